From an optimization exercise on the open Yosys and OpenROAD flow, aimed at small area, a short achievable clock period and few clock cycles; shortcuts taken in it are not production practice. At most, simulation tests tie the RTL to the original design; equivalence was not proved. Runs are listed by start time; runs that overlapped did not see each other's results, and the first one shown may already differ from the original design. The series may have gaps, and a smaller design here may also do less where the tests do not look. Only the layout flow was run in run 2; the RTL was not checked for function there.

==> flow/design.v <==
module top(
    input             clk,          
    input             rst,          
    input             read_n,       
    input             start_in,     
    input             valid_input,  
    input      [7:0]  r_addr,        
    input      [7:0]  X_load,        
    output            ry,           
    output     [8:0]  data_out,     
    output            finish      
);
  wire web;
  wire xload_done;
  wire ALU_en;
  wire input_load_en;
  controller controller_inst (
      .clk           (clk          ),
      .rst           (rst          ),
      .start_in      (start_in     ),
      .web           (web          ),
      .xload_done    (xload_done   ),
      .valid_input   (valid_input  ),
      .ALU_en        (ALU_en       ),
      .input_load_en (input_load_en)
  );
  logic_top logic_top_inst (
      .clk           ( clk          ),
      .rst           ( rst          ),
      .read_n        ( read_n       ),
      .ALU_en        ( ALU_en       ),
      .r_addr        ( r_addr       ),
      .X_load        ( X_load       ),
      .valid_input   ( valid_input  ),
      .input_load_en ( input_load_en),
      .web           ( web          ),
      .xload_done    ( xload_done   ),
      .ry            ( ry           ),
      .data_out      ( data_out     ),
      .ALU_done      ( finish       )
  );
endmodule
module logic_top(
    input  clk,
    input  rst,
	input  read_n,
	input  ALU_en,
    input  input_load_en,
	input  [7:0] r_addr,
    input  [7:0] X_load,
    input  valid_input,
    output ry,
	output web,
	output ALU_done,
	output [8:0]data_out,
    output xload_done
);
wire [7:0] 	X_reg1;
wire [7:0] 	X_reg2;
wire [7:0] 	X_reg3;
wire [7:0] 	X_reg4;
X_buffer u_X_buffer(
	.clk           	( clk            ),
	.rst           	( rst            ),
	.valid_input   	( valid_input    ),
	.input_load_en 	( input_load_en  ),
	.X_load        	( X_load         ),
	.X_shift       	( ALU_en         ),
	.X_reg1        	( X_reg1         ),
	.X_reg2        	( X_reg2         ),
	.X_reg3        	( X_reg3         ),
	.X_reg4        	( X_reg4         ),
	.xload_done    	( xload_done     )
);
wire [13:0] 	A_input;
wire [3:0]      rom_addr;
A_rom u_A_rom(
	.clk     	( clk       ),
	.rst     	( rst       ),
	.rom_addr   ( rom_addr  ),
	.A_input 	( A_input   )
);
wire [17:0] 	MU1;
wire [17:0] 	MU2;
wire [17:0] 	MU3;
wire [17:0] 	MU4;
ALU u_ALU(
	.clk       	( clk        ),
	.rst       	( rst        ),
	.A_input   	( A_input    ),
	.ALU_en     ( ALU_en     ),
	.X_reg1    	( X_reg1     ),
	.X_reg2    	( X_reg2     ),
	.X_reg3    	( X_reg3     ),
	.X_reg4    	( X_reg4     ),
	.MU1       	( MU1        ),
	.MU2       	( MU2        ),
	.MU3       	( MU3        ),
	.MU4       	( MU4        ),
	.web        ( web        ),
	.ALU_done   ( ALU_done   ),
    .rom_addr   ( rom_addr   )
);
wire            we_n;
wire [7:0 ]     w_addr;
wire [31:0] 	dataRAM;
wb u_wb(
	.clk     	( clk      ),
	.rst     	( rst      ),
	.web     	( web      ),
	.MU1     	( MU1      ),
	.MU2     	( MU2      ),
	.MU3     	( MU3      ),
	.MU4     	( MU4      ),
	.we_n  	    ( we_n     ),
	.w_addr 	( w_addr   ),
	.dataRAM 	( dataRAM  ) 
);
sram_mem u_sram_mem(
	.clk        	( clk         ),
	.rst        	( rst         ),
	.we_n       	( we_n        ),
	.read_n     	( read_n      ),
	.w_addr     	( w_addr      ),
	.r_addr     	( r_addr      ),
	.write_data 	( dataRAM     ),
	.ry         	( ry          ),
	.data_out   	( data_out    )
);
endmodule
module controller(
    input  clk,
    input  rst,
    input  web,
    input  start_in,
    input  xload_done,
    input  valid_input,
    output input_load_en,
    output ALU_en
);  
    parameter IDLE        = 2'b00;
    parameter shift_input = 2'b01;
    parameter ALU         = 2'b10;
    parameter next_col    = 2'b11;
    reg [1:0] state;
    reg [1:0] state_next;
    reg [1:0] count_col;
    reg [1:0] count_col_next;
    assign ALU_en=(state == ALU) ? 1'b1 : 1'b0;
    assign input_load_en = (state == shift_input) ? 1'b1 : 1'b0;
always @(posedge clk or negedge rst) begin
    if(!rst) begin
        count_col   <= 2'b0;
        state <= IDLE;
    end
    else begin
        state <= state_next;
        count_col <= count_col_next;
    end
end
always @(*) begin
    count_col_next = count_col;
    state_next = state;
    case (state) 
        IDLE        : begin state_next = start_in ? shift_input : IDLE; count_col_next  = 2'b0; end 
        shift_input : state_next = (xload_done && valid_input) ? ALU : shift_input; 
        ALU         : state_next = web   ? next_col : ALU;         
        next_col    : begin state_next = (count_col == 2'b11) ? IDLE : ALU; count_col_next = count_col + 2'b1;end  
        default     : state_next = IDLE;
    endcase
end
endmodule
module X_buffer(
    input  clk,
    input  rst,
    input  valid_input,
    input  input_load_en,
    input  [7:0] X_load, 
    input  X_shift,
    output [7:0] X_reg1,
    output [7:0] X_reg2,
    output [7:0] X_reg3,
    output [7:0] X_reg4,
    output xload_done
);
    reg [4:0] count;
    reg [4:0] count_next;
    reg [63:0] s_reg1;
    reg [63:0] s_reg2;
    reg [63:0] s_reg3;
    reg [63:0] s_reg4;
    reg [63:0] s_reg1_next;
    reg [63:0] s_reg2_next;
    reg [63:0] s_reg3_next;
    reg [63:0] s_reg4_next;
    assign X_reg1 = s_reg1[63:56];
    assign X_reg2 = s_reg2[63:56];
    assign X_reg3 = s_reg3[63:56];
    assign X_reg4 = s_reg4[63:56];
    assign xload_done = (count == 5'b11111);
always @(posedge clk or negedge rst) begin
    if(!rst) begin
        s_reg1      <= 64'b0;
        s_reg2      <= 64'b0;
        s_reg3      <= 64'b0;
        s_reg4      <= 64'b0;
        count       <= 5'b0;
    end
    else begin
        count       <= count_next;
        s_reg1      <= s_reg1_next;
        s_reg2      <= s_reg2_next;
        s_reg3      <= s_reg3_next;
        s_reg4      <= s_reg4_next;
    end
end
always @(*) begin
    count_next     = count;
    s_reg1_next    = s_reg1;
    s_reg2_next    = s_reg2;
    s_reg3_next    = s_reg3;
    s_reg4_next    = s_reg4;
    if(input_load_en && valid_input)begin
        case(count[1:0])
        2'b00 : s_reg1_next = {s_reg1[55:0] , X_load} ;
        2'b01 : s_reg2_next = {s_reg2[55:0] , X_load} ;
        2'b10 : s_reg3_next = {s_reg3[55:0] , X_load} ;
        2'b11 : s_reg4_next = {s_reg4[55:0] , X_load} ;
        endcase
        count_next = count + 5'b1;
    end
    else if(X_shift) begin
        s_reg1_next = {s_reg1[55:0] , s_reg1[63:56]};
        s_reg2_next = {s_reg2[55:0] , s_reg2[63:56]};
        s_reg3_next = {s_reg3[55:0] , s_reg3[63:56]};
        s_reg4_next = {s_reg4[55:0] , s_reg4[63:56]};
    end
end
endmodule
module A_rom(
    input  clk,
    input  rst,
    input  [3:0]  rom_addr,
    output [13:0] A_input
);
    parameter num_1_1 = 7'b1100011;
    parameter num_2_1 = 7'b1000000;
    parameter num_3_1 = 7'b0110110;
    parameter num_4_1 = 7'b1001110;
    parameter num_5_1 = 7'b1101101;
    parameter num_6_1 = 7'b1010101;
    parameter num_7_1 = 7'b1000011;
    parameter num_8_1 = 7'b0100110;
    parameter num_1_2 = 7'b1011010;
    parameter num_2_2 = 7'b0110000;
    parameter num_3_2 = 7'b1001000;
    parameter num_4_2 = 7'b1110001;
    parameter num_5_2 = 7'b1101011;
    parameter num_6_2 = 7'b1110011;
    parameter num_7_2 = 7'b1111000;
    parameter num_8_2 = 7'b1101000;
    parameter num_1_3 = 7'b0000000;
    parameter num_2_3 = 7'b0000000;
    parameter num_3_3 = 7'b0001011;
    parameter num_4_3 = 7'b0100001;
    parameter num_5_3 = 7'b0000010;
    parameter num_6_3 = 7'b0110110;
    parameter num_7_3 = 7'b0101011;
    parameter num_8_3 = 7'b1000101;
    parameter num_1_4 = 7'b1110110;
    parameter num_2_4 = 7'b0100110;
    parameter num_3_4 = 7'b0101011;
    parameter num_4_4 = 7'b1101110;
    parameter num_5_4 = 7'b0101011;
    parameter num_6_4 = 7'b0010001;
    parameter num_7_4 = 7'b1000000;
    parameter num_8_4 = 7'b1101101;
    reg [13:0] rom_out;
    reg [13:0] rom_out_next;
    assign A_input = rom_out;
always @(posedge clk or negedge rst) begin
    if(!rst) begin
        rom_out <= 14'b0;
    end
    else begin
       rom_out <= rom_out_next;
    end
end
always @(*) begin
    case (rom_addr)
        4'b0000 : rom_out_next = {num_1_1 , num_2_1};
        4'b0001 : rom_out_next = {num_3_1 , num_4_1};
        4'b0010 : rom_out_next = {num_5_1 , num_6_1};
        4'b0011 : rom_out_next = {num_7_1 , num_8_1};
        4'b0100 : rom_out_next = {num_1_2 , num_2_2};
        4'b0101 : rom_out_next = {num_3_2 , num_4_2};
        4'b0110 : rom_out_next = {num_5_2 , num_6_2};
        4'b0111 : rom_out_next = {num_7_2 , num_8_2};
        4'b1000 : rom_out_next = {num_1_3 , num_2_3};
        4'b1001 : rom_out_next = {num_3_3 , num_4_3};
        4'b1010 : rom_out_next = {num_5_3 , num_6_3};
        4'b1011 : rom_out_next = {num_7_3 , num_8_3};
        4'b1100 : rom_out_next = {num_1_4 , num_2_4};
        4'b1101 : rom_out_next = {num_3_4 , num_4_4};
        4'b1110 : rom_out_next = {num_5_4 , num_6_4};
        4'b1111 : rom_out_next = {num_7_4 , num_8_4};
        default : rom_out_next = 14'b0;
    endcase
end
endmodule
module ALU(
    input  clk,
    input  rst,
    input [13:0] A_input,
    input [7:0] X_reg1,         
    input [7:0] X_reg2,
    input [7:0] X_reg3,  
    input [7:0] X_reg4,
    input       ALU_en,
    output [17:0] MU1,      
    output [17:0] MU2,
    output [17:0] MU3,
    output [17:0] MU4,
    output [3:0] rom_addr,      
    output web,
    output ALU_done   
);  
    reg [4:0] counter, counter_next;
    assign rom_addr  = counter_next[4:1];
    assign ALU_done= (counter[4:0] == 5'd31);
    assign web     = (counter[2:0] == 3'd7);
    reg [17:0]  MU1_r;
    reg [17:0]  MU2_r;
    reg [17:0]  MU3_r;
    reg [17:0]  MU4_r;
    reg [17:0]  MU1_next,MU2_next,MU3_next,MU4_next;
    assign MU1 = MU1_next;
    assign MU2 = MU2_next;
    assign MU3 = MU3_next;
    assign MU4 = MU4_next;
    wire [6:0]  data_even = A_input [13:7];
    wire [6:0]  data_odd  = A_input [6:0];
    wire [6:0]  A;
    assign A = (counter[0] == 1) ? data_odd : data_even;
    always @(posedge clk or negedge rst) begin
        if(!rst) begin
            MU1_r <= 0; MU2_r <= 0; MU3_r <= 0; MU4_r <= 0;
            counter <= 0; 
        end
        else begin
                counter <= counter_next;
                MU1_r <= MU1_next; 
                MU2_r <= MU2_next; 
                MU3_r <= MU3_next; 
                MU4_r <= MU4_next;
        end
    end
    always @(*) begin
        counter_next = counter;
        if (ALU_en) begin
            counter_next = counter + 1;
            MU1_next = A*X_reg1 + MU1_r;
            MU2_next = A*X_reg2 + MU2_r;
            MU3_next = A*X_reg3 + MU3_r;
            MU4_next = A*X_reg4 + MU4_r;
        end
        else begin
            MU1_next = 18'b0; MU2_next = 18'b0; MU3_next = 18'b0; MU4_next = 18'b0; 
        end
    end 
endmodule
module wb(
    input  clk,
    input  rst,
    input  web,
    input  [17:0] MU1,
    input  [17:0] MU2,
    input  [17:0] MU3,
    input  [17:0] MU4,
    output we_n,
    output [7:0]  w_addr,
    output [31:0] dataRAM
);
    reg wb_next;
    reg wb_state;
    localparam wb_IDLE  = 1'b0;
    localparam wb_start = 1'b1;
    reg [5:0] ram_addr;
    reg [5:0] ram_addr_next;
    assign w_addr = {3'b0 , ram_addr};
    reg [17:0] result [2:0];
    reg [17:0] result_next [2:0];
    wire [1:0] count;
    wire [1:0] num;
    assign count = ram_addr[1:0];
    assign num   = (count==0)? count : count - 1'b1; 
    assign dataRAM[31:18] = 14'b0;
    assign dataRAM[17: 0] = web ? MU1 : result[num]; 
    assign we_n =! (wb_state||web); 
always @(posedge clk or negedge rst) begin
    if(!rst) begin
        ram_addr    <= 6'b0;
        result [0]  <= 17'b0;
        result [1]  <= 17'b0;
        result [2]  <= 17'b0;
        wb_state    <= wb_IDLE;
    end
    else begin
        result [0] <= result_next[0];
        result [1] <= result_next[1];
        result [2] <= result_next[2];
        wb_state  <= wb_next;
        ram_addr  <= ram_addr_next;
    end
end
always @(*) begin
    wb_next = wb_state;
    ram_addr_next  = we_n? ram_addr : ram_addr + 6'b1 ;  
    result_next[0] = web ? MU2 : result[0];
    result_next[1] = web ? MU3 : result[1];
    result_next[2] = web ? MU4 : result[2];
    case(wb_state)                                   
        wb_IDLE  : wb_next = web ? wb_start : wb_IDLE; 
        wb_start : wb_next = (count == 2'b11) ?  wb_IDLE:wb_start; 
    endcase 
end
endmodule
module sram_mem(
    input         clk,
    input         rst,  
    input         we_n,
    input         read_n,
    input  [7:0]  w_addr,  
    input  [7:0]  r_addr,
    input  [31:0] write_data,
    output reg ry,
    output reg [8:0] data_out
);
    wire        ry_sram;   
    wire        cs_n;
    wire [7:0]  addr;
    wire [31:0] sram_data;
    assign addr = we_n ? r_addr:w_addr;
    assign cs_n = (read_n&&we_n);
    localparam IDLE      = 2'd0;
    localparam WAIT_DATA = 2'd1;
    localparam READ_DATA = 2'd2;
    localparam OUT_NEXT  = 2'd3;
    reg [1:0] state, next_state;
    reg [8:0] data_buffer;   
    reg [8:0] data_buffer_next;
    always @(posedge clk) begin
        if (!rst) begin
            state     <= IDLE;
            data_buffer  <= 32'b0;
        end 
        else begin
            state        <= next_state;
            data_buffer  <= data_buffer_next;
        end
    end
    always @(*) begin
        case(state)
            IDLE:      next_state = read_n||(!ry_sram) ? IDLE:WAIT_DATA;
            WAIT_DATA: next_state = READ_DATA;
            READ_DATA: next_state = OUT_NEXT;
            OUT_NEXT:  next_state = IDLE;
            default:   next_state = IDLE;
        endcase
    end
    always @(*) begin
        ry = 1'b0;
        data_out = 9'd0;
        data_buffer_next = data_buffer;
        case(state)
            IDLE: begin
                ry = 1'b0;
                data_out = 9'd0;
            end
            WAIT_DATA: begin
                ry = 1'b0;
                data_out = 9'd0;
            end
            READ_DATA: begin
                ry = 1'b1;
                data_out = sram_data[8:0];
                data_buffer_next =sram_data[17:9];
            end
            OUT_NEXT: begin
                ry = 1'b1;
                data_out = data_buffer;
            end
            default: begin
                ry = 1'b0;
                data_out = 9'd0;
            end
        endcase
    end
    sram_64x18 u_sram (
    .clk        (clk        ),
    .csn        (cs_n       ),
    .wen        (we_n       ),
    .a          (addr       ),
    .d          (write_data ),
    .q          (sram_data  )
    );
    assign ry_sram = 1'b1;
endmodule
module sram_64x18(
    input         clk,
    input         csn,
    input         wen,
    input  [7:0]  a,
    input  [31:0] d,
    output [31:0] q
);
    reg [17:0] mem [0:63];
    reg [17:0] q_r;
    assign q = {14'b0, q_r};
    always @(posedge clk) begin
        if (!csn) begin
            if (!wen)
                mem[a[5:0]] <= d[17:0];
            else
                q_r <= mem[a[5:0]];
        end
    end
endmodule
==> flow/run.sh <==
#!/bin/bash
# synth_recipe.tcl (not shown) runs the flow's synth.tcl, then flattens the netlist and writes it again
# the make line also repeats each setting of config.mk as NAME=value (left out here)
make -C /OpenROAD-flow-scripts/flow DESIGN_CONFIG=/design/flow/config.mk WORK_HOME=/design/flow/orfs CLKGATE_MAP_FILE= SYNTH_SCRIPT=/design/flow/synth_recipe.tcl finish
==> flow/config.mk <==
export PLATFORM = sky130hd
export DESIGN_NAME = top
export DESIGN_NICKNAME = top
export VERILOG_FILES = /design/flow/design.v
export SDC_FILE = /design/flow/constraint.sdc
export NUM_CORES = 4
export LEC_CHECK = 0
export CAP_MARGIN = 20
export CORE_MARGIN = 2
export CORE_UTILIZATION = 40
export SLEW_MARGIN = 20
==> flow/constraint.sdc <==
create_clock -name core_clock -period 8.0 [get_ports {clk}]
set_input_delay 1.6000 -clock core_clock [delete_from_list [all_inputs] [get_ports {clk}]]
set_output_delay 1.6000 -clock core_clock [all_outputs]
set_load 0.01 [all_outputs]
==> impl_metrics.ini, run 1 <==
[outcome]
outcome = timing/DRC/antenna clean

[setup_path]
startpoint_type = flip-flop
path_max_fanout = 64
critical_path_class = flip-flop to flip-flop
r2r_cells = 18
crit_arrival_ns = 7.13
endpoint_kind = flip-flop
timing.rr.start = logic_top_inst.u_ALU.counter[0]
timing.critical_path.required_ns = 8.49
r2r-end = logic_top_inst.u_sram_mem.u_sram.mem[24][16]
regToRegSetupSlack_ns = 1.36

[sta]
fmax_mhz = 151
finalCriticalPeriod_ns = 6.64
hold_viol = 0
setup_ws_ns = 1.36
setup_violations = 0
maxSlewHeadroom = 0.169
drv_slew = 0
grt_setup_unrepaired = false
setup_tns_ns = 0
tightest_slew_ns = 1.24
skew_ns = 0.0503
fin_crit_sh = 0.830

[routing]
vias = 41599
drt-wirelength-per-cell_um = 25.2
dr.pass1.iters = 8
final_antenna_net_count = 0
drtIter0Drc = 4491
drcViolationCount = 0
via_per_inst = 5.63
wl_mm = 187

[logic_synthesis]
syn_nets = 5205
synth_top_area_share = 0.504
synth_ff_type = edfxtp_1
seq_area_frac_synth = 0.657
ys_async_sr_fraction = 0.261
yosysMostFrequentCell = edfxtp_1
yosysWarnings = 9
synth_common_cells = edfxtp_1, dfrtp_1, nand2_1
netlist-cell-type-count = 76
avgSynthCellArea_um2 = 14.4
synth-seq-cells = 1598
syn-instance-count = 4828
netlist_area_um2 = 69700
synth_enable_flop_cells = 1170
synth.top_cells.by_area = edfxtp_1, dfrtp_1, fa_1
synth_area_leader_cell = edfxtp_1

[global_routing]
antenna_found_initial = 15
grt_max_degree = 156
grt-ovfl-total = 0
grt_pass1_vias = 41149
grt.total_usage = 0.209
grt_pass1_wl_mm = 276

[cts]
post-cts-setup-buffers = 0
path_clk_slew_ns = 0.06
clock-sinks = 1598
cts_tree = built
cts-resized-gates = 0
h-tree-depth = 4
clk_latency_ns = 0.83
cts_buffers = 157
postCtsHoldBufs = 0
root_buffer = clkbuf_16
cts_max_path_buffers = 3

[hold_path]
hp-start = logic_top_inst.u_X_buffer.count[3]
min_to = logic_top_inst.u_X_buffer.count[3]
hp-class = flip-flop to flip-flop
min_path_cells = 1

[placed_design]
dp_slack_ns = 1.42
hpwl_mm = 112
place_congestion = 0.839
port-buffer-count = 29

[layout]
regArea_um2 = 45800
final_nets = 5303
multi_input_area_um2 = 22300
syn_to_final_growth_pct = 13.2
post_route_cells_drive_above_1_share = 0.164
fillCellCount = 15307

[run]
cap_violations = 0

[floorplan]
start_util = 0.402
die_w_um = 421
dieArea_um2 = 178000
rows = 153
core_um2 = 173000
die_y_um = 421
ios = 32
-- routing by layer --
layer	global-route usage	part of all wire
met2	0.339	0.48
met1	0.280	0.41
met3	0.0345	0.075
met5	0	0.000059
met4	0.0813	0.041
-- worst max-delay path by stage --
stage | from | to | slack [ns] | depth (start not counted)
floorplan | logic_top_inst.u_ALU.counter[0] | logic_top_inst.u_sram_mem.u_sram.mem[0][11] | 0.87 | 18
global placement | logic_top_inst.u_ALU.counter[0] | logic_top_inst.u_sram_mem.u_sram.mem[31][16] | 1.41 | 18
detailed placement | logic_top_inst.u_ALU.counter[0] | logic_top_inst.u_sram_mem.u_sram.mem[31][16] | 1.42 | 18
CTS | logic_top_inst.u_ALU.counter[0] | logic_top_inst.u_sram_mem.u_sram.mem[24][16] | 1.39 | 18
global route | logic_top_inst.u_ALU.counter[0] | logic_top_inst.u_sram_mem.u_sram.mem[24][16] | 1.06 | 18
finish | logic_top_inst.u_ALU.counter[0] | logic_top_inst.u_sram_mem.u_sram.mem[24][16] | 1.36 | 18
-- state kept, by name, summed over array words and instances, names as in the netlist --
signal	flops
logic_top_inst.u_sram_mem.u_sram.mem	1152
logic_top_inst.u_X_buffer.s_reg1	64
logic_top_inst.u_X_buffer.s_reg2	64
logic_top_inst.u_X_buffer.s_reg3	64
logic_top_inst.u_X_buffer.s_reg4	64
logic_top_inst.u_wb.result	54
logic_top_inst.u_ALU.MU1_r	18
logic_top_inst.u_ALU.MU2_r	18
logic_top_inst.u_ALU.MU3_r	18
logic_top_inst.u_ALU.MU4_r	18
logic_top_inst.u_sram_mem.u_sram.q_r	18
logic_top_inst.u_A_rom.rom_out	14
logic_top_inst.u_sram_mem.data_buffer	9
logic_top_inst.u_wb.ram_addr	6
logic_top_inst.u_ALU.counter	5
logic_top_inst.u_X_buffer.count	5
controller_inst.count_col	2
controller_inst.state	2
logic_top_inst.u_sram_mem.state	2
logic_top_inst.u_wb.wb_state	1
-- area by class of cell --
| cell class | count | area share |
|---|---|---|
| well taps | 2325 | 0.0369 |
| clock inverters | 73 | 0.00956 |
| inverters | 268 | 0.0128 |
| multi-input cells | 2704 | 0.283 |
| repair buffers | 197 | 0.0215 |
| clock buffers | 218 | 0.0558 |
| diodes | 5 | 0.000159 |
| flip-flops and latches | 1598 | 0.580 |
-- cell families after synthesis --
kind of cell             share of synthesized area
flip-flops                                   0.657
AND/OR/NAND/NOR                             0.0690
AO/OA/AOI/OAI                               0.0947
buffers and inverters                       0.0303
multiplexers                                0.0598
adder cells (fa/ha/maj)                     0.0820
XOR/XNOR                                   0.00704
-- layout by cell type (no fill, tap or decap), types with 22 or more instances in the layout --
master	netlist	layout
edfxtp_1	1170	1170
dfrtp_1	417	417
nand2_1	355	354
a22oi_1	301	301
mux2_2	291	291
inv_1	267	267
and2_1	227	227
ha_1	188	186
a21oi_1	191	182
fa_1	168	168
clkbuf_16	0	161
buf_4	5	157
nor2_1	158	92
mux2i_1	84	83
a31oi_1	88	83
and3_1	81	81
o21ai_0	68	66
nor2_2	5	60
clkbuf_1	158	41
a22o_1	38	38
xnor2_1	36	36
nor4_1	32	30
clkinv_2	0	30
clkdlybuf4s50_1	0	28
a41oi_1	26	26
o22a_1	23	23
a222oi_1	23	23
clkinv_1	1	22
-- critical path, cell delays in order, from the launching register on --
cell and delay, ns:
dfrtp_1 0.60, mux2_2 0.73, nand2_1 0.17, fa_1 0.52, fa_1 0.49, inv_1 0.05
fa_1 0.48, inv_1 0.05, fa_1 0.47, inv_1 0.04, ha_1 0.32, o21ai_0 0.10
nor2_1 0.26, o211ai_1 0.20, nand3b_1 0.18, a31oi_1 0.17, or4b_2 0.67, o211ai_1 0.13
buf_4 0.61
-- per-stage QoR --
stage | hold slack (ns) | util | cells | area (µm²)
after floorplan | 0.439 | - | 4828 | 69700
after global placement | 0.457 | 0.425 | 7089 | 73600
after detailed placement | 0.459 | 0.425 | 7090 | 73600
after CTS | 0.471 | 0.454 | 7381 | 78800
after global routing | 0.504 | 0.455 | 7384 | 78900
final | 0.474 | 0.455 | 7388 | 78900
Testbench counts, summed over its fixed seeds: cycles 8,544.
Power of run 1 is not shown: the default activity estimate is doubtful for this run.
==> run 2, diff against run 1 <==
==> flow/design.v (replaced) <==
module top(
    input             clk,
    input             rst,
    input             read_n,
    input             start_in,
    input             valid_input,
    input      [7:0]  r_addr,
    input      [7:0]  X_load,
    output            ry,
    output     [8:0]  data_out,
    output            finish
);
  reg [1:0] ph;
  always @(posedge clk or negedge rst)
    if (!rst) ph <= 2'd0;
    else      ph <= ph + 2'd1;
  wire [1:0] col_head = 2'd0 - ph;    
  wire [1:0] col_sel  = 2'd2 - ph;    
  reg       loading;
  reg [4:0] cnt;
  reg [1:0] jslot;
  reg       fin_r;
  reg       vr;
  reg [4:0] ir;
  reg [7:0] xr;
  always @(posedge clk or negedge rst)
    if (!rst) begin
      loading <= 1'b0;
      cnt     <= 5'd0;
      jslot   <= 2'd3;
      fin_r   <= 1'b0;
      vr      <= 1'b0;
      ir      <= 5'd0;
    end else begin
      fin_r <= valid_input & loading & (cnt == 5'd31);
      vr    <= valid_input & loading;
      ir    <= cnt;
      if (start_in) begin
        loading <= 1'b1;
        cnt     <= 5'd0;
        jslot   <= jslot + 2'd1;
      end else if (valid_input & loading) begin
        cnt <= cnt + 5'd1;
        if (cnt == 5'd31) loading <= 1'b0;
      end
    end
  always @(posedge clk) xr <= X_load;
  reg [7:0] xb0, xb1, xb2, xb3;
  reg [2:0] kb0, kb1, kb2, kb3;
  reg [1:0] tg0, tg1, tg2, tg3;
  reg [3:0] pend;
  wire [3:0] ld = {4{vr}} & (4'b0001 << ir[1:0]);
  wire [3:0] sl = 4'b0001 << col_sel;
  always @(posedge clk) begin
    if (ld[0]) begin xb0 <= xr; kb0 <= ir[4:2]; tg0 <= jslot; end
    if (ld[1]) begin xb1 <= xr; kb1 <= ir[4:2]; tg1 <= jslot; end
    if (ld[2]) begin xb2 <= xr; kb2 <= ir[4:2]; tg2 <= jslot; end
    if (ld[3]) begin xb3 <= xr; kb3 <= ir[4:2]; tg3 <= jslot; end
  end
  always @(posedge clk or negedge rst)
    if (!rst) pend <= 4'd0;
    else      pend <= ld | (pend & ~sl);
  reg [7:0] xs;
  reg [2:0] ks;
  reg [1:0] ts;
  reg       vs;
  always @(posedge clk) begin
    case (col_sel)
      2'd0: begin xs <= xb0; ks <= kb0; ts <= tg0; end
      2'd1: begin xs <= xb1; ks <= kb1; ts <= tg1; end
      2'd2: begin xs <= xb2; ks <= kb2; ts <= tg2; end
      default: begin xs <= xb3; ks <= kb3; ts <= tg3; end
    endcase
  end
  always @(posedge clk or negedge rst)
    if (!rst) vs <= 1'b0;
    else      vs <= |(pend & sl);
  function [6:0] coef;
    input [1:0] c;
    input [2:0] k;
    begin
      case ({c, k})
        5'd0:  coef = 7'b1100011;
        5'd1:  coef = 7'b1000000;
        5'd2:  coef = 7'b0110110;
        5'd3:  coef = 7'b1001110;
        5'd4:  coef = 7'b1101101;
        5'd5:  coef = 7'b1010101;
        5'd6:  coef = 7'b1000011;
        5'd7:  coef = 7'b0100110;
        5'd8:  coef = 7'b1011010;
        5'd9:  coef = 7'b0110000;
        5'd10: coef = 7'b1001000;
        5'd11: coef = 7'b1110001;
        5'd12: coef = 7'b1101011;
        5'd13: coef = 7'b1110011;
        5'd14: coef = 7'b1111000;
        5'd15: coef = 7'b1101000;
        5'd16: coef = 7'b0000000;
        5'd17: coef = 7'b0000000;
        5'd18: coef = 7'b0001011;
        5'd19: coef = 7'b0100001;
        5'd20: coef = 7'b0000010;
        5'd21: coef = 7'b0110110;
        5'd22: coef = 7'b0101011;
        5'd23: coef = 7'b1000101;
        5'd24: coef = 7'b1110110;
        5'd25: coef = 7'b0100110;
        5'd26: coef = 7'b0101011;
        5'd27: coef = 7'b1101110;
        5'd28: coef = 7'b0101011;
        5'd29: coef = 7'b0010001;
        5'd30: coef = 7'b1000000;
        default: coef = 7'b1101101;
      endcase
    end
  endfunction
  reg [14:0] p0, p1, p2, p3;
  reg        fm;
  reg        vm;
  reg [1:0]  tm;
  reg [3:0]  wr;
  reg [1:0]  msel;
  wire [5:0] pred_nx;
  always @(posedge clk) begin
    p0 <= coef(2'd0, ks) * xs;
    p1 <= coef(2'd1, ks) * xs;
    p2 <= coef(2'd2, ks) * xs;
    p3 <= coef(2'd3, ks) * xs;
    fm <= (ks == 3'd0);
  end
  always @(posedge clk or negedge rst)
    if (!rst) begin
      vm   <= 1'b0;
      tm   <= 2'd0;
      wr   <= 4'd0;
      msel <= 2'd0;
    end else begin
      vm   <= vs;
      tm   <= ts;
      wr   <= {4{vs}} & (4'b0001 << ts);
      msel <= vs ? ts : pred_nx[5:4];
    end
  wire [17:0] head0, head1, head3;
  wire [15:0] head2;
  wire [17:0] sum0 = (fm ? 18'd0 : head0) + {3'd0, p0};
  wire [17:0] sum1 = (fm ? 18'd0 : head1) + {3'd0, p1};
  wire [15:0] sum2 = (fm ? 16'd0 : head2) + {1'd0, p2};
  wire [17:0] sum3 = (fm ? 18'd0 : head3) + {3'd0, p3};
  ring_row #(.W(18)) u_row0 (.clk(clk), .wr(wr), .sel(msel), .sum(sum0), .head(head0));
  ring_row #(.W(18)) u_row1 (.clk(clk), .wr(wr), .sel(msel), .sum(sum1), .head(head1));
  ring_row #(.W(16)) u_row2 (.clk(clk), .wr(wr), .sel(msel), .sum(sum2), .head(head2));
  ring_row #(.W(18)) u_row3 (.clk(clk), .wr(wr), .sel(msel), .sum(sum3), .head(head3));
  localparam S_IDLE = 2'd0, S_B0 = 2'd1, S_B1 = 2'd2, S_WAIT = 2'd3;
  reg [1:0]  st;
  reg [5:0]  pred;
  reg        pfv;
  reg        ry_r;
  reg [8:0]  do_r;
  reg [17:0] pf;
  reg [17:0] cap;
  always @(*) begin
    case (pred[3:2])
      2'd0: cap = head0;
      2'd1: cap = head1;
      2'd2: cap = {2'd0, head2};
      default: cap = head3;
    endcase
  end
  wire [1:0] pn = pred[5:4];
  wire busy_pred = ((loading | vr) & (jslot == pn)) |
                   (pend[0] & (tg0 == pn)) | (pend[1] & (tg1 == pn)) |
                   (pend[2] & (tg2 == pn)) | (pend[3] & (tg3 == pn)) |
                   (vs & (ts == pn)) | (vm & (tm == pn));
  wire cap_now = ~pfv & (col_head == pred[1:0]) & ~busy_pred & ~vm;
  wire req     = ~read_n;
  wire hit     = (r_addr[5:0] == pred) & (pfv | cap_now);
  assign pred_nx = (st == S_IDLE && req) ? r_addr[5:0] :
                   (st == S_B0)          ? pred + 6'd1 : pred;
  always @(posedge clk or negedge rst)
    if (!rst) begin
      st   <= S_IDLE;
      pred <= 6'd0;
      pfv  <= 1'b0;
      ry_r <= 1'b0;
    end else begin
      pred <= pred_nx;
      case (st)
        S_IDLE: begin
          ry_r <= req & hit;
          if (req) st <= hit ? S_B0 : S_WAIT;
        end
        S_WAIT: begin
          ry_r <= cap_now;
          if (cap_now) st <= S_B0;
        end
        S_B0: begin
          ry_r <= 1'b1;
          st   <= S_B1;
        end
        default: begin
          ry_r <= 1'b0;
          st   <= S_IDLE;
        end
      endcase
      if (busy_pred || (st == S_IDLE && req) || st == S_B0) pfv <= 1'b0;
      else if (cap_now)                                       pfv <= 1'b1;
    end
  always @(posedge clk) begin
    if (cap_now) pf <= cap;
    case (st)
      S_IDLE:  do_r <= pfv ? pf[8:0] : cap[8:0];
      S_WAIT:  do_r <= cap[8:0];
      S_B0:    do_r <= pf[17:9];
      default: do_r <= do_r;
    endcase
  end
  assign ry       = ry_r;
  assign data_out = do_r;
  assign finish   = fin_r;
endmodule
module ring_row #(parameter W = 18) (
    input              clk,
    input      [3:0]   wr,
    input      [1:0]   sel,
    input      [W-1:0] sum,
    output reg [W-1:0] head
);
  reg [W-1:0] a0, a1, a2, a3;
  reg [W-1:0] b0, b1, b2, b3;
  reg [W-1:0] c0, c1, c2, c3;
  reg [W-1:0] d0, d1, d2, d3;
  always @(posedge clk) begin
    a0 <= a1; a1 <= a2; a2 <= a3; a3 <= wr[0] ? sum : a0;
    b0 <= b1; b1 <= b2; b2 <= b3; b3 <= wr[1] ? sum : b0;
    c0 <= c1; c1 <= c2; c2 <= c3; c3 <= wr[2] ? sum : c0;
    d0 <= d1; d1 <= d2; d2 <= d3; d3 <= wr[3] ? sum : d0;
  end
  always @(*) begin
    case (sel)
      2'd0: head = a0;
      2'd1: head = b0;
      2'd2: head = c0;
      default: head = d0;
    endcase
  end
endmodule
==> impl_metrics.ini, run 2 <==
[global_routing]
grt_pass1_wl_mm = 140
grt_pass1_vias = 24280
grt-busiest-layer = met2
grt-ovfl-total = 0
use_met3 = 0.0290
antenna_found_initial = 3
grt.total_usage = 0.158
met1_usage = 0.228
grt_max_degree = 49
grtUsageMet2 = 0.240

[hold_path]
min_to = u_row3.a2[15]
hp-class = flip-flop to flip-flop
hp-start = u_row3.a3[15]
min_path_cells = 0

[logic_synthesis]
seq_area_frac_synth = 0.617
syn_nets = 3734
yosysMostFrequentCell = dfxtp_1
synth_ff_type = dfxtp_1
synth_common_cells = dfxtp_1, ha_1, mux2_2
avgSynthCellArea_um2 = 13.2
synth.top_cells.by_area = dfxtp_1, ha_1, edfxtp_1
ys_async_sr_fraction = 0.0309
synth_top_area_share = 0.541
synth-seq-cells = 1329
netlist_area_um2 = 44800
syn-instance-count = 3386
netlist-cell-type-count = 67
synth_area_leader_cell = dfxtp_1
synth_enable_flop_cells = 79
yosysWarnings = 3

[setup_path]
crit_arrival_ns = 6.16
slowest_delay_ns = 0.79
startpoint_type = flip-flop
cpLargestDelayFamily = adder cells
r2r-end = p3[14]
endpoint_kind = flip-flop
path_max_fanout = 20
regToRegSetupSlack_ns = 2.48
cp.buffers_inverters = 1
timing.rr.start = ks[2]
cp_slowest_cell = dfxtp_1
critPathMostFrequentCell = fa_1
crit_chain = nand2_1, a21oi_1, nand2_1, fa_1, fa_1, fa_1, fa_1, inv_1, ha_1, nor2b_1, nor2_1, o21ai_0, a41o_1, o41ai_1, xnor2_1
r2r_cells = 15
timing.critical_path.required_ns = 8.64
critical_path_class = flip-flop to flip-flop

[cts]
postCtsHoldBufs = 0
cts-resized-gates = 0
clk_latency_ns = 0.71
post-cts-setup-buffers = 0
h-tree-depth = 3
cts_max_path_buffers = 3
cts_buffers = 121
root_buffer = clkbuf_16
path_clk_slew_ns = 0.06
cts_tree = built
clock-sinks = 1329

[sta]
grt_setup_unrepaired = false
skew_ns = 0.0256
drv_slew = 0
tightest_slew_ns = 1.00
setup_violations = 0
fin_crit_sh = 0.690
hold_viol = 0
finalCriticalPeriod_ns = 5.52
fmax_mhz = 181
maxSlewHeadroom = 0.332
setup_tns_ns = 0

[placed_design]
place_congestion = 0.808
placedCellCount = 4821
hpwl_mm = 59.0
port-buffer-count = 29

[floorplan]
dieArea_um2 = 115000
ios = 32
rows = 122
start_util = 0.404
core_um2 = 111000
die_y_um = 339
die_w_um = 339

[layout]
syn_to_final_growth_pct = 13.9
layout_common_cells = dfxtp_1, ha_1, mux2_2, nor2_1, inv_1
fin_cells = 5053
final_common_cell = dfxtp_1
post-route-util = 0.460
final_nets = 3804
post_route_cells_drive_above_1_share = 0.154

[outcome]
outcome = timing/DRC/antenna clean

[routing]
final_antenna_net_count = 0
drt-wirelength-per-cell_um = 17.7
via_per_inst = 4.72
vias = 23829
wl_mm = 89.5
drtIter0Drc = 1330
dr.pass1.iters = 5
drcViolationCount = 0

[run]
cap_violations = 0
[run 2: cell types whose count changed after synthesis, sizes merged, moves of 70 or more]
cell	previous run	this run
dfrtp	417	39
edfxtp	1170	79
and2	227	103
nor2b	19	113
a31oi	89	5
dfxtp	11	1209
a22oi	301	25
mux2	293	206
mux2i	84	14
inv	267	158
buf	100	17
nand2	355	138
mux4	1	85
[run 2: cell type report]
type,count,area [µm²]
Multi-Input combinational cell,1790,16200
Tap cell,1488,1860
Antenna cell,3,7.51
Sequential cell,1329,27600
Clock buffer,177,3580
Inverter,159,597
Clock inverter,52,639
Fill cell,9895,59900
Timing Repair Buffer,55,493
[run 2: kinds of logic (layout without fill, tap and decap cells)]
group | count (synthesis) | count (layout) | share of synthesized area
compound gates | 384 | 384 | 0.0551
xor+xnor | 129 | 129 | 0.0254
fa+ha+maj | 327 | 327 | 0.110
buf+inv | 267 | 443 | 0.0228
flops | 1329 | 1329 | 0.617
mux | 305 | 305 | 0.0977
other cells | 0 | 3 | 0
simple gates | 645 | 645 | 0.0722
[run 2: worst max-delay path by stage]
stage	slack, ns	end	depth (start not counted)	startpoint
finish	2.48	p3[14]	15	ks[2]
global route	2.04	p2[14]	17	ks[2]
CTS	2.26	p2[14]	18	ks[2]
detailed placement	2.27	p2[14]	18	ks[2]
global placement	2.30	p2[14]	18	ks[2]
floorplan	3.34	p3[14]	18	ks[2]
[run 2: worst reg2reg max path: stages, from the launching register on]
cell and delay, ns:
dfxtp_1 0.79, nand2_1 0.39, a21oi_1 0.55, nand2_1 0.16, fa_1 0.58, fa_1 0.43, fa_1 0.46, fa_1 0.49
inv_1 0.04, ha_1 0.32, nor2b_1 0.15, nor2_1 0.15, o21ai_0 0.18, a41o_1 0.30, o41ai_1 0.31, xnor2_1 0.16
[run 2: per-layer routing]
metal,routed length (µm),part of all wire
met1,44800,0.50
met2,38500,0.43
met3,3880,0.043
met4,2230,0.025
met5,0,0
[run 2: per-stage QoR]
step / hold slack, ns / worst slack, ns / cell area, µm²
after global placement: 0.310 / 2.30 / 46700
after floorplan: 0.310 / 3.34 / 44800
after detailed placement: 0.312 / 2.27 / 46700
after global routing: 0.320 / 2.04 / 51000
after CTS: 0.318 / 2.26 / 51000
final: 0.314 / 2.48 / 51000
Power of run 2 is not shown: the default activity estimate is doubtful for this run.
==> run 3, diff against run 2 <==
==> flow/design.v (replaced) <==
module top(
    input             clk,
    input             rst,
    input             read_n,
    input             start_in,
    input             valid_input,
    input      [7:0]  r_addr,
    input      [7:0]  X_load,
    output            ry,
    output     [8:0]  data_out,
    output            finish
);
  reg [1:0] ph;
  always @(posedge clk or negedge rst)
    if (!rst) ph <= 2'd0;
    else      ph <= ph + 2'd1;
  wire [1:0] col_head = 2'd0 - ph;    
  reg [3:0] sl;
  always @(posedge clk or negedge rst)
    if (!rst) sl <= 4'b0010;
    else      sl <= {sl[0], sl[3:1]};
  reg       loading;
  reg [4:0] cnt;
  reg [1:0] jslot;
  reg       fin_r;
  always @(posedge clk or negedge rst)
    if (!rst) begin
      loading <= 1'b0;
      cnt     <= 5'd0;
      jslot   <= 2'd3;
      fin_r   <= 1'b0;
    end else begin
      fin_r <= valid_input & loading & (cnt == 5'd31);
      if (start_in) begin
        loading <= 1'b1;
        cnt     <= 5'd0;
        jslot   <= jslot + 2'd1;
      end else if (valid_input & loading) begin
        cnt <= cnt + 5'd1;
        if (cnt == 5'd31) loading <= 1'b0;
      end
    end
  reg [7:0] xb0, xb1, xb2, xb3;
  reg [2:0] kb0, kb1, kb2, kb3;
  reg [1:0] tg0, tg1, tg2, tg3;
  reg [3:0] pend;
  wire       vin = valid_input & loading;
  wire [3:0] ld  = {4{vin}} & (4'b0001 << cnt[1:0]);
  always @(posedge clk) begin
    if (ld[0]) begin xb0 <= X_load; kb0 <= cnt[4:2]; tg0 <= jslot; end
    if (ld[1]) begin xb1 <= X_load; kb1 <= cnt[4:2]; tg1 <= jslot; end
    if (ld[2]) begin xb2 <= X_load; kb2 <= cnt[4:2]; tg2 <= jslot; end
    if (ld[3]) begin xb3 <= X_load; kb3 <= cnt[4:2]; tg3 <= jslot; end
  end
  always @(posedge clk or negedge rst)
    if (!rst) pend <= 4'd0;
    else      pend <= ld | (pend & ~sl);
  function [6:0] coef;
    input [1:0] c;
    input [2:0] k;
    begin
      case ({c, k})
        5'd0:  coef = 7'b1100011;
        5'd1:  coef = 7'b1000000;
        5'd2:  coef = 7'b0110110;
        5'd3:  coef = 7'b1001110;
        5'd4:  coef = 7'b1101101;
        5'd5:  coef = 7'b1010101;
        5'd6:  coef = 7'b1000011;
        5'd7:  coef = 7'b0100110;
        5'd8:  coef = 7'b1011010;
        5'd9:  coef = 7'b0110000;
        5'd10: coef = 7'b1001000;
        5'd11: coef = 7'b1110001;
        5'd12: coef = 7'b1101011;
        5'd13: coef = 7'b1110011;
        5'd14: coef = 7'b1111000;
        5'd15: coef = 7'b1101000;
        5'd16: coef = 7'b0000000;
        5'd17: coef = 7'b0000000;
        5'd18: coef = 7'b0001011;
        5'd19: coef = 7'b0100001;
        5'd20: coef = 7'b0000010;
        5'd21: coef = 7'b0110110;
        5'd22: coef = 7'b0101011;
        5'd23: coef = 7'b1000101;
        5'd24: coef = 7'b1110110;
        5'd25: coef = 7'b0100110;
        5'd26: coef = 7'b0101011;
        5'd27: coef = 7'b1101110;
        5'd28: coef = 7'b0101011;
        5'd29: coef = 7'b0010001;
        5'd30: coef = 7'b1000000;
        default: coef = 7'b1101101;
      endcase
    end
  endfunction
  function [9:0] digits;
    input [6:0] a;
    begin
      digits[2:0] = {a[1:0] == 2'd3, a[1:0] == 2'd2, a[1:0] == 2'd1};
      digits[5:3] = {a[3:2] == 2'd3, a[3:2] == 2'd2, a[3:2] == 2'd1};
      digits[8:6] = {a[5:4] == 2'd3, a[5:4] == 2'd2, a[5:4] == 2'd1};
      digits[9]   = a[6];
    end
  endfunction
  reg [7:0] xsel;
  reg [2:0] ksel;
  reg [1:0] tsel;
  always @(*) begin
    xsel = ({8{sl[0]}} & xb0) | ({8{sl[1]}} & xb1) | ({8{sl[2]}} & xb2) | ({8{sl[3]}} & xb3);
    ksel = ({3{sl[0]}} & kb0) | ({3{sl[1]}} & kb1) | ({3{sl[2]}} & kb2) | ({3{sl[3]}} & kb3);
    tsel = ({2{sl[0]}} & tg0) | ({2{sl[1]}} & tg1) | ({2{sl[2]}} & tg2) | ({2{sl[3]}} & tg3);
  end
  reg [7:0] xs;
  reg [9:0] x3s;
  reg [2:0] ks;
  reg       fs;
  reg [1:0] ts;
  reg       vs;
  always @(posedge clk) begin
    xs  <= xsel;
    x3s <= {2'b00, xsel} + {1'b0, xsel, 1'b0};
    ks  <= ksel;
    fs  <= (ksel == 3'd0);
    ts  <= tsel;
  end
  always @(posedge clk or negedge rst)
    if (!rst) vs <= 1'b0;
    else      vs <= |(pend & sl);
  function [9:0] pp;
    input [2:0] d;
    input [7:0] x;
    input [9:0] x3;
    pp = ({10{d[0]}} & {2'b00, x}) | ({10{d[1]}} & {1'b0, x, 1'b0}) |
         ({10{d[2]}} & x3);
  endfunction
  function [29:0] csa4;
    input [9:0] dg;
    input [7:0] x;
    input [9:0] x3;
    reg [14:0] a, b, c, d, s1, c1, s2, c2;
    begin
      a  = {5'd0, pp(dg[2:0], x, x3)};
      b  = {3'd0, pp(dg[5:3], x, x3), 2'd0};
      c  = {1'd0, pp(dg[8:6], x, x3), 4'd0};
      d  = {1'd0, {8{dg[9]}} & x, 6'd0};
      s1 = a ^ b ^ c;
      c1 = {(a[13:0] & b[13:0]) | (a[13:0] & c[13:0]) | (b[13:0] & c[13:0]), 1'b0};
      s2 = s1 ^ c1 ^ d;
      c2 = {(s1[13:0] & c1[13:0]) | (s1[13:0] & d[13:0]) | (c1[13:0] & d[13:0]), 1'b0};
      csa4 = {c2, s2};
    end
  endfunction
  reg [29:0] cs0, cs1, cs2, cs3;
  reg        f1;
  reg [1:0]  t1;
  reg        v1;
  always @(posedge clk) begin
    cs0 <= csa4(digits(coef(2'd0, ks)), xs, x3s);
    cs1 <= csa4(digits(coef(2'd1, ks)), xs, x3s);
    cs2 <= csa4(digits(coef(2'd2, ks)), xs, x3s);
    cs3 <= csa4(digits(coef(2'd3, ks)), xs, x3s);
    f1  <= fs;
    t1  <= ts;
  end
  always @(posedge clk or negedge rst)
    if (!rst) v1 <= 1'b0;
    else      v1 <= vs;
  reg [14:0] p0, p1, p2, p3;
  reg [3:0]  wr;
  always @(posedge clk) begin
    p0 <= cs0[14:0] + cs0[29:15];
    p1 <= cs1[14:0] + cs1[29:15];
    p2 <= cs2[14:0] + cs2[29:15];
    p3 <= cs3[14:0] + cs3[29:15];
  end
  reg [1:0] t2;
  reg       v2;
  always @(posedge clk or negedge rst)
    if (!rst) begin
      wr <= 4'd0;
      t2 <= 2'd0;
      v2 <= 1'b0;
    end else begin
      wr <= {4{v1}} & (4'b0001 << t1);
      t2 <= t1;
      v2 <= v1;
    end
  wire [1:0]  msel;
  wire [17:0] hm0, hm1, hm3;
  wire [15:0] hm2;
  reg  [17:0] hr0, hr1, hr3;
  reg  [15:0] hr2;
  reg  [1:0]  hslot;
  wire        hz = v1 & f1;      
  always @(posedge clk) begin
    hr0 <= hz ? 18'd0 : hm0;
    hr1 <= hz ? 18'd0 : hm1;
    hr2 <= hz ? 16'd0 : hm2;
    hr3 <= hz ? 18'd0 : hm3;
  end
  always @(posedge clk or negedge rst)
    if (!rst) hslot <= 2'd0;
    else      hslot <= msel;
  wire [17:0] sum0 = hr0 + {3'd0, p0};
  wire [17:0] sum1 = hr1 + {3'd0, p1};
  wire [15:0] sum2 = hr2 + {1'd0, p2};
  wire [17:0] sum3 = hr3 + {3'd0, p3};
  ring_row #(.W(18)) u_row0 (.clk(clk), .wr(wr), .sel(msel), .sum(sum0), .head(hm0));
  ring_row #(.W(18)) u_row1 (.clk(clk), .wr(wr), .sel(msel), .sum(sum1), .head(hm1));
  ring_row #(.W(16)) u_row2 (.clk(clk), .wr(wr), .sel(msel), .sum(sum2), .head(hm2));
  ring_row #(.W(18)) u_row3 (.clk(clk), .wr(wr), .sel(msel), .sum(sum3), .head(hm3));
  localparam S_IDLE = 2'd0, S_B0 = 2'd1, S_B1 = 2'd2, S_WAIT = 2'd3;
  reg [1:0]  st;
  reg [5:0]  pred;
  reg        pfv;
  reg        ry_r;
  reg [8:0]  do_r;
  reg [17:0] pf;
  wire       nb0  = (st == S_B0);
  reg  [1:0] pinc;     
  wire [3:0] tgt  = nb0 ? pred[3:0] + 4'd1 : pred[3:0];
  wire [1:0] tn   = nb0 ? pinc : pred[5:4];
  wire [1:0] tn_h = (nb0 | (st == S_IDLE & pfv)) ? pinc : pred[5:4];
  assign msel = v1 ? t1 : tn_h;
  reg [17:0] cap;
  always @(*) begin
    case (tgt[3:2])
      2'd0: cap = hr0;
      2'd1: cap = hr1;
      2'd2: cap = {2'd0, hr2};
      default: cap = hr3;
    endcase
  end
  wire busy = (loading & (jslot == tn)) |
              (pend[0] & (tg0 == tn)) | (pend[1] & (tg1 == tn)) |
              (pend[2] & (tg2 == tn)) | (pend[3] & (tg3 == tn)) |
              (vs & (ts == tn)) | (v1 & (t1 == tn)) | (v2 & (t2 == tn));
  wire cap_now = ~pfv & (hslot == tn) & (col_head == tgt[1:0]) & ~busy;
  wire req     = ~read_n;
  wire hit     = (r_addr[5:0] == pred) & (pfv | cap_now);
  always @(posedge clk or negedge rst)
    if (!rst) begin
      st   <= S_IDLE;
      pred <= 6'd0;
      pinc <= 2'd0;
      pfv  <= 1'b0;
      ry_r <= 1'b0;
    end else begin
      case (st)
        S_IDLE: begin
          ry_r <= req & hit;
          if (req) begin
            st   <= hit ? S_B0 : S_WAIT;
            pred <= r_addr[5:0];
            pinc <= r_addr[5:4] + {1'b0, &r_addr[3:0]};
          end
        end
        S_WAIT: begin
          ry_r <= cap_now;
          if (cap_now) st <= S_B0;
        end
        S_B0: begin
          ry_r <= 1'b1;
          st   <= S_B1;
          pred <= pred + 6'd1;
          pinc <= pred[5:4] + {1'b0, &pred[3:0]} + {1'b0, pred[3:0] == 4'd14};
        end
        default: begin
          ry_r <= 1'b0;
          st   <= S_IDLE;
        end
      endcase
      if ((loading & (jslot == pred[5:4])) || (st == S_IDLE && req)) pfv <= 1'b0;
      else if (st == S_B0)                                            pfv <= cap_now;
      else if (cap_now)                                               pfv <= 1'b1;
    end
  always @(posedge clk) begin
    if (cap_now) pf <= cap;
    case (st)
      S_B0:    do_r <= pf[17:9];
      S_WAIT:  do_r <= cap[8:0];
      default: do_r <= pfv ? pf[8:0] : cap[8:0];
    endcase
  end
  assign ry       = ry_r;
  assign data_out = do_r;
  assign finish   = fin_r;
endmodule
module ring_row #(parameter W = 18) (
    input              clk,
    input      [3:0]   wr,
    input      [1:0]   sel,
    input      [W-1:0] sum,
    output reg [W-1:0] head
);
  reg [W-1:0] a0, a1, a2, a3;
  reg [W-1:0] b0, b1, b2, b3;
  reg [W-1:0] c0, c1, c2, c3;
  reg [W-1:0] d0, d1, d2, d3;
  always @(posedge clk) begin
    a0 <= a1; a1 <= a2; a2 <= a3; a3 <= wr[0] ? sum : a0;
    b0 <= b1; b1 <= b2; b2 <= b3; b3 <= wr[1] ? sum : b0;
    c0 <= c1; c1 <= c2; c2 <= c3; c3 <= wr[2] ? sum : c0;
    d0 <= d1; d1 <= d2; d2 <= d3; d3 <= wr[3] ? sum : d0;
  end
  always @(*) begin
    case (sel)
      2'd0: head = a1;
      2'd1: head = b1;
      2'd2: head = c1;
      default: head = d1;
    endcase
  end
endmodule
--- a/flow/config.mk
+++ b/flow/config.mk
@@ -8,4 +8,7 @@
 export CAP_MARGIN = 20
 export CORE_MARGIN = 2
-export CORE_UTILIZATION = 40
+export CORE_UTILIZATION = 45
+export CTS_CLUSTER_DIAMETER = 100
+export CTS_CLUSTER_SIZE = 28
+export SETUP_SLACK_MARGIN = 5
 export SLEW_MARGIN = 20
==> impl_metrics.ini, run 3 <==
[logic_synthesis]
synth_enable_flop_cells = 70
netlist_area_um2 = 47300
ys_async_sr_fraction = 0.0279
synth_top_area_share = 0.589
synth-seq-cells = 1503
synth.top_cells.by_area = dfxtp_1, mux2_2, edfxtp_1
synth_area_leader_cell = dfxtp_1
yosysMostFrequentCell = dfxtp_1
avgSynthCellArea_um2 = 13.5
synth_ff_type = dfxtp_1
syn-instance-count = 3493
seq_area_frac_synth = 0.656
syn_nets = 3732
netlist-cell-type-count = 77
synth_common_cells = dfxtp_1, mux2_2, ha_1
yosysWarnings = 3

[sta]
setup_tns_ns = 0
setup_violations = 0
setup_ws_ns = 5.06
tightest_slew_ns = 0.970
maxSlewHeadroom = 0.353
skew_ns = 0.0550
hold_viol = 0
grt_setup_unrepaired = true
drv_slew = 0
fmax_mhz = 341
fin_crit_sh = 0.367
finalCriticalPeriod_ns = 2.94

[global_routing]
grt-ovfl-total = 0
antenna_found_initial = 7
grt_pass1_vias = 24591
grt_max_degree = 62
grt_pass1_wl_mm = 148
grt.total_usage = 0.179

[setup_path]
critical_path_class = flip-flop to output pin
slowest_delay_ns = 0.38
startpoint_type = flip-flop
cp.buffers_inverters = 1
endpoint_kind = output pin
crit_arrival_ns = 1.34
crit_chain = clkdlybuf4s15_1
cp_slowest_cell = dfxtp_1
cpLargestDelayFamily = flip-flops
path_max_fanout = 1
timing.critical_path.required_ns = 6.40

[routing]
vias = 24574
wl_mm = 96.4
drt-wirelength-per-cell_um = 19.8
drcViolationCount = 0
via_per_inst = 5.04
drtIter0Drc = 1839
final_antenna_net_count = 0
dr.pass1.iters = 7

[layout]
fillCellCount = 9055
final_common_cell = dfxtp_1
diodes = 0
final_nets = 3719
syn_to_final_growth_pct = 8.16
post_route_cells_drive_above_1_share = 0.156
layout_common_cells = dfxtp_1, mux2_2, ha_1, inv_1, a21oi_1
reg_top3 = cs0: 25 flops, cs2: 25 flops, cs3: 25 flops

[cts]
clock-sinks = 1503
postCtsHoldBufs = 0
cts_max_path_buffers = 3
h-tree-depth = 2
clk_latency_ns = 0.74
cts_buffers = 60
root_buffer = clkbuf_16
cts_tree = built
path_clk_slew_ns = 0.10

[placed_design]
place_congestion = 0.832
hpwl_mm = 61.1
port-buffer-count = 29
dp_slack_ns = 4.02

[floorplan]
start_util = 0.455
ios = 32
die_y_um = 328
rows = 118
die_w_um = 328
dieArea_um2 = 108000
core_um2 = 104000

[outcome]
outcome = timing/DRC/antenna clean

[run]
cap_violations = 0

[hold_path]
hp-class = flip-flop to flip-flop
## run 3: changes by cell type after synthesis, sizes merged, moves of 17 or more
cell / change
mux2: +49
ha: -58
mux2i: +21
a22oi: +32
and2: -79
inv: -23
o21ai: +27
a22o: +24
a31oi: +17
clkbuf: +38
dfxtp: +182
fa: -51
nand2: -25
nor2: -54
## run 3: path summary, 6_finish.rpt
kind / cells after the start / slack (ns) / from / endpoint
max in group asynchronous: 2 / 6.58 / rst / wr[3]
min in group asynchronous: 2 / 0.96 / rst / fin_r
worst max-delay path: 1 / 5.06 / do_r[6] / data_out[6]
worst min-delay path: 0 / 0.29 / u_row3.d3[9] / u_row3.d2[9]
worst min register to register: 0 / 0.29 / u_row3.d3[9] / u_row3.d2[9]
worst max register to register: 10 / 5.10 / st[1] / hr2[6]
## run 3: cell families after synthesis
group           Yosys count  synth area share
other cells               1         0.0000793
simple gates            490            0.0522
compound gates          489            0.0681
fa+ha+maj               218            0.0674
mux                     376             0.109
flops                  1503             0.656
xor+xnor                125            0.0232
buf+inv                 291            0.0238
## run 3: metal layers
layer,share of wire,vias to the layer above,track usage
li1,-,11898,-
met1,0.49,12105,0.260
met2,0.44,451,0.275
met3,0.050,120,0.0344
met4,0.024,0,0.0444
met5,0,-,0
## run 3: area by class of cell
class / instances / area, µm² / area share
Sequential cell: 1503 / 31000 / 0.607
Multi-Input combinational cell: 1700 / 15400 / 0.301
Tap cell: 1380 / 1730 / 0.0338
Clock buffer: 69 / 1560 / 0.0304
Timing Repair Buffer: 79 / 773 / 0.0151
Inverter: 135 / 518 / 0.0101
Clock inverter: 7 / 96.3 / 0.00188
Timing Repair inverter: 1 / 5.00 / 0.0000979
## run 3: repair_timing
item	4_1_cts	5_1_grt
pin swaps	3	2
setup buffers	7	15
hold endpoints to repair	0	0
gates resized for setup	63	38
setup endpoints to repair	176	191
cloned	2	3
## run 3: metrics by stage
step / hold slack (ns) / area [µm²] / instances / utilization
after CTS: 0.289 / 50800 / 4856 / 0.489
after detailed placement: 0.312 / 48900 / 4771 / 0.471
after global placement: 0.310 / 48900 / 4770 / 0.471
after floorplan: 0.310 / 47300 / 3493 / -
final: 0.293 / 51100 / 4874 / 0.492
after global routing: 0.297 / 51100 / 4874 / 0.492
Testbench counts for the RTL of run 3, summed over its fixed seeds: cycles 5,344.
Power of run 3 is not shown: the default activity estimate is doubtful for this run.
==> run 4, diff against run 3 <==
==> flow/flow/run.sh (new file) <==
#!/bin/bash
set -euo pipefail
bash standard.sh SETUP_SLACK_MARGIN=5.3 finish > flow_make.log 2>&1
==> flow/standard.sh (new file) <==
#!/bin/bash
# synth_recipe.tcl (not shown) runs the flow's synth.tcl, then flattens the netlist and writes it again
# the make line also repeats each setting of config.mk as NAME=value (left out here)
make -C /OpenROAD-flow-scripts/flow DESIGN_CONFIG=/design/flow/config.mk WORK_HOME=/design/flow/orfs CLKGATE_MAP_FILE= SYNTH_SCRIPT=/design/flow/synth_recipe.tcl "${@:-finish}"
--- a/flow/config.mk
+++ b/flow/config.mk
@@ -11,4 +11,3 @@
 export CTS_CLUSTER_DIAMETER = 100
 export CTS_CLUSTER_SIZE = 28
-export SETUP_SLACK_MARGIN = 5
 export SLEW_MARGIN = 20
removed: flow/run.sh
==> impl_metrics.ini, run 4 <==
[placed_design]
place_congestion = 0.840
place_area_um2 = 48900
dp_slack_ns = 4.03
port-buffer-count = 29
hpwl_mm = 61.0

[setup_path]
cp.buffers_inverters = 1
cpLargestDelayFamily = flip-flops
slowest_delay_ns = 0.41
r2r_cells = 12
regToRegSetupSlack_ns = 5.30
critPathLaunch = do_r[2]
crit_chain = buf_6
timing.critical_path.required_ns = 6.40
path_max_fanout = 1
timing.rr.start = st[1]
endpoint_kind = output pin
cp_slowest_cell = dfxtp_4
crit_arrival_ns = 1.23
startpoint_type = flip-flop
r2r-end = pf[11]
critical_path_class = flip-flop to output pin

[routing]
via_per_inst = 5.05
dr.pass1.iters = 8
drt-wirelength-per-cell_um = 20.1
drtIter0Drc = 1931
wl_mm = 99.1
drcViolationCount = 0
final_antenna_net_count = 0
vias = 24860

[logic_synthesis]
ys_async_sr_fraction = 0.0279
netlist-cell-type-count = 77
synth-compound-area-share = 0.0681
synth_mux_area_frac = 0.109
synth_top_family_by_area = multiplexers
synth_fa_ha_area_frac = 0.0674
synth-seq-cells = 1503
synth_common_cells = dfxtp_1, mux2_2, ha_1
synth_enable_flop_cells = 70
synth-xor-area-share = 0.0232
avgSynthCellArea_um2 = 13.5
synth_area_leader_cell = dfxtp_1
netlist_area_um2 = 47300
yosysWarnings = 3
synth-simple-area-share = 0.0522
synth_ff_type = dfxtp_1
synth_top_area_share = 0.589
syn-instance-count = 3493
seq_area_frac_synth = 0.656
synth.top_cells.by_area = dfxtp_1, mux2_2, edfxtp_1
syn_nets = 3732
yosysMostFrequentCell = dfxtp_1

[sta]
setup_ws_ns = 5.17
finalCriticalPeriod_ns = 2.83
tightest_slew_ns = 0.992
fmax_mhz = 353
setup_violations = 0
skew_ns = 0.0414
setup_tns_ns = 0
maxSlewHeadroom = 0.336
grt_setup_unrepaired = true
drv_slew = 0
fin_crit_sh = 0.354
hold_viol = 0

[cts]
cts_tree = built
cts_max_path_buffers = 3
root_buffer = clkbuf_16
clock-sinks = 1503
clk_latency_ns = 0.72
cts_buffers = 60
path_clk_slew_ns = 0.11
h-tree-depth = 2

[global_routing]
antenna_found_initial = 6
grt_max_degree = 62
use_met3 = 0.0193
grt-ovfl-total = 0
met1_usage = 0.263
grt_pass1_vias = 24749
grt-busiest-layer = met2
grt_pass1_wl_mm = 149
grt.total_usage = 0.180
grtUsageMet2 = 0.286

[layout]
final_nets = 3771
layout_common_cells = dfxtp_1, mux2_2, ha_1, inv_1, a21oi_1
diodes = 0
final_common_cell = dfxtp_1
post_route_cells_drive_above_1_share = 0.195
reg_top3 = cs0: 25 flops, cs2: 25 flops, cs3: 25 flops
syn_to_final_growth_pct = 10.8
design_area_um2 = 52400

[outcome]
outcome = timing/DRC/antenna clean

[hold_path]
hp-start = u_row3.a3[9]
hp-class = flip-flop to flip-flop
min_path_cells = 0
min_to = u_row3.a2[9]

[floorplan]
ios = 32
die_w_um = 328
rows = 118
core_um2 = 104000
start_util = 0.455
dieArea_um2 = 108000
die_y_um = 328

[run]
cap_violations = 0
==> run 4: cell counts after synthesis <==
Identical to the previous run, type by type.
==> run 4: what timing repair did <==
item,CTS,global route
resized for setup,172,105
hold buffers,0,0
pin swaps,18,54
gates cloned,5,12
setup buffers,32,32
setup endpoints to repair,295,226
==> run 4: cell families (layout without fill, tap and decap cells) <==
logic type / Yosys count / in the layout
XOR/XNOR: 125 / 125
other: 1 / 1
multiplexers: 376 / 377
AND/OR/NAND/NOR: 490 / 490
buffers and inverters: 291 / 344
adder cells (fa/ha/maj): 218 / 218
AO/OA/AOI/OAI: 489 / 489
flip-flops: 1503 / 1503
==> run 4: per-layer routing <==
layer  wire [µm]  share of wire
met1       48400           0.49
met2       44300           0.45
met3        3900          0.039
met4        2470          0.025
met5           0              0
==> run 4: worst register-to-register path, stage by stage (launching register included) <==
cell and delay (ns):
dfrtp_1 0.43, inv_2 0.10, ha_4 0.17, buf_12 0.13, mux2i_4 0.34, xor2_1 0.21, nand3_1 0.11, o21ai_2 0.18
nor3_2 0.06, nand4_1 0.13, buf_6 0.17, clkinvlp_4 0.23, clkbuf_16 0.24
==> run 4: metrics by stage <==
step	hold slack, ns	instances	utilization
2_1_floorplan	0.310	3493	-
3_3_place_gp	0.310	4769	0.471
3_5_place_dp	0.312	4769	0.471
4_1_cts	0.294	4883	0.496
5_1_grt	0.305	4927	0.505
6_report	0.303	4927	0.505
==> run 4: worst max path at each step <==
stage / end / slack (ns) / depth (start not counted)
finish: data_out[2] / 5.17 / 1
global route: ry / 5.13 / 1
CTS: ry / 5.13 / 1
detailed placement: pf[7] / 4.03 / 9
global placement: pf[15] / 4.01 / 9
floorplan: kb3[0] / 5.32 / 4
==> run 4: final cells by class <==
| type | count | area [µm²] |
|---|---|---|
| inverters | 135 | 522 |
| clock buffers | 69 | 1560 |
| flip-flops and latches | 1503 | 31100 |
| clock inverters | 8 | 139 |
| well taps | 1380 | 1730 |
| multi-input cells | 1700 | 15800 |
| fillers | 8963 | 51400 |
| repair buffers | 131 | 1480 |
| repair inverters | 1 | 5.00 |
Power of run 4 is not shown: the default activity estimate is doubtful for this run.
==> run 5, diff against run 4 <==
--- a/flow/design.v
+++ b/flow/design.v
@@ -18,9 +18,9 @@
   reg [3:0] sl;
   always @(posedge clk or negedge rst)
-    if (!rst) sl <= 4'b0010;
+    if (!rst) sl <= 4'b0100;
     else      sl <= {sl[0], sl[3:1]};
   reg       loading;
   reg [4:0] cnt;
-  reg [1:0] jslot;
+  reg [1:0] jslot;      
   reg       fin_r;
   always @(posedge clk or negedge rst)
@@ -43,13 +43,12 @@
   reg [7:0] xb0, xb1, xb2, xb3;
   reg [2:0] kb0, kb1, kb2, kb3;
-  reg [1:0] tg0, tg1, tg2, tg3;
   reg [3:0] pend;
   wire       vin = valid_input & loading;
   wire [3:0] ld  = {4{vin}} & (4'b0001 << cnt[1:0]);
   always @(posedge clk) begin
-    if (ld[0]) begin xb0 <= X_load; kb0 <= cnt[4:2]; tg0 <= jslot; end
-    if (ld[1]) begin xb1 <= X_load; kb1 <= cnt[4:2]; tg1 <= jslot; end
-    if (ld[2]) begin xb2 <= X_load; kb2 <= cnt[4:2]; tg2 <= jslot; end
-    if (ld[3]) begin xb3 <= X_load; kb3 <= cnt[4:2]; tg3 <= jslot; end
+    if (ld[0]) begin xb0 <= X_load; kb0 <= cnt[4:2]; end
+    if (ld[1]) begin xb1 <= X_load; kb1 <= cnt[4:2]; end
+    if (ld[2]) begin xb2 <= X_load; kb2 <= cnt[4:2]; end
+    if (ld[3]) begin xb3 <= X_load; kb3 <= cnt[4:2]; end
   end
   always @(posedge clk or negedge rst)
@@ -107,9 +106,7 @@
   reg [7:0] xsel;
   reg [2:0] ksel;
-  reg [1:0] tsel;
   always @(*) begin
     xsel = ({8{sl[0]}} & xb0) | ({8{sl[1]}} & xb1) | ({8{sl[2]}} & xb2) | ({8{sl[3]}} & xb3);
     ksel = ({3{sl[0]}} & kb0) | ({3{sl[1]}} & kb1) | ({3{sl[2]}} & kb2) | ({3{sl[3]}} & kb3);
-    tsel = ({2{sl[0]}} & tg0) | ({2{sl[1]}} & tg1) | ({2{sl[2]}} & tg2) | ({2{sl[3]}} & tg3);
   end
   reg [7:0] xs;
@@ -117,5 +114,4 @@
   reg [2:0] ks;
   reg       fs;
-  reg [1:0] ts;
   reg       vs;
   always @(posedge clk) begin
@@ -124,5 +120,4 @@
     ks  <= ksel;
     fs  <= (ksel == 3'd0);
-    ts  <= tsel;
   end
   always @(posedge clk or negedge rst)
@@ -154,7 +149,5 @@
   endfunction
   reg [29:0] cs0, cs1, cs2, cs3;
-  reg        f1;
-  reg [1:0]  t1;
-  reg        v1;
+  wire       z1 = vs & fs;     
   always @(posedge clk) begin
     cs0 <= csa4(digits(coef(2'd0, ks)), xs, x3s);
@@ -162,81 +155,71 @@
     cs2 <= csa4(digits(coef(2'd2, ks)), xs, x3s);
     cs3 <= csa4(digits(coef(2'd3, ks)), xs, x3s);
-    f1  <= fs;
-    t1  <= ts;
   end
-  always @(posedge clk or negedge rst)
-    if (!rst) v1 <= 1'b0;
-    else      v1 <= vs;
-  reg [14:0] p0, p1, p2, p3;
-  reg [3:0]  wr;
-  always @(posedge clk) begin
-    p0 <= cs0[14:0] + cs0[29:15];
-    p1 <= cs1[14:0] + cs1[29:15];
-    p2 <= cs2[14:0] + cs2[29:15];
-    p3 <= cs3[14:0] + cs3[29:15];
-  end
-  reg [1:0] t2;
-  reg       v2;
+  reg v2;      
+  reg sh;      
   always @(posedge clk or negedge rst)
     if (!rst) begin
-      wr <= 4'd0;
-      t2 <= 2'd0;
       v2 <= 1'b0;
+      sh <= 1'b0;
     end else begin
-      wr <= {4{v1}} & (4'b0001 << t1);
-      t2 <= t1;
-      v2 <= v1;
+      v2 <= vs;
+      sh <= vs & fs;
     end
-  wire [1:0]  msel;
-  wire [17:0] hm0, hm1, hm3;
-  wire [15:0] hm2;
-  reg  [17:0] hr0, hr1, hr3;
-  reg  [15:0] hr2;
-  reg  [1:0]  hslot;
-  wire        hz = v1 & f1;      
-  always @(posedge clk) begin
-    hr0 <= hz ? 18'd0 : hm0;
-    hr1 <= hz ? 18'd0 : hm1;
-    hr2 <= hz ? 16'd0 : hm2;
-    hr3 <= hz ? 18'd0 : hm3;
-  end
+  wire [1:0]  rsel;                    
+  wire [17:0] h0, h1, h3;              
+  wire [15:0] h2;
+  wire [17:0] q0, q1, q3;              
+  wire [15:0] q2;
+  wire [17:0] sum0 = h0 + {3'd0, cs0[14:0]} + {3'd0, cs0[29:15]};
+  wire [17:0] sum1 = h1 + {3'd0, cs1[14:0]} + {3'd0, cs1[29:15]};
+  wire [15:0] sum2 = h2 + {1'd0, cs2[14:0]} + {1'd0, cs2[29:15]};
+  wire [17:0] sum3 = h3 + {3'd0, cs3[14:0]} + {3'd0, cs3[29:15]};
+  ring_row #(.W(18)) u_row0 (.clk(clk), .wr(v2), .mv(z1), .sel(rsel), .sum(sum0), .acc(h0), .head(q0));
+  ring_row #(.W(18)) u_row1 (.clk(clk), .wr(v2), .mv(z1), .sel(rsel), .sum(sum1), .acc(h1), .head(q1));
+  ring_row #(.W(16)) u_row2 (.clk(clk), .wr(v2), .mv(z1), .sel(rsel), .sum(sum2), .acc(h2), .head(q2));
+  ring_row #(.W(18)) u_row3 (.clk(clk), .wr(v2), .mv(z1), .sel(rsel), .sum(sum3), .acc(h3), .head(q3));
+  reg [3:0] shd;
   always @(posedge clk or negedge rst)
-    if (!rst) hslot <= 2'd0;
-    else      hslot <= msel;
-  wire [17:0] sum0 = hr0 + {3'd0, p0};
-  wire [17:0] sum1 = hr1 + {3'd0, p1};
-  wire [15:0] sum2 = hr2 + {1'd0, p2};
-  wire [17:0] sum3 = hr3 + {3'd0, p3};
-  ring_row #(.W(18)) u_row0 (.clk(clk), .wr(wr), .sel(msel), .sum(sum0), .head(hm0));
-  ring_row #(.W(18)) u_row1 (.clk(clk), .wr(wr), .sel(msel), .sum(sum1), .head(hm1));
-  ring_row #(.W(16)) u_row2 (.clk(clk), .wr(wr), .sel(msel), .sum(sum2), .head(hm2));
-  ring_row #(.W(18)) u_row3 (.clk(clk), .wr(wr), .sel(msel), .sum(sum3), .head(hm3));
+    if (!rst)          shd <= 4'b1111;
+    else if (start_in) shd <= 4'b0000;
+    else if (sh)       shd <= shd | (4'b0001 << col_head);
   localparam S_IDLE = 2'd0, S_B0 = 2'd1, S_B1 = 2'd2, S_WAIT = 2'd3;
   reg [1:0]  st;
   reg [5:0]  pred;
+  reg [1:0]  pinc;      
   reg        pfv;
   reg        ry_r;
   reg [8:0]  do_r;
   reg [17:0] pf;
-  wire       nb0  = (st == S_B0);
-  reg  [1:0] pinc;     
-  wire [3:0] tgt  = nb0 ? pred[3:0] + 4'd1 : pred[3:0];
-  wire [1:0] tn   = nb0 ? pinc : pred[5:4];
-  wire [1:0] tn_h = (nb0 | (st == S_IDLE & pfv)) ? pinc : pred[5:4];
-  assign msel = v1 ? t1 : tn_h;
+  wire       nb0 = (st == S_B0);
+  wire [3:0] tgt = nb0 ? pred[3:0] + 4'd1 : pred[3:0];
+  wire [1:0] tn  = nb0 ? pinc : pred[5:4];
+  reg  [1:0] ra, rb;
+  assign rsel = nb0 ? rb : ra;
   reg [17:0] cap;
   always @(*) begin
     case (tgt[3:2])
-      2'd0: cap = hr0;
-      2'd1: cap = hr1;
-      2'd2: cap = {2'd0, hr2};
-      default: cap = hr3;
+      2'd0: cap = q0;
+      2'd1: cap = q1;
+      2'd2: cap = {2'd0, q2};
+      default: cap = q3;
     endcase
   end
-  wire busy = (loading & (jslot == tn)) |
-              (pend[0] & (tg0 == tn)) | (pend[1] & (tg1 == tn)) |
-              (pend[2] & (tg2 == tn)) | (pend[3] & (tg3 == tn)) |
-              (vs & (ts == tn)) | (v1 & (t1 == tn)) | (v2 & (t2 == tn));
-  wire cap_now = ~pfv & (hslot == tn) & (col_head == tgt[1:0]) & ~busy;
+  wire busy = ~&shd | ((jslot == tn) & (loading | (|pend) | vs | v2));
+  wire cap_now = ~pfv & (col_head == tgt[1:0]) & ~busy;
+  wire [1:0] jslot_nx = jslot + {1'b0, start_in};
+  reg  [5:0] pred_nx;
+  reg  [1:0] pinc_nx;
+  always @(*) begin
+    pred_nx = pred;
+    pinc_nx = pinc;
+    if (st == S_IDLE && ~read_n) begin
+      pred_nx = r_addr[5:0];
+      pinc_nx = r_addr[5:4] + {1'b0, &r_addr[3:0]};
+    end else if (st == S_B0) begin
+      pred_nx = pred + 6'd1;
+      pinc_nx = pred[5:4] + {1'b0, &pred[3:0]} + {1'b0, pred[3:0] == 4'd14};
+    end
+  end
   wire req     = ~read_n;
   wire hit     = (r_addr[5:0] == pred) & (pfv | cap_now);
@@ -246,15 +229,17 @@
       pred <= 6'd0;
       pinc <= 2'd0;
+      ra   <= 2'd3;
+      rb   <= 2'd3;
       pfv  <= 1'b0;
       ry_r <= 1'b0;
     end else begin
+      pred <= pred_nx;
+      pinc <= pinc_nx;
+      ra   <= jslot_nx - pred_nx[5:4];
+      rb   <= jslot_nx - pinc_nx;
       case (st)
         S_IDLE: begin
           ry_r <= req & hit;
-          if (req) begin
-            st   <= hit ? S_B0 : S_WAIT;
-            pred <= r_addr[5:0];
-            pinc <= r_addr[5:4] + {1'b0, &r_addr[3:0]};
-          end
+          if (req) st <= hit ? S_B0 : S_WAIT;
         end
         S_WAIT: begin
@@ -265,6 +250,4 @@
           ry_r <= 1'b1;
           st   <= S_B1;
-          pred <= pred + 6'd1;
-          pinc <= pred[5:4] + {1'b0, &pred[3:0]} + {1'b0, pred[3:0] == 4'd14};
         end
         default: begin
@@ -291,7 +274,9 @@
 module ring_row #(parameter W = 18) (
     input              clk,
-    input      [3:0]   wr,
+    input              wr,
+    input              mv,
     input      [1:0]   sel,
     input      [W-1:0] sum,
+    output     [W-1:0] acc,
     output reg [W-1:0] head
 );
@@ -301,15 +286,16 @@
   reg [W-1:0] d0, d1, d2, d3;
   always @(posedge clk) begin
-    a0 <= a1; a1 <= a2; a2 <= a3; a3 <= wr[0] ? sum : a0;
-    b0 <= b1; b1 <= b2; b2 <= b3; b3 <= wr[1] ? sum : b0;
-    c0 <= c1; c1 <= c2; c2 <= c3; c3 <= wr[2] ? sum : c0;
-    d0 <= d1; d1 <= d2; d2 <= d3; d3 <= wr[3] ? sum : d0;
+    a0 <= mv ? {W{1'b0}} : a1; a1 <= a2; a2 <= a3; a3 <= wr ? sum : a0;
+    b0 <= mv ? a1 : b1;        b1 <= b2; b2 <= b3; b3 <= b0;
+    c0 <= mv ? b1 : c1;        c1 <= c2; c2 <= c3; c3 <= c0;
+    d0 <= mv ? c1 : d1;        d1 <= d2; d2 <= d3; d3 <= d0;
   end
+  assign acc = a0;
   always @(*) begin
     case (sel)
-      2'd0: head = a1;
-      2'd1: head = b1;
-      2'd2: head = c1;
-      default: head = d1;
+      2'd0: head = a0;
+      2'd1: head = b0;
+      2'd2: head = c0;
+      default: head = d0;
     endcase
   end
==> flow/run.sh (new file) <==
#!/bin/bash
# synth_recipe.tcl (not shown) runs the flow's synth.tcl, then flattens the netlist and writes it again
# the make line also repeats each setting of config.mk as NAME=value (left out here)
make -C /OpenROAD-flow-scripts/flow DESIGN_CONFIG=/design/flow/config.mk WORK_HOME=/design/flow/orfs CLKGATE_MAP_FILE= SYNTH_SCRIPT=/design/flow/synth_recipe.tcl finish
--- a/flow/config.mk
+++ b/flow/config.mk
@@ -11,3 +11,4 @@
 export CTS_CLUSTER_DIAMETER = 100
 export CTS_CLUSTER_SIZE = 28
+export SETUP_SLACK_MARGIN = 5
 export SLEW_MARGIN = 20
removed: flow/flow/run.sh
removed: flow/standard.sh
==> impl_metrics.ini, run 5 <==
[layout]
layout_common_cells = dfxtp_1, mux2_2, nand2_1, ha_1, inv_1
diodes = 0
syn_to_final_growth_pct = 9.52
reg_top3 = cs0: 25 flops, cs2: 25 flops, cs3: 25 flops
final_nets = 3494
post_route_cells_drive_above_1_share = 0.178
final_common_cell = dfxtp_1
fin_cells = 4529
post-route-util = 0.496
fillCellCount = 8321

[logic_synthesis]
synth_common_cells = dfxtp_1, mux2_2, nand2_1
synth_ff_type = dfxtp_1
seq_area_frac_synth = 0.642
synth-xor-area-share = 0.0148
avgSynthCellArea_um2 = 13.6
syn-instance-count = 3217
synth_mux_area_frac = 0.107
ys_async_sr_fraction = 0.0309
synth.top_cells.by_area = dfxtp_1, mux2_2, fa_1
syn_nets = 3480
synth-compound-area-share = 0.0736
netlist_area_um2 = 43700
synth-simple-area-share = 0.0530
yosysWarnings = 3
yosysMostFrequentCell = dfxtp_1
synth_top_family_by_area = multiplexers
synth-seq-cells = 1360
netlist-cell-type-count = 76
synth_enable_flop_cells = 62
synth_top_area_share = 0.575
synth_area_leader_cell = dfxtp_1
synth_fa_ha_area_frac = 0.0858

[sta]
hold_viol = 0
fin_crit_sh = 0.378
setup_violations = 0
tightest_slew_ns = 1.01
finalCriticalPeriod_ns = 3.03
drv_slew = 0
setup_tns_ns = 0
fmax_mhz = 330
maxSlewHeadroom = 0.330
setup_ws_ns = 4.97
skew_ns = 0.0259
grt_setup_unrepaired = true

[setup_path]
endpoint_kind = flip-flop
critical_path_class = flip-flop to flip-flop
critPathMostFrequentCell = buf_12
crit_arrival_ns = 3.41
slowest_delay_ns = 0.74
timing.critical_path.required_ns = 8.38
cp.buffers_inverters = 6
startpoint_type = flip-flop
cpLargestDelayFamily = compound AO/OA/AOI/OAI gates
path_max_fanout = 5
cp_slowest_cell = a222oi_1
crit_chain = inv_2, ha_4, buf_12, mux2i_4, buf_12, buf_12, buf_16, buf_12, mux4_2, a222oi_1, nand2_1

[floorplan]
rows = 114
core_um2 = 96400
die_y_um = 316
die_w_um = 316
dieArea_um2 = 99600
start_util = 0.453
ios = 32

[placed_design]
place_congestion = 0.835
hpwl_mm = 60.5
placedCellCount = 4407
port-buffer-count = 29
dp_slack_ns = 3.69

[routing]
drt-wirelength-per-cell_um = 20.7
drtIter0Drc = 1806
via_per_inst = 5.17
dr.pass1.iters = 8
vias = 23419
wl_mm = 93.6
drcViolationCount = 0
final_antenna_net_count = 0

[cts]
cts_buffers = 55
clk_latency_ns = 0.67
clock-sinks = 1360
cts_tree = built
root_buffer = clkbuf_16
h-tree-depth = 2
cts_max_path_buffers = 3
path_clk_slew_ns = 0.11
postCtsHoldBufs = 0

[run]
cap_violations = 0

[hold_path]
hp-class = flip-flop to flip-flop

[global_routing]
antenna_found_initial = 6
grt_max_degree = 123
grt-ovfl-total = 0
grt_pass1_wl_mm = 144
grt.total_usage = 0.187
grt_pass1_vias = 24040

[outcome]
outcome = timing/DRC/antenna clean
## run 5: logic make-up after synthesis
family          after synthesis
xor+xnor                     74
fa+ha+maj                   242
other cells                   1
buf+inv                     258
compound gates              457
simple gates                469
mux                         356
flops                      1360
## run 5: worst reg2reg max path, stage by stage, from the launching register on
cell,delay [ns]
dfrtp_1,0.40
inv_2,0.08
ha_4,0.14
buf_12,0.12
mux2i_4,0.24
buf_12,0.14
buf_12,0.12
buf_16,0.12
buf_12,0.10
mux4_2,0.49
a222oi_1,0.74
nand2_1,0.09
## run 5: worst paths after layout
kind                       slack, ns            end     startpoint  cells after the start
max                             4.97         pf[10]          st[1]                     11
min                             0.32  u_row0.a2[13]  u_row0.a3[13]                      0
max reg2reg                     4.97         pf[10]          st[1]                     11
min reg2reg                     0.32  u_row0.a2[13]  u_row0.a3[13]                      0
max in group asynchronous       6.26             v2            rst                      1
min in group asynchronous       1.07           ry_r            rst                      1
## run 5: what timing repair did
action | 4_1_cts | 5_1_grt
resized for setup | 93 | 52
buffers inserted | 22 | 13
endpoints found under the hold margin | 0 | 0
setup endpoints to repair | 101 | 47
pin swaps | 22 | 31
gates cloned | 7 | 1
## run 5: cell type report
type                            instances  area (µm²)  area share
Clock buffer                           73        1480      0.0308
Clock inverter                          6        75.1     0.00157
Inverter                              110         427     0.00891
Multi-Input combinational cell       1600       15000       0.314
Sequential cell                      1360       28100       0.587
Tap cell                             1276        1600      0.0334
Timing Repair Buffer                  103        1170      0.0245
Timing Repair inverter                  1        5.00    0.000105
## run 5: per-stage QoR
stage                     hold WS (ns)  cell area [µm²]
after floorplan                  0.310            43700
after global placement           0.310            45300
after detailed placement         0.312            45300
after CTS                        0.326            47500
after global routing             0.332            47900
final                            0.322            47900
## run 5: layer usage
metal | track usage | vias up | routed length [µm]
met1 | 0.264 | 11654 | 43900
met4 | 0.0618 | 0 | 3040
met3 | 0.0249 | 137 | 4290
met2 | 0.297 | 520 | 42400
li1 | - | 11108 | -
met5 | 0 | - | 0
Testbench counts for the RTL of run 5, summed over its fixed seeds: cycles 5,344.
Power of run 5 is not shown: the default activity estimate is doubtful for this run.
==> run 6, diff against run 5 <==
==> flow/flow/run.sh (new file) <==
#!/bin/bash
set -euo pipefail
bash standard.sh SETUP_SLACK_MARGIN=5.3 finish > flow_make.log 2>&1
==> flow/standard.sh (new file) <==
#!/bin/bash
# synth_recipe.tcl (not shown) runs the flow's synth.tcl, then flattens the netlist and writes it again
# the make line also repeats each setting of config.mk as NAME=value (left out here)
make -C /OpenROAD-flow-scripts/flow DESIGN_CONFIG=/design/flow/config.mk WORK_HOME=/design/flow/orfs CLKGATE_MAP_FILE= SYNTH_SCRIPT=/design/flow/synth_recipe.tcl "${@:-finish}"
--- a/flow/config.mk
+++ b/flow/config.mk
@@ -11,4 +11,3 @@
 export CTS_CLUSTER_DIAMETER = 100
 export CTS_CLUSTER_SIZE = 28
-export SETUP_SLACK_MARGIN = 5
 export SLEW_MARGIN = 20
removed: flow/run.sh
==> impl_metrics.ini, run 6 <==
[outcome]
outcome = timing/DRC/antenna clean

[global_routing]
grt-ovfl-total = 0
grt.total_usage = 0.192
grt_pass1_wl_mm = 147
grt_max_degree = 77
antenna_found_initial = 2
grt_pass1_vias = 24416

[sta]
hold_viol = 0
skew_ns = 0.0317
drv_slew = 0
fin_crit_sh = 0.385
fmax_mhz = 325
finalCriticalPeriod_ns = 3.08
maxSlewHeadroom = 0.285
setup_violations = 0
setup_tns_ns = 0
grt_setup_unrepaired = true
tightest_slew_ns = 1.07

[placed_design]
place_congestion = 0.831
hpwl_mm = 60.1
port-buffer-count = 29

[cts]
path_clk_slew_ns = 0.11
clock-sinks = 1360
cts_buffers = 55
cts_max_path_buffers = 3
clk_latency_ns = 0.66
cts_tree = built
root_buffer = clkbuf_16
h-tree-depth = 2
postCtsHoldBufs = 0

[hold_path]
min_to = u_row0.d1[16]
min_path_cells = 0
hp-start = u_row0.d2[16]
hp-class = flip-flop to flip-flop

[setup_path]
crit_chain = inv_2, ha_4, buf_12, mux2i_4, buf_12, buf_12, buf_16, mux4_2, a222oi_1, nand2_1
regToRegSetupSlack_ns = 4.92
path_max_fanout = 4
slowest_delay_ns = 0.75
startpoint_type = flip-flop
timing.rr.start = st[1]
cp_slowest_cell = a222oi_1
cpLargestDelayFamily = compound AO/OA/AOI/OAI gates
r2r-end = pf[9]
crit_arrival_ns = 3.44
critPathLaunch = st[1]
critPathMostFrequentCell = buf_12
critical_path_class = flip-flop to flip-flop
r2r_cells = 10
cp.buffers_inverters = 5
timing.critical_path.required_ns = 8.37
endpoint_kind = flip-flop

[run]
cap_violations = 0

[routing]
vias = 23886
drt-wirelength-per-cell_um = 21.0
dr.pass1.iters = 7
via_per_inst = 5.21
drtIter0Drc = 1755
final_antenna_net_count = 0
wl_mm = 96.4
drcViolationCount = 0

[layout]
final_nets = 3551
reg_top3 = cs0: 25 flops, cs2: 25 flops, cs3: 25 flops
syn_to_final_growth_pct = 12.3
final_common_cell = dfxtp_1
fillCellCount = 8150
layout_common_cells = dfxtp_1, mux2_2, nand2_1, ha_1
post_route_cells_drive_above_1_share = 0.224

[floorplan]
core_um2 = 96400
rows = 114
die_y_um = 316
dieArea_um2 = 99600
start_util = 0.453
ios = 32
die_w_um = 316

[logic_synthesis]
avgSynthCellArea_um2 = 13.6
netlist_area_um2 = 43700
yosysMostFrequentCell = dfxtp_1
synth_top_area_share = 0.575
ys_async_sr_fraction = 0.0309
yosysWarnings = 3
synth-seq-cells = 1360
synth_common_cells = dfxtp_1, mux2_2, nand2_1
synth_area_leader_cell = dfxtp_1
netlist-cell-type-count = 76
synth_ff_type = dfxtp_1
syn-instance-count = 3217
synth.top_cells.by_area = dfxtp_1, mux2_2, fa_1
synth_enable_flop_cells = 62
syn_nets = 3480
seq_area_frac_synth = 0.642
==> run 6: cell types whose count changed in the layout (fill, tap and decap cells not counted), sizes merged <==
cell,previous run,this run
bufbuf,2,3
dlygate4sd2,11,0
clkinv,5,2
clkdlybuf4s50,17,16
diode,0,1
buf,72,138
dlymetal6s2s,0,1
clkbuf,74,76
clkinvlp,2,4
==> run 6: kinds of logic (layout without fill, tap and decap cells) <==
| kind of cell | Yosys count | in the layout | synth area share |
|---|---|---|---|
| flops | 1360 | 1360 | 0.642 |
| fa+ha+maj | 242 | 242 | 0.0858 |
| simple gates | 469 | 469 | 0.0530 |
| xor+xnor | 74 | 74 | 0.0148 |
| mux | 356 | 357 | 0.107 |
| buf+inv | 258 | 350 | 0.0235 |
| compound gates | 457 | 457 | 0.0736 |
| other cells | 1 | 2 | 0.0000858 |
==> run 6: worst reg2reg max path, delay by kind of cell (launching register included) <==
kind / cells / cell delay, ns
AO/OA/AOI/OAI: 1 / 0.75
multiplexers: 2 / 0.74
buffers and inverters: 5 / 0.62
flip-flops: 1 / 0.41
adder cells (fa/ha/maj): 1 / 0.14
AND/OR/NAND/NOR: 1 / 0.11
==> run 6: layout make-up <==
| type | instances | area, µm² | share of cell area |
|---|---|---|---|
| clock inverters | 5 | 48.8 | 0.000994 |
| multi-input cells | 1600 | 15500 | 0.315 |
| diodes | 1 | 2.50 | 0.0000510 |
| repair inverters | 1 | 5.00 | 0.000102 |
| repair buffers | 160 | 1890 | 0.0386 |
| well taps | 1276 | 1600 | 0.0325 |
| flip-flops and latches | 1360 | 28100 | 0.573 |
| inverters | 110 | 435 | 0.00887 |
| clock buffers | 74 | 1490 | 0.0304 |
==> run 6: what timing repair did <==
item	4_1_cts	5_1_grt
pin swaps	69	54
resized for setup	246	100
setup buffers	63	28
hold endpoints to repair	0	0
gates cloned	11	2
setup endpoints to repair	152	93
==> run 6: worst max-delay path by stage <==
stage	endpoint	slack [ns]	cells after the start
finish	pf[9]	4.92	10
global route	do_r[3]	4.87	14
CTS	pf[9]	4.97	10
detailed placement	do_r[7]	3.59	12
global placement	do_r[7]	3.63	12
floorplan	ra[1]	5.26	6
==> run 6: layer usage <==
layer  up-vias  global-route usage  part of all wire
li1      11238                   -                 -
met1     11937               0.272              0.47
met2       566               0.313              0.46
met3       145              0.0223             0.047
met4         0              0.0501             0.027
met5         -                   0                 0
==> run 6: stage by stage <==
stage / hold WS (ns) / worst slack, ns / cell area, µm² / util / instances
after floorplan: 0.310 / 5.26 / 43700 / - / 3217
after global placement: 0.310 / 3.63 / 45300 / 0.469 / 4403
after detailed placement: 0.312 / 3.59 / 45300 / 0.469 / 4403
after CTS: 0.322 / 4.97 / 48500 / 0.503 / 4556
after global routing: 0.331 / 4.87 / 49100 / 0.509 / 4586
final: 0.320 / 4.92 / 49100 / 0.509 / 4587
Power of run 6 is not shown: the default activity estimate is doubtful for this run.
==> run 7, diff against run 6 <==
==> flow/run.sh (new file) <==
#!/bin/bash
# synth_recipe.tcl (not shown) runs the flow's synth.tcl, then flattens the netlist and writes it again
# the make line also repeats each setting of config.mk as NAME=value (left out here)
make -C /OpenROAD-flow-scripts/flow DESIGN_CONFIG=/design/flow/config.mk WORK_HOME=/design/flow/orfs CLKGATE_MAP_FILE= SYNTH_SCRIPT=/design/flow/synth_recipe.tcl finish
--- a/flow/config.mk
+++ b/flow/config.mk
@@ -8,6 +8,7 @@
 export CAP_MARGIN = 20
 export CORE_MARGIN = 2
-export CORE_UTILIZATION = 45
+export CORE_UTILIZATION = 60
 export CTS_CLUSTER_DIAMETER = 100
 export CTS_CLUSTER_SIZE = 28
+export SETUP_SLACK_MARGIN = 5
 export SLEW_MARGIN = 20
removed: flow/flow/run.sh
removed: flow/standard.sh
==> impl_metrics.ini, run 7 <==
[sta]
setup_tns_ns = 0
finalCriticalPeriod_ns = 3.11
fin_crit_sh = 0.388
tightest_slew_ns = 0.990
drv_slew = 0
grt_setup_unrepaired = true
maxSlewHeadroom = 0.340
hold_viol = 0
setup_ws_ns = 4.89
fmax_mhz = 322
skew_ns = 0.0315
setup_violations = 0

[logic_synthesis]
ys_async_sr_fraction = 0.0309
syn_nets = 3480
synth_top_area_share = 0.575
syn-instance-count = 3217
synth_ff_type = dfxtp_1
synth_common_cells = dfxtp_1, mux2_2, nand2_1
synth-seq-cells = 1360
avgSynthCellArea_um2 = 13.6
yosysWarnings = 3
synth.top_cells.by_area = dfxtp_1, mux2_2, fa_1
synth_area_leader_cell = dfxtp_1
netlist_area_um2 = 43700
yosysMostFrequentCell = dfxtp_1
seq_area_frac_synth = 0.642
netlist-cell-type-count = 76
synth_enable_flop_cells = 62

[cts]
clock-sinks = 1360
cts_max_path_buffers = 3
path_clk_slew_ns = 0.11
postCtsHoldBufs = 0
cts_buffers = 55
h-tree-depth = 2
root_buffer = clkbuf_16
clk_latency_ns = 0.66
cts_tree = built

[hold_path]
min_path_cells = 0
hp-start = u_row1.b2[10]
min_to = u_row1.b1[10]
hp-class = flip-flop to flip-flop

[setup_path]
timing.critical_path.required_ns = 8.39
crit_chain = inv_2, ha_4, buf_12, mux2i_4, buf_12, buf_4, buf_16, mux4_2, a222oi_1, nand2_1
startpoint_type = flip-flop
r2r_cells = 10
crit_arrival_ns = 3.49
critPathMostFrequentCell = buf_12
cp_slowest_cell = a222oi_1
regToRegSetupSlack_ns = 4.89
r2r-end = pf[9]
slowest_delay_ns = 0.76
timing.rr.start = st[1]
endpoint_kind = flip-flop
critical_path_class = flip-flop to flip-flop
path_max_fanout = 5

[floorplan]
core_um2 = 71900
die_w_um = 274
die_y_um = 274
ios = 32
dieArea_um2 = 75000
rows = 98
start_util = 0.608

[routing]
dr.pass1.iters = 11
drtIter0Drc = 1730
wl_mm = 90.3
top_layer = met4
via_per_inst = 5.59
drcViolationCount = 0
drt-wirelength-per-cell_um = 21.5
final_antenna_net_count = 0
met1Wirelength_mm = 42.2
route.met3.wl_mm = 4.04
wl_met2_mm = 41.8
vias = 23524

[global_routing]
grt-ovfl-total = 0
grt_max_degree = 63
grt_pass1_wl_mm = 139
antenna_found_initial = 2
grt.total_usage = 0.240
grt_pass1_vias = 24023

[layout]
syn_to_final_growth_pct = 8.46
final_common_cell = dfxtp_1
post_route_cells_drive_above_1_share = 0.179
reg_top3 = cs0: 25 flops, cs2: 25 flops, cs3: 25 flops
layout_common_cells = dfxtp_1, mux2_2, nand2_1, ha_1, inv_1
fillCellCount = 5362
final_nets = 3500

[placed_design]
port-buffer-count = 29
hpwl_mm = 59.4
dp_slack_ns = 3.71
place_congestion = 0.872

[outcome]
outcome = timing/DRC/antenna clean

[run]
cap_violations = 0
[run 7: cell count changes in the layout (fill, tap and decap cells not counted), moves of 10 or more]
cell / delta
ha_1: +18
o21ai_0: +10
ha_4: -14
buf_4: -21
dlygate4sd2_1: +11
buf_12: -12
buf_6: -17
dfxtp_1: +27
dfxtp_2: -19
[run 7: cell type report]
type                       instances  area [µm²]  share of cell area
sequential                      1360       28100               0.593
multi-input combinational       1599       15000               0.317
clock buffer                      71        1440              0.0303
tap                              950        1190              0.0251
timing repair buffer             110        1170              0.0248
inverter                         110         427             0.00900
clock inverter                     3        55.1             0.00116
timing repair inverter             1        5.00            0.000106
antenna                            1        2.50           0.0000528
[run 7: repair_timing]
item	4_1_cts	5_1_grt
gates cloned	4	3
buffers inserted	17	27
gates resized for setup	80	69
endpoints found under the setup margin	143	63
pin swaps	16	25
[run 7: worst max path at each step]
stage / end / startpoint
after floorplan: ra[1] / read_n
after global placement: pf[9] / st[1]
after detailed placement: pf[9] / st[1]
after CTS: pf[9] / st[0]
after global routing: pf[9] / st[1]
final: pf[9] / st[1]
[run 7: layer usage]
metal  up-vias  track usage
met4         0       0.0684
met1     11753        0.340
li1      11112            -
met3       125       0.0300
met5         -            0
met2       534        0.391
[run 7: stage by stage]
step / util / hold slack (ns) / cell area, µm² / cells
floorplan: - / 0.310 / 43700 / 3217
global placement: 0.624 / 0.309 / 44800 / 4079
detailed placement: 0.624 / 0.312 / 44800 / 4079
CTS: 0.652 / 0.304 / 46900 / 4174
global route: 0.660 / 0.327 / 47400 / 4204
finish: 0.660 / 0.312 / 47400 / 4205
[run 7: kinds of logic after synthesis]
group | synth area share
AND/OR/NAND/NOR | 0.0530
flip-flops | 0.642
adder cells (fa/ha/maj) | 0.0858
multiplexers | 0.107
AO/OA/AOI/OAI | 0.0736
XOR/XNOR | 0.0148
buffers and inverters | 0.0235
other | 0.0000858
[run 7: critical path, delay by kind of cell, from the launching register on]
family                   cells  cell delay, ns
flip-flops                   1            0.41
adder cells (fa/ha/maj)      1            0.14
buffers and inverters        5            0.63
AND/OR/NAND/NOR              1            0.12
AO/OA/AOI/OAI                1            0.76
multiplexers                 2            0.78
Power of run 7 is not shown: the default activity estimate is doubtful for this run.
==> run 8, diff against run 7 <==
--- a/flow/design.v
+++ b/flow/design.v
@@ -106,6 +106,7 @@
   reg [7:0] xsel;
   reg [2:0] ksel;
+  wire [3:0] sp = sl & pend;
   always @(*) begin
-    xsel = ({8{sl[0]}} & xb0) | ({8{sl[1]}} & xb1) | ({8{sl[2]}} & xb2) | ({8{sl[3]}} & xb3);
+    xsel = ({8{sp[0]}} & xb0) | ({8{sp[1]}} & xb1) | ({8{sp[2]}} & xb2) | ({8{sp[3]}} & xb3);
     ksel = ({3{sl[0]}} & kb0) | ({3{sl[1]}} & kb1) | ({3{sl[2]}} & kb2) | ({3{sl[3]}} & kb3);
   end
@@ -123,5 +124,5 @@
   always @(posedge clk or negedge rst)
     if (!rst) vs <= 1'b0;
-    else      vs <= |(pend & sl);
+    else      vs <= |sp;
   function [9:0] pp;
     input [2:0] d;
@@ -175,8 +176,8 @@
   wire [15:0] sum2 = h2 + {1'd0, cs2[14:0]} + {1'd0, cs2[29:15]};
   wire [17:0] sum3 = h3 + {3'd0, cs3[14:0]} + {3'd0, cs3[29:15]};
-  ring_row #(.W(18)) u_row0 (.clk(clk), .wr(v2), .mv(z1), .sel(rsel), .sum(sum0), .acc(h0), .head(q0));
-  ring_row #(.W(18)) u_row1 (.clk(clk), .wr(v2), .mv(z1), .sel(rsel), .sum(sum1), .acc(h1), .head(q1));
-  ring_row #(.W(16)) u_row2 (.clk(clk), .wr(v2), .mv(z1), .sel(rsel), .sum(sum2), .acc(h2), .head(q2));
-  ring_row #(.W(18)) u_row3 (.clk(clk), .wr(v2), .mv(z1), .sel(rsel), .sum(sum3), .acc(h3), .head(q3));
+  ring_row #(.W(18)) u_row0 (.clk(clk), .mv(z1), .sel(rsel), .sum(sum0), .acc(h0), .head(q0));
+  ring_row #(.W(18)) u_row1 (.clk(clk), .mv(z1), .sel(rsel), .sum(sum1), .acc(h1), .head(q1));
+  ring_row #(.W(16)) u_row2 (.clk(clk), .mv(z1), .sel(rsel), .sum(sum2), .acc(h2), .head(q2));
+  ring_row #(.W(18)) u_row3 (.clk(clk), .mv(z1), .sel(rsel), .sum(sum3), .acc(h3), .head(q3));
   reg [3:0] shd;
   always @(posedge clk or negedge rst)
@@ -193,7 +194,8 @@
   reg [17:0] pf;
   wire       nb0 = (st == S_B0);
-  wire [3:0] tgt = nb0 ? pred[3:0] + 4'd1 : pred[3:0];
-  wire [1:0] tn  = nb0 ? pinc : pred[5:4];
   reg  [1:0] ra, rb;
+  reg  [3:0] ta, tb;
+  wire [3:0] tgt = nb0 ? tb : ta;
+  wire [1:0] tn  = nb0 ? pinc : pred[5:4];
   assign rsel = nb0 ? rb : ra;
   reg [17:0] cap;
@@ -231,4 +233,6 @@
       ra   <= 2'd3;
       rb   <= 2'd3;
+      ta   <= 4'd0;
+      tb   <= 4'd1;
       pfv  <= 1'b0;
       ry_r <= 1'b0;
@@ -237,4 +241,6 @@
       pinc <= pinc_nx;
       ra   <= jslot_nx - pred_nx[5:4];
+      ta   <= pred_nx[3:0];
+      tb   <= pred_nx[3:0] + 4'd1;
       rb   <= jslot_nx - pinc_nx;
       case (st)
@@ -274,5 +280,4 @@
 module ring_row #(parameter W = 18) (
     input              clk,
-    input              wr,
     input              mv,
     input      [1:0]   sel,
@@ -286,5 +291,5 @@
   reg [W-1:0] d0, d1, d2, d3;
   always @(posedge clk) begin
-    a0 <= mv ? {W{1'b0}} : a1; a1 <= a2; a2 <= a3; a3 <= wr ? sum : a0;
+    a0 <= mv ? {W{1'b0}} : a1; a1 <= a2; a2 <= a3; a3 <= sum;
     b0 <= mv ? a1 : b1;        b1 <= b2; b2 <= b3; b3 <= b0;
     c0 <= mv ? b1 : c1;        c1 <= c2; c2 <= c3; c3 <= c0;
--- a/flow/config.mk
+++ b/flow/config.mk
@@ -8,5 +8,5 @@
 export CAP_MARGIN = 20
 export CORE_MARGIN = 2
-export CORE_UTILIZATION = 60
+export CORE_UTILIZATION = 45
 export CTS_CLUSTER_DIAMETER = 100
 export CTS_CLUSTER_SIZE = 28
==> impl_metrics.ini, run 8 <==
[cts]
cts_buffers = 55
path_clk_slew_ns = 0.12
postCtsHoldBufs = 0
cts_tree = built
clock-sinks = 1364
root_buffer = clkbuf_16
h-tree-depth = 2
clk_latency_ns = 0.67
cts_max_path_buffers = 3

[logic_synthesis]
syn_nets = 3437
netlist_area_um2 = 42600
ys_async_sr_fraction = 0.0337
synth_common_cells = dfxtp_1, mux2_2, nand2_1
synth_ff_type = dfxtp_1
synth.top_cells.by_area = dfxtp_1, mux2_2, fa_1
synth_area_leader_cell = dfxtp_1
yosysMostFrequentCell = dfxtp_1
yosysWarnings = 3
synth_enable_flop_cells = 62
syn-instance-count = 3174
netlist-cell-type-count = 81
synth_top_area_share = 0.590
seq_area_frac_synth = 0.661
synth-seq-cells = 1364
avgSynthCellArea_um2 = 13.4

[routing]
dr.pass1.iters = 8
drtIter0Drc = 1668
wl_mm = 93.4
via_per_inst = 5.17
final_antenna_net_count = 0
drcViolationCount = 0
vias = 22975
drt-wirelength-per-cell_um = 21.0

[layout]
post_route_cells_drive_above_1_share = 0.147
final_nets = 3434
reg_top3 = cs0: 25 flops, cs2: 25 flops, cs3: 25 flops
regArea_um2 = 28200
syn_to_final_growth_pct = 9.34
final_common_cell = dfxtp_1
multi_input_area_um2 = 13900
post-route-util = 0.498
fillCellCount = 8110
layout_common_cells = dfxtp_1, mux2_2, nand2_1, ha_1, and2_1

[setup_path]
crit_arrival_ns = 3.58
regToRegSetupSlack_ns = 5.02
crit_chain = fa_1, ha_4, o21a_1, a2111oi_4, buf_4, o31ai_4, o311a_4, o21a_1, o21ai_2, xnor2_1
critPathLaunch = cs3[20]
timing.critical_path.required_ns = 8.59
timing.rr.start = cs3[20]
slowest_delay_ns = 0.58
critical_path_class = flip-flop to flip-flop
critPathMostFrequentCell = o21a_1
path_max_fanout = 3
cp_slowest_cell = fa_1
endpoint_kind = flip-flop
startpoint_type = flip-flop

[sta]
skew_ns = 0.0320
setup_violations = 0
drv_slew = 0
fin_crit_sh = 0.373
fmax_mhz = 335
finalCriticalPeriod_ns = 2.98
maxSlewHeadroom = 0.173
setup_tns_ns = 0
setup_ws_ns = 5.02
hold_viol = 0
grt_setup_unrepaired = true
tightest_slew_ns = 1.24

[floorplan]
ios = 32
die_w_um = 312
rows = 112
dieArea_um2 = 97200
core_um2 = 93600
die_y_um = 312
start_util = 0.455

[outcome]
outcome = timing/DRC/antenna clean

[global_routing]
grt.total_usage = 0.190
grt-ovfl-total = 0
antenna_found_initial = 5
grt_pass1_vias = 23808
grt_max_degree = 134
grt_pass1_wl_mm = 144

[placed_design]
dp_slack_ns = 3.84
hpwl_mm = 60.9
place_congestion = 0.873
port-buffer-count = 29

[hold_path]
hp-class = flip-flop to flip-flop
hp-start = u_row3.b2[14]

[run]
cap_violations = 0
-- run 8: cell count changes after synthesis, sizes merged, moves of 13 or more --
cell / previous run / this run
xnor2: 49 / 67
o221ai: 2 / 43
mux2: 274 / 238
mux4: 60 / 10
a31oi: 16 / 46
a21oi: 68 / 102
a21o: 39 / 26
a22oi: 69 / 49
inv: 108 / 78
nand2: 163 / 198
-- run 8: worst paths after layout --
| check | to | depth (start not counted) |
|---|---|---|
| worst max-delay path | u_row3.a3[17] | 10 |
| worst min-delay path | u_row3.b1[14] | 0 |
| worst max register to register | u_row3.a3[17] | 10 |
| worst min register to register | u_row3.b1[14] | 0 |
| max in group asynchronous | vs | 1 |
| min in group asynchronous | pinc[1] | 1 |
-- run 8: critical path: cells and delay by family, from the launching register on --
kind                       cells  cell delay (ns)
AOI/OAI and AO/OA              6             1.42
xor gates and xnor gates       1             0.15
adders and majority gates      2             0.80
buffers and inverters          1             0.20
DFF                            1             0.34
-- run 8: repair_timing --
action                     in CTS  in global routing
setup endpoints to repair     115                 35
cloned                          6                  3
resized for setup             102                 31
buffers inserted               19                  6
pin swaps                      23                 14
-- run 8: per-layer routing --
layer | global-route usage | vias up | wire length, µm
li1 | - | 10898 | -
met1 | 0.263 | 11386 | 42900
met2 | 0.313 | 540 | 43200
met3 | 0.0237 | 149 | 4490
met4 | 0.0546 | 2 | 2790
met5 | 0 | - | 13
-- run 8: final cells by class --
cell class / instances / area share
clock inverter: 6 / 0.00150
clock buffer: 72 / 0.0320
inverter: 78 / 0.00650
sequential: 1364 / 0.605
multi-input combinational: 1586 / 0.299
antenna: 1 / 0.0000537
timing repair buffer: 84 / 0.0219
timing repair inverter: 2 / 0.000215
tap: 1254 / 0.0337
-- run 8: cells by family (layout without fill, tap and decap cells) --
kind of cell    count (synthesis)  in the layout  share of synthesized area
compound gates                501            501                     0.0817
xor+xnor                       97             97                     0.0199
fa+ha+maj                     242            242                     0.0879
buf+inv                       224            242                     0.0210
flops                        1364           1364                      0.661
mux                           276            276                     0.0758
other cells                     1              2                  0.0000880
simple gates                  469            469                     0.0528
-- run 8: metrics by stage --
step | cells | hold slack, ns | instance area, µm²
2_1_floorplan | 3174 | 0.310 | 42600
3_3_place_gp | 4334 | 0.310 | 44200
3_5_place_dp | 4334 | 0.312 | 44200
4_1_cts | 4437 | 0.320 | 46400
5_1_grt | 4446 | 0.324 | 46600
6_report | 4447 | 0.311 | 46600
Testbench counts for the RTL of run 8, summed over its fixed seeds: cycles 5,344.
Power of run 8 is not shown: the default activity estimate is doubtful for this run.
==> run 9, diff against run 8 <==
==> flow/flow/run.sh (new file) <==
#!/bin/bash
set -euo pipefail
bash standard.sh SETUP_SLACK_MARGIN=5.3 finish > flow_make.log 2>&1
==> flow/standard.sh (new file) <==
#!/bin/bash
# synth_recipe.tcl (not shown) runs the flow's synth.tcl, then flattens the netlist and writes it again
# the make line also repeats each setting of config.mk as NAME=value (left out here)
make -C /OpenROAD-flow-scripts/flow DESIGN_CONFIG=/design/flow/config.mk WORK_HOME=/design/flow/orfs CLKGATE_MAP_FILE= SYNTH_SCRIPT=/design/flow/synth_recipe.tcl "${@:-finish}"
--- a/flow/config.mk
+++ b/flow/config.mk
@@ -11,4 +11,3 @@
 export CTS_CLUSTER_DIAMETER = 100
 export CTS_CLUSTER_SIZE = 28
-export SETUP_SLACK_MARGIN = 5
 export SLEW_MARGIN = 20
removed: flow/run.sh
==> impl_metrics.ini, run 9 <==
[layout]
layout_common_cells = dfxtp_1, mux2_2, nand2_1, ha_1, and2_1
final_common_cell = dfxtp_1
syn_to_final_growth_pct = 13.4
fillCellCount = 7942
final_nets = 3509
post-route-util = 0.516
design_area_um2 = 48300
fin_cells = 4522
post_route_cells_drive_above_1_share = 0.209
reg_top3 = cs0: 25 flops, cs2: 25 flops, cs3: 25 flops
diodes = 0

[routing]
drtIter0Drc = 1732
drcViolationCount = 0
vias = 23525
drt-wirelength-per-cell_um = 21.8
final_antenna_net_count = 0
via_per_inst = 5.20
wl_mm = 98.4
dr.pass1.iters = 8

[logic_synthesis]
seq_area_frac_synth = 0.661
yosysWarnings = 3
netlist_area_um2 = 42600
ys_async_sr_fraction = 0.0337
synth_enable_flop_cells = 62
synth-seq-cells = 1364
synth_top_area_share = 0.590
synth_ff_type = dfxtp_1
avgSynthCellArea_um2 = 13.4
syn-instance-count = 3174
syn_nets = 3437
synth_common_cells = dfxtp_1, mux2_2, nand2_1
synth.top_cells.by_area = dfxtp_1, mux2_2, fa_1
netlist-cell-type-count = 81
synth_area_leader_cell = dfxtp_1
yosysMostFrequentCell = dfxtp_1

[cts]
cts_buffers = 56
clk_latency_ns = 0.65
path_clk_slew_ns = 0.11
cts_tree = built
h-tree-depth = 2
clock-sinks = 1364
postCtsHoldBufs = 0
root_buffer = clkbuf_16
cts_max_path_buffers = 3

[run]
cap_violations = 0

[setup_path]
startpoint_type = flip-flop
crit_arrival_ns = 3.58
cpLargestDelayFamily = compound AO/OA/AOI/OAI gates
critical_path_class = flip-flop to flip-flop
slowest_delay_ns = 0.44
path_max_fanout = 3
cp_slowest_cell = or4_4
cp.buffers_inverters = 0
timing.critical_path.required_ns = 8.58
critPathMostFrequentCell = ha_4
crit_chain = ha_4, ha_4, fa_2, a21o_1, a21oi_4, nor2_4, or4_4, a221o_1, a31o_1, a21oi_2, xnor2_1
endpoint_kind = flip-flop

[global_routing]
antenna_found_initial = 1
grt.total_usage = 0.198
grt_max_degree = 68
grt-ovfl-total = 0
grt_pass1_vias = 24518
grt_pass1_wl_mm = 148

[sta]
hold_viol = 0
setup_violations = 0
skew_ns = 0.0300
fmax_mhz = 334
finalCriticalPeriod_ns = 3.00
tightest_slew_ns = 0.916
maxSlewHeadroom = 0.389
drv_slew = 0
fin_crit_sh = 0.375
grt_setup_unrepaired = true
setup_tns_ns = 0

[placed_design]
place_area_um2 = 44200
placedCellCount = 4337
hpwl_mm = 61.1
place_congestion = 0.874
port-buffer-count = 29

[floorplan]
start_util = 0.455
dieArea_um2 = 97200
die_w_um = 312
ios = 32
core_um2 = 93600
die_y_um = 312
rows = 112

[outcome]
outcome = timing/DRC/antenna clean

[hold_path]
hp-class = flip-flop to flip-flop
[run 9: cell counts after synthesis]
No cell type changed its count.
[run 9: per-stage QoR]
stage               hold slack [ns]  worst slack [ns]
floorplan                     0.310              5.23
global placement              0.309              3.84
detailed placement            0.312              3.71
CTS                           0.319              4.96
global route                  0.321              4.91
finish                        0.321              5.00
[run 9: worst register-to-register path, cell delays in order (launching register included)]
cell and delay, ns:
dfxtp_2 0.35, ha_4 0.24, ha_4 0.17, fa_2 0.41, a21o_1 0.21, a21oi_4 0.18
nor2_4 0.07, or4_4 0.44, a221o_1 0.34, a31o_1 0.20, a21oi_2 0.20, xnor2_1 0.13
[run 9: routing by layer]
metal | wire (µm) | track usage | vias to the layer above
li1 | - | - | 11071
met1 | 44600 | 0.267 | 11758
met2 | 46700 | 0.333 | 558
met3 | 4500 | 0.0274 | 138
met4 | 2550 | 0.0549 | 0
met5 | 0 | 0 | -
[run 9: layout make-up]
cell class / count / area (µm²) / share of cell area
sequential: 1364 / 28300 / 0.585
multi-input combinational: 1587 / 14600 / 0.303
timing repair buffer: 158 / 1960 / 0.0405
tap: 1254 / 1570 / 0.0325
clock buffer: 73 / 1510 / 0.0312
inverter: 78 / 303 / 0.00627
clock inverter: 7 / 93.8 / 0.00194
timing repair inverter: 1 / 7.51 / 0.000155
[run 9: final timing paths]
path | endpoint | cells past startpoint | slack, ns | start
worst min register to register | u_row3.c1[12] | 0 | 0.32 | u_row3.c2[12]
min in group asynchronous | ph[0] | 1 | 0.94 | rst
worst min-delay path | u_row3.c1[12] | 0 | 0.32 | u_row3.c2[12]
worst max register to register | u_row2.a3[15] | 11 | 5.00 | cs2[1]
max in group asynchronous | sl[1] | 1 | 6.62 | rst
worst max-delay path | u_row2.a3[15] | 11 | 5.00 | cs2[1]
[run 9: logic make-up after synthesis]
group | after synthesis | synth area share
AOI/OAI and AO/OA | 501 | 0.0817
buffers and inverters | 224 | 0.0210
muxes | 276 | 0.0758
DFF | 1364 | 0.661
adders and majority gates | 242 | 0.0879
other | 1 | 0.0000880
and+or+nand+nor | 469 | 0.0528
xor gates and xnor gates | 97 | 0.0199
[run 9: timing repair]
item	4_1_cts	5_1_grt
cloned	16	2
pin swaps	64	62
buffers inserted	50	37
resized for setup	267	109
endpoints found under the setup margin	203	96
Power of run 9 is not shown: the default activity estimate is doubtful for this run.
==> run 10, diff against run 9 <==
--- a/flow/design.v
+++ b/flow/design.v
@@ -172,11 +172,27 @@
   wire [17:0] q0, q1, q3;              
   wire [15:0] q2;
-  wire [17:0] sum0 = h0 + {3'd0, cs0[14:0]} + {3'd0, cs0[29:15]};
-  wire [17:0] sum1 = h1 + {3'd0, cs1[14:0]} + {3'd0, cs1[29:15]};
-  wire [15:0] sum2 = h2 + {1'd0, cs2[14:0]} + {1'd0, cs2[29:15]};
-  wire [17:0] sum3 = h3 + {3'd0, cs3[14:0]} + {3'd0, cs3[29:15]};
+  function [18:0] acc3;
+    input [17:0] h;
+    input [29:0] v;
+    reg   [17:0] a, b, s, c;
+    reg   [9:0]  lo;
+    reg   [8:0]  hi;
+    begin
+      a   = {3'd0, v[14:0]};
+      b   = {3'd0, v[29:15]};
+      s   = h ^ a ^ b;
+      c   = {(h[16:0] & a[16:0]) | (h[16:0] & b[16:0]) | (a[16:0] & b[16:0]), 1'b0};
+      lo  = {1'b0, s[8:0]} + {1'b0, c[8:0]};
+      hi  = s[17:9] + c[17:9];
+      acc3 = {lo[9], hi, lo[8:0]};
+    end
+  endfunction
+  wire [18:0] sum0 = acc3(h0, cs0);
+  wire [18:0] sum1 = acc3(h1, cs1);
+  wire [18:0] sum2 = acc3({2'd0, h2}, cs2);
+  wire [18:0] sum3 = acc3(h3, cs3);
   ring_row #(.W(18)) u_row0 (.clk(clk), .mv(z1), .sel(rsel), .sum(sum0), .acc(h0), .head(q0));
   ring_row #(.W(18)) u_row1 (.clk(clk), .mv(z1), .sel(rsel), .sum(sum1), .acc(h1), .head(q1));
-  ring_row #(.W(16)) u_row2 (.clk(clk), .mv(z1), .sel(rsel), .sum(sum2), .acc(h2), .head(q2));
+  ring_row #(.W(16)) u_row2 (.clk(clk), .mv(z1), .sel(rsel), .sum({sum2[18], sum2[15:0]}), .acc(h2), .head(q2));
   ring_row #(.W(18)) u_row3 (.clk(clk), .mv(z1), .sel(rsel), .sum(sum3), .acc(h3), .head(q3));
   reg [3:0] shd;
@@ -282,5 +298,5 @@
     input              mv,
     input      [1:0]   sel,
-    input      [W-1:0] sum,
+    input      [W:0]   sum,
     output     [W-1:0] acc,
     output reg [W-1:0] head
@@ -290,6 +306,8 @@
   reg [W-1:0] c0, c1, c2, c3;
   reg [W-1:0] d0, d1, d2, d3;
+  reg         cy;
   always @(posedge clk) begin
-    a0 <= mv ? {W{1'b0}} : a1; a1 <= a2; a2 <= a3; a3 <= sum;
+    a0 <= mv ? {W{1'b0}} : a1; a1 <= a2; a3 <= sum[W-1:0]; cy <= sum[W];
+    a2 <= {a3[W-1:9] + {{(W-10){1'b0}}, cy}, a3[8:0]};
     b0 <= mv ? a1 : b1;        b1 <= b2; b2 <= b3; b3 <= b0;
     c0 <= mv ? b1 : c1;        c1 <= c2; c2 <= c3; c3 <= c0;
==> flow/run.sh (new file) <==
#!/bin/bash
# synth_recipe.tcl (not shown) runs the flow's synth.tcl, then flattens the netlist and writes it again
# the make line also repeats each setting of config.mk as NAME=value (left out here)
make -C /OpenROAD-flow-scripts/flow DESIGN_CONFIG=/design/flow/config.mk WORK_HOME=/design/flow/orfs CLKGATE_MAP_FILE= SYNTH_SCRIPT=/design/flow/synth_recipe.tcl finish
--- a/flow/config.mk
+++ b/flow/config.mk
@@ -10,4 +10,5 @@
 export CORE_UTILIZATION = 45
 export CTS_CLUSTER_DIAMETER = 100
-export CTS_CLUSTER_SIZE = 28
+export CTS_CLUSTER_SIZE = 22
+export SETUP_SLACK_MARGIN = 5
 export SLEW_MARGIN = 20
removed: flow/flow/run.sh
removed: flow/standard.sh
==> impl_metrics.ini, run 10 <==
[hold_path]
hp-class = flip-flop to flip-flop
min_to = u_row2.b1[8]
min_path_cells = 0
hp-start = u_row2.b2[8]

[logic_synthesis]
synth_common_cells = dfxtp_1, mux2_2, ha_1
ys_async_sr_fraction = 0.0336
avgSynthCellArea_um2 = 14.0
synth-seq-cells = 1368
yosysWarnings = 3
netlist_area_um2 = 43200
synth_ff_type = dfxtp_1
yosysMostFrequentCell = dfxtp_1
synth_area_leader_cell = dfxtp_1
syn_nets = 3367
netlist-cell-type-count = 75
seq_area_frac_synth = 0.655
synth_enable_flop_cells = 62
syn-instance-count = 3092
synth.top_cells.by_area = dfxtp_1, mux2_2, fa_1
synth_top_area_share = 0.585

[layout]
fin_cells = 4390
post_route_cells_drive_above_1_share = 0.154
post-route-util = 0.495
layout_common_cells = dfxtp_1, mux2_2, ha_1, nand2_1
syn_to_final_growth_pct = 9.04
diodes = 0
reg_top3 = cs0: 25 flops, cs2: 25 flops, cs3: 25 flops
final_common_cell = dfxtp_1
final_nets = 3375

[setup_path]
cp.buffers_inverters = 1
startpoint_type = flip-flop
endpoint_kind = output pin
crit_arrival_ns = 1.34
timing.rr.start = st[1]
critical_path_class = flip-flop to output pin
r2r_cells = 10
cp_slowest_cell = dfxtp_2
slowest_delay_ns = 0.40
r2r-end = do_r[5]
path_max_fanout = 1
regToRegSetupSlack_ns = 5.12
cpLargestDelayFamily = flip-flops
crit_chain = dlygate4sd2_1
timing.critical_path.required_ns = 6.40

[sta]
grt_setup_unrepaired = true
finalCriticalPeriod_ns = 2.94
drv_slew = 0
fmax_mhz = 340
tightest_slew_ns = 1.02
hold_viol = 0
maxSlewHeadroom = 0.318
setup_tns_ns = 0
setup_ws_ns = 5.06
fin_crit_sh = 0.367
setup_violations = 0
skew_ns = 0.0255

[global_routing]
antenna_found_initial = 2
grt-ovfl-total = 0
grt_pass1_vias = 23316
grt_pass1_wl_mm = 137
grt.total_usage = 0.181
grt_max_degree = 73

[cts]
postCtsHoldBufs = 0
clock-sinks = 1368
h-tree-depth = 3
root_buffer = clkbuf_16
cts_max_path_buffers = 3
path_clk_slew_ns = 0.09
cts_buffers = 72
cts_tree = built
clk_latency_ns = 0.65

[routing]
final_antenna_net_count = 0
vias = 22116
dr.pass1.iters = 8
via_per_inst = 5.04
wl_mm = 88.2
drtIter0Drc = 1355
drcViolationCount = 0
drt-wirelength-per-cell_um = 20.1

[floorplan]
dieArea_um2 = 98400
die_y_um = 314
ios = 32
die_w_um = 314
start_util = 0.454
core_um2 = 95000
rows = 113

[placed_design]
hpwl_mm = 56.7
placedCellCount = 4277
port-buffer-count = 29
dp_slack_ns = 4.05
place_congestion = 0.859

[run]
cap_violations = 0

[outcome]
outcome = timing/DRC/antenna clean
## run 10: changes by cell type in the layout (fill, tap and decap cells not counted), sizes merged, moves of 23 or more
cell | before | now
a31oi | 46 | 10
nand2 | 198 | 126
nand3 | 17 | 40
a21oi | 102 | 66
buf | 131 | 39
mux4 | 10 | 50
o221ai | 43 | 3
## run 10: area by class of cell
class	count	area (µm²)
Multi-Input combinational cell	1494	14100
Clock buffer	95	1970
Sequential cell	1368	28300
Timing Repair Buffer	69	731
Fill cell	8117	48000
Inverter	95	362
Tap cell	1265	1580
Clock inverter	4	45.0
## run 10: worst max path at each step
stage	from	to	slack, ns	cells past startpoint
after CTS	st[1]	do_r[2]	5.02	10
after global placement	read_n	ra[1]	4.08	6
after detailed placement	read_n	ra[1]	4.05	6
after floorplan	read_n	ra[1]	5.06	7
after global routing	st[1]	do_r[6]	4.96	10
final	do_r[3]	data_out[3]	5.06	1
## run 10: repair_timing
item	CTS	global route
pin swaps	1	0
buffers inserted	4	7
resized for setup	43	20
gates cloned	3	0
setup endpoints to repair	65	32
## run 10: cell families (layout without fill, tap and decap cells)
logic type | count (synthesis) | count (layout) | synth area share
buf+inv | 231 | 263 | 0.0224
mux | 336 | 337 | 0.100
simple gates | 438 | 438 | 0.0514
flops | 1368 | 1368 | 0.655
fa+ha+maj | 254 | 254 | 0.0910
xor+xnor | 112 | 112 | 0.0227
other cells | 1 | 1 | 0.0000869
compound gates | 352 | 352 | 0.0576
## run 10: stage by stage
| stage | cell area [µm²] | hold slack [ns] |
|---|---|---|
| after floorplan | 43200 | 0.310 |
| after global placement | 44700 | 0.309 |
| after detailed placement | 44700 | 0.312 |
| after CTS | 46900 | 0.318 |
| after global routing | 47100 | 0.328 |
| final | 47100 | 0.320 |
## run 10: layer usage
layer	global-route usage	vias to the layer above	wire length (µm)
li1	-	10535	-
met1	0.253	11076	42000
met2	0.295	397	40900
met3	0.0218	108	3490
met4	0.0542	0	1920
met5	0	-	0
Testbench counts for the RTL of run 10, summed over its fixed seeds: cycles 5,344.
Power of run 10 is not shown: the default activity estimate is doubtful for this run.
==> run 11, diff against run 10 <==
==> flow/flow/run.sh (new file) <==
#!/bin/bash
set -euo pipefail
bash standard.sh SETUP_SLACK_MARGIN=5.3 finish > flow_make.log 2>&1
==> flow/standard.sh (new file) <==
#!/bin/bash
# synth_recipe.tcl (not shown) runs the flow's synth.tcl, then flattens the netlist and writes it again
# the make line also repeats each setting of config.mk as NAME=value (left out here)
make -C /OpenROAD-flow-scripts/flow DESIGN_CONFIG=/design/flow/config.mk WORK_HOME=/design/flow/orfs CLKGATE_MAP_FILE= SYNTH_SCRIPT=/design/flow/synth_recipe.tcl "${@:-finish}"
--- a/flow/config.mk
+++ b/flow/config.mk
@@ -11,4 +11,3 @@
 export CTS_CLUSTER_DIAMETER = 100
 export CTS_CLUSTER_SIZE = 22
-export SETUP_SLACK_MARGIN = 5
 export SLEW_MARGIN = 20
removed: flow/run.sh
==> impl_metrics.ini, run 11 <==
[floorplan]
die_w_um = 314
start_util = 0.454
dieArea_um2 = 98400
core_um2 = 95000
rows = 113
die_y_um = 314
ios = 32

[sta]
fmax_mhz = 362
drv_slew = 0
setup_ws_ns = 5.24
grt_setup_unrepaired = true
setup_violations = 0
finalCriticalPeriod_ns = 2.76
setup_tns_ns = 0
skew_ns = 0.0213
maxSlewHeadroom = 0.299
whs_ns = 0.314
hold_viol = 0
tightest_slew_ns = 1.04
fin_crit_sh = 0.345

[placed_design]
place_congestion = 0.849
port-buffer-count = 29
hpwl_mm = 57.3
dp_slack_ns = 4.11

[global_routing]
grt-ovfl-total = 0
antenna_found_initial = 3
grt.total_usage = 0.182
grt_max_degree = 69
use_met3 = 0.0257
grt_pass1_vias = 23525
met1_usage = 0.254
grt_pass1_wl_mm = 138
grt-busiest-layer = met2
grtUsageMet2 = 0.296

[cts]
cts_tree = built
h-tree-depth = 3
clock-sinks = 1368
clk_latency_ns = 0.65
cts_buffers = 72
path_clk_slew_ns = 0.09
root_buffer = clkbuf_16
cts_max_path_buffers = 3

[logic_synthesis]
synth_common_cells = dfxtp_1, mux2_2, ha_1
synth_top_area_share = 0.585
ys_async_sr_fraction = 0.0336
syn-instance-count = 3092
synth_area_leader_cell = dfxtp_1
netlist_area_um2 = 43200
synth.top_cells.by_area = dfxtp_1, mux2_2, fa_1
synth-seq-cells = 1368
yosysMostFrequentCell = dfxtp_1
syn_nets = 3367
seq_area_frac_synth = 0.655
synth_enable_flop_cells = 62
netlist-cell-type-count = 75
synth_ff_type = dfxtp_1
avgSynthCellArea_um2 = 14.0
yosysWarnings = 3

[layout]
regArea_um2 = 28300
reg_top3 = cs0: 25 flops, cs2: 25 flops, cs3: 25 flops
post-route-util = 0.504
multi_input_area_um2 = 14300
fillCellCount = 8007
layout_common_cells = dfxtp_1, mux2_2, ha_1, nand2_1, fa_1
final_nets = 3413
diodes = 0
final_common_cell = dfxtp_1
syn_to_final_growth_pct = 10.9
post_route_cells_drive_above_1_share = 0.181

[setup_path]
cp_slowest_cell = dfxtp_4
crit_arrival_ns = 1.16
startpoint_type = flip-flop
slowest_delay_ns = 0.40
cpLargestDelayFamily = flip-flops
cp.buffers_inverters = 1
path_max_fanout = 1
crit_chain = buf_6
endpoint_kind = output pin
timing.critical_path.required_ns = 6.40
critical_path_class = flip-flop to output pin

[routing]
drtIter0Drc = 1629
drt-wirelength-per-cell_um = 20.4
via_per_inst = 5.11
vias = 22594
dr.pass1.iters = 7
drcViolationCount = 0
wl_mm = 90.3
final_antenna_net_count = 0

[hold_path]
hp-class = flip-flop to flip-flop

[outcome]
outcome = timing/DRC/antenna clean

[run]
cap_violations = 0
## run 11: changes by cell type in the layout (fill, tap and decap cells not counted), sizes merged, moves of 4 or more
cell and delta:
buf +45, dlymetal6s2s +4, clkdlybuf4s50 -4, dlygate4sd2 -11
## run 11: what timing repair did
item | in CTS | in global routing
hold buffers | 0 | 0
gates cloned | 5 | 6
endpoints found under the hold margin | 0 | 0
pin swaps | 15 | 18
setup endpoints to repair | 236 | 126
setup buffers | 12 | 29
resized for setup | 149 | 60
## run 11: worst reg2reg max path: stages, from the launching register on
cell	delay, ns
dfrtp_1	0.40
inv_2	0.08
ha_4	0.18
mux2i_4	0.28
buf_12	0.19
buf_16	0.16
buf_4	0.16
buf_12	0.10
mux4_2	0.51
a22oi_2	0.18
a22oi_2	0.15
o21ai_1	0.13
nand3_1	0.09
## run 11: path summary, 6_finish.rpt
path	slack, ns	from	cells past startpoint	endpoint
min reg2reg	0.31	u_row2.a2[6]	0	u_row2.a1[6]
min in group asynchronous	1.12	rst	1	pfv
min	0.31	u_row2.a2[6]	0	u_row2.a1[6]
max reg2reg	5.26	st[1]	12	do_r[0]
max in group asynchronous	6.18	rst	1	sl[3]
max	5.24	do_r[2]	1	data_out[2]
## run 11: cell type report
type / instances / area share
Sequential cell: 1368 / 0.591
Multi-Input combinational cell: 1495 / 0.298
Clock buffer: 91 / 0.0414
Tap cell: 1265 / 0.0331
Timing Repair Buffer: 106 / 0.0275
Inverter: 95 / 0.00774
Clock inverter: 4 / 0.000863
## run 11: kinds of logic after synthesis
logic type,synth area share
flops,0.655
simple gates,0.0514
compound gates,0.0576
mux,0.100
fa+ha+maj,0.0910
buf+inv,0.0224
xor+xnor,0.0227
other cells,0.0000869
## run 11: metrics by stage
step	std cells	cell area [µm²]
after floorplan	3092	43200
after global placement	4277	44700
after detailed placement	4277	44700
after CTS	4389	47300
after global routing	4424	47800
final	4424	47800
## run 11: routing by layer
metal	share of wire	vias up
met5	0	-
met4	0.021	0
met3	0.044	111
met2	0.46	509
met1	0.47	11343
li1	-	10631
Power of run 11 is not shown: the default activity estimate is doubtful for this run.
==> run 12, diff against run 11 <==
==> flow/flow/run.sh (replaced) <==
#!/bin/bash
set -euo pipefail
bash standard.sh SETUP_SLACK_MARGIN=5.5 finish > flow_make.log 2>&1
--- a/flow/config.mk
+++ b/flow/config.mk
@@ -10,4 +10,4 @@
 export CORE_UTILIZATION = 45
 export CTS_CLUSTER_DIAMETER = 100
-export CTS_CLUSTER_SIZE = 22
+export CTS_CLUSTER_SIZE = 25
 export SLEW_MARGIN = 20
==> impl_metrics.ini, run 12 <==
[outcome]
outcome = timing/DRC/antenna clean

[logic_synthesis]
netlist-cell-type-count = 75
synth_area_leader_cell = dfxtp_1
synth_common_cells = dfxtp_1, mux2_2, ha_1
synth_ff_type = dfxtp_1
synth_fa_ha_area_frac = 0.0910
netlist_area_um2 = 43200
synth-compound-area-share = 0.0576
synth.top_cells.by_area = dfxtp_1, mux2_2, fa_1
yosysMostFrequentCell = dfxtp_1
synth_enable_flop_cells = 62
synth-xor-area-share = 0.0227
ys_async_sr_fraction = 0.0336
seq_area_frac_synth = 0.655
synth-simple-area-share = 0.0514
syn-instance-count = 3092
yosysWarnings = 3
synth_top_family_by_area = multiplexers
synth-seq-cells = 1368
synth_mux_area_frac = 0.100
avgSynthCellArea_um2 = 14.0
synth_top_area_share = 0.585
syn_nets = 3367

[hold_path]
hp-class = flip-flop to flip-flop
min_to = u_row0.b1[9]
min_path_cells = 0
hp-start = u_row0.b2[9]

[sta]
tightest_slew_ns = 0.845
maxSlewHeadroom = 0.437
hold_viol = 0
fmax_mhz = 357
fin_crit_sh = 0.350
skew_ns = 0.0316
drv_slew = 0
finalCriticalPeriod_ns = 2.80
setup_tns_ns = 0
grt_setup_unrepaired = true
setup_violations = 0
setup_ws_ns = 5.20

[cts]
cts_buffers = 60
path_clk_slew_ns = 0.10
clock-sinks = 1368
cts_max_path_buffers = 3
cts_tree = built
h-tree-depth = 2
root_buffer = clkbuf_16
clk_latency_ns = 0.69

[floorplan]
rows = 113
start_util = 0.454
die_y_um = 314
core_um2 = 95000
ios = 32
dieArea_um2 = 98400
die_w_um = 314

[setup_path]
cp_slowest_cell = dfxtp_4
r2r_cells = 12
crit_chain = buf_6
critical_path_class = flip-flop to output pin
regToRegSetupSlack_ns = 5.27
timing.rr.start = st[1]
startpoint_type = flip-flop
cpLargestDelayFamily = flip-flops
path_max_fanout = 1
slowest_delay_ns = 0.41
crit_arrival_ns = 1.20
endpoint_kind = output pin
r2r-end = do_r[2]
cp.buffers_inverters = 1
timing.critical_path.required_ns = 6.40

[placed_design]
hpwl_mm = 58.2
place_area_um2 = 44700
dp_slack_ns = 4.15
port-buffer-count = 29
place_congestion = 0.883

[layout]
final_common_cell = dfxtp_1
post_route_cells_drive_above_1_share = 0.224
syn_to_final_growth_pct = 13.7
post-route-util = 0.516
layout_common_cells = dfxtp_1, mux2_2, ha_1, nand2_1, and2_1
diodes = 0
design_area_um2 = 49100
fillCellCount = 7973
reg_top3 = cs0: 25 flops, cs2: 25 flops, cs3: 25 flops
final_nets = 3488

[global_routing]
grt_pass1_wl_mm = 140
antenna_found_initial = 1
grt-ovfl-total = 0
grt_max_degree = 60
grt.total_usage = 0.185
grt_pass1_vias = 23693

[routing]
drcViolationCount = 0
wl_met2_mm = 43.6
wl_mm = 94.1
final_antenna_net_count = 0
via_per_inst = 5.12
top_layer = met4
drtIter0Drc = 1514
vias = 23011
met1Wirelength_mm = 43.7
route.met3.wl_mm = 3.75
dr.pass1.iters = 6
drt-wirelength-per-cell_um = 20.9

[run]
cap_violations = 0
-- run 12: cell counts after synthesis --
Identical to the previous run, type by type.
-- run 12: worst max path at each step --
stage / startpoint / end / cells past startpoint
after global routing: st[1] / do_r[4] / 16
after detailed placement: st[1] / do_r[8] / 9
final: do_r[4] / data_out[4] / 1
after floorplan: r_addr[1] / rb[1] / 7
after global placement: st[1] / do_r[8] / 9
after CTS: fin_r / finish / 1
-- run 12: cell type report --
class / instances / area [µm²] / share of cell area
Inverter: 95 / 380 / 0.00775
Tap cell: 1265 / 1580 / 0.0323
Clock inverter: 3 / 26.3 / 0.000536
Clock buffer: 74 / 1580 / 0.0321
Sequential cell: 1368 / 28300 / 0.577
Timing Repair Buffer: 192 / 2360 / 0.0482
Multi-Input combinational cell: 1496 / 14800 / 0.302
-- run 12: per-layer routing --
metal / track usage / vias to the layer above
met2: 0.301 / 530
li1: - / 10792
met5: 0 / -
met3: 0.0240 / 184
met4: 0.0563 / 0
met1: 0.257 / 11505
-- run 12: logic make-up after synthesis --
group | after synthesis
XOR/XNOR | 112
AND/OR/NAND/NOR | 438
buffers and inverters | 231
flip-flops | 1368
AO/OA/AOI/OAI | 352
other | 1
multiplexers | 336
adder cells (fa/ha/maj) | 254
-- run 12: stage by stage --
stage	hold WS [ns]	instances
after floorplan	0.310	3092
after global placement	0.310	4275
after detailed placement	0.312	4275
after CTS	0.311	4413
after global routing	0.329	4493
final	0.311	4493
-- run 12: repair_timing --
item / CTS / global route
hold buffers: 0 / 0
gates resized for setup: 243 / 139
endpoints found under the setup margin: 236 / 136
pin swaps: 42 / 81
setup buffers: 46 / 72
cloned: 15 / 8
Power of run 12 is not shown: the default activity estimate is doubtful for this run.
==> run 13, diff against run 12 <==
==> flow/flow/run.sh (replaced) <==
#!/bin/bash
set -euo pipefail
bash standard.sh SETUP_SLACK_MARGIN=5.3 finish > flow_make.log 2>&1
--- a/flow/config.mk
+++ b/flow/config.mk
@@ -12,2 +12,3 @@
 export CTS_CLUSTER_SIZE = 25
 export SLEW_MARGIN = 20
+export TNS_END_PERCENT = 10
==> impl_metrics.ini, run 13 <==
[sta]
drv_slew = 0
setup_tns_ns = 0
fin_crit_sh = 0.351
skew_ns = 0.0406
finalCriticalPeriod_ns = 2.81
fmax_mhz = 357
setup_violations = 0
tightest_slew_ns = 1.01
grt_setup_unrepaired = true
hold_viol = 0
maxSlewHeadroom = 0.324

[logic_synthesis]
netlist_area_um2 = 43200
yosysWarnings = 3
synth_enable_flop_cells = 62
synth-seq-cells = 1368
syn-instance-count = 3092
seq_area_frac_synth = 0.655
netlist-cell-type-count = 75
ys_async_sr_fraction = 0.0336
synth_area_leader_cell = dfxtp_1
synth_top_area_share = 0.585
avgSynthCellArea_um2 = 14.0
syn_nets = 3367
synth_ff_type = dfxtp_1
synth_common_cells = dfxtp_1, mux2_2, ha_1
synth.top_cells.by_area = dfxtp_1, mux2_2, fa_1
yosysMostFrequentCell = dfxtp_1

[cts]
path_clk_slew_ns = 0.11
clk_latency_ns = 0.69
postCtsHoldBufs = 0
cts_tree = built
cts_buffers = 61
clock-sinks = 1368
root_buffer = clkbuf_16
cts_max_path_buffers = 3
h-tree-depth = 2

[floorplan]
core_um2 = 95000
die_w_um = 314
start_util = 0.454
rows = 113
die_y_um = 314
dieArea_um2 = 98400
ios = 32

[layout]
layout_common_cells = dfxtp_1, mux2_2, ha_1, nand2_1, fa_1
fillCellCount = 8109
syn_to_final_growth_pct = 9.62
final_common_cell = dfxtp_1
diodes = 0
regArea_um2 = 28300
post_route_cells_drive_above_1_share = 0.168
reg_top3 = cs0: 25 flops, cs2: 25 flops, cs3: 25 flops
final_nets = 3392
multi_input_area_um2 = 14200

[global_routing]
grt-busiest-layer = met2
met1_usage = 0.259
grt_max_degree = 73
grt_pass1_vias = 23378
grtUsageMet2 = 0.298
antenna_found_initial = 1
use_met3 = 0.0214
grt_pass1_wl_mm = 138
grt-ovfl-total = 0
grt.total_usage = 0.183

[setup_path]
endpoint_kind = output pin
cp_slowest_cell = dfxtp_4
startpoint_type = flip-flop
critical_path_class = flip-flop to output pin
crit_chain = buf_6
cpLargestDelayFamily = flip-flops
path_max_fanout = 1
crit_arrival_ns = 1.21
cp.buffers_inverters = 1
slowest_delay_ns = 0.41
timing.critical_path.required_ns = 6.40

[run]
cap_violations = 0

[placed_design]
hpwl_mm = 56.7
place_congestion = 0.859
port-buffer-count = 29

[routing]
vias = 22316
final_antenna_net_count = 0
drcViolationCount = 0
wl_mm = 90.0
drt-wirelength-per-cell_um = 20.4
via_per_inst = 5.07
dr.pass1.iters = 6
drtIter0Drc = 1432

[outcome]
outcome = timing/DRC/antenna clean

[hold_path]
hp-class = flip-flop to flip-flop
==> run 13: cell counts after synthesis <==
Identical to the previous run, type by type.
==> run 13: logic make-up (layout without fill, tap and decap cells) <==
family | Yosys count | after routing | share of synthesized area
adders and majority gates | 254 | 254 | 0.0910
muxes | 336 | 337 | 0.100
and+or+nand+nor | 438 | 438 | 0.0514
DFF | 1368 | 1368 | 0.655
xor gates and xnor gates | 112 | 112 | 0.0227
other | 1 | 1 | 0.0000869
AOI/OAI and AO/OA | 352 | 352 | 0.0576
buffers and inverters | 231 | 276 | 0.0224
==> run 13: stage by stage <==
step                      utilization  std cells  cell area, µm²  setup slack (ns)  hold slack [ns]
after global routing            0.498       4403           47300              5.14            0.333
after global placement          0.470       4277           44700              4.08            0.309
after detailed placement        0.470       4277           44700              4.05            0.312
final                           0.498       4403           47300              5.19            0.322
after floorplan                     -       3092           43200              5.06            0.310
after CTS                       0.495       4392           47000              5.17            0.313
==> run 13: layout make-up <==
type / instances / share of cell area
flip-flops and latches: 1368 / 0.598
multi-input cells: 1494 / 0.300
clock buffers: 80 / 0.0338
well taps: 1265 / 0.0335
repair buffers: 97 / 0.0255
inverters: 95 / 0.00786
clock inverters: 4 / 0.00124
==> run 13: per-layer routing <==
metal / routed length, µm / part of all wire / vias to the layer above
met2: 41900 / 0.47 / 398
met3: 3120 / 0.035 / 117
met1: 43100 / 0.48 / 11207
met4: 1910 / 0.021 / 2
met5: 13 / 0.00014 / -
li1: - / - / 10592
==> run 13: path summary, 6_finish.rpt <==
check                              from            to  slack, ns  depth (start not counted)
max                             do_r[8]   data_out[8]       5.19                          1
min                        u_row3.c3[8]  u_row3.c2[8]       0.32                          0
max reg2reg                       st[0]        pf[14]       5.21                         13
min reg2reg                u_row3.c3[8]  u_row3.c2[8]       0.32                          0
max in group asynchronous           rst         sl[0]       6.66                          1
min in group asynchronous           rst       pred[4]       0.92                          1
==> run 13: what timing repair did <==
action                                  in CTS  in global routing
gates resized for setup                    124                 43
gates cloned                                 8                  3
hold endpoints to repair                     0                  0
setup buffers                               23                  8
endpoints found under the setup margin     182                135
pin swaps                                    8                 10
Power of run 13 is not shown: the default activity estimate is doubtful for this run.
==> run 14, diff against run 13 <==
--- a/flow/config.mk
+++ b/flow/config.mk
@@ -12,3 +12,3 @@
 export CTS_CLUSTER_SIZE = 25
 export SLEW_MARGIN = 20
-export TNS_END_PERCENT = 10
+export TNS_END_PERCENT = 0
==> impl_metrics.ini, run 14 <==
[outcome]
outcome = timing/DRC/antenna clean

[logic_synthesis]
synth_ff_type = dfxtp_1
syn_nets = 3367
synth_area_leader_cell = dfxtp_1
synth.top_cells.by_area = dfxtp_1, mux2_2, fa_1
netlist_area_um2 = 43200
synth_enable_flop_cells = 62
ys_async_sr_fraction = 0.0336
syn-instance-count = 3092
synth_top_area_share = 0.585
yosysWarnings = 3
synth-seq-cells = 1368
yosysMostFrequentCell = dfxtp_1
synth_common_cells = dfxtp_1, mux2_2, ha_1
netlist-cell-type-count = 75
avgSynthCellArea_um2 = 14.0
seq_area_frac_synth = 0.655

[sta]
grt_setup_unrepaired = true
whs_ns = 0.321
fmax_mhz = 357
setup_tns_ns = 0
fin_crit_sh = 0.350
tightest_slew_ns = 1.01
drv_slew = 0
setup_violations = 0
finalCriticalPeriod_ns = 2.80
maxSlewHeadroom = 0.324
hold_viol = 0
skew_ns = 0.0418

[setup_path]
timing.critical_path.required_ns = 6.40
crit_cells = 1
startpoint_type = flip-flop
crit_chain = buf_6
slowest_delay_ns = 0.40
crit_arrival_ns = 1.20
endpoint_kind = output pin
cp_slowest_cell = dfxtp_4
critical_path_class = flip-flop to output pin
cpLargestDelayFamily = flip-flops
path_max_fanout = 1
r2r_cells = 11
cp.buffers_inverters = 1

[floorplan]
die_w_um = 314
rows = 113
ios = 32
core_um2 = 95000
start_util = 0.454
dieArea_um2 = 98400
die_y_um = 314

[layout]
reg_top3 = cs0: 25 flops, cs2: 25 flops, cs3: 25 flops
final_nets = 3388
fillCellCount = 8135
syn_to_final_growth_pct = 9.23
diodes = 0
regArea_um2 = 28300
layout_common_cells = dfxtp_1, mux2_2, ha_1, nand2_1, fa_1
final_common_cell = dfxtp_1
post-route-util = 0.496
post_route_cells_drive_above_1_share = 0.165
multi_input_area_um2 = 14200

[cts]
root_buffer = clkbuf_16
cts_max_path_buffers = 3
cts_buffers = 61
cts_tree = built
path_clk_slew_ns = 0.11
clk_latency_ns = 0.68
clock-sinks = 1368
h-tree-depth = 2

[global_routing]
grt.total_usage = 0.181
grt_pass1_vias = 23301
grt_max_degree = 73
antenna_found_initial = 0
grt-ovfl-total = 0
grt_pass1_wl_mm = 138

[placed_design]
port-buffer-count = 29
hpwl_mm = 56.7
place_congestion = 0.859

[routing]
dr.pass1.iters = 6
vias = 22234
via_per_inst = 5.05
drcViolationCount = 0
drtIter0Drc = 1415
final_antenna_net_count = 0
wl_mm = 89.6
drt-wirelength-per-cell_um = 20.4

[hold_path]
min_path_cells = 0
hp-class = flip-flop to flip-flop

[run]
cap_violations = 0
[run 14: cell counts after synthesis]
Identical to the previous run, type by type.
[run 14: repair_timing]
item / 4_1_cts / 5_1_grt
resized for setup: 114 / 35
pin swaps: 3 / 8
hold buffers: 0 / 0
endpoints found under the setup margin: 182 / 135
gates cloned: 5 / 3
setup buffers: 12 / 18
[run 14: layer usage]
layer	wire, µm	vias to the layer above	part of all wire	global-route usage
li1	-	10576	-	-
met1	42700	11157	0.48	0.257
met2	41900	375	0.47	0.296
met3	3080	126	0.034	0.0203
met4	1980	0	0.022	0.0478
met5	0	-	0	0
[run 14: path summary, 6_finish.rpt]
| kind | from | endpoint | slack (ns) |
|---|---|---|---|
| hold / removal | u_row3.c3[8] | u_row3.c2[8] | 0.32 |
| setup / recovery | do_r[8] | data_out[8] | 5.20 |
| max in group asynchronous | rst | vs | 6.68 |
| setup reg to reg | st[1] | do_r[5] | 5.22 |
| hold reg to reg | u_row3.c3[8] | u_row3.c2[8] | 0.32 |
| min in group asynchronous | rst | pred[4] | 0.92 |
[run 14: cell type report]
class                   count  area share
flip-flops and latches   1368       0.600
multi-input cells        1494       0.300
clock buffers              80      0.0339
well taps                1265      0.0336
repair buffers             93      0.0230
inverters                  95     0.00780
clock inverters             4     0.00125
[run 14: cells by family after synthesis]
group | synth area share
AO/OA/AOI/OAI | 0.0576
XOR/XNOR | 0.0227
adder cells (fa/ha/maj) | 0.0910
buffers and inverters | 0.0224
flip-flops | 0.655
multiplexers | 0.100
other | 0.0000869
AND/OR/NAND/NOR | 0.0514
[run 14: per-stage QoR]
stage / area, µm² / setup WS, ns / cells
detailed placement: 44700 / 4.05 / 4277
floorplan: 43200 / 5.06 / 3092
global route: 47100 / 5.13 / 4399
global placement: 44700 / 4.08 / 4277
CTS: 46800 / 5.17 / 4378
finish: 47100 / 5.20 / 4399
Power of run 14 is not shown: the default activity estimate is doubtful for this run.
==> run 15, diff against run 14 <==
--- a/flow/config.mk
+++ b/flow/config.mk
@@ -12,3 +12,2 @@
 export CTS_CLUSTER_SIZE = 25
 export SLEW_MARGIN = 20
-export TNS_END_PERCENT = 0
==> impl_metrics.ini, run 15 <==
[routing]
wl_met2_mm = 41.0
met1Wirelength_mm = 42.4
dr.pass1.iters = 7
route.met3.wl_mm = 3.56
top_layer = met4
wl_mm = 89.4
final_antenna_net_count = 0
vias = 22429
via_per_inst = 5.09
drt-wirelength-per-cell_um = 20.3
drcViolationCount = 0
drtIter0Drc = 1427

[layout]
reg_top3 = cs0: 25 flops, cs2: 25 flops, cs3: 25 flops
diodes = 0
layout_common_cells = dfxtp_1, mux2_2, ha_1, nand2_1, fa_1
final_nets = 3399
post_route_cells_drive_above_1_share = 0.179
final_common_cell = dfxtp_1
syn_to_final_growth_pct = 10.1

[sta]
hold_viol = 0
fmax_mhz = 357
grt_setup_unrepaired = true
tightest_slew_ns = 1.08
skew_ns = 0.0276
setup_tns_ns = 0
maxSlewHeadroom = 0.276
fin_crit_sh = 0.351
finalCriticalPeriod_ns = 2.80
drv_slew = 0
setup_violations = 0

[cts]
clock-sinks = 1368
h-tree-depth = 2
root_buffer = clkbuf_16
cts_buffers = 60
cts_max_path_buffers = 3
clk_latency_ns = 0.68
cts_tree = built
path_clk_slew_ns = 0.10

[logic_synthesis]
seq_area_frac_synth = 0.655
synth_top_family_by_area = multiplexers
synth-seq-cells = 1368
synth_common_cells = dfxtp_1, mux2_2, ha_1
syn_nets = 3367
synth-xor-area-share = 0.0227
yosysMostFrequentCell = dfxtp_1
synth_area_leader_cell = dfxtp_1
synth_top_area_share = 0.585
synth-simple-area-share = 0.0514
avgSynthCellArea_um2 = 14.0
ys_async_sr_fraction = 0.0336
synth_ff_type = dfxtp_1
synth.top_cells.by_area = dfxtp_1, mux2_2, fa_1
synth_mux_area_frac = 0.100
syn-instance-count = 3092
synth_enable_flop_cells = 62
netlist_area_um2 = 43200
netlist-cell-type-count = 75
synth_fa_ha_area_frac = 0.0910
yosysWarnings = 3
synth-compound-area-share = 0.0576

[global_routing]
grt_pass1_vias = 23332
grt.total_usage = 0.181
grt_pass1_wl_mm = 138
grt_max_degree = 69
grt-ovfl-total = 0
antenna_found_initial = 2

[setup_path]
crit_chain = buf_6
cp.buffers_inverters = 1
slowest_delay_ns = 0.41
timing.rr.start = st[1]
startpoint_type = flip-flop
critPathLaunch = do_r[2]
timing.critical_path.required_ns = 6.40
cp_slowest_cell = dfxtp_4
path_max_fanout = 1
endpoint_kind = output pin
crit_arrival_ns = 1.20
cpLargestDelayFamily = flip-flops
critical_path_class = flip-flop to output pin

[placed_design]
hpwl_mm = 57.3
port-buffer-count = 29
place_congestion = 0.849

[floorplan]
die_y_um = 314
start_util = 0.454
ios = 32
dieArea_um2 = 98400
rows = 113
die_w_um = 314
core_um2 = 95000

[run]
cap_violations = 0

[hold_path]
hp-class = flip-flop to flip-flop
hp-start = u_row0.d3[7]

[outcome]
outcome = timing/DRC/antenna clean
[run 15: repair_timing]
item / CTS / global route
setup buffers: 21 / 17
endpoints found under the hold margin: 0 / 0
resized for setup: 166 / 58
pin swaps: 20 / 22
gates cloned: 6 / 6
hold buffers: 0 / 0
setup endpoints to repair: 229 / 141
[run 15: logic make-up (layout without fill, tap and decap cells)]
family                     count (synthesis)  in the layout
buffers and inverters                    231            279
AOI/OAI and AO/OA                        352            352
xor gates and xnor gates                 112            112
DFF                                     1368           1368
other                                      1              1
muxes                                    336            336
adders and majority gates                254            254
and+or+nand+nor                          438            438
[run 15: worst paths after layout]
kind                            slack (ns)  cells after the start           end
max in group asynchronous             6.23                      1         sl[3]
worst min register to register        0.32                      0  u_row0.d2[7]
worst max-delay path                  5.20                      1   data_out[2]
worst max register to register        5.28                     10       do_r[1]
min in group asynchronous             1.09                      1          ry_r
worst min-delay path                  0.32                      0  u_row0.d2[7]
[run 15: stage by stage]
step	setup WS [ns]	cells	hold slack, ns	area [µm²]	utilization
4_1_cts	5.15	4382	0.321	47000	0.495
2_1_floorplan	5.30	3092	0.310	43200	-
3_3_place_gp	4.14	4277	0.310	44700	0.470
3_5_place_dp	4.11	4277	0.312	44700	0.470
5_1_grt	5.15	4405	0.331	47500	0.500
6_report	5.20	4405	0.322	47500	0.500
[run 15: area by class of cell]
cell class | count | area [µm²]
Clock buffer | 74 | 1580
Sequential cell | 1368 | 28300
Multi-Input combinational cell | 1493 | 14300
Clock inverter | 4 | 52.6
Timing Repair Buffer | 106 | 1330
Tap cell | 1265 | 1580
Inverter | 95 | 374
Fill cell | 8046 | 47500
[run 15: layer usage]
metal  up-vias  global-route usage
met5         -                   0
met4         0              0.0539
met3       120              0.0212
met2       460               0.291
met1     11252               0.257
li1      10597                   -
Power of run 15 is not shown: the default activity estimate is doubtful for this run.
==> run 16, diff against run 15 <==
--- a/flow/design.v
+++ b/flow/design.v
@@ -13,10 +13,10 @@
   reg [1:0] ph;
   always @(posedge clk or negedge rst)
-    if (!rst) ph <= 2'd0;
+    if (!rst) ph <= 2'd2;
     else      ph <= ph + 2'd1;
   wire [1:0] col_head = 2'd0 - ph;    
   reg [3:0] sl;
   always @(posedge clk or negedge rst)
-    if (!rst) sl <= 4'b0100;
+    if (!rst) sl <= 4'b0001;
     else      sl <= {sl[0], sl[3:1]};
   reg       loading;
@@ -204,18 +204,12 @@
   reg [1:0]  st;
   reg [5:0]  pred;
-  reg [1:0]  pinc;      
-  reg        pfv;
+  reg [1:0]  ra;        
   reg        ry_r;
   reg [8:0]  do_r;
-  reg [17:0] pf;
-  wire       nb0 = (st == S_B0);
-  reg  [1:0] ra, rb;
-  reg  [3:0] ta, tb;
-  wire [3:0] tgt = nb0 ? tb : ta;
-  wire [1:0] tn  = nb0 ? pinc : pred[5:4];
-  assign rsel = nb0 ? rb : ra;
+  reg [8:0]  hi_r;      
+  assign rsel = ra;
   reg [17:0] cap;
   always @(*) begin
-    case (tgt[3:2])
+    case (pred[3:2])
       2'd0: cap = q0;
       2'd1: cap = q1;
@@ -224,40 +218,24 @@
     endcase
   end
-  wire busy = ~&shd | ((jslot == tn) & (loading | (|pend) | vs | v2));
-  wire cap_now = ~pfv & (col_head == tgt[1:0]) & ~busy;
+  wire busy = ~&shd | ((jslot == pred[5:4]) & (loading | (|pend) | vs | v2));
+  wire at_head = (col_head == pred[1:0]) & ~busy;
   wire [1:0] jslot_nx = jslot + {1'b0, start_in};
   reg  [5:0] pred_nx;
-  reg  [1:0] pinc_nx;
   always @(*) begin
     pred_nx = pred;
-    pinc_nx = pinc;
-    if (st == S_IDLE && ~read_n) begin
-      pred_nx = r_addr[5:0];
-      pinc_nx = r_addr[5:4] + {1'b0, &r_addr[3:0]};
-    end else if (st == S_B0) begin
-      pred_nx = pred + 6'd1;
-      pinc_nx = pred[5:4] + {1'b0, &pred[3:0]} + {1'b0, pred[3:0] == 4'd14};
-    end
+    if (st == S_IDLE && ~read_n) pred_nx = r_addr[5:0];
+    else if (st == S_B0)         pred_nx = pred + 6'd1;
   end
-  wire req     = ~read_n;
-  wire hit     = (r_addr[5:0] == pred) & (pfv | cap_now);
+  wire req = ~read_n;
+  wire hit = (r_addr[5:0] == pred) & at_head;
   always @(posedge clk or negedge rst)
     if (!rst) begin
       st   <= S_IDLE;
       pred <= 6'd0;
-      pinc <= 2'd0;
       ra   <= 2'd3;
-      rb   <= 2'd3;
-      ta   <= 4'd0;
-      tb   <= 4'd1;
-      pfv  <= 1'b0;
       ry_r <= 1'b0;
     end else begin
       pred <= pred_nx;
-      pinc <= pinc_nx;
       ra   <= jslot_nx - pred_nx[5:4];
-      ta   <= pred_nx[3:0];
-      tb   <= pred_nx[3:0] + 4'd1;
-      rb   <= jslot_nx - pinc_nx;
       case (st)
         S_IDLE: begin
@@ -266,6 +244,6 @@
         end
         S_WAIT: begin
-          ry_r <= cap_now;
-          if (cap_now) st <= S_B0;
+          ry_r <= at_head;
+          if (at_head) st <= S_B0;
         end
         S_B0: begin
@@ -278,15 +256,8 @@
         end
       endcase
-      if ((loading & (jslot == pred[5:4])) || (st == S_IDLE && req)) pfv <= 1'b0;
-      else if (st == S_B0)                                            pfv <= cap_now;
-      else if (cap_now)                                               pfv <= 1'b1;
     end
   always @(posedge clk) begin
-    if (cap_now) pf <= cap;
-    case (st)
-      S_B0:    do_r <= pf[17:9];
-      S_WAIT:  do_r <= cap[8:0];
-      default: do_r <= pfv ? pf[8:0] : cap[8:0];
-    endcase
+    hi_r <= cap[17:9];
+    do_r <= (st == S_B0) ? hi_r : cap[8:0];
   end
   assign ry       = ry_r;
==> impl_metrics.ini, run 16 <==
[setup_path]
cp_slowest_cell = dfrtp_1
crit_arrival_ns = 1.17
cp.buffers_inverters = 1
startpoint_type = flip-flop
critPathLaunch = fin_r
regToRegSetupSlack_ns = 5.34
r2r_cells = 8
slowest_delay_ns = 0.38
crit_chain = buf_2
cpLargestDelayFamily = flip-flops
critical_path_class = flip-flop to output pin
crit_cells = 1
r2r-end = cs3[7]
timing.rr.start = ks[0]
timing.critical_path.required_ns = 6.40
endpoint_kind = output pin
path_max_fanout = 1

[sta]
setup_tns_ns = 0
grt_setup_unrepaired = true
drv_slew = 0
skew_ns = 0.0158
finalCriticalPeriod_ns = 2.77
setup_violations = 0
fmax_mhz = 361
hold_viol = 0
fin_crit_sh = 0.347
tightest_slew_ns = 1.00
maxSlewHeadroom = 0.329

[floorplan]
die_w_um = 310
dieArea_um2 = 96000
rows = 112
start_util = 0.452
core_um2 = 93000
ios = 32
die_y_um = 310

[logic_synthesis]
yosysWarnings = 3
synth-seq-cells = 1350
synth_top_family_by_area = multiplexers
ys_async_sr_fraction = 0.0274
synth-compound-area-share = 0.0507
synth_common_cells = dfxtp_1, mux2_2, ha_1
synth-simple-area-share = 0.0484
yosysMostFrequentCell = dfxtp_1
seq_area_frac_synth = 0.657
synth_area_leader_cell = dfxtp_1
synth_enable_flop_cells = 44
synth_ff_type = dfxtp_1
synth.top_cells.by_area = dfxtp_1, mux2_2, fa_1
synth_fa_ha_area_frac = 0.0917
synth_mux_area_frac = 0.110
synth_top_area_share = 0.604
avgSynthCellArea_um2 = 14.1
syn-instance-count = 2980
syn_nets = 3250
synth-xor-area-share = 0.0208
netlist-cell-type-count = 61
netlist_area_um2 = 42100

[cts]
h-tree-depth = 2
cts_tree = built
cts_buffers = 60
clock-sinks = 1350
clk_latency_ns = 0.66
root_buffer = clkbuf_16
path_clk_slew_ns = 0.10
cts_max_path_buffers = 3

[routing]
drtIter0Drc = 1273
dr.pass1.iters = 8
final_antenna_net_count = 0
vias = 21328
drt-wirelength-per-cell_um = 19.5
wl_mm = 82.9
drcViolationCount = 0
via_per_inst = 5.01

[layout]
post-route-util = 0.491
fin_cells = 4258
reg_top3 = cs0: 25 flops, cs2: 25 flops, cs3: 25 flops
layout_common_cells = dfxtp_1, mux2_2, ha_1, and2_1, fa_1
post_route_cells_drive_above_1_share = 0.167
syn_to_final_growth_pct = 8.53
final_common_cell = dfxtp_1
final_nets = 3262

[placed_design]
place_congestion = 0.839
hpwl_mm = 54.3
placedCellCount = 4156
port-buffer-count = 29

[global_routing]
grt.total_usage = 0.173
antenna_found_initial = 2
grt_max_degree = 63
grt_pass1_wl_mm = 128
grt-ovfl-total = 0
grt_pass1_vias = 21923

[hold_path]
min_path_cells = 0
min_to = u_row0.b1[8]
hp-class = flip-flop to flip-flop
hp-start = u_row0.b2[8]

[run]
cap_violations = 0

[outcome]
outcome = timing/DRC/antenna clean
## run 16: cell count changes in the layout (fill, tap and decap cells not counted), sizes merged, moves of 11 or more
cell / previous run / this run
xnor2: 83 / 71
buf: 82 / 56
edfxtp: 62 / 44
nor2: 64 / 77
clkbuf: 81 / 70
nand3: 40 / 25
nand2: 126 / 93
mux4: 50 / 69
a22oi: 57 / 27
## run 16: area by class of cell
class | instances | area [µm²]
Tap cell | 1254 | 1570
Timing Repair Buffer | 75 | 734
Multi-Input combinational cell | 1414 | 13700
Inverter | 89 | 350
Fill cell | 7971 | 47400
Antenna cell | 1 | 2.50
Clock inverter | 5 | 46.3
Timing Repair inverter | 2 | 10.0
Sequential cell | 1350 | 27700
Clock buffer | 68 | 1560
## run 16: cell families after synthesis
group	Yosys count
xor+xnor	100
flops	1350
fa+ha+maj	249
other cells	1
mux	346
compound gates	317
simple gates	400
buf+inv	217
## run 16: worst max-delay path by stage
stage | end | slack, ns
after global routing | finish | 5.17
final | finish | 5.23
after CTS | finish | 5.17
after detailed placement | cs2[7] | 4.33
after floorplan | ra[1] | 5.10
after global placement | cs2[6] | 4.41
## run 16: metrics by stage
step / hold WS [ns] / area, µm² / setup WS, ns
2_1_floorplan: 0.310 / 42100 / 5.10
3_3_place_gp: 0.310 / 43600 / 4.41
3_5_place_dp: 0.312 / 43600 / 4.33
4_1_cts: 0.328 / 45400 / 5.17
5_1_grt: 0.329 / 45700 / 5.17
6_report: 0.324 / 45700 / 5.23
## run 16: what timing repair did
action / 4_1_cts / 5_1_grt
hold buffers: 0 / 0
endpoints found under the setup margin: 130 / 43
resized for setup: 98 / 28
setup buffers: 6 / 17
cloned: 1 / 4
pin swaps: 1 / 3
## run 16: layer usage
layer / vias to the layer above / routed length [µm] / GRT usage / part of all wire
met5: - / 40 / 0.00303 / 0.00048
met4: 2 / 1950 / 0.0467 / 0.024
met3: 135 / 3670 / 0.0250 / 0.044
met2: 444 / 38300 / 0.281 / 0.46
met1: 10597 / 38900 / 0.242 / 0.47
li1: 10150 / - / - / -
Testbench counts for the RTL of run 16, summed over its fixed seeds: cycles 5,360.
Power of run 16 is not shown: the default activity estimate is doubtful for this run.
==> run 17, diff against run 16 <==
--- a/flow/config.mk
+++ b/flow/config.mk
@@ -8,5 +8,5 @@
 export CAP_MARGIN = 20
 export CORE_MARGIN = 2
-export CORE_UTILIZATION = 45
+export CORE_UTILIZATION = 52
 export CTS_CLUSTER_DIAMETER = 100
 export CTS_CLUSTER_SIZE = 25
==> impl_metrics.ini, run 17 <==
[setup_path]
cp.buffers_inverters = 1
startpoint_type = flip-flop
path_max_fanout = 1
timing.critical_path.required_ns = 6.40
slowest_delay_ns = 0.37
crit_arrival_ns = 1.17
critical_path_class = flip-flop to output pin
endpoint_kind = output pin
cpLargestDelayFamily = flip-flops
cp_slowest_cell = dfrtp_1
crit_cells = 1
crit_chain = buf_2
r2r_cells = 5

[floorplan]
core_um2 = 80300
start_util = 0.524
die_w_um = 288
die_y_um = 288
dieArea_um2 = 83200
ios = 32
rows = 104

[sta]
setup_tns_ns = 0
setup_violations = 0
hold_viol = 0
finalCriticalPeriod_ns = 2.77
grt_setup_unrepaired = true
fmax_mhz = 361
fin_crit_sh = 0.346
tightest_slew_ns = 0.980
maxSlewHeadroom = 0.347
whs_ns = 0.315
skew_ns = 0.0397
drv_slew = 0

[cts]
cts_tree = built
postCtsHoldBufs = 0
clock-sinks = 1350
h-tree-depth = 2
path_clk_slew_ns = 0.09
clk_latency_ns = 0.70
cts_max_path_buffers = 3
root_buffer = clkbuf_16
cts_buffers = 60

[logic_synthesis]
avgSynthCellArea_um2 = 14.1
syn_nets = 3250
synth_area_leader_cell = dfxtp_1
synth_ff_type = dfxtp_1
ys_async_sr_fraction = 0.0274
synth_common_cells = dfxtp_1, mux2_2, ha_1
synth-seq-cells = 1350
syn-instance-count = 2980
netlist-cell-type-count = 61
yosysWarnings = 3
seq_area_frac_synth = 0.657
netlist_area_um2 = 42100
synth_enable_flop_cells = 44
synth_top_area_share = 0.604
yosysMostFrequentCell = dfxtp_1
synth.top_cells.by_area = dfxtp_1, mux2_2, fa_1

[global_routing]
grt-ovfl-total = 0
grt_pass1_wl_mm = 128
grt_max_degree = 75
grt_pass1_vias = 22012
antenna_found_initial = 1
grt.total_usage = 0.199

[outcome]
outcome = timing/DRC/antenna clean

[layout]
final_nets = 3257
fillCellCount = 6472
final_common_cell = dfxtp_1
layout_common_cells = dfxtp_1, mux2_2, ha_1, and2_1, fa_1
diodes = 0
syn_to_final_growth_pct = 8.04
post_route_cells_drive_above_1_share = 0.168
fin_cells = 4058
reg_top3 = cs0: 25 flops, cs2: 25 flops, cs3: 25 flops

[placed_design]
place_congestion = 0.867
hpwl_mm = 53.4
placedCellCount = 3961
port-buffer-count = 29

[routing]
drt-wirelength-per-cell_um = 20.1
vias = 21102
via_per_inst = 5.20
drcViolationCount = 0
final_antenna_net_count = 0
drtIter0Drc = 1157
wl_mm = 81.6
dr.pass1.iters = 6

[run]
cap_violations = 0

[hold_path]
min_path_cells = 0
hp-class = flip-flop to flip-flop
==> run 17: cell counts after synthesis <==
Identical to the previous run, type by type.
==> run 17: cell type report <==
type / count / area (µm²) / area share
multi-input combinational: 1413 / 13700 / 0.302
clock buffer: 68 / 1530 / 0.0337
clock inverter: 5 / 72.6 / 0.00160
sequential: 1350 / 27700 / 0.609
tap: 1060 / 1330 / 0.0292
timing repair buffer: 72 / 763 / 0.0168
timing repair inverter: 1 / 5.00 / 0.000110
inverter: 89 / 350 / 0.00770
==> run 17: kinds of logic (layout without fill, tap and decap cells) <==
group / count (synthesis) / in the layout / synth area share
other cells: 1 / 1 / 0.0000891
simple gates: 400 / 400 / 0.0484
mux: 346 / 346 / 0.110
fa+ha+maj: 249 / 249 / 0.0917
compound gates: 317 / 317 / 0.0507
xor+xnor: 100 / 100 / 0.0208
flops: 1350 / 1350 / 0.657
buf+inv: 217 / 235 / 0.0209
==> run 17: worst paths after layout <==
check | from | end | slack, ns
worst min-delay path | u_row3.b2[0] | u_row3.b1[0] | 0.31
worst min register to register | u_row3.b2[0] | u_row3.b1[0] | 0.31
min in group asynchronous | rst | ph[0] | 1.04
worst max-delay path | fin_r | finish | 5.23
max in group asynchronous | rst | pred[2] | 6.37
worst max register to register | ra[0] | do_r[7] | 5.38
==> run 17: through the flow <==
stage	utilization	instance area, µm²	setup slack (ns)
final	0.566	45500	5.23
after global routing	0.566	45500	5.18
after CTS	0.564	45300	5.17
after detailed placement	0.540	43300	4.27
after global placement	0.540	43300	4.31
after floorplan	-	42100	5.10
==> run 17: per-layer routing <==
layer	routed length (µm)	vias to the layer above	track usage
met4	2410	0	0.0646
met3	2850	119	0.0253
met1	39000	10500	0.280
met5	0	-	0
met2	37400	345	0.321
li1	-	10138	-
==> run 17: worst reg2reg max path, cell delays in order, from the launching register on <==
cell and delay (ns):
dfstp_4 0.78, buf_6 0.31, mux4_2 0.57, mux4_2 0.48, a31oi_2 0.28, o21ai_1 0.10
==> run 17: repair_timing <==
item,in CTS,in global routing
cloned,3,0
endpoints found under the hold margin,0,0
gates resized for setup,104,38
setup endpoints to repair,159,73
pin swaps,0,5
buffers inserted,8,13
Power of run 17 is not shown: the default activity estimate is doubtful for this run.
==> run 18, diff against run 17 <==
--- a/flow/design.v
+++ b/flow/design.v
@@ -24,4 +24,6 @@
   reg [1:0] jslot;      
   reg       fin_r;
+  always @(posedge clk)
+    fin_r <= rst & valid_input & loading & (cnt == 5'd31);
   always @(posedge clk or negedge rst)
     if (!rst) begin
@@ -29,7 +31,5 @@
       cnt     <= 5'd0;
       jslot   <= 2'd3;
-      fin_r   <= 1'b0;
     end else begin
-      fin_r <= valid_input & loading & (cnt == 5'd31);
       if (start_in) begin
         loading <= 1'b1;
@@ -234,27 +234,24 @@
       pred <= 6'd0;
       ra   <= 2'd3;
-      ry_r <= 1'b0;
     end else begin
       pred <= pred_nx;
       ra   <= jslot_nx - pred_nx[5:4];
       case (st)
-        S_IDLE: begin
-          ry_r <= req & hit;
-          if (req) st <= hit ? S_B0 : S_WAIT;
-        end
-        S_WAIT: begin
-          ry_r <= at_head;
-          if (at_head) st <= S_B0;
-        end
-        S_B0: begin
-          ry_r <= 1'b1;
-          st   <= S_B1;
-        end
-        default: begin
-          ry_r <= 1'b0;
-          st   <= S_IDLE;
-        end
+        S_IDLE:  if (req) st <= hit ? S_B0 : S_WAIT;
+        S_WAIT:  if (at_head) st <= S_B0;
+        S_B0:    st <= S_B1;
+        default: st <= S_IDLE;
       endcase
     end
+  reg ry_nx;
+  always @(*) begin
+    case (st)
+      S_IDLE:  ry_nx = req & hit;
+      S_WAIT:  ry_nx = at_head;
+      S_B0:    ry_nx = 1'b1;
+      default: ry_nx = 1'b0;
+    endcase
+  end
+  always @(posedge clk) ry_r <= rst & ry_nx;
   always @(posedge clk) begin
     hi_r <= cap[17:9];
--- a/flow/config.mk
+++ b/flow/config.mk
@@ -8,5 +8,5 @@
 export CAP_MARGIN = 20
 export CORE_MARGIN = 2
-export CORE_UTILIZATION = 52
+export CORE_UTILIZATION = 45
 export CTS_CLUSTER_DIAMETER = 100
 export CTS_CLUSTER_SIZE = 25
==> impl_metrics.ini, run 18 <==
[layout]
layout_common_cells = dfxtp_1, mux2_2, ha_1, and2_1, fa_1
syn_to_final_growth_pct = 8.31
final_nets = 3259
reg_top3 = cs0: 25 flops, cs2: 25 flops, cs3: 25 flops
final_common_cell = dfxtp_1
fin_cells = 4252
fillCellCount = 7999
diodes = 0
post_route_cells_drive_above_1_share = 0.163

[setup_path]
slowest_delay_ns = 0.37
r2r_cells = 9
timing.rr.start = ks[0]
regToRegSetupSlack_ns = 5.36
cp_slowest_cell = dfxtp_4
crit_arrival_ns = 1.13
timing.critical_path.required_ns = 6.40
crit_path_end = data_out[6]
crit_cells = 1
critical_path_class = flip-flop to output pin
startpoint_type = flip-flop
cp.buffers_inverters = 1
r2r-end = cs1[6]
path_max_fanout = 1
endpoint_kind = output pin
critPathLaunch = do_r[6]
crit_chain = buf_6
cpLargestDelayFamily = flip-flops

[global_routing]
grt_max_degree = 67
grt-ovfl-total = 0
antenna_found_initial = 2
grt_pass1_wl_mm = 125
grt_pass1_vias = 21956
grt.total_usage = 0.167

[cts]
cts_buffers = 60
clock-sinks = 1350
cts_tree = built
cts_max_path_buffers = 3
path_clk_slew_ns = 0.09
root_buffer = clkbuf_16
clk_latency_ns = 0.67
h-tree-depth = 2

[routing]
drcViolationCount = 0
dr.pass1.iters = 6
drt-wirelength-per-cell_um = 18.8
final_antenna_net_count = 0
vias = 21093
drtIter0Drc = 1263
via_per_inst = 4.96
wl_mm = 79.9

[logic_synthesis]
synth_top_area_share = 0.604
yosysMostFrequentCell = dfxtp_1
yosysWarnings = 3
synth.top_cells.by_area = dfxtp_1, mux2_2, fa_1
seq_area_frac_synth = 0.657
synth_area_leader_cell = dfxtp_1
synth_common_cells = dfxtp_1, mux2_2, ha_1
netlist-cell-type-count = 60
synth-seq-cells = 1350
ys_async_sr_fraction = 0.0259
syn_nets = 3263
synth_enable_flop_cells = 44
syn-instance-count = 2993
netlist_area_um2 = 42100
synth_ff_type = dfxtp_1
avgSynthCellArea_um2 = 14.1

[sta]
finalCriticalPeriod_ns = 2.73
hold_viol = 0
maxSlewHeadroom = 0.364
setup_tns_ns = 0
fmax_mhz = 366
skew_ns = 0.0352
grt_setup_unrepaired = true
whs_ns = 0.310
fin_crit_sh = 0.342
drv_slew = 0
tightest_slew_ns = 0.947
setup_violations = 0

[floorplan]
ios = 32
rows = 112
core_um2 = 93000
start_util = 0.453
dieArea_um2 = 96100
die_y_um = 310
die_w_um = 310

[placed_design]
place_congestion = 0.822
placedCellCount = 4164
port-buffer-count = 29
hpwl_mm = 52.4

[run]
cap_violations = 0

[outcome]
outcome = timing/DRC/antenna clean

[hold_path]
hp-start = u_row0.c2[15]
hp-class = flip-flop to flip-flop
run 18: changes by cell type after synthesis, moves of 4 or more:
cell | before | now
buf_1 | 13 | 6
buf_2 | 9 | 28
clkbuf_1 | 97 | 90
nand2_1 | 93 | 99
o211ai_1 | 12 | 16
o21ai_0 | 65 | 70
run 18: area by class of cell:
cell class,instances,area (µm²),share of cell area
inverters,86,339,0.00743
repair buffers,67,734,0.0161
multi-input cells,1424,13700,0.300
well taps,1254,1570,0.0344
clock inverters,4,48.8,0.00107
flip-flops and latches,1350,27700,0.607
clock buffers,67,1550,0.0340
run 18: what timing repair did:
item / CTS / global route
hold buffers: 0 / 0
cloned: 1 / 3
buffers inserted: 9 / 4
pin swaps: 2 / 2
resized for setup: 102 / 30
setup endpoints to repair: 159 / 48
run 18: layer usage:
| layer | global-route usage | vias to the layer above | wire, µm |
|---|---|---|---|
| li1 | - | 10164 | - |
| met1 | 0.235 | 10381 | 37800 |
| met3 | 0.0232 | 106 | 3500 |
| met5 | 0 | - | 0 |
| met4 | 0.0442 | 0 | 1970 |
| met2 | 0.269 | 442 | 36600 |
run 18: worst min path at each step:
stage | end | depth (start not counted) | slack, ns
6_report | u_row0.c1[15] | 0 | 0.31
3_3_place_gp | u_row2.c1[11] | 0 | 0.31
5_1_grt | u_row0.c1[15] | 0 | 0.33
4_1_cts | u_row0.c1[15] | 0 | 0.32
2_1_floorplan | u_row0.a1[0] | 0 | 0.31
3_5_place_dp | u_row0.b1[13] | 0 | 0.31
run 18: logic make-up (layout without fill, tap and decap cells):
group | count (synthesis) | count (layout) | synth area share
compound gates | 323 | 323 | 0.0513
xor+xnor | 100 | 100 | 0.0208
fa+ha+maj | 249 | 249 | 0.0916
buf+inv | 219 | 224 | 0.0213
flops | 1350 | 1350 | 0.657
mux | 346 | 346 | 0.109
other cells | 1 | 1 | 0.0000890
simple gates | 405 | 405 | 0.0492
run 18: stage by stage:
stage	utilization	instance area (µm²)	setup WS (ns)
after floorplan	-	42100	5.08
after global routing	0.490	45600	5.21
after detailed placement	0.468	43600	4.43
final	0.490	45600	5.27
after CTS	0.488	45400	5.21
after global placement	0.468	43600	4.44
run 18: worst reg2reg max path, stage by stage (launching register included):
cell and delay [ns]:
dfxtp_4 0.38, buf_12 0.16, nor2b_4 0.15, buf_6 0.13, nor2_2 0.08, a22o_1 0.19
a222oi_1 0.32, inv_1 0.11, fa_1 0.56, fa_1 0.42
Testbench counts for the RTL of run 18, summed over its fixed seeds: cycles 5,360.
Power of run 18 is not shown: the default activity estimate is doubtful for this run.
==> run 19, diff against run 18 <==
--- a/flow/config.mk
+++ b/flow/config.mk
@@ -8,5 +8,5 @@
 export CAP_MARGIN = 20
 export CORE_MARGIN = 2
-export CORE_UTILIZATION = 45
+export CORE_UTILIZATION = 52
 export CTS_CLUSTER_DIAMETER = 100
 export CTS_CLUSTER_SIZE = 25
==> impl_metrics.ini, run 19 <==
[sta]
finalCriticalPeriod_ns = 2.72
setup_ws_ns = 5.28
drv_slew = 0
fin_crit_sh = 0.340
tightest_slew_ns = 1.00
maxSlewHeadroom = 0.330
setup_tns_ns = 0
setup_violations = 0
skew_ns = 0.0324
hold_viol = 0
grt_setup_unrepaired = true
fmax_mhz = 368

[routing]
drtIter0Drc = 1375
via_per_inst = 5.18
dr.pass1.iters = 8
wl_mm = 80.3
vias = 21044
drt-wirelength-per-cell_um = 19.8
drcViolationCount = 0
final_antenna_net_count = 0

[setup_path]
timing.critical_path.required_ns = 6.40
startpoint_type = flip-flop
cpLargestDelayFamily = flip-flops
crit_chain = buf_2
path_max_fanout = 1
r2r-end = cs3[7]
regToRegSetupSlack_ns = 5.36
cp.buffers_inverters = 1
r2r_cells = 5
slowest_delay_ns = 0.32
crit_arrival_ns = 1.12
cp_slowest_cell = dfxtp_1
critical_path_class = flip-flop to output pin
timing.rr.start = xs[7]
endpoint_kind = output pin

[cts]
clk_latency_ns = 0.67
cts_tree = built
clock-sinks = 1350
cts_buffers = 60
h-tree-depth = 2
root_buffer = clkbuf_16
path_clk_slew_ns = 0.09
cts_max_path_buffers = 3

[layout]
syn_to_final_growth_pct = 7.82
post_route_cells_drive_above_1_share = 0.163
final_common_cell = dfxtp_1
reg_top3 = cs0: 25 flops, cs2: 25 flops, cs3: 25 flops
final_nets = 3264
layout_common_cells = dfxtp_1, mux2_2, ha_1, and2_1, fa_1

[logic_synthesis]
synth_fa_ha_area_frac = 0.0916
synth-xor-area-share = 0.0208
synth_area_leader_cell = dfxtp_1
synth-compound-area-share = 0.0513
avgSynthCellArea_um2 = 14.1
yosysWarnings = 3
synth-simple-area-share = 0.0492
synth_top_area_share = 0.604
synth_ff_type = dfxtp_1
syn-instance-count = 2993
synth.top_cells.by_area = dfxtp_1, mux2_2, fa_1
synth_mux_area_frac = 0.109
seq_area_frac_synth = 0.657
syn_nets = 3263
synth_enable_flop_cells = 44
netlist_area_um2 = 42100
synth_common_cells = dfxtp_1, mux2_2, ha_1
yosysMostFrequentCell = dfxtp_1
netlist-cell-type-count = 60
synth_top_family_by_area = multiplexers
synth-seq-cells = 1350
ys_async_sr_fraction = 0.0259

[global_routing]
grt_max_degree = 66
grt.total_usage = 0.193
grt-ovfl-total = 0
grt_pass1_wl_mm = 125
grt_pass1_vias = 21838
antenna_found_initial = 2

[hold_path]
min_to = u_row0.d2[1]
hp-class = flip-flop to flip-flop
hp-start = u_row0.d3[1]
min_path_cells = 0

[outcome]
outcome = timing/DRC/antenna clean

[floorplan]
start_util = 0.524
rows = 104
dieArea_um2 = 83300
die_y_um = 289
core_um2 = 80400
ios = 32
die_w_um = 289

[placed_design]
hpwl_mm = 52.5
place_congestion = 0.842
dp_slack_ns = 4.41
port-buffer-count = 29

[run]
cap_violations = 0
run 19: cell counts after synthesis:
Identical to the previous run, type by type.
run 19: per-layer routing:
layer	part of all wire	wire length [µm]	global-route usage	vias up
met4	0.018	1460	0.0412	0
met2	0.46	36700	0.311	338
met3	0.035	2810	0.0246	103
met1	0.49	39400	0.281	10428
met5	0	0	0	-
li1	-	-	-	10175
run 19: worst max-delay path by stage:
| stage | startpoint | to | slack, ns | cells after the start |
|---|---|---|---|---|
| 3_5_place_dp | ks[2] | cs2[6] | 4.41 | 7 |
| 4_1_cts | do_r[8] | data_out[8] | 5.24 | 1 |
| 6_report | do_r[5] | data_out[5] | 5.28 | 1 |
| 2_1_floorplan | read_n | ra[1] | 5.08 | 10 |
| 5_1_grt | do_r[5] | data_out[5] | 5.23 | 1 |
| 3_3_place_gp | read_n | ra[1] | 4.42 | 10 |
run 19: cells by family (layout without fill, tap and decap cells):
family / count (synthesis) / after routing
multiplexers: 346 / 346
buffers and inverters: 219 / 228
AO/OA/AOI/OAI: 323 / 323
flip-flops: 1350 / 1350
other: 1 / 2
AND/OR/NAND/NOR: 405 / 405
XOR/XNOR: 100 / 100
adder cells (fa/ha/maj): 249 / 249
run 19: layout make-up:
cell class	instances	area [µm²]
clock inverters	3	76.3
multi-input cells	1424	13700
repair buffers	72	741
clock buffers	67	1570
diodes	1	2.50
inverters	86	337
flip-flops and latches	1350	27700
well taps	1060	1330
fillers	6446	35000
run 19: through the flow:
step | hold WS, ns | cell area [µm²] | util | std cells
3_3_place_gp | 0.310 | 43300 | 0.539 | 3969
5_1_grt | 0.323 | 45400 | 0.565 | 4062
2_1_floorplan | 0.310 | 42100 | - | 2993
3_5_place_dp | 0.312 | 43300 | 0.539 | 3969
4_1_cts | 0.319 | 45200 | 0.562 | 4049
6_report | 0.314 | 45400 | 0.565 | 4063
run 19: worst reg2reg max path, delay by kind of cell, from the launching register on:
family | cells | cell delay (ns)
AO/OA/AOI/OAI | 2 | 0.55
adder cells (fa/ha/maj) | 2 | 0.97
buffers and inverters | 1 | 0.04
flip-flops | 1 | 0.99
run 19: timing repair:
item,CTS,global route
gates resized for setup,90,27
hold buffers,0,0
pin swaps,0,5
setup buffers,9,11
setup endpoints to repair,169,83
gates cloned,1,2
Power of run 19 is not shown: the default activity estimate is doubtful for this run.
==> run 20, diff against run 19 <==
==> flow/flow/run.sh (replaced) <==
#!/bin/bash
set -euo pipefail
bash standard.sh SETUP_SLACK_MARGIN=5.2 finish > flow_make.log 2>&1
==> impl_metrics.ini, run 20 <==
[outcome]
outcome = timing/DRC/antenna clean

[cts]
path_clk_slew_ns = 0.09
cts_max_path_buffers = 3
clk_latency_ns = 0.67
clock-sinks = 1350
h-tree-depth = 2
root_buffer = clkbuf_16
cts_tree = built
postCtsHoldBufs = 0
cts_buffers = 60

[floorplan]
core_um2 = 80400
rows = 104
ios = 32
die_y_um = 289
dieArea_um2 = 83300
die_w_um = 289
start_util = 0.524

[setup_path]
critical_path_class = flip-flop to flip-flop
endpoint_kind = flip-flop
timing.critical_path.required_ns = 8.56
startpoint_type = flip-flop
crit_arrival_ns = 3.29
path_max_fanout = 27

[global_routing]
grt_pass1_wl_mm = 125
grt-ovfl-total = 0
grt_max_degree = 66
grt_pass1_vias = 21795
grt.total_usage = 0.193
antenna_found_initial = 2

[logic_synthesis]
synth_common_cells = dfxtp_1, mux2_2, ha_1
synth_top_area_share = 0.604
yosysMostFrequentCell = dfxtp_1
synth_area_leader_cell = dfxtp_1
netlist_area_um2 = 42100
ys_async_sr_fraction = 0.0259
synth-seq-cells = 1350
syn-instance-count = 2993
netlist-cell-type-count = 60
yosysWarnings = 3
avgSynthCellArea_um2 = 14.1
syn_nets = 3263
synth.top_cells.by_area = dfxtp_1, mux2_2, fa_1
seq_area_frac_synth = 0.657
synth_ff_type = dfxtp_1
synth_enable_flop_cells = 44

[sta]
setup_ws_ns = 5.27
setup_violations = 0
maxSlewHeadroom = 0.231
skew_ns = 0.0308
fmax_mhz = 366
hold_viol = 0
finalCriticalPeriod_ns = 2.73
drv_slew = 0
fin_crit_sh = 0.342
setup_tns_ns = 0
tightest_slew_ns = 1.15
grt_setup_unrepaired = true

[routing]
drtIter0Drc = 1361
dr.pass1.iters = 9
drt-wirelength-per-cell_um = 19.7
vias = 21088
wl_met2_mm = 36.3
via_per_inst = 5.20
wl_mm = 79.9
route.met3.wl_mm = 2.97
top_layer = met4
drcViolationCount = 0
met1Wirelength_mm = 39.2
final_antenna_net_count = 0

[layout]
fin_cells = 4052
fillCellCount = 6458
final_nets = 3252
syn_to_final_growth_pct = 7.38
post_route_cells_drive_above_1_share = 0.156
design_area_um2 = 45200
layout_common_cells = dfxtp_1, mux2_2, ha_1, and2_1, fa_1
reg_top3 = cs0: 25 flops, cs2: 25 flops, cs3: 25 flops
multi_input_area_um2 = 13700
regArea_um2 = 27700
final_common_cell = dfxtp_1

[placed_design]
place_congestion = 0.842
hpwl_mm = 52.5
dp_slack_ns = 4.41
port-buffer-count = 29
place_area_um2 = 43300
placedCellCount = 3969

[hold_path]
hp-class = flip-flop to flip-flop

[run]
cap_violations = 0
run 20: cell counts after synthesis:
Identical to the previous run, type by type.
run 20: logic make-up (layout without fill, tap and decap cells):
family | after synthesis | in the layout | share of synthesized area
flops | 1350 | 1350 | 0.657
simple gates | 405 | 405 | 0.0492
mux | 346 | 346 | 0.109
compound gates | 323 | 323 | 0.0513
fa+ha+maj | 249 | 249 | 0.0916
buf+inv | 219 | 216 | 0.0213
xor+xnor | 100 | 100 | 0.0208
other cells | 1 | 3 | 0.0000890
run 20: path summary, 6_finish.rpt:
check / startpoint / endpoint / slack [ns] / cells after the start
min in group asynchronous: rst / v2 / 1.03 / 1
max reg2reg: xs[6] / cs3[6] / 5.27 / 5
min reg2reg: u_row3.c3[10] / u_row3.c2[10] / 0.32 / 0
min: u_row3.c3[10] / u_row3.c2[10] / 0.32 / 0
max: xs[6] / cs3[6] / 5.27 / 5
max in group asynchronous: rst / pred[3] / 6.38 / 1
run 20: layer usage:
metal  track usage  vias to the layer above
li1              -                    10148
met1         0.280                    10464
met2         0.311                      368
met3        0.0242                      108
met4        0.0405                        0
met5             0                        -
run 20: worst max-delay path, cell delays in order (launching register included):
cell	delay, ns
dfxtp_1	1.09
a221oi_1	0.22
a31o_2	0.29
fa_1	0.49
fa_1	0.50
inv_1	0.04
run 20: final cells by class:
type                            instances  share of cell area
Tap cell                             1060              0.0293
Antenna cell                            2            0.000111
Clock buffer                           67              0.0347
Sequential cell                      1350               0.612
Clock inverter                          3             0.00169
Timing Repair Buffer                   60              0.0132
Multi-Input combinational cell       1424               0.302
Inverter                               86             0.00730
run 20: timing repair:
item / CTS / global route
pin swaps: 0 / 3
gates resized for setup: 74 / 20
hold endpoints to repair: 0 / 0
setup endpoints to repair: 161 / 29
cloned: 1 / 1
setup buffers: 4 / 5
run 20: per-stage QoR:
stage	hold slack [ns]	utilization
final	0.318	0.562
after global routing	0.323	0.562
after CTS	0.319	0.561
after detailed placement	0.312	0.539
after global placement	0.310	0.539
after floorplan	0.310	-
Power of run 20 is not shown: the default activity estimate is doubtful for this run.

-- what the ideal ports hide --
The results above use ideal ports. As a check the final layouts listed here were re-extracted and re-timed, cells and wires unchanged. Step 1 assumes that a clkbuf_16 drives the clock port and a buf_2 every other input. Step 2 moves the port delays by t, midway between the first and last clock arrival at a register: inputs arrive t later, outputs are due t later. That takes back most of the time a late clock gives input paths. Slacks: ideal ports / drivers / drivers and shift; pairs: ideal ports / drivers.
run | t (ns) | setup slack, ns | hold slack, ns | clock arrival spread, ns | cell pins on the clock port's net
run 1 | 0.883 | 1.363 / 1.363 / 1.363 | 0.474 / 0.474 / 0.474 | 0.051 / 0.051 | 1
run 2 | 0.770 | 2.479 / 2.479 / 2.479 | 0.314 / 0.314 / 0.314 | 0.026 / 0.027 | 1
run 3 | 0.774 | 5.064 / 4.999 / 4.516 | 0.293 / 0.293 / 0.293 | 0.056 / 0.056 | 1
run 4 | 0.761 | 5.166 / 5.100 / 4.677 | 0.303 / 0.303 / 0.303 | 0.042 / 0.042 | 1
run 5 | 0.722 | 4.972 / 4.972 / 4.589 | 0.322 / 0.322 / 0.322 | 0.033 / 0.033 | 1
run 6 | 0.714 | 4.924 / 4.924 / 4.691 | 0.320 / 0.320 / 0.320 | 0.037 / 0.037 | 1
run 7 | 0.714 | 4.893 / 4.893 / 4.581 | 0.312 / 0.312 / 0.312 | 0.036 / 0.036 | 1
run 8 | 0.724 | 5.016 / 5.001 / 4.553 | 0.311 / 0.311 / 0.311 | 0.032 / 0.033 | 1
run 9 | 0.710 | 5.004 / 5.004 / 4.773 | 0.321 / 0.321 / 0.321 | 0.038 / 0.039 | 1
run 10 | 0.712 | 5.063 / 4.991 / 4.568 | 0.320 / 0.320 / 0.320 | 0.027 / 0.028 | 1
run 11 | 0.704 | 5.240 / 5.170 / 4.678 | 0.314 / 0.314 / 0.314 | 0.027 / 0.027 | 1
run 12 | 0.742 | 5.199 / 5.127 / 4.774 | 0.311 / 0.311 / 0.311 | 0.037 / 0.037 | 1
run 13 | 0.735 | 5.195 / 5.127 / 4.610 | 0.322 / 0.322 / 0.322 | 0.042 / 0.042 | 1
run 14 | 0.732 | 5.200 / 5.130 / 4.601 | 0.321 / 0.321 / 0.321 | 0.045 / 0.045 | 1
run 15 | 0.737 | 5.195 / 5.124 / 4.675 | 0.322 / 0.322 / 0.322 | 0.028 / 0.028 | 1
run 16 | 0.718 | 5.226 / 5.163 / 4.704 | 0.324 / 0.324 / 0.324 | 0.018 / 0.017 | 1
run 17 | 0.740 | 5.231 / 5.164 / 4.687 | 0.315 / 0.315 / 0.315 | 0.049 / 0.048 | 1
run 18 | 0.714 | 5.268 / 5.202 / 4.716 | 0.310 / 0.310 / 0.310 | 0.035 / 0.036 | 1
run 19 | 0.727 | 5.280 / 5.211 / 4.713 | 0.314 / 0.314 / 0.314 | 0.036 / 0.036 | 1
run 20 | 0.728 | 5.266 / 5.201 / 4.679 | 0.318 / 0.318 / 0.318 | 0.034 / 0.034 | 1
After both steps every run listed still meets setup and hold. For run 14, which loses most, drivers alone change the setup slack by -0.070 ns; drivers and shift together by -0.599 ns.
